Background: an optimization exercise with open tools, aiming at small area. Do not read the settings as production practice.
Where RTL was checked, it was by simulation tests only, not by an equivalence proof against the original.
Runs are listed by start time; runs that overlapped did not see each other's results, and the first one shown may already differ from the original design.
Not every run is shown, and edits may drop behaviour that the tests do not exercise.
No functional check of the RTL was part of run 5.

==> design/flow/design.v <==
`timescale 1ns / 1ps
module adc_fsm ( clk, rst, start_fsm, stop_sampling, samplingInProcess, configInProcess, CSnot, SCLK, SSTRB, 
							DIN, DOUT, ADC_ValueCH1, ADC_ValueCH2, ADC_ValueCH3 , sample_updated  );
input 										clk ;								 
input 										rst ;								 
input 										start_fsm ;						 
input 										stop_sampling ;				 
input 										DOUT ;							 
output 		reg 						 	SSTRB;							 
output 		reg 						 	DIN;								 
output 			 						 	SCLK;								 
output 			 						 	CSnot;							 
output		reg							samplingInProcess;	 
output		reg							configInProcess;		 
output		reg	[15:0]				ADC_ValueCH1;		 
output		reg	[15:0]				ADC_ValueCH2;		 
output		reg	[15:0]				ADC_ValueCH3;  		 
output 										sample_updated;				 
				reg	[15:0]				ADC_ValueCH1_temp;	 
				reg	[15:0]				ADC_ValueCH2_temp;	 
				reg	[15:0]				ADC_ValueCH3_temp;  
				reg [7:0]	ChannelConfig;
				reg [7:0]	ChannelConfig_config;
				reg [7:0]	ChannelConfigSample;
parameter ADC_channel0 = 4'b0001;
parameter ADC_channel1 = 4'b1001;
parameter ADC_channel2 = 4'b0101;
parameter ADC_config0 = 4'b1100;													 
parameter ADC_config1 = 4'b1100;
parameter ADC_config2 = 4'b1100;
parameter config_config_ADC0 = { ADC_config0 , ADC_channel0 };			 
parameter config_config_ADC1 = { ADC_config1 , ADC_channel1 };			 
parameter config_config_ADC2 = { ADC_config2 , ADC_channel2 };			 
parameter config_sample_ADC0 = { 	4'd0 , ADC_channel0 };	 			 
parameter config_sample_ADC1 = {  	4'd0 , ADC_channel1 };	 			 
parameter config_sample_ADC2 = {  	4'd0 , ADC_channel2 };	 			 
				reg 			start_transmit_config;											
				reg 			start_transmit_sampling;
	parameter	HIGH 			= 1'b1;
	parameter 	LOW 			= 1'b0;
			reg done_config;
			reg done_spi;
   parameter 	state0 		= 2'b00;											 
   parameter 	state1 		= 2'b01;											 
   parameter 	state2 		= 2'b10;											 
   reg [1:0] state;
   always@(posedge clk)
      if (rst || stop_sampling) begin										 
         state <= state0;
         samplingInProcess <= LOW;
			configInProcess <= LOW;
      end
      else
         case (state)
            state0 : begin
               if (start_fsm)
                  state <= state1;
               else
               state <= state0;
               samplingInProcess <= LOW;
					configInProcess <= LOW;
            end
            state1 : begin														
               if (done_config)
                  state <= state2;
               else
                  state <= state1;
               samplingInProcess <= LOW;
					configInProcess <= HIGH;
            end
            state2 : begin														 
               if (stop_sampling)
                  state <= state0;
               else
                  state <= state2;
               samplingInProcess <= HIGH;
					configInProcess <= LOW;
            end
         endcase
   parameter config_state0 = 3'b000;												 
   parameter config_ch1 	= 3'b001;
   parameter config_ch2 	= 3'b010;
   parameter config_ch3 	= 3'b011;
   parameter config_idle 	= 3'b100;												 
  reg [2:0] config_state;
   always@(posedge clk)
      if (rst || stop_sampling) begin
         config_state <= config_state0;
			done_config <= LOW;
			if (rst) begin
				start_transmit_config <= LOW;
				ChannelConfig_config <= 8'd0;
			end
      end
      else
 case (config_state)
            config_state0 : begin
               if (state==state1)													 
						begin
                  config_state <= config_ch1;
						start_transmit_config <= HIGH;
						ChannelConfig_config <= config_config_ADC0;
						end
               else
                  begin
						config_state <= config_state0;
						start_transmit_config <= LOW;
						end
            end
            config_ch1 : begin
               if (done_spi)
                  begin
						config_state <= config_ch2;
						start_transmit_config <= HIGH;
						ChannelConfig_config <= config_config_ADC1;
						end
               else
						begin
                  config_state <= config_ch1;
						done_config <= LOW;
						start_transmit_config <= LOW;
						end
            end
            config_ch2 : begin
               if (done_spi)
						begin
                  config_state <= config_ch3;
						start_transmit_config <= HIGH;		
						ChannelConfig_config <= config_config_ADC2;						
						end
               else
						begin
                  config_state <= config_ch2;
						done_config <= LOW;
						start_transmit_config <= LOW;						
						end
            end
            config_ch3 : begin
               if (done_spi)
						begin
						config_state <= config_idle;
						done_config <= LOW;
						start_transmit_config <= LOW;
						end
               else
						begin
						config_state <= config_ch3;
						done_config <= LOW;
						start_transmit_config <= LOW;						
						end
            end
				 config_idle : 																		 
					begin
               	config_state <= config_idle;
						done_config <= HIGH;
					end
         endcase
   parameter sampling_state0 			= 3'b000;
   parameter sampling_ch1 				= 3'b001;
   parameter sampling_ch2 				= 3'b010;
   parameter sampling_ch3 				= 3'b011;
   parameter sampling_wait 			= 3'b100;										 
 reg [2:0] sampling_state;
	reg [9:0] counter;
	always@(posedge clk)
      if (rst || stop_sampling) begin
         sampling_state <= sampling_state0;
			start_transmit_sampling <= LOW;
			counter <= 7'd0;
			if (rst)
				ChannelConfigSample <= 8'd0;
      end
      else
         case (sampling_state)
            sampling_state0 : begin
               if (state==state2) 
						begin
                  sampling_state <= sampling_ch1;
						start_transmit_sampling <= HIGH;
						ChannelConfigSample <= config_sample_ADC0;
						end
               else
						begin
                  sampling_state <= sampling_state0;
						start_transmit_sampling <= LOW;
						end
            end
            sampling_ch1 : begin
               if (done_spi)
                  begin
						sampling_state <= sampling_ch2;
						start_transmit_sampling <= HIGH;
						ChannelConfigSample <= config_sample_ADC1;
						end
               else 
						begin
                  sampling_state <= sampling_ch1;
						start_transmit_sampling <= LOW;
						end
            end
            sampling_ch2 : begin
               if (done_spi)
                  begin
						sampling_state <= sampling_ch3;
						start_transmit_sampling <= HIGH;
						ChannelConfigSample <= config_sample_ADC2;
						end
               else
                  begin
						sampling_state <= sampling_ch2;
						start_transmit_sampling <= LOW;
						end
            end
				sampling_ch3 : begin
               if (done_spi)
						begin
                  sampling_state <= sampling_wait;
						start_transmit_sampling <= LOW;
						end
               else
                  begin
						sampling_state <= sampling_ch3;
						start_transmit_sampling <= LOW;
						end
            end
				sampling_wait : begin
               if (counter == 10'd90)		 
						begin
                  sampling_state <= sampling_state0;
						counter <= 10'd0;
						start_transmit_sampling <= LOW;						
						end
               else
						begin
                  counter <= counter + 10'd1;
						sampling_state <= sampling_wait;
						start_transmit_sampling <= LOW;
						end
            end
         endcase
assign sample_updated = (counter == 10'd1)? HIGH : LOW;
 always @ (posedge clk)
 if (rst)
 ChannelConfig <= 8'd0;
 else if( start_transmit_config)
 ChannelConfig <= ChannelConfig_config;					 
 else
  ChannelConfig <= ChannelConfigSample;					 
	parameter state1_adc 		= 2'b00;
   parameter state2_adc 		= 2'b01;
   parameter state3_adc 		= 2'b10;
	parameter incr 		= 6'd1;
	reg 			[5:0] counter_adc;
	reg DIN_start;
	reg reg_sclk;
	reg reg_CSnot;
  reg [1:0] state_adc;
   always@(posedge clk)
      if (rst) begin
         state_adc <= state1_adc;
			reg_sclk 	<= LOW;
			SSTRB <= LOW;
			done_spi <= LOW;
			counter_adc <= 6'd0;
			DIN_start <= LOW;
      end
      else
  case (state_adc)
            state1_adc : begin
               if (start_transmit_sampling || start_transmit_config)						 
                  begin
						state_adc 		<= state2_adc;
						reg_sclk 	<= LOW;
						SSTRB 		<= LOW;
						DIN_start	<= LOW;
						done_spi <= LOW;
						end
               else
					begin
                  state_adc 		<= state1_adc;
						reg_sclk 	<= LOW;
						SSTRB 		<= LOW;
						DIN_start	<= LOW;
						done_spi <= LOW;
					end
            end
            state2_adc : begin
               if (counter_adc <  6'd32)
						begin
							if (counter_adc >= 6'd7)	
								begin
								DIN_start	<= LOW;
								end
							else 
								begin 
								DIN_start	<= HIGH;
								end
                  state_adc <= state2_adc;
						counter_adc <= counter_adc + incr;
						reg_sclk 	<= HIGH;
						SSTRB <= LOW;
						done_spi <= LOW;
						end
               else if (counter_adc == 6'd32)
                  begin
						state_adc <= state3_adc;
						reg_sclk 	<= LOW;
						SSTRB <= LOW;
						done_spi <= LOW;
						end
            end
            state3_adc : begin
						counter_adc <= 6'd0;
                  state_adc <= state1_adc;
						reg_sclk 	<= LOW;
						SSTRB <= LOW;
						done_spi <= HIGH;
            end
         endcase
	assign CSnot = (state_adc == state1_adc || ( counter_adc == 6'd32 && reg_CSnot))? HIGH :LOW;
	assign SCLK = reg_sclk;	 
	parameter piso_shift = 8;
   reg [piso_shift-2:0] reg_DIN;
   always @(negedge clk)
      if (rst) begin
         reg_DIN <= 7'd0;
         DIN    <= LOW;
      end
      else if (state_adc == state2_adc && ~DIN_start && counter_adc == 6'd0) begin
         reg_DIN <= ChannelConfig[piso_shift-1:1];
         DIN    <= ChannelConfig[0];
      end
      else if (DIN_start) begin
         reg_DIN <= {1'b0, reg_DIN[piso_shift-2:1]};
         DIN   <= reg_DIN[0];
			end
		else if (state_adc == state2_adc)
			  begin
         DIN   <= LOW;
			end
		else
			DIN <= LOW;    
    parameter shift = 16;
   reg [shift-1:0] reg_adc_value;
   always @(negedge clk)
	if (rst) begin
	reg_CSnot <= LOW;
	reg_adc_value <= 16'd0;
	end
	else if (counter_adc >= 6'd16 && counter_adc <= 6'd32 && (state_adc!=state3_adc) )
      begin
			if (counter_adc == 6'd32)
				begin
				reg_CSnot <= HIGH;
				end
			else
				begin
				reg_CSnot <= LOW;
				end
			reg_adc_value  <= { reg_adc_value[shift-2:0], DOUT};
		end
	else 
		begin
		reg_adc_value <= reg_adc_value;
		end
always @ (posedge clk)
	if (rst) 
		begin 
		ADC_ValueCH1 	<= 16'd0;
		ADC_ValueCH2	<= 16'd0;
		ADC_ValueCH3	<= 16'd0;
		ADC_ValueCH1_temp	<= 16'd0;
		ADC_ValueCH2_temp	<= 16'd0;
		ADC_ValueCH3_temp	<= 16'd0;
		end
	else if (sampling_state == sampling_ch1)
				ADC_ValueCH1_temp <= reg_adc_value;
	else if (sampling_state == sampling_ch2)	
				ADC_ValueCH2_temp <= reg_adc_value;	
	else if (sampling_state == sampling_ch3)				
				ADC_ValueCH3_temp <= reg_adc_value;
	else if(sampling_state == sampling_wait)
				begin 
				ADC_ValueCH1 <= ADC_ValueCH1_temp;
				ADC_ValueCH2 <= ADC_ValueCH2_temp;
				ADC_ValueCH3 <= ADC_ValueCH3_temp;
				end
endmodule
==> design/flow/run.sh <==
#!/bin/bash
# synth_recipe.tcl (not shown) runs the flow's synth.tcl, then flattens the netlist and writes it again
# the make line also repeats each setting of config.mk as NAME=value (left out here)
make -C /OpenROAD-flow-scripts/flow DESIGN_CONFIG=/design/flow/config.mk WORK_HOME=/design/flow/orfs CLKGATE_MAP_FILE= SYNTH_SCRIPT=/design/flow/synth_recipe.tcl finish
==> design/flow/config.mk <==
export PLATFORM = sky130hd
export DESIGN_NAME = adc_fsm
export DESIGN_NICKNAME = adc_fsm
export VERILOG_FILES = /design/flow/design.v
export SDC_FILE = /design/flow/constraint.sdc
export NUM_CORES = 4
export LEC_CHECK = 0
export CAP_MARGIN = 20
export CORE_MARGIN = 2
export CORE_UTILIZATION = 40
export SLEW_MARGIN = 20
==> design/flow/constraint.sdc <==
create_clock -name core_clock -period 8.0 [get_ports {clk}]
set_input_delay 1.6000 -clock core_clock [delete_from_list [all_inputs] [get_ports {clk}]]
set_output_delay 1.6000 -clock core_clock [all_outputs]
set_load 0.01 [all_outputs]
==> impl_metrics.env, run 1 <==
export IMPL_status="finished clean"
export IMPL_slew_violations=0
export IMPL_synth_area_leaders="dfxtp_1, nand2_1, a21oi_1"
export IMPL_hold_class="register to register"
export IMPL_synthFlopType="dfxtp_1"
export IMPL_synthCells=778
export IMPL_clk_pin_slew_worst_paths_ns=0.06
export IMPL_cp_arrival_ns=5.47
export IMPL_cts_resized_gates=0
export IMPL_final_common_cell="nand2_1"
export IMPL_syn_to_final_growth_pct=20.3
export IMPL_drv_cap=0
export IMPL_ant_nets=0
export IMPL_fp_coreArea_sq_um=15900
export IMPL_drt_first_iter_violations=255
export IMPL_finalHoldViolations=0
export IMPL_wl_met2_mm=6.85
export IMPL_totalWireLength_mm=14.0
export IMPL_grt_pass1_vias=5011
export IMPL_cp_end_kind="output port"
export IMPL_hold_buffers=0
export IMPL_cts_root_buf="clkbuf_16"
export IMPL_layout_common_cells="nand2_1, dfxtp_1, a21oi_1"
export IMPL_rsz0062_at_grt="false"
export IMPL_cts_num_sinks=165
export IMPL_hpwl_mm=9.27
export IMPL_grt_max_degree=84
export IMPL_gp_congestion=0.774
export IMPL_synth_cell_area_sq_um=6560
export IMPL_dr_total_vias=5178
export IMPL_rows=46
export IMPL_worst_pin_slew_ns=1.00
export IMPL_die_h_um=132
export IMPL_fin_nets=844
export IMPL_routed_top_layer="met4"
export IMPL_grt_pass1_wl_mm=23.4
export IMPL_viasPerCell=4.91
export IMPL_clockBufferDepth=2
export IMPL_synthArstFlopShare_pct=0
export IMPL_io_pins=60
export IMPL_die_area_sq_um=17400
export IMPL_critPathKind="register to output port"
export IMPL_synth_avg_cell_area_sq_um=8.43
export IMPL_overflow=0
export IMPL_synth_seq_cells=165
export IMPL_first_pass_iters=4
export IMPL_ys_seq_area_share_pct=51.5
export IMPL_cts_made_buffers=17
export IMPL_nFillCells=1563
export IMPL_fin_worst_skew_ns=0.0397
export IMPL_multi_input_area_sq_um=2880
export IMPL_slew_headroom_pct=33.1
export IMPL_clk_insertion_delay_late_ns=0.45
export IMPL_wl_met3_um=443
export IMPL_synth_edf_count=7
export IMPL_initial_core_util_pct=41.1
export IMPL_critPathLaunchType="register"
export IMPL_synth_nets=796
export IMPL_synth_warnings=1
export IMPL_yosys_area_top_type="dfxtp_1"
export IMPL_netlist_area_leader_share_pct=48.3
export IMPL_final_util_pct=49.5
export IMPL_wl_met1_mm=6.45
export IMPL_drive_gt1_share_pct=5.96
export IMPL_cts_tree="built"
export IMPL_drc=0
export IMPL_ys_types=56
export IMPL_regArea_sq_um=3370
export IMPL_fin_tns_setup_ns=0
export IMPL_cts_htree_levels=4
export IMPL_post_cts_buffers=0
export IMPL_grt_usage_pct=16.4
export IMPL_finalSetupViolCount=0
export IMPL_die_w_um=132
export IMPL_routedWlPerCell_um=13.2
export IMPL_stdcell_count=1055
export IMPL_cp_max_fo=3
export IMPL_dp_cells=999
export IMPL_antenna_cells=0
export IMPL_portBuffers=58
export IMPL_required_ns=6.40
export IMPL_antenna_found_initial=0
## cells in the mapped netlist (all sizes together), types with 7 or more instances
library cell,instances
o21ai,12
nor2,39
nand2,213
nand2b,23
buf,14
nor3,10
clkbuf,41
a211oi,7
mux2i,26
ha,13
xnor2,8
dfxtp,158
a21oi,122
edfxtp,7
inv,16
## registers in the layout, summed over array words and instances, names as in the netlist, 2 cells and up
name / count
ChannelConfig_config: 3
config_state: 3
counter_adc: 6
state_adc: 2
counter: 10
sampling_state: 3
ADC_ValueCH3_temp: 16
ChannelConfig: 4
ADC_ValueCH1: 16
ADC_ValueCH2: 16
ADC_ValueCH1_temp: 16
reg_adc_value: 16
state: 2
ADC_ValueCH2_temp: 16
reg_DIN: 7
ADC_ValueCH3: 16
ChannelConfigSample: 3
## logic make-up after synthesis
kind of cell             after synthesis  share of synthesized area (%)
AO/OA/AOI/OAI                        158                           13.2
XOR/XNOR                              11                           1.47
adder cells (fa/ha/maj)               13                           2.48
buffers and inverters                 72                           4.58
flip-flops                           165                           51.5
multiplexers                          26                           3.97
other                                  1                         0.0572
AND/OR/NAND/NOR                      332                           22.8
## path summary, 6_finish.rpt
| check | from | to | slack, ns | cells past startpoint |
|---|---|---|---|---|
| max | reg_CSnot | CSnot | 0.93 | 2 |
| min | ADC_ValueCH3[10] | ADC_ValueCH3[10] | 0.45 | 2 |
| max reg2reg | counter_adc[0] | reg_adc_value[12] | 1.96 | 6 |
| min reg2reg | ADC_ValueCH3[10] | ADC_ValueCH3[10] | 0.45 | 2 |
## worst max-delay path, cell delays in order, from the launching register on
cell and delay (ns):
dfxtp_1 0.34, a31o_2 0.16, clkdlybuf4s50_1 0.53
## routing by layer
layer	GRT usage, %	vias to the layer above
met4	5.98	0
met2	28.5	68
met5	0	-
met3	4.08	17
met1	19.7	2414
li1	-	2679
## metrics by stage
| step | hold slack (ns) | instance area [sq um] | worst slack [ns] |
|---|---|---|---|
| global route | 0.468 | 7890 | 0.862 |
| global placement | 0.444 | 7180 | 1.35 |
| CTS | 0.455 | 7880 | 0.908 |
| finish | 0.451 | 7890 | 0.930 |
| detailed placement | 0.446 | 7180 | 1.30 |
| floorplan | 0.432 | 6560 | 1.72 |
## layout make-up
| class | count | area share [%] |
|---|---|---|
| Clock buffer | 21 | 5.97 |
| Inverter | 16 | 0.762 |
| Clock inverter | 36 | 2.97 |
| Multi-Input combinational cell | 541 | 36.6 |
| Sequential cell | 165 | 42.8 |
| Timing Repair Buffer | 60 | 7.52 |
| Tap cell | 216 | 3.43 |
Power of run 1 is not shown: the default activity estimate is doubtful for this run.
==> run 2: changes to the inputs <==
==> design/flow/design.v (replaced) <==
`timescale 1ns / 1ps
module adc_fsm ( clk, rst, start_fsm, stop_sampling, samplingInProcess, configInProcess, CSnot, SCLK, SSTRB,
                 DIN, DOUT, ADC_ValueCH1, ADC_ValueCH2, ADC_ValueCH3 , sample_updated );
input             clk;
input             rst;
input             start_fsm;
input             stop_sampling;
input             DOUT;
output            SSTRB;
output reg        DIN;
output            SCLK;
output            CSnot;
output            samplingInProcess;
output            configInProcess;
output reg [15:0] ADC_ValueCH1;
output reg [15:0] ADC_ValueCH2;
output reg [15:0] ADC_ValueCH3;
output            sample_updated;
localparam [6:0] J_A  = 7'd26,   
                 J_B  = 7'd27,   
                 J_C1 = 7'd28,
                 J_C2 = 7'd29,
                 J_C3 = 7'd30,
                 J_D0 = 7'd31,   
                 J_D1 = 7'd32,   
                 J_E1 = 7'd33,   
                 J_S1 = 7'd34,
                 J_S2 = 7'd35,
                 J_S3 = 7'd36,
                 J_W0 = 7'd37,   
                 J_W1 = 7'd38,
                 J_E2 = 7'd0;    
reg  [6:0] js;
reg  [1:0] stc;       
reg        sts;       
reg  [5:0] t;         
reg        done_spi;
reg  [2:0] cw;        
wire wait_st = js >= J_W0;
wire adv = ((js == J_A) & start_fsm) | (js == J_B) | (js == J_D0) | (js == J_D1) | (js == J_E1) |
           (((js == J_C1) | (js == J_C2) | (js == J_C3) | (js == J_S1) | (js == J_S2) | (js == J_S3)) & done_spi) |
           wait_st;
always @(posedge clk)
  if (rst || stop_sampling)
    js <= J_A;
  else if (js == J_E2)
    js <= J_S1;
  else if (adv)
    js <= js + 7'd1;
always @(posedge clk)
  if (rst)
    stc <= 2'd0;
  else if (!stop_sampling)
    stc <= (js == J_B) ? 2'd1 :
           ((js == J_C1) & done_spi) ? 2'd2 :
           ((js == J_C2) & done_spi) ? 2'd3 : 2'd0;
always @(posedge clk)
  if (rst || stop_sampling)
    sts <= 1'b0;
  else
    sts <= (js == J_E1) | (js == J_E2) | (((js == J_S1) | (js == J_S2)) & done_spi);
assign configInProcess   = (js >= J_C1) & (js <= J_E1);
assign samplingInProcess = (js >= J_S1) | (js == J_E2);
assign sample_updated    = (js == J_W1);
assign SSTRB             = 1'b0;
wire idle  = (t == 6'd0);
wire start = idle & ((stc != 2'd0) | sts);
always @(posedge clk)
  if (rst) begin
    t        <= 6'd0;
    done_spi <= 1'b0;
  end else begin
    done_spi <= (t == 6'd34);
    if (idle)
      t <= start ? 6'd1 : 6'd0;
    else if (t == 6'd34)
      t <= 6'd0;
    else
      t <= t + 6'd1;
  end
always @(posedge clk)
  if (idle)
    cw <= (stc != 2'd0) ? {1'b1, stc == 2'd2, stc == 2'd3} : {1'b0, js == J_S2, js == J_S3};
assign SCLK  = (t >= 6'd2) & (t <= 6'd33);
reg cs_hold;
assign CSnot = idle | (((t == 6'd33) | (t == 6'd34)) & cs_hold);
always @(negedge clk) begin
  cs_hold <= ~rst & ((t == 6'd33) | (t == 6'd34));
  DIN     <= ~rst & ((t == 6'd1) | ((t == 6'd3) & cw[0]) | ((t == 6'd4) & cw[1]) |
                     (((t == 6'd7) | (t == 6'd8)) & cw[2]));
end
reg [18:0] sr;
reg [15:0] ring1, ring2;
always @(negedge clk) begin
  sr    <= {sr[17:0], DOUT};
  ring1 <= {ring1[14:0], (js == J_S1) ? sr[1] : ring1[15]};
  ring2 <= {ring2[14:0], (js == J_S2) ? sr[1] : ring2[15]};
end
wire ld_g = (js == J_W0) & ~rst;    
wire ld_h = (js != J_W0) & ~rst;    
wire [47:0] ch_new = {ring1[8:0], ring1[15:9], ring2[4:0], ring2[15:5], sr[18:3]};
wire [47:0] ch_q   = {ADC_ValueCH1, ADC_ValueCH2, ADC_ValueCH3};
wire [47:0] ch_d   = ({48{ld_g}} & ch_new) | ({48{ld_h}} & ch_q);
always @(posedge clk)
  {ADC_ValueCH1, ADC_ValueCH2, ADC_ValueCH3} <= ch_d;
endmodule
==> run 2 against run 1 <==
  * Still clean
  * Hold slack got worse by 0.13 ns
  * Clock skew fell by 0.013 ns
  * Synthesized area decreased by 38%
  * Routed wire length decreased by 39%
  * Utilization rose by 6.0 points
  * Critical path type unchanged
  * Largest cell class unchanged
==> impl_metrics.env, run 2 <==
export IMPL_status="finished clean"
export IMPL_die_area_sq_um=11000
export IMPL_max_stage_delay_ns=0.55
export IMPL_overflow=0
export IMPL_clk_pin_slew_worst_paths_ns=0.03
export IMPL_totalWireLength_mm=8.50
export IMPL_synth_cell_area_sq_um=4080
export IMPL_viasPerCell=4.78
export IMPL_netlist_area_leader_share_pct=57.8
export IMPL_die_h_um=105
export IMPL_cp_arrival_ns=5.57
export IMPL_die_w_um=105
export IMPL_required_ns=6.40
export IMPL_synth_seq_cells=121
export IMPL_rows=36
export IMPL_final_common_cell="dfxtp_1"
export IMPL_cp_end_kind="output port"
export IMPL_initial_core_util_pct=41.4
export IMPL_portBuffers=58
export IMPL_clk_insertion_delay_late_ns=0.51
export IMPL_slew_headroom_pct=39.2
export IMPL_drv_cap=0
export IMPL_ys_seq_area_share_pct=60.0
export IMPL_cts_htree_levels=4
export IMPL_synth_area_leaders="dfxtp_1, nand2_1, a21oi_1"
export IMPL_critPathLaunchType="register"
export IMPL_path_cells="o211ai_1 -> a21oi_1 -> clkdlybuf4s50_1"
export IMPL_syn_to_final_growth_pct=34.1
export IMPL_crit_slowest_cell="clkdlybuf4s50_1"
export IMPL_nFillCells=900
export IMPL_ys_types=50
export IMPL_synth_warnings=1
export IMPL_hold_buffers=0
export IMPL_synthFlopType="dfxtp_1"
export IMPL_finalSetupViolCount=0
export IMPL_critPathKind="register to output port"
export IMPL_first_pass_iters=4
export IMPL_post_cts_buffers=0
export IMPL_worst_pin_slew_ns=0.909
export IMPL_gp_congestion=0.889
export IMPL_largest_reg_flops=19
export IMPL_grt_pass1_wl_mm=14.2
export IMPL_synthCells=436
export IMPL_rsz0062_at_grt="false"
export IMPL_grt_pass1_vias=3047
export IMPL_hpwl_mm=5.17
export IMPL_cp_max_fo=1
export IMPL_synth_avg_cell_area_sq_um=9.37
export IMPL_cts_made_buffers=17
export IMPL_fin_worst_skew_ns=0.0272
export IMPL_synthArstFlopShare_pct=0
export IMPL_ant_nets=0
export IMPL_fp_coreArea_sq_um=9860
export IMPL_synth_edf_count=3
export IMPL_cts_root_buf="clkbuf_8"
export IMPL_io_pins=60
export IMPL_slew_violations=0
export IMPL_path_buf_inv=1
export IMPL_routedWlPerCell_um=12.4
export IMPL_synth_nets=449
export IMPL_hold_class="register to register"
export IMPL_fin_nets=553
export IMPL_drive_gt1_share_pct=8.14
export IMPL_grt_usage_pct=16.1
export IMPL_layout_common_cells="dfxtp_1, nand2_1, inv_1"
export IMPL_regMostFlops="sr"
export IMPL_drc=0
export IMPL_dr_total_vias=3276
export IMPL_synth_common_cells="dfxtp_1, nand2_1, a21oi_1"
export IMPL_fin_tns_setup_ns=0
export IMPL_drt_first_iter_violations=134
export IMPL_yosys_area_top_type="dfxtp_1"
export IMPL_finalHoldViolations=0
export IMPL_cts_resized_gates=0
export IMPL_clockBufferDepth=2
export IMPL_crit_family="buffers and inverters"
export IMPL_cts_num_sinks=121
export IMPL_antenna_cells=0
export IMPL_antenna_found_initial=0
export IMPL_grt_max_degree=53
export IMPL_cts_tree="built"
export IMPL_yosysMostFrequentCell="dfxtp_1"
run 2: logic make-up after synthesis:
group | Yosys count | synth area share [%]
AO/OA/AOI/OAI | 90 | 12.4
XOR/XNOR | 5 | 1.07
buffers and inverters | 37 | 4.32
flip-flops | 121 | 60.0
multiplexers | 3 | 0.827
other | 1 | 0.0918
adder cells (fa/ha/maj) | 8 | 2.45
AND/OR/NAND/NOR | 171 | 18.8
run 2: path summary, 6_finish.rpt:
path                            startpoint  depth (start not counted)  slack, ns        to
worst min register to register       sr[2]                          0       0.32     sr[3]
worst max-delay path               cs_hold                          3       0.83     CSnot
worst min-delay path                 sr[2]                          0       0.32     sr[3]
worst max register to register       js[5]                          4       2.18  ring1[0]
run 2: layer usage:
metal  vias to the layer above  GRT usage [%]  share of wire (%)
met1                      1520           20.5                 47
met5                         -              0                  0
met2                        79           25.4                 48
met4                         0           7.81                1.1
li1                       1668              -                  -
met3                         9           4.30                4.2
run 2: layout make-up:
class	instances	area [sq um]	share of cell area, %
sequential	121	2450	44.8
clock inverter	65	310	5.67
tap	133	166	3.04
clock buffer	20	468	8.55
timing repair buffer	59	583	10.6
inverter	10	37.5	0.686
multi-input combinational	278	1460	26.6
run 2: stage by stage:
step | hold slack [ns] | instances | setup WS [ns] | util [%] | area [sq um]
finish | 0.321 | 686 | 0.833 | 55.5 | 5480
detailed placement | 0.315 | 602 | 1.32 | 47.7 | 4700
global placement | 0.315 | 602 | 1.34 | 47.7 | 4700
floorplan | 0.310 | 436 | 1.80 | - | 4080
CTS | 0.322 | 686 | 0.804 | 55.5 | 5480
global route | 0.338 | 686 | 0.752 | 55.5 | 5480
Power of run 2 is not shown: the default activity estimate is doubtful for this run.
==> run 3: changes to the inputs <==
--- a/design/flow/design.v
+++ b/design/flow/design.v
@@ -34,9 +34,9 @@
 reg  [1:0] stc;       
 reg        sts;       
 reg  [5:0] t;         
-reg        done_spi;
 reg  [2:0] cw;        
-wire wait_st = js >= J_W0;
+wire done_spi = (t == 6'd35);
+wire wait_st  = js >= J_W0;
 wire adv = ((js == J_A) & start_fsm) | (js == J_B) | (js == J_D0) | (js == J_D1) | (js == J_E1) |
            (((js == J_C1) | (js == J_C2) | (js == J_C3) | (js == J_S1) | (js == J_S2) | (js == J_S3)) & done_spi) |
            wait_st;
@@ -63,42 +63,40 @@
 assign samplingInProcess = (js >= J_S1) | (js == J_E2);
 assign sample_updated    = (js == J_W1);
 assign SSTRB             = 1'b0;
-wire idle  = (t == 6'd0);
+wire idle  = (t == 6'd0) | done_spi;
 wire start = idle & ((stc != 2'd0) | sts);
 always @(posedge clk)
-  if (rst) begin
-    t        <= 6'd0;
-    done_spi <= 1'b0;
-  end else begin
-    done_spi <= (t == 6'd34);
-    if (idle)
-      t <= start ? 6'd1 : 6'd0;
-    else if (t == 6'd34)
-      t <= 6'd0;
-    else
-      t <= t + 6'd1;
-  end
+  if (rst)
+    t <= 6'd0;
+  else if (idle)
+    t <= start ? 6'd1 : 6'd0;
+  else
+    t <= t + 6'd1;
 always @(posedge clk)
   if (idle)
     cw <= (stc != 2'd0) ? {1'b1, stc == 2'd2, stc == 2'd3} : {1'b0, js == J_S2, js == J_S3};
+wire t_end = (t == 6'd33) | (t == 6'd34);    
 assign SCLK  = (t >= 6'd2) & (t <= 6'd33);
 reg cs_hold;
-assign CSnot = idle | (((t == 6'd33) | (t == 6'd34)) & cs_hold);
+assign CSnot = idle | (t_end & cs_hold);
 always @(negedge clk) begin
-  cs_hold <= ~rst & ((t == 6'd33) | (t == 6'd34));
+  cs_hold <= ~rst & t_end;
   DIN     <= ~rst & ((t == 6'd1) | ((t == 6'd3) & cw[0]) | ((t == 6'd4) & cw[1]) |
                      (((t == 6'd7) | (t == 6'd8)) & cw[2]));
 end
-reg [18:0] sr;
-reg [15:0] ring1, ring2;
-always @(negedge clk) begin
-  sr    <= {sr[17:0], DOUT};
-  ring1 <= {ring1[14:0], (js == J_S1) ? sr[1] : ring1[15]};
-  ring2 <= {ring2[14:0], (js == J_S2) ? sr[1] : ring2[15]};
+wire shift_in = (t <= 6'd33);
+reg        dout_n;    
+reg [15:0] ring1, ring2, ring3;
+always @(negedge clk)
+  dout_n <= DOUT;
+always @(posedge clk) begin
+  ring1 <= {ring1[14:0], ((js == J_S1) & shift_in) ? dout_n : ring1[15]};
+  ring2 <= {ring2[14:0], ((js == J_S2) & shift_in) ? dout_n : ring2[15]};
+  ring3 <= {ring3[14:0], ((js == J_S3) & shift_in) ? dout_n : ring3[15]};
 end
 wire ld_g = (js == J_W0) & ~rst;    
 wire ld_h = (js != J_W0) & ~rst;    
-wire [47:0] ch_new = {ring1[8:0], ring1[15:9], ring2[4:0], ring2[15:5], sr[18:3]};
+wire [47:0] ch_new = {ring1[9:0], ring1[15:10], ring2[5:0], ring2[15:6], ring3[1:0], ring3[15:2]};
 wire [47:0] ch_q   = {ADC_ValueCH1, ADC_ValueCH2, ADC_ValueCH3};
 wire [47:0] ch_d   = ({48{ld_g}} & ch_new) | ({48{ld_h}} & ch_q);
 always @(posedge clk)
==> run 3 against run 2 <==
  * Still clean
  * Non-clock buffer count stayed put
  * Routed wire length is 2.2% lower
  * Register-to-register slack better by 0.42 ns
  * Synthesized cell count is 1.6% lower
  * Count of clock-buffer cells in the layout is 1 lower
  * First-iteration DRC count is 3.0% higher
  * Final cell count is 8.5% lower
  * Critical path depth is 1 lower
  * Flip-flop and latch count is 3 lower
  * Final area is 4.0% lower
  * Worst setup slack better by 0.17 ns
  * Critical endpoint unchanged
  * Largest cell class unchanged
==> impl_metrics.env, run 3 <==
export IMPL_synth_warnings=1
export IMPL_ys_seq_area_share_pct=59.6
export IMPL_first_pass_iters=4
export IMPL_routedWlPerCell_um=13.2
export IMPL_dr_total_vias=2990
export IMPL_r2r_end="DIN"
export IMPL_cp_end_kind="output port"
export IMPL_drc=0
export IMPL_yosysMostFrequentCell="dfxtp_1"
export IMPL_synth_top_family_by_area="simple AND/OR/NAND/NOR gates"
export IMPL_antenna_cells=0
export IMPL_synth_area_leaders="dfxtp_1, nand2_1, a21oi_1"
export IMPL_finalHoldViolations=0
export IMPL_gp_congestion=0.833
export IMPL_use_met2_pct=24.0
export IMPL_fin_ws_ns=1.00
export IMPL_fin_nets=496
export IMPL_synth_edf_count=3
export IMPL_drive_gt1_share_pct=9.49
export IMPL_final_common_cell="dfxtp_1"
export IMPL_rsz0062_at_grt="false"
export IMPL_place_ws_ns=1.49
export IMPL_fin_area_sq_um=5260
export IMPL_post_cts_buffers=0
export IMPL_synth_xor_area_share_pct=1.09
export IMPL_grt_pass1_vias=2901
export IMPL_yosys_area_top_type="dfxtp_1"
export IMPL_drv_cap=0
export IMPL_fin_tns_setup_ns=0
export IMPL_hold_buffers=0
export IMPL_overflow=0
export IMPL_hold_class="register to register"
export IMPL_dpl_cell_area_sq_um=4650
export IMPL_synth_nets=443
export IMPL_synthArstFlopShare_pct=0
export IMPL_rows=36
export IMPL_cp_max_fo=1
export IMPL_hpwl_mm=5.29
export IMPL_required_ns=6.40
export IMPL_grt_usage_pct=16.2
export IMPL_critPathKind="register to output port"
export IMPL_die_h_um=104
export IMPL_synthAdderAreaFrac_pct=2.81
export IMPL_cts_root_buf="clkbuf_8"
export IMPL_yosys_area_share_simple_pct=18.2
export IMPL_synthCells=429
export IMPL_portBuffers=58
export IMPL_hold_depth=0
export IMPL_totalWireLength_mm=8.31
export IMPL_synth_cell_area_sq_um=4010
export IMPL_antenna_found_initial=0
export IMPL_layout_common_cells="dfxtp_1, nand2_1, a21oi_1, clkdlybuf4s50_1, nor2_1"
export IMPL_ff2ff_path_depth=6
export IMPL_clk_insertion_delay_late_ns=0.50
export IMPL_netlist_area_leader_share_pct=57.4
export IMPL_clockBufferDepth=2
export IMPL_critPathLaunchType="register"
export IMPL_grt_max_degree=52
export IMPL_synth_seq_cells=118
export IMPL_initial_core_util_pct=41.0
export IMPL_whs_endpoint="ring2[4]"
export IMPL_top_usage_layer="met2"
export IMPL_cts_num_sinks=118
export IMPL_worst_pin_slew_ns=0.891
export IMPL_r2r_start="t[0]"
export IMPL_synth_avg_cell_area_sq_um=9.35
export IMPL_grt_util_met3_pct=4.39
export IMPL_synth_common_cells="dfxtp_1, nand2_1, a21oi_1"
export IMPL_synthFlopType="dfxtp_1"
export IMPL_cts_tree="built"
export IMPL_r2r_setup_slack_ns=2.60
export IMPL_slew_violations=0
export IMPL_fin_worst_skew_ns=0.0265
export IMPL_slew_headroom_pct=40.6
export IMPL_die_area_sq_um=10800
export IMPL_viasPerCell=4.76
export IMPL_hold_start="ring2[3]"
export IMPL_synth_compound_area_share_pct=13.2
export IMPL_clk_pin_slew_worst_paths_ns=0.05
export IMPL_cts_htree_levels=4
export IMPL_cp_arrival_ns=5.40
export IMPL_die_w_um=104
export IMPL_syn_to_final_growth_pct=31.0
export IMPL_ant_nets=0
export IMPL_use_met1_pct=22.0
export IMPL_finalSetupViolCount=0
export IMPL_drt_first_iter_violations=138
export IMPL_cts_resized_gates=0
export IMPL_fp_coreArea_sq_um=9770
export IMPL_cts_made_buffers=17
export IMPL_synth_mux_area_share_pct=1.34
export IMPL_status="finished clean"
export IMPL_grt_pass1_wl_mm=14.1
export IMPL_io_pins=60
export IMPL_final_util_pct=53.8
export IMPL_ys_types=49
==> run 3: worst max-delay path by stage <==
stage	startpoint	endpoint	depth (start not counted)
final	cs_hold	CSnot	2
after global placement	cs_hold	CSnot	2
after global routing	cs_hold	CSnot	2
after detailed placement	cs_hold	CSnot	2
after floorplan	rst	DIN	2
after CTS	cs_hold	CSnot	2
==> run 3: critical path, cell delays in order, from the launching register on <==
cell and delay [ns]:
dfxtp_1 0.29, a21o_1 0.10, clkdlybuf4s50_1 0.52
==> run 3: routing by layer <==
metal | vias to the layer above | share of wire (%)
met4 | 0 | 1.1
met3 | 7 | 3.5
met1 | 1383 | 50
met2 | 58 | 45
li1 | 1542 | -
met5 | - | 0
==> run 3: cell type report <==
class | count | area, sq um
fill | 907 | 4520
sequential | 118 | 2390
multi-input combinational | 277 | 1480
timing repair buffer | 59 | 583
clock buffer | 19 | 432
clock inverter | 16 | 183
tap | 133 | 166
inverter | 6 | 22.5
==> run 3: cells by family (layout without fill, tap and decap cells) <==
family	Yosys count	in the layout
adder cells (fa/ha/maj)	9	9
XOR/XNOR	5	5
AO/OA/AOI/OAI	88	88
flip-flops	118	118
multiplexers	5	5
other	1	1
AND/OR/NAND/NOR	169	169
buffers and inverters	34	100
==> run 3: stage by stage <==
step                      hold slack, ns  cells
after floorplan                    0.331    429
after global placement             0.334    594
after global routing               0.354    628
after detailed placement           0.336    594
final                              0.349    628
after CTS                          0.349    628
Power of run 3 is not shown: the default activity estimate is doubtful for this run.
==> run 4: changes to the inputs <==
--- a/design/flow/config.mk
+++ b/design/flow/config.mk
@@ -8,4 +8,5 @@
 export CAP_MARGIN = 20
 export CORE_MARGIN = 2
 export CORE_UTILIZATION = 40
+export CTS_BUF_LIST = sky130_fd_sc_hd__clkbuf_8
 export SLEW_MARGIN = 20
==> run 4 against run 3 <==
  * Routed wire length fell by 1.7%
  * Via count rose by 0.10%
  * Sequential share of layout area rose by 1.6 points
  * Hold slack got worse by 0.0012 ns
  * Final area fell by 3.4%
  * Critical path depth did not move
  * Non-clock buffer count did not move
  * Final cell count did not move
  * Global-route usage fell by 0.13 points
  * Die area did not move
  * Worst setup slack improved by 0.059 ns
  * Synthesized cell count did not move
  * Largest cell class unchanged
==> impl_metrics.env, run 4 <==
export IMPL_status="finished clean"
export IMPL_rows=36
export IMPL_cts_made_buffers=17
export IMPL_drive_gt1_share_pct=9.49
export IMPL_cp_arrival_ns=5.34
export IMPL_post_cts_buffers=0
export IMPL_fin_worst_skew_ns=0.0153
export IMPL_cts_htree_levels=4
export IMPL_portBuffers=58
export IMPL_ff2ff_path_depth=6
export IMPL_whs_endpoint="ring3[3]"
export IMPL_viasPerCell=4.77
export IMPL_ys_seq_area_share_pct=59.6
export IMPL_finalSetupViolCount=0
export IMPL_hold_depth=0
export IMPL_rsz0062_at_grt="false"
export IMPL_totalWireLength_mm=8.17
export IMPL_hold_class="register to register"
export IMPL_ant_nets=0
export IMPL_slew_violations=0
export IMPL_die_w_um=104
export IMPL_hold_buffers=0
export IMPL_final_common_cell="dfxtp_1"
export IMPL_dr_total_vias=2993
export IMPL_drc=0
export IMPL_io_pins=60
export IMPL_synth_warnings=1
export IMPL_hpwl_mm=5.29
export IMPL_multi_input_area_sq_um=1480
export IMPL_clk_insertion_delay_late_ns=0.43
export IMPL_fin_tns_setup_ns=0
export IMPL_synthFlopType="dfxtp_1"
export IMPL_synth_avg_cell_area_sq_um=9.35
export IMPL_yosys_area_top_type="dfxtp_1"
export IMPL_nFillCells=942
export IMPL_die_area_sq_um=10800
export IMPL_clk_pin_slew_worst_paths_ns=0.08
export IMPL_first_pass_iters=4
export IMPL_fin_nets=496
export IMPL_synthArstFlopShare_pct=0
export IMPL_netlist_area_leader_share_pct=57.4
export IMPL_antenna_found_initial=0
export IMPL_hold_ws_ns=0.348
export IMPL_gp_congestion=0.833
export IMPL_die_h_um=104
export IMPL_overflow=0
export IMPL_initial_core_util_pct=41.0
export IMPL_synth_area_leaders="dfxtp_1, nand2_1, a21oi_1"
export IMPL_critPathKind="register to output port"
export IMPL_cts_resized_gates=0
export IMPL_worst_pin_slew_ns=0.885
export IMPL_clockBufferDepth=2
export IMPL_synth_cell_area_sq_um=4010
export IMPL_critPathLaunchType="register"
export IMPL_fp_coreArea_sq_um=9770
export IMPL_grt_pass1_wl_mm=14.0
export IMPL_grt_pass1_vias=2886
export IMPL_r2r_setup_slack_ns=2.63
export IMPL_synth_common_cells="dfxtp_1, nand2_1, a21oi_1"
export IMPL_ys_types=49
export IMPL_yosysMostFrequentCell="dfxtp_1"
export IMPL_cp_end_kind="output port"
export IMPL_antenna_cells=0
export IMPL_regArea_sq_um=2390
export IMPL_grt_max_degree=52
export IMPL_layout_common_cells="dfxtp_1, nand2_1, a21oi_1, clkdlybuf4s50_1, nor2_1"
export IMPL_synth_edf_count=3
export IMPL_grt_usage_pct=16.1
export IMPL_synth_nets=443
export IMPL_cts_root_buf="clkbuf_8"
export IMPL_cts_tree="built"
export IMPL_required_ns=6.40
export IMPL_synthCells=429
export IMPL_r2r_start="t[0]"
export IMPL_slew_headroom_pct=40.8
export IMPL_finalHoldViolations=0
export IMPL_synth_seq_cells=118
export IMPL_drv_cap=0
export IMPL_drt_first_iter_violations=76
export IMPL_r2r_end="DIN"
export IMPL_routedWlPerCell_um=13.0
export IMPL_hold_start="ring3[2]"
export IMPL_cts_num_sinks=118
export IMPL_syn_to_final_growth_pct=26.5
export IMPL_cp_max_fo=1
run 4: logic make-up (layout without fill, tap and decap cells):
family | count (synthesis) | count (layout) | share of synthesized area (%)
compound gates | 88 | 88 | 13.2
buf+inv | 34 | 100 | 3.62
fa+ha+maj | 9 | 9 | 2.81
other cells | 1 | 1 | 0.0935
flops | 118 | 118 | 59.6
mux | 5 | 5 | 1.34
xor+xnor | 5 | 5 | 1.09
simple gates | 169 | 169 | 18.2
run 4: routing by layer:
metal | track usage, % | vias to the layer above | share of wire (%)
met1 | 21.7 | 1383 | 50
met5 | 0 | - | 0
met2 | 24.1 | 61 | 45
met3 | 4.95 | 6 | 4.2
li1 | - | 1543 | -
met4 | 6.27 | 0 | 0.70
run 4: worst max-delay path by stage:
stage / startpoint / to / slack, ns / cells after the start
2_1_floorplan: rst / DIN / 1.90 / 2
3_3_place_gp: cs_hold / CSnot / 1.48 / 2
3_5_place_dp: cs_hold / CSnot / 1.49 / 2
4_1_cts: cs_hold / CSnot / 1.03 / 2
5_1_grt: cs_hold / CSnot / 0.99 / 2
6_report: cs_hold / CSnot / 1.06 / 2
run 4: final cells by class:
class | instances | share of cell area (%)
clock buffer | 18 | 4.88
tap | 133 | 3.28
clock inverter | 17 | 3.67
timing repair buffer | 59 | 11.5
inverter | 6 | 0.444
sequential | 118 | 47.1
multi-input combinational | 277 | 29.1
run 4: per-stage QoR:
step	area [sq um]	cells	utilization [%]	setup slack (ns)
6_report	5080	628	51.9	1.06
4_1_cts	5080	628	51.9	1.03
2_1_floorplan	4010	429	-	1.90
3_5_place_dp	4650	594	47.5	1.49
3_3_place_gp	4650	594	47.5	1.48
5_1_grt	5080	628	51.9	0.992
run 4: worst max-delay path: stages (launching register included):
cell and delay (ns):
dfxtp_1 0.29, a21o_1 0.10, clkdlybuf4s50_1 0.52
Power of run 4 is not shown: the default activity estimate is doubtful for this run.
==> run 5: changes to the inputs <==
==> design/flow/design.v (replaced) <==
`timescale 1ns / 1ps
module adc_fsm ( clk, rst, start_fsm, stop_sampling, samplingInProcess, configInProcess, CSnot, SCLK, SSTRB,
                 DIN, DOUT, ADC_ValueCH1, ADC_ValueCH2, ADC_ValueCH3 , sample_updated );
input             clk;
input             rst;
input             start_fsm;
input             stop_sampling;
input             DOUT;
output            SSTRB;
output reg        DIN;
output            SCLK;
output            CSnot;
output            samplingInProcess;
output            configInProcess;
output reg [15:0] ADC_ValueCH1;
output reg [15:0] ADC_ValueCH2;
output reg [15:0] ADC_ValueCH3;
output            sample_updated;
localparam [3:0] J_A  = 4'd0,    
                 J_B  = 4'd1,    
                 J_C1 = 4'd2,    
                 J_C2 = 4'd3,
                 J_C3 = 4'd4,
                 J_D0 = 4'd5,    
                 J_D1 = 4'd6,    
                 J_E1 = 4'd7,    
                 J_S1 = 4'd12,   
                 J_S2 = 4'd13,
                 J_S3 = 4'd14,   
                 J_E2 = 4'd15;   
localparam [6:0] T_DONE = 7'd35,
                 T_W0   = 7'd37,
                 T_W1   = 7'd38,
                 T_WEND = 7'd127;
reg  [3:0] js;
reg  [1:0] stc;       
reg        sts;       
reg  [6:0] t;
reg  [2:0] cw;        
wire done_spi = (t == T_DONE);
wire waiting  = (t >= T_W0);
wire adv = ((js == J_A) & start_fsm) | (js == J_B) | (js == J_D0) | (js == J_D1) |
           (((js == J_C1) | (js == J_C2) | (js == J_C3) | (js == J_S1) | (js == J_S2)) & done_spi) |
           ((js == J_S3) & (t == T_WEND));
always @(posedge clk)
  if (rst || stop_sampling)
    js <= J_A;
  else if (js == J_E1 || js == J_E2)
    js <= J_S1;
  else if (adv)
    js <= js + 4'd1;
always @(posedge clk)
  if (rst)
    stc <= 2'd0;
  else if (!stop_sampling)
    stc <= (js == J_B) ? 2'd1 :
           ((js == J_C1) & done_spi) ? 2'd2 :
           ((js == J_C2) & done_spi) ? 2'd3 : 2'd0;
always @(posedge clk)
  if (rst || stop_sampling)
    sts <= 1'b0;
  else
    sts <= (js == J_E1) | (js == J_E2) | (((js == J_S1) | (js == J_S2)) & done_spi);
assign configInProcess   = (js >= J_C1) & (js <= J_E1);
assign samplingInProcess = (js >= J_S1);
assign sample_updated    = (t == T_W1);
assign SSTRB             = 1'b0;
wire idle  = (t == 7'd0) | done_spi;
wire start = idle & ((stc != 2'd0) | sts);
always @(posedge clk)
  if (rst)
    t <= 7'd0;
  else if (idle)
    t <= start ? 7'd1 : (done_spi & (js == J_S3) & ~stop_sampling) ? T_W0 : 7'd0;
  else if (waiting & stop_sampling)
    t <= 7'd0;
  else
    t <= t + 7'd1;
always @(posedge clk)
  if (idle)
    cw <= (stc != 2'd0) ? {1'b1, stc == 2'd2, stc == 2'd3} : {1'b0, js == J_S2, js == J_S3};
wire t_end = (t == 7'd33) | (t == 7'd34);    
assign SCLK  = (t >= 7'd2) & (t <= 7'd33);
reg cs_hold;
assign CSnot = ~((t >= 7'd1) & (t <= 7'd34)) | (t_end & cs_hold);
always @(negedge clk) begin
  cs_hold <= ~rst & t_end;
  DIN     <= ~rst & ((t == 7'd1) | ((t == 7'd3) & cw[0]) | ((t == 7'd4) & cw[1]) |
                     (((t == 7'd7) | (t == 7'd8)) & cw[2]));
end
wire shift_in = (t <= 7'd33);
reg        dout_n;    
reg [15:0] ring1, ring2, ring3;
always @(negedge clk)
  dout_n <= DOUT;
always @(posedge clk) begin
  ring1 <= {ring1[14:0], ((js == J_S1) & shift_in) ? dout_n : ring1[15]};
  ring2 <= {ring2[14:0], ((js == J_S2) & shift_in) ? dout_n : ring2[15]};
  ring3 <= {ring3[14:0], ((js == J_S3) & shift_in) ? dout_n : ring3[15]};
end
wire ld_g = (t == T_W0) & ~rst;    
wire ld_h = (t != T_W0) & ~rst;    
wire [47:0] ch_new = {ring1[9:0], ring1[15:10], ring2[5:0], ring2[15:6], ring3[1:0], ring3[15:2]};
wire [47:0] ch_q   = {ADC_ValueCH1, ADC_ValueCH2, ADC_ValueCH3};
wire [47:0] ch_d   = ({48{ld_g}} & ch_new) | ({48{ld_h}} & ch_q);
always @(posedge clk)
  {ADC_ValueCH1, ADC_ValueCH2, ADC_ValueCH3} <= ch_d;
endmodule
==> design/flow/flow/run.sh (new file) <==
#!/bin/bash
# Standard layout (standard.sh: ORFS from synthesis to the final layout) with
# two changes to the ORFS defaults:
#  - ports are buffered with the smallest buffer (buf_1);
#  - clock tree synthesis uses clkbuf_8 and inserts no dummy loads.
# make's full output goes to flow_make.log in this folder; ORFS's own per-step logs
# are under orfs/logs/.
set -euo pipefail
export BUFFER_PORTS_ARGS="-buffer_cell sky130_fd_sc_hd__buf_1"
export CTS_ARGS="-sink_clustering_enable -repair_clock_nets -buf_list sky130_fd_sc_hd__clkbuf_8 -dont_use_dummy_load"
bash standard.sh > flow_make.log 2>&1
==> design/flow/standard.sh (new file) <==
#!/bin/bash
# synth_recipe.tcl (not shown) runs the flow's synth.tcl, then flattens the netlist and writes it again
# the make line also repeats each setting of config.mk as NAME=value (left out here)
make -C /OpenROAD-flow-scripts/flow DESIGN_CONFIG=/design/flow/config.mk WORK_HOME=/design/flow/orfs CLKGATE_MAP_FILE= SYNTH_SCRIPT=/design/flow/synth_recipe.tcl "${@:-finish}"
--- a/design/flow/config.mk
+++ b/design/flow/config.mk
@@ -8,5 +8,4 @@
 export CAP_MARGIN = 20
 export CORE_MARGIN = 2
 export CORE_UTILIZATION = 40
-export CTS_BUF_LIST = sky130_fd_sc_hd__clkbuf_8
 export SLEW_MARGIN = 20
removed: design/flow/run.sh
==> run 5 against run 4 <==
  * Utilization shrank 4.6 points
  * Critical path depth stayed put
  * Hold slack improved by 0.0021 ns
  * Routed wire length shrank 3.0%
==> impl_metrics.env, run 5 <==
export IMPL_nFillCells=937
export IMPL_initial_core_util_pct=41.7
export IMPL_antenna_found_initial=0
export IMPL_grt_usage_pct=15.9
export IMPL_place_ws_ns=1.50
export IMPL_layout_common_cells="dfxtp_1, nand2_1, a21oi_1"
export IMPL_hpwl_mm=5.10
export IMPL_required_ns=6.40
export IMPL_drv_cap=0
export IMPL_clk_insertion_delay_late_ns=0.42
export IMPL_synth_common_cells="dfxtp_1, nand2_1, a21oi_1"
export IMPL_synth_area_leaders="dfxtp_1, nand2_1, a21oi_1"
export IMPL_slew_headroom_pct=38.6
export IMPL_hold_class="register to register"
export IMPL_die_h_um=103
export IMPL_drive_gt1_share_pct=6.00
export IMPL_portBuffers=58
export IMPL_critPathKind="register to output port"
export IMPL_finalSetupViolCount=0
export IMPL_cts_tree="built"
export IMPL_final_util_pct=47.3
export IMPL_hold_buffers=0
export IMPL_cts_num_sinks=116
export IMPL_grt_pass1_wl_mm=12.6
export IMPL_drt_first_iter_violations=135
export IMPL_synthCells=414
export IMPL_ys_types=47
export IMPL_synth_seq_cells=116
export IMPL_routedWlPerCell_um=13.3
export IMPL_yosys_area_top_type="dfxtp_1"
export IMPL_synth_edf_count=3
export IMPL_status="finished clean"
export IMPL_finalHoldViolations=0
export IMPL_fp_coreArea_sq_um=9330
export IMPL_critPathLaunchType="register"
export IMPL_synth_cell_area_sq_um=3890
export IMPL_totalWireLength_mm=7.92
export IMPL_clk_pin_slew_worst_paths_ns=0.07
export IMPL_rsz0062_at_grt="false"
export IMPL_gp_congestion=0.822
export IMPL_synth_avg_cell_area_sq_um=9.40
export IMPL_antenna_cells=0
export IMPL_synthArstFlopShare_pct=0
export IMPL_cts_root_buf="clkbuf_8"
export IMPL_synth_nets=427
export IMPL_yosysMostFrequentCell="dfxtp_1"
export IMPL_cp_arrival_ns=5.12
export IMPL_synthFlopType="dfxtp_1"
export IMPL_slew_violations=0
export IMPL_viasPerCell=4.87
export IMPL_cts_made_buffers=17
export IMPL_die_w_um=103
export IMPL_grt_pass1_vias=2642
export IMPL_dr_total_vias=2905
export IMPL_grt_max_degree=56
export IMPL_cts_resized_gates=0
export IMPL_post_cts_buffers=0
export IMPL_cp_end_kind="output port"
export IMPL_fin_ws_ns=1.28
export IMPL_syn_to_final_growth_pct=13.4
export IMPL_clockBufferDepth=2
export IMPL_fin_nets=482
export IMPL_die_area_sq_um=10500
export IMPL_io_pins=60
export IMPL_ys_seq_area_share_pct=60.5
export IMPL_worst_pin_slew_ns=0.918
export IMPL_fin_tns_setup_ns=0
export IMPL_drc=0
export IMPL_rows=35
export IMPL_cp_max_fo=1
export IMPL_final_common_cell="dfxtp_1"
export IMPL_cts_htree_levels=4
export IMPL_ant_nets=0
export IMPL_synth_warnings=1
export IMPL_first_pass_iters=4
export IMPL_netlist_area_leader_share_pct=58.1
export IMPL_fin_worst_skew_ns=0.0190
export IMPL_overflow=0
==> run 5: changes by cell type after synthesis, moves of 3 or more <==
cell / before / now
o21ai_0: 6 / 2
and3_1: 4 / 1
a211oi_1: 3 / 0
nand3_1: 10 / 5
or4_1: 0 / 3
mux2_1: 0 / 3
nand2_1: 111 / 107
nor2_1: 19 / 22
==> run 5: metrics by stage <==
stage,hold slack [ns],instances,instance area [sq um]
after detailed placement,0.337,577,4170
after floorplan,0.331,414,3890
after global placement,0.336,577,4170
final,0.350,596,4410
after CTS,0.349,596,4410
after global routing,0.356,596,4410
==> run 5: layout make-up <==
cell class                      count  area, sq um  share of cell area, %
Clock buffer                       17          234                   5.30
Clock inverter                      3         11.3                  0.255
Inverter                            8         30.0                  0.680
Multi-Input combinational cell    264         1400                   31.7
Sequential cell                   116         2350                   53.3
Tap cell                          129          161                   3.66
Timing Repair Buffer               59          226                   5.13
==> run 5: final timing paths <==
| kind | start | end | slack [ns] | depth (start not counted) |
|---|---|---|---|---|
| setup / recovery | cs_hold | CSnot | 1.28 | 2 |
| hold reg to reg | ring2[8] | ring2[9] | 0.35 | 0 |
| hold / removal | ring2[8] | ring2[9] | 0.35 | 0 |
| setup reg to reg | t[1] | DIN | 2.46 | 7 |
==> run 5: cells by family (layout without fill, tap and decap cells) <==
group	Yosys count	after routing	synth area share, %
compound gates	79	79	11.8
xor+xnor	6	6	1.35
fa+ha+maj	8	8	2.57
buf+inv	34	87	3.70
flops	116	116	60.5
mux	5	5	1.41
other cells	1	1	0.0964
simple gates	165	165	18.6
==> run 5: metal layers <==
metal	wire length, um	vias to the layer above	global-route usage [%]
li1	-	1479	-
met1	3970	1346	20.9
met2	3490	70	23.7
met3	328	10	4.41
met4	133	0	8.72
met5	0	-	0
==> run 5: worst max-delay path, cell delays in order, from the launching register on <==
cell and delay, ns:
dfxtp_1 0.29, a221o_1 0.30, buf_1 0.13
Power of run 5 is not shown: the default activity estimate is doubtful for this run.
==> run 6: changes to the inputs <==
--- a/design/flow/design.v
+++ b/design/flow/design.v
@@ -98,11 +98,19 @@
   ring2 <= {ring2[14:0], ((js == J_S2) & shift_in) ? dout_n : ring2[15]};
   ring3 <= {ring3[14:0], ((js == J_S3) & shift_in) ? dout_n : ring3[15]};
 end
-wire ld_g = (t == T_W0) & ~rst;    
-wire ld_h = (t != T_W0) & ~rst;    
+wire ld_g, ld_h;
+adc_fsm_load u_load (.t(t), .rst(rst), .ld_g(ld_g), .ld_h(ld_h));
 wire [47:0] ch_new = {ring1[9:0], ring1[15:10], ring2[5:0], ring2[15:6], ring3[1:0], ring3[15:2]};
 wire [47:0] ch_q   = {ADC_ValueCH1, ADC_ValueCH2, ADC_ValueCH3};
 wire [47:0] ch_d   = ({48{ld_g}} & ch_new) | ({48{ld_h}} & ch_q);
 always @(posedge clk)
   {ADC_ValueCH1, ADC_ValueCH2, ADC_ValueCH3} <= ch_d;
 endmodule
+module adc_fsm_load ( t, rst, ld_g, ld_h );
+input  [6:0] t;
+input        rst;
+output       ld_g;
+output       ld_h;
+assign ld_g = (t == 7'd37) & ~rst;
+assign ld_h = (t != 7'd37) & ~rst;
+endmodule
==> design/flow/run.sh (new file) <==
#!/bin/bash
# synth_recipe.tcl (not shown) runs the flow's synth.tcl, then flattens the netlist and writes it again
# the make line also repeats each setting of config.mk as NAME=value (left out here)
make -C /OpenROAD-flow-scripts/flow DESIGN_CONFIG=/design/flow/config.mk WORK_HOME=/design/flow/orfs CLKGATE_MAP_FILE= SYNTH_SCRIPT=/design/flow/synth_recipe.tcl finish
--- a/design/flow/config.mk
+++ b/design/flow/config.mk
@@ -8,4 +8,7 @@
 export CAP_MARGIN = 20
 export CORE_MARGIN = 2
 export CORE_UTILIZATION = 40
+export CTS_BUF_LIST = sky130_fd_sc_hd__clkbuf_8
 export SLEW_MARGIN = 20
+export SYNTH_HIERARCHICAL = 1
+export SYNTH_MINIMUM_KEEP_SIZE = 0
removed: design/flow/flow/run.sh
removed: design/flow/standard.sh
==> run 6 against run 5 <==
  * Still clean
  * Count of clock-buffer cells in the layout is 1 higher
  * Flip-flop and latch count did not move
  * Synthesized cell count fell by 24%
  * Die area down 4.3%
  * Via count is 13% lower
  * Highest routed layer unchanged
==> impl_metrics.env, run 6 <==
export IMPL_rows=35
export IMPL_hold_buffers=0
export IMPL_drt_first_iter_violations=94
export IMPL_ys_seq_area_share_pct=63.3
export IMPL_viasPerCell=5.08
export IMPL_clk_pin_slew_worst_paths_ns=0.07
export IMPL_final_common_cell="dfxtp_1"
export IMPL_drv_cap=0
export IMPL_yosysMostFrequentCell="dfxtp_1"
export IMPL_finalHoldViolations=0
export IMPL_grt_usage_pct=15.3
export IMPL_syn_to_final_growth_pct=29.3
export IMPL_cp_max_fo=2
export IMPL_dr_total_vias=2532
export IMPL_post_cts_buffers=0
export IMPL_synth_nets=327
export IMPL_die_area_sq_um=10100
export IMPL_grt_pass1_vias=2415
export IMPL_synth_edf_count=3
export IMPL_cts_root_buf="clkbuf_8"
export IMPL_slew_headroom_pct=38.6
export IMPL_synth_seq_cells=116
export IMPL_synth_warnings=7
export IMPL_initial_core_util_pct=40.8
export IMPL_die_h_um=100
export IMPL_synth_mux_area_share_pct=1.18
export IMPL_first_pass_iters=4
export IMPL_slew_violations=0
export IMPL_finalSetupViolCount=0
export IMPL_hold_class="register to register"
export IMPL_synthAdderAreaFrac_pct=2.69
export IMPL_totalWireLength_mm=7.28
export IMPL_hpwl_mm=4.67
export IMPL_synth_common_cells="dfxtp_1, a22o_1, nor2_1"
export IMPL_antenna_cells=0
export IMPL_critPathLaunchType="register"
export IMPL_cp_arrival_ns=5.60
export IMPL_routedWlPerCell_um=14.6
export IMPL_gp_congestion=0.875
export IMPL_critPathKind="register to output port"
export IMPL_drive_gt1_share_pct=11.9
export IMPL_clk_insertion_delay_late_ns=0.43
export IMPL_fin_nets=388
export IMPL_synthArstFlopShare_pct=0
export IMPL_cts_htree_levels=4
export IMPL_fp_coreArea_sq_um=9110
export IMPL_synth_avg_cell_area_sq_um=11.8
export IMPL_clockBufferDepth=2
export IMPL_synth_cell_area_sq_um=3720
export IMPL_cts_made_buffers=17
export IMPL_required_ns=6.40
export IMPL_ant_nets=0
export IMPL_ys_types=51
export IMPL_drc=0
export IMPL_fin_worst_skew_ns=0.0210
export IMPL_fin_tns_setup_ns=0
export IMPL_grt_max_degree=49
export IMPL_cts_num_sinks=116
export IMPL_worst_pin_slew_ns=0.922
export IMPL_cts_tree="built"
export IMPL_die_w_um=100
export IMPL_antenna_found_initial=0
export IMPL_yosys_area_top_type="dfxtp_1"
export IMPL_portBuffers=58
export IMPL_cts_resized_gates=0
export IMPL_grt_pass1_wl_mm=11.9
export IMPL_synth_top_family_by_area="compound AO/OA/AOI/OAI gates"
export IMPL_synthCells=314
export IMPL_cp_end_kind="output port"
export IMPL_synth_compound_area_share_pct=17.6
export IMPL_synth_xor_area_share_pct=1.41
export IMPL_yosys_area_share_simple_pct=9.76
export IMPL_rsz0062_at_grt="false"
export IMPL_synth_area_leaders="dfxtp_1, a22o_1, ha_1"
export IMPL_netlist_area_leader_share_pct=60.9
export IMPL_layout_common_cells="dfxtp_1, clkdlybuf4s50_1, a22o_1"
export IMPL_io_pins=60
export IMPL_status="finished clean"
export IMPL_overflow=0
export IMPL_synthFlopType="dfxtp_1"
run 6: per-stage QoR:
stage	setup slack [ns]	cells	hold WS, ns	util, %	area (sq um)
6_report	0.796	498	0.349	52.8	4810
5_1_grt	0.674	498	0.348	52.8	4810
4_1_cts	0.783	498	0.349	52.8	4810
3_5_place_dp	1.23	465	0.338	47.8	4350
3_3_place_gp	1.25	465	0.336	47.8	4350
2_1_floorplan	1.73	314	0.331	-	3720
run 6: logic make-up (layout without fill, tap and decap cells):
group / count (synthesis) / in the layout
flip-flops: 116 / 116
AO/OA/AOI/OAI: 82 / 82
AND/OR/NAND/NOR: 67 / 67
buffers and inverters: 30 / 103
adder cells (fa/ha/maj): 8 / 8
XOR/XNOR: 6 / 6
multiplexers: 4 / 4
other: 1 / 1
run 6: final cells by class:
type                            instances  area (sq um)
Timing Repair Buffer                   59           588
Clock buffer                           18           248
Tap cell                              111           139
Multi-Input combinational cell        168          1230
Sequential cell                       116          2350
Fill cell                             822          4300
Inverter                               10          37.5
Clock inverter                         16           209
run 6: per-layer routing:
layer	up-vias	GRT usage [%]	part of all wire, %
met5	-	0	0
li1	1259	-	-
met1	1205	20.6	48
met3	6	6.82	6.0
met4	0	5.90	0.76
met2	62	21.6	45
run 6: path summary, 6_finish.rpt:
path	start	endpoint	slack, ns	cells past startpoint
hold / removal	ring1[10]	ring1[11]	0.35	0
setup / recovery	cs_hold	CSnot	0.80	3
setup reg to reg	t[1]	DIN	2.41	4
hold reg to reg	ring1[10]	ring1[11]	0.35	0
run 6: Yosys stat by module (local to each module, per instance):
module | area (sq um) | times used | cells inside
adc_fsm_load | 32.5 | 1 | 4
adc_fsm | 3680 | 1 | 310
run 6: critical path, cell delays in order, from the launching register on:
cell	delay (ns)
dfxtp_1	0.31
a41oi_1	0.12
o211ai_1	0.20
clkdlybuf4s50_1	0.56
Power of run 6 is not shown: the default activity estimate is doubtful for this run.
==> run 7: changes to the inputs <==
==> design/flow/flow/run.sh (new file) <==
#!/bin/bash
# Standard layout (standard.sh: ORFS from synthesis to the final layout) with
# two changes to the ORFS defaults:
#  - ports are buffered with the smallest buffer (buf_1);
#  - clock tree synthesis uses the buffers in CTS_BUFS and inserts no dummy loads.
# make's full output goes to flow_make.log in this folder; ORFS's own per-step logs
# are under orfs/logs/.
set -euo pipefail
CTS_BUFS="sky130_fd_sc_hd__clkbuf_4"
export BUFFER_PORTS_ARGS="-buffer_cell sky130_fd_sc_hd__buf_1"
export CTS_ARGS="-sink_clustering_enable -repair_clock_nets -buf_list $CTS_BUFS -dont_use_dummy_load"
bash standard.sh > flow_make.log 2>&1
==> design/flow/standard.sh (new file) <==
#!/bin/bash
# synth_recipe.tcl (not shown) runs the flow's synth.tcl, then flattens the netlist and writes it again
# the make line also repeats each setting of config.mk as NAME=value (left out here)
make -C /OpenROAD-flow-scripts/flow DESIGN_CONFIG=/design/flow/config.mk WORK_HOME=/design/flow/orfs CLKGATE_MAP_FILE= SYNTH_SCRIPT=/design/flow/synth_recipe.tcl "${@:-finish}"
--- a/design/flow/config.mk
+++ b/design/flow/config.mk
@@ -7,8 +7,7 @@
 export LEC_CHECK = 0
 export CAP_MARGIN = 20
 export CORE_MARGIN = 2
-export CORE_UTILIZATION = 40
-export CTS_BUF_LIST = sky130_fd_sc_hd__clkbuf_8
+export CORE_UTILIZATION = 65
 export SLEW_MARGIN = 20
 export SYNTH_HIERARCHICAL = 1
 export SYNTH_MINIMUM_KEEP_SIZE = 0
removed: design/flow/run.sh
==> run 7 against run 6 <==
  * Final cell count shrank 11%
  * Still clean on timing, DRC and antenna
  * Critical path depth unchanged
  * Count of clock-buffer cells in the layout is 1 lower
  * Synthesized cell count stayed put
  * First-iteration DRC count up 130%
  * Synthesized area stayed put
  * Clock skew grew 0.023 ns
==> impl_metrics.env, run 7 <==
export IMPL_status="finished clean"
export IMPL_rsz0062_at_grt="false"
export IMPL_cp_startpoint="cs_hold"
export IMPL_r2r_start="t[1]"
export IMPL_fin_nets=388
export IMPL_gp_congestion=0.908
export IMPL_first_pass_iters=4
export IMPL_r2r_end="DIN"
export IMPL_cts_made_buffers=17
export IMPL_die_area_sq_um=6340
export IMPL_synth_cell_area_sq_um=3720
export IMPL_dr_total_vias=2510
export IMPL_synth_avg_cell_area_sq_um=11.8
export IMPL_clockBufferDepth=2
export IMPL_slew_headroom_pct=38.0
export IMPL_cp_end_kind="output port"
export IMPL_dpl_cell_area_sq_um=3940
export IMPL_hold_class="register to register"
export IMPL_synth_area_leaders="dfxtp_1, a22o_1, ha_1"
export IMPL_hpwl_mm=4.57
export IMPL_synth_seq_cells=116
export IMPL_yosys_area_top_type="dfxtp_1"
export IMPL_slew_violations=0
export IMPL_whs_endpoint="ring1[9]"
export IMPL_drc=0
export IMPL_routedWlPerCell_um=15.0
export IMPL_totalWireLength_mm=6.68
export IMPL_clk_pin_slew_worst_paths_ns=0.11
export IMPL_grt_pass1_wl_mm=11.0
export IMPL_initial_core_util_pct=67.5
export IMPL_synth_common_cells="dfxtp_1, a22o_1, nor2_1"
export IMPL_r2r_setup_slack_ns=2.42
export IMPL_fp_coreArea_sq_um=5510
export IMPL_viasPerCell=5.64
export IMPL_hold_depth=0
export IMPL_synthFlopType="dfxtp_1"
export IMPL_grt_max_degree=49
export IMPL_hold_start="ring1[8]"
export IMPL_cts_num_sinks=116
export IMPL_die_h_um=79.6
export IMPL_portBuffers=58
export IMPL_ant_nets=0
export IMPL_layout_common_cells="dfxtp_1, buf_1, a22o_1"
export IMPL_ff2ff_path_depth=4
export IMPL_syn_to_final_growth_pct=9.69
export IMPL_fin_worst_skew_ns=0.0442
export IMPL_cp_max_fo=2
export IMPL_post_cts_buffers=0
export IMPL_place_ws_ns=1.61
export IMPL_clk_insertion_delay_late_ns=0.48
export IMPL_netlist_area_leader_share_pct=60.9
export IMPL_critPathKind="register to output port"
export IMPL_hold_buffers=0
export IMPL_fin_ws_ns=1.16
export IMPL_grt_pass1_vias=2336
export IMPL_drive_gt1_share_pct=8.58
export IMPL_cp_arrival_ns=5.24
export IMPL_yosysMostFrequentCell="dfxtp_1"
export IMPL_fin_tns_setup_ns=0
export IMPL_fin_area_sq_um=4080
export IMPL_drt_first_iter_violations=212
export IMPL_finalHoldViolations=0
export IMPL_antenna_cells=0
export IMPL_overflow=0
export IMPL_grt_usage_pct=22.6
export IMPL_cts_htree_levels=4
export IMPL_die_w_um=79.6
export IMPL_worst_pin_slew_ns=0.930
export IMPL_cts_root_buf="clkbuf_4"
export IMPL_synthCells=314
export IMPL_synth_warnings=7
export IMPL_finalSetupViolCount=0
export IMPL_required_ns=6.40
export IMPL_cts_tree="built"
export IMPL_ys_seq_area_share_pct=63.3
export IMPL_ys_types=51
export IMPL_antenna_found_initial=0
export IMPL_cts_resized_gates=0
export IMPL_final_common_cell="dfxtp_1"
export IMPL_drv_cap=0
export IMPL_rows=27
export IMPL_nFillCells=415
export IMPL_critPathLaunchType="register"
export IMPL_synth_edf_count=3
export IMPL_synth_nets=327
export IMPL_io_pins=60
export IMPL_synthArstFlopShare_pct=0
==> run 7: cell counts after synthesis <==
No cell type changed its count.
==> run 7: cell type report <==
| type | instances | area [sq um] | area share (%) |
|---|---|---|---|
| Clock buffer | 17 | 128 | 3.13 |
| Clock inverter | 3 | 11.3 | 0.276 |
| Inverter | 10 | 37.5 | 0.921 |
| Multi-Input combinational cell | 168 | 1230 | 30.3 |
| Sequential cell | 116 | 2350 | 57.7 |
| Tap cell | 72 | 90.1 | 2.21 |
| Timing Repair Buffer | 59 | 225 | 5.52 |
==> run 7: worst max-delay path, stage by stage (launching register included) <==
cell	delay, ns
dfxtp_1	0.32
a41oi_1	0.13
o211ai_1	0.18
buf_1	0.17
==> run 7: per-module statistics from Yosys (local to each module, per instance) <==
module,flip-flops and latches,copies in the design,cells
adc_fsm,116,1,310
adc_fsm_load,0,1,4
==> run 7: cells by family after synthesis <==
kind of cell / synth area share (%)
and+or+nand+nor: 9.76
other: 0.101
xor gates and xnor gates: 1.41
adders and majority gates: 2.69
muxes: 1.18
buffers and inverters: 3.97
AOI/OAI and AO/OA: 17.6
DFF: 63.3
==> run 7: per-stage QoR <==
step | utilization, % | cells | hold slack [ns]
global route | 74.1 | 445 | 0.326
CTS | 74.1 | 445 | 0.320
finish | 74.1 | 445 | 0.323
global placement | 71.6 | 426 | 0.335
floorplan | - | 314 | 0.331
detailed placement | 71.6 | 426 | 0.340
==> run 7: how the worst max path moves through the flow <==
stage,to,depth (start not counted)
3_3_place_gp,CSnot,3
3_5_place_dp,CSnot,3
6_report,CSnot,3
5_1_grt,CSnot,3
2_1_floorplan,CSnot,2
4_1_cts,CSnot,3
==> run 7: per-layer routing <==
metal	routed length [um]	track usage [%]
met3	494	6.67
met5	0	0
met4	69	10.3
met2	3030	33.3
met1	3090	30.8
Power of run 7 is not shown: the default activity estimate is doubtful for this run.
==> run 8: changes to the inputs <==
--- a/design/flow/flow/run.sh
+++ b/design/flow/flow/run.sh
@@ -6,7 +6,7 @@
 # make's full output goes to flow_make.log in this folder; ORFS's own per-step logs
 # are under orfs/logs/.
 set -euo pipefail
-CTS_BUFS="sky130_fd_sc_hd__clkbuf_4"
+CTS_BUFS="${CTS_BUFS:-sky130_fd_sc_hd__clkbuf_8}"
 export BUFFER_PORTS_ARGS="-buffer_cell sky130_fd_sc_hd__buf_1"
 export CTS_ARGS="-sink_clustering_enable -repair_clock_nets -buf_list $CTS_BUFS -dont_use_dummy_load"
 bash standard.sh > flow_make.log 2>&1
--- a/design/flow/config.mk
+++ b/design/flow/config.mk
@@ -7,7 +7,7 @@
 export LEC_CHECK = 0
 export CAP_MARGIN = 20
 export CORE_MARGIN = 2
-export CORE_UTILIZATION = 65
+export CORE_UTILIZATION = 40
 export SLEW_MARGIN = 20
 export SYNTH_HIERARCHICAL = 1
 export SYNTH_MINIMUM_KEEP_SIZE = 0
==> run 8 against run 7 <==
  * Critical path depth did not move
  * Global-route usage down 7.6 points
  * Worst setup slack better by 0.042 ns
  * Still clean
  * Count of clock-buffer cells in the layout did not move
  * Via count is 0.68% lower
==> impl_metrics.env, run 8 <==
export IMPL_clk_pin_slew_worst_paths_ns=0.07
export IMPL_hold_buffers=0
export IMPL_required_ns=6.40
export IMPL_multi_input_area_sq_um=1230
export IMPL_synth_warnings=7
export IMPL_critPathKind="register to output port"
export IMPL_final_common_cell="dfxtp_1"
export IMPL_path_cells="a41oi_1 -> o211ai_1 -> buf_1"
export IMPL_routedWlPerCell_um=14.4
export IMPL_regArea_sq_um=2350
export IMPL_final_util_pct=46.5
export IMPL_synth_edf_count=3
export IMPL_layout_common_cells="dfxtp_1, buf_1, a22o_1"
export IMPL_die_h_um=100
export IMPL_place_ws_ns=1.64
export IMPL_grt_usage_pct=15.0
export IMPL_drive_gt1_share_pct=8.58
export IMPL_synth_seq_cells=116
export IMPL_die_area_sq_um=10100
export IMPL_fp_coreArea_sq_um=9110
export IMPL_dpl_cell_area_sq_um=3990
export IMPL_cts_num_sinks=116
export IMPL_synth_cell_area_sq_um=3720
export IMPL_dr_total_vias=2493
export IMPL_synthCells=314
export IMPL_grt_pass1_vias=2394
export IMPL_clockBufferDepth=2
export IMPL_slew_headroom_pct=38.3
export IMPL_finalHoldViolations=0
export IMPL_synth_area_leaders="dfxtp_1, a22o_1, ha_1"
export IMPL_cp_max_fo=2
export IMPL_cp_arrival_ns=5.19
export IMPL_cts_tree="built"
export IMPL_fin_tns_setup_ns=0
export IMPL_totalWireLength_mm=6.97
export IMPL_path_buf_inv=1
export IMPL_rsz0062_at_grt="false"
export IMPL_yosys_area_top_type="dfxtp_1"
export IMPL_fin_nets=388
export IMPL_initial_core_util_pct=40.8
export IMPL_worst_pin_slew_ns=0.926
export IMPL_synthFlopType="dfxtp_1"
export IMPL_fin_worst_skew_ns=0.0281
export IMPL_first_pass_iters=4
export IMPL_synth_common_cells="dfxtp_1, a22o_1, nor2_1"
export IMPL_synth_avg_cell_area_sq_um=11.8
export IMPL_io_pins=60
export IMPL_ys_types=51
export IMPL_nFillCells=851
export IMPL_synth_nets=327
export IMPL_antenna_cells=0
export IMPL_grt_pass1_wl_mm=11.6
export IMPL_post_cts_buffers=0
export IMPL_status="finished clean"
export IMPL_slew_violations=0
export IMPL_finalSetupViolCount=0
export IMPL_cts_made_buffers=17
export IMPL_viasPerCell=5.15
export IMPL_netlist_area_leader_share_pct=60.9
export IMPL_max_stage_delay_ns=0.32
export IMPL_overflow=0
export IMPL_portBuffers=58
export IMPL_hpwl_mm=4.56
export IMPL_yosysMostFrequentCell="dfxtp_1"
export IMPL_drt_first_iter_violations=138
export IMPL_synthArstFlopShare_pct=0
export IMPL_crit_slowest_cell="dfxtp_1"
export IMPL_critPathLaunchType="register"
export IMPL_rows=35
export IMPL_fin_ws_ns=1.21
export IMPL_syn_to_final_growth_pct=13.9
export IMPL_grt_max_degree=49
export IMPL_clk_insertion_delay_late_ns=0.41
export IMPL_die_w_um=100
export IMPL_cts_resized_gates=0
export IMPL_fin_area_sq_um=4230
export IMPL_cts_root_buf="clkbuf_8"
export IMPL_ant_nets=0
export IMPL_drc=0
export IMPL_gp_congestion=0.867
export IMPL_drv_cap=0
export IMPL_hold_class="register to register"
export IMPL_crit_family="flip-flops"
export IMPL_cts_htree_levels=4
export IMPL_ys_seq_area_share_pct=63.3
export IMPL_antenna_found_initial=0
export IMPL_cp_end_kind="output port"
## run 8: cell counts after synthesis
No cell type changed its count.
## run 8: worst paths after layout
check                start  endpoint  slack [ns]  cells after the start
hold reg to reg   ring3[2]  ring3[3]        0.33                      0
setup reg to reg      t[1]       DIN        2.45                      4
hold / removal    ring3[2]  ring3[3]        0.33                      0
setup / recovery   cs_hold     CSnot        1.21                      3
## run 8: layout make-up
class | count | share of cell area (%)
repair buffers | 59 | 5.32
clock inverters | 3 | 0.266
inverters | 10 | 0.887
multi-input cells | 168 | 29.1
well taps | 111 | 3.28
flip-flops and latches | 116 | 55.6
clock buffers | 17 | 5.53
## run 8: Yosys stat by module (local to each module, per instance)
| module | cell area, sq um | flops+latches |
|---|---|---|
| adc_fsm | 3680 | 116 |
| adc_fsm_load | 32.5 | 0 |
## run 8: cell families after synthesis
group	Yosys count	share of synthesized area, %
AOI/OAI and AO/OA	82	17.6
xor gates and xnor gates	6	1.41
adders and majority gates	8	2.69
buffers and inverters	30	3.97
DFF	116	63.3
muxes	4	1.18
other	1	0.101
and+or+nand+nor	67	9.76
## run 8: per-layer routing
layer | vias up | track usage, % | part of all wire (%)
met4 | 0 | 6.95 | 1.0
met5 | - | 0 | 0
met1 | 1179 | 20.0 | 49
li1 | 1245 | - | -
met2 | 61 | 21.4 | 44
met3 | 8 | 5.85 | 5.0
## run 8: stage by stage
step                cells  hold WS [ns]
detailed placement    465         0.338
global placement      465         0.337
global route          484         0.340
CTS                   484         0.335
floorplan             314         0.331
finish                484         0.333
Power of run 8 is not shown: the default activity estimate is doubtful for this run.
==> run 9: changes to the inputs <==
==> design/flow/flow/run.sh (replaced) <==
#!/bin/bash
# Layout flow: standard.sh (ORFS from synthesis to the final layout) with
#  - synthesis: the standard synthesis script, but ABC maps the combinational
#    logic with an area-oriented script (flow/my_synth.tcl, flow/abc_area.script);
#  - ports buffered with the smallest buffer (buf_1);
#  - clock tree synthesis with CTS_BUFS and no dummy loads.
# make's full output goes to flow_make.log in this folder; ORFS's per-step logs are
# under orfs/logs/.
set -euo pipefail
HERE="$(cd "$(dirname "${BASH_SOURCE[0]}")" && pwd)"
CTS_BUFS="sky130_fd_sc_hd__clkbuf_8"
export BUFFER_PORTS_ARGS="-buffer_cell sky130_fd_sc_hd__buf_1"
export CTS_ARGS="-sink_clustering_enable -repair_clock_nets -buf_list $CTS_BUFS -dont_use_dummy_load"
bash standard.sh SYNTH_SCRIPT="$HERE/my_synth.tcl" finish > flow_make.log 2>&1
==> design/flow/flow/abc_area.script (new file) <==
&get -n
&st
&dch -f
&nf -a -R 1000
&put
==> design/flow/flow/my_synth.tcl (new file) <==
# The standard synthesis (synth_recipe.tcl, in the folder above) with one change:
# the technology mapping of the combinational logic uses the area-oriented ABC script
# abc_area.script beside this file instead of ORFS's speed script. The registers
# (dfflibmap, before ABC) are exactly the standard synthesis's.
set my_flow_dir [file dirname [file normalize [info script]]]
proc abc {args} {
  set i [lsearch -exact $args -script]
  if {$i >= 0} { lset args [expr {$i + 1}] [file join $::my_flow_dir abc_area.script] }
  yosys abc {*}$args
}
source [file join $my_flow_dir .. synth_recipe.tcl]
==> run 9 against run 8 <==
  * Die area is 4.7% lower
  * Flip-flop and latch count stayed put
  * Routed wire length is 1.6% lower
  * Sequential share of layout area is 0.61 points higher
  * Synthesized cell count is 6.7% lower
  * First-iteration DRC count is 72% lower
  * Via count is 1.0% lower
==> impl_metrics.env, run 9 <==
export IMPL_status="finished clean"
export IMPL_post_cts_buffers=0
export IMPL_synthFlopType="dfxtp_1"
export IMPL_rsz0062_at_grt="false"
export IMPL_hold_class="register to register"
export IMPL_synthCells=293
export IMPL_cts_tree="built"
export IMPL_finalHoldViolations=0
export IMPL_clk_insertion_delay_late_ns=0.41
export IMPL_fin_worst_skew_ns=0.0223
export IMPL_critPathKind="register to output port"
export IMPL_layout_common_cells="dfxtp_1, buf_1, a22o_1"
export IMPL_cts_num_sinks=116
export IMPL_synth_avg_cell_area_sq_um=12.1
export IMPL_drv_cap=0
export IMPL_hold_buffers=0
export IMPL_cts_resized_gates=0
export IMPL_synthAdderAreaFrac_pct=2.83
export IMPL_r2r_setup_slack_ns=2.37
export IMPL_overflow=0
export IMPL_synth_common_cells="dfxtp_1, a22o_1, nor2_1"
export IMPL_r2r_start="t[0]"
export IMPL_dr_total_vias=2468
export IMPL_ys_seq_area_share_pct=66.5
export IMPL_syn_to_final_growth_pct=18.4
export IMPL_io_pins=60
export IMPL_synth_compound_area_share_pct=17.5
export IMPL_drt_first_iter_violations=38
export IMPL_totalWireLength_mm=6.87
export IMPL_clk_pin_slew_worst_paths_ns=0.07
export IMPL_synth_nets=306
export IMPL_ant_nets=0
export IMPL_synthArstFlopShare_pct=0
export IMPL_initial_core_util_pct=41.0
export IMPL_final_common_cell="dfxtp_1"
export IMPL_grt_pass1_vias=2340
export IMPL_cp_arrival_ns=5.04
export IMPL_clockBufferDepth=2
export IMPL_hold_start="ring2[5]"
export IMPL_hpwl_mm=4.46
export IMPL_die_area_sq_um=9610
export IMPL_ys_types=36
export IMPL_gp_congestion=0.852
export IMPL_dp_cells=458
export IMPL_cts_made_buffers=17
export IMPL_finalSetupViolCount=0
export IMPL_drive_gt1_share_pct=5.66
export IMPL_yosysMostFrequentCell="dfxtp_1"
export IMPL_antenna_found_initial=0
export IMPL_yosys_area_share_simple_pct=10.0
export IMPL_routedWlPerCell_um=14.3
export IMPL_stdcell_count=479
export IMPL_slew_headroom_pct=48.2
export IMPL_synth_edf_count=3
export IMPL_cp_max_fo=1
export IMPL_synth_mux_area_share_pct=0.955
export IMPL_die_w_um=98.0
export IMPL_grt_max_degree=49
export IMPL_critPathLaunchType="register"
export IMPL_required_ns=6.40
export IMPL_cts_htree_levels=4
export IMPL_synth_xor_area_share_pct=0.990
export IMPL_fp_coreArea_sq_um=8640
export IMPL_cp_end_kind="output port"
export IMPL_portBuffers=58
export IMPL_yosys_area_top_type="dfxtp_1"
export IMPL_rows=34
export IMPL_grt_pass1_wl_mm=11.5
export IMPL_first_pass_iters=4
export IMPL_synth_warnings=7
export IMPL_netlist_area_leader_share_pct=64.0
export IMPL_cts_root_buf="clkbuf_8"
export IMPL_die_h_um=98.0
export IMPL_viasPerCell=5.15
export IMPL_synth_cell_area_sq_um=3540
export IMPL_synth_area_leaders="dfxtp_1, a22o_1, ha_1"
export IMPL_drc=0
export IMPL_synth_top_family_by_area="compound AO/OA/AOI/OAI gates"
export IMPL_worst_pin_slew_ns=0.778
export IMPL_grt_usage_pct=15.2
export IMPL_antenna_cells=0
export IMPL_slew_violations=0
export IMPL_synth_seq_cells=116
export IMPL_fin_nets=386
export IMPL_fin_tns_setup_ns=0
export IMPL_cp_startpoint="cs_hold"
## run 9: cell types whose count changed after synthesis, sizes merged, moves of 3 or more
cell,before,now
inv,11,0
buf,10,1
clkbuf,9,0
clkinv,0,8
nand2,12,15
## run 9: worst max-delay path, stage by stage, from the launching register on
cell     delay [ns]
dfxtp_1        0.29
a22oi_1        0.16
nand2_1        0.07
buf_1          0.13
## run 9: final cells by class
| cell class | count | area (sq um) |
|---|---|---|
| Fill cell | 814 | 4450 |
| Sequential cell | 116 | 2350 |
| Multi-Input combinational cell | 168 | 1160 |
| Timing Repair Buffer | 60 | 265 |
| Clock buffer | 17 | 234 |
| Tap cell | 108 | 135 |
| Inverter | 7 | 26.3 |
| Clock inverter | 3 | 11.3 |
## run 9: modules after synthesis, one instance, submodules excluded
module	copies in the design	area [sq um]	cells	flip-flops and latches
adc_fsm_load	1	26.3	4	0
adc_fsm	1	3510	289	116
## run 9: kinds of logic (layout without fill, tap and decap cells)
family | after synthesis | count (layout)
buffers and inverters | 9 | 87
other | 1 | 1
xor gates and xnor gates | 4 | 4
DFF | 116 | 116
adders and majority gates | 8 | 8
muxes | 3 | 3
AOI/OAI and AO/OA | 80 | 80
and+or+nand+nor | 72 | 72
## run 9: path summary, 6_finish.rpt
| check | cells after the start | end |
|---|---|---|
| worst max-delay path | 3 | CSnot |
| worst min-delay path | 0 | ring2[6] |
| worst max register to register | 7 | DIN |
| worst min register to register | 0 | ring2[6] |
## run 9: metal layers
metal  vias to the layer above  track usage [%]  routed length, um
li1                       1229                -                  -
met1                      1163             21.5               3480
met2                        67             19.7               2870
met3                         9             6.51                403
met4                         0             7.69                110
met5                         -                0                  0
## run 9: per-stage QoR
step                      hold slack [ns]  util [%]  area, sq um  worst slack [ns]
after global placement              0.334      45.1         3900              1.55
after global routing                0.336      48.5         4190              1.25
final                               0.330      48.5         4190              1.36
after floorplan                     0.331         -         3540              1.87
after CTS                           0.329      47.9         4140              1.34
after detailed placement            0.339      45.1         3900              1.56
Power of run 9 is not shown: the default activity estimate is doubtful for this run.
==> run 10: changes to the inputs <==
--- a/design/flow/design.v
+++ b/design/flow/design.v
@@ -16,18 +16,18 @@
 output reg [15:0] ADC_ValueCH2;
 output reg [15:0] ADC_ValueCH3;
 output            sample_updated;
-localparam [3:0] J_A  = 4'd0,    
-                 J_B  = 4'd1,    
-                 J_C1 = 4'd2,    
+localparam [3:0] J_A = 4'd0,
+                 J_B = 4'd1,
+                 J_C1 = 4'd2,
                  J_C2 = 4'd3,
                  J_C3 = 4'd4,
-                 J_D0 = 4'd5,    
-                 J_D1 = 4'd6,    
-                 J_E1 = 4'd7,    
-                 J_S1 = 4'd12,   
+                 J_D0 = 4'd5,
+                 J_D1 = 4'd6,
+                 J_E1 = 4'd7,
+                 J_S1 = 4'd12,
                  J_S2 = 4'd13,
-                 J_S3 = 4'd14,   
-                 J_E2 = 4'd15;   
+                 J_S3 = 4'd14,
+                 J_E2 = 4'd15;
 localparam [6:0] T_DONE = 7'd35,
                  T_W0   = 7'd37,
                  T_W1   = 7'd38,
@@ -39,16 +39,25 @@
 reg  [2:0] cw;        
 wire done_spi = (t == T_DONE);
 wire waiting  = (t >= T_W0);
-wire adv = ((js == J_A) & start_fsm) | (js == J_B) | (js == J_D0) | (js == J_D1) |
-           (((js == J_C1) | (js == J_C2) | (js == J_C3) | (js == J_S1) | (js == J_S2)) & done_spi) |
-           ((js == J_S3) & (t == T_WEND));
 always @(posedge clk)
   if (rst || stop_sampling)
     js <= J_A;
-  else if (js == J_E1 || js == J_E2)
-    js <= J_S1;
-  else if (adv)
-    js <= js + 4'd1;
+  else
+    case (js)
+      J_A:  if (start_fsm) js <= J_B;
+      J_B:  js <= J_C1;
+      J_C1: if (done_spi) js <= J_C2;
+      J_C2: if (done_spi) js <= J_C3;
+      J_C3: if (done_spi) js <= J_D0;
+      J_D0: js <= J_D1;
+      J_D1: js <= J_E1;
+      J_E1: js <= J_S1;
+      J_S1: if (done_spi) js <= J_S2;
+      J_S2: if (done_spi) js <= J_S3;
+      J_S3: if (t == T_WEND) js <= J_E2;
+      J_E2: js <= J_S1;
+      default: js <= J_A;
+    endcase
 always @(posedge clk)
   if (rst)
     stc <= 2'd0;
@@ -61,8 +70,8 @@
     sts <= 1'b0;
   else
     sts <= (js == J_E1) | (js == J_E2) | (((js == J_S1) | (js == J_S2)) & done_spi);
-assign configInProcess   = (js >= J_C1) & (js <= J_E1);
-assign samplingInProcess = (js >= J_S1);
+assign configInProcess   = (js == J_C1) | (js == J_C2) | (js == J_C3) | (js == J_D0) | (js == J_D1) | (js == J_E1);
+assign samplingInProcess = (js == J_S1) | (js == J_S2) | (js == J_S3) | (js == J_E2);
 assign sample_updated    = (t == T_W1);
 assign SSTRB             = 1'b0;
 wire idle  = (t == 7'd0) | done_spi;
@@ -98,19 +107,25 @@
   ring2 <= {ring2[14:0], ((js == J_S2) & shift_in) ? dout_n : ring2[15]};
   ring3 <= {ring3[14:0], ((js == J_S3) & shift_in) ? dout_n : ring3[15]};
 end
-wire ld_g, ld_h;
-adc_fsm_load u_load (.t(t), .rst(rst), .ld_g(ld_g), .ld_h(ld_h));
-wire [47:0] ch_new = {ring1[9:0], ring1[15:10], ring2[5:0], ring2[15:6], ring3[1:0], ring3[15:2]};
-wire [47:0] ch_q   = {ADC_ValueCH1, ADC_ValueCH2, ADC_ValueCH3};
-wire [47:0] ch_d   = ({48{ld_g}} & ch_new) | ({48{ld_h}} & ch_q);
-always @(posedge clk)
-  {ADC_ValueCH1, ADC_ValueCH2, ADC_ValueCH3} <= ch_d;
+wire [2:0] ld_g, ld_h;
+wire w0 = (t == T_W0);
+adc_fsm_load u_load1 (.ld(w0), .rst(rst), .ld_g(ld_g[0]), .ld_h(ld_h[0]));
+adc_fsm_load u_load2 (.ld(w0), .rst(rst), .ld_g(ld_g[1]), .ld_h(ld_h[1]));
+adc_fsm_load u_load3 (.ld(w0), .rst(rst), .ld_g(ld_g[2]), .ld_h(ld_h[2]));
+wire [15:0] ch1_new = {ring1[9:0], ring1[15:10]};
+wire [15:0] ch2_new = {ring2[5:0], ring2[15:6]};
+wire [15:0] ch3_new = {ring3[1:0], ring3[15:2]};
+always @(posedge clk) begin
+  ADC_ValueCH1 <= ({16{ld_g[0]}} & ch1_new) | ({16{ld_h[0]}} & ADC_ValueCH1);
+  ADC_ValueCH2 <= ({16{ld_g[1]}} & ch2_new) | ({16{ld_h[1]}} & ADC_ValueCH2);
+  ADC_ValueCH3 <= ({16{ld_g[2]}} & ch3_new) | ({16{ld_h[2]}} & ADC_ValueCH3);
+end
 endmodule
-module adc_fsm_load ( t, rst, ld_g, ld_h );
-input  [6:0] t;
+module adc_fsm_load ( ld, rst, ld_g, ld_h );
+input        ld;
 input        rst;
 output       ld_g;
 output       ld_h;
-assign ld_g = (t == 7'd37) & ~rst;
-assign ld_h = (t != 7'd37) & ~rst;
+assign ld_g = ld & ~rst;
+assign ld_h = ~ld & ~rst;
 endmodule
--- a/design/flow/flow/run.sh
+++ b/design/flow/flow/run.sh
@@ -8,7 +8,7 @@
 # under orfs/logs/.
 set -euo pipefail
 HERE="$(cd "$(dirname "${BASH_SOURCE[0]}")" && pwd)"
-CTS_BUFS="sky130_fd_sc_hd__clkbuf_8"
+CTS_BUFS="sky130_fd_sc_hd__clkbuf_4"
 export BUFFER_PORTS_ARGS="-buffer_cell sky130_fd_sc_hd__buf_1"
 export CTS_ARGS="-sink_clustering_enable -repair_clock_nets -buf_list $CTS_BUFS -dont_use_dummy_load"
 bash standard.sh SYNTH_SCRIPT="$HERE/my_synth.tcl" finish > flow_make.log 2>&1
--- a/design/flow/config.mk
+++ b/design/flow/config.mk
@@ -7,7 +7,7 @@
 export LEC_CHECK = 0
 export CAP_MARGIN = 20
 export CORE_MARGIN = 2
-export CORE_UTILIZATION = 40
+export CORE_UTILIZATION = 65
 export SLEW_MARGIN = 20
 export SYNTH_HIERARCHICAL = 1
 export SYNTH_MINIMUM_KEEP_SIZE = 0
==> run 10 against run 9 <==
  * Still clean
  * Final cell count down 8.1%
  * Routed wire length fell by 6.1%
  * Via count up 0.77%
  * Synthesized area is 1.1% lower
  * Worst setup slack worse by 0.031 ns
  * Synthesized cell count is 0.34% higher
  * Final area shrank 6.0%
==> impl_metrics.env, run 10 <==
export IMPL_status="finished clean"
export IMPL_cp_depth=3
export IMPL_clockBufferDepth=2
export IMPL_ant_nets=0
export IMPL_slew_headroom_pct=28.9
export IMPL_cts_root_buf="clkbuf_4"
export IMPL_cts_resized_gates=0
export IMPL_cts_htree_levels=4
export IMPL_grt_pass1_vias=2216
export IMPL_synthCells=294
export IMPL_die_w_um=77.4
export IMPL_synth_nets=303
export IMPL_synth_common_cells="dfxtp_1, a22o_1, nor2_1"
export IMPL_fin_nets=381
export IMPL_yosys_area_top_type="dfxtp_1"
export IMPL_nFillCells=361
export IMPL_drt_first_iter_violations=142
export IMPL_yosysMostFrequentCell="dfxtp_1"
export IMPL_die_area_sq_um=5990
export IMPL_hold_class="register to register"
export IMPL_cp_startpoint="cs_hold"
export IMPL_finalHoldViolations=0
export IMPL_netlist_area_leader_share_pct=64.6
export IMPL_grt_usage_pct=22.9
export IMPL_r2r_start="t[0]"
export IMPL_synth_cell_area_sq_um=3500
export IMPL_synth_avg_cell_area_sq_um=11.9
export IMPL_initial_core_util_pct=68.1
export IMPL_cp_max_fo=1
export IMPL_hold_buffers=0
export IMPL_cp_arrival_ns=5.07
export IMPL_hpwl_mm=4.24
export IMPL_crit_slowest_cell="dfxtp_1"
export IMPL_required_ns=6.40
export IMPL_grt_pass1_wl_mm=10.5
export IMPL_hold_ws_ns=0.332
export IMPL_rsz0062_at_grt="false"
export IMPL_totalWireLength_mm=6.45
export IMPL_path_cells="a21oi_1 -> o41ai_1 -> buf_1"
export IMPL_fin_worst_skew_ns=0.0292
export IMPL_cts_tree="built"
export IMPL_synthArstFlopShare_pct=0
export IMPL_cts_num_sinks=116
export IMPL_layout_common_cells="dfxtp_1, buf_1, a22o_1"
export IMPL_cts_made_buffers=17
export IMPL_path_buf_inv=1
export IMPL_final_common_cell="dfxtp_1"
export IMPL_rows=26
export IMPL_gp_congestion=0.853
export IMPL_io_pins=60
export IMPL_cp_endpoint="CSnot"
export IMPL_viasPerCell=5.65
export IMPL_finalSetupViolCount=0
export IMPL_clk_pin_slew_worst_paths_ns=0.10
export IMPL_synthFlopType="dfxtp_1"
export IMPL_crit_family="flip-flops"
export IMPL_r2r_end="DIN"
export IMPL_antenna_found_initial=0
export IMPL_clk_insertion_delay_late_ns=0.49
export IMPL_synth_seq_cells=116
export IMPL_r2r_setup_slack_ns=2.38
export IMPL_critPathKind="register to output port"
export IMPL_critPathLaunchType="register"
export IMPL_ys_seq_area_share_pct=67.2
export IMPL_max_stage_delay_ns=0.28
export IMPL_ff2ff_path_depth=7
export IMPL_drv_cap=0
export IMPL_portBuffers=58
export IMPL_synth_edf_count=3
export IMPL_drc=0
export IMPL_slew_violations=0
export IMPL_cp_end_kind="output port"
export IMPL_first_pass_iters=4
export IMPL_synth_area_leaders="dfxtp_1, a22o_1, nor2_1"
export IMPL_ys_types=34
export IMPL_antenna_cells=0
export IMPL_drive_gt1_share_pct=4.86
export IMPL_grt_max_degree=17
export IMPL_dr_total_vias=2487
export IMPL_fp_coreArea_sq_um=5140
export IMPL_fin_tns_setup_ns=0
export IMPL_syn_to_final_growth_pct=12.4
export IMPL_die_h_um=77.4
export IMPL_post_cts_buffers=0
export IMPL_overflow=0
export IMPL_worst_pin_slew_ns=1.06
export IMPL_synth_warnings=7
export IMPL_routedWlPerCell_um=14.7
run 10: changes by cell type after synthesis, moves of 3 or more:
cell     before  now
o22ai_1       3    0
a21oi_1       9   13
nor2_1       20   27
ha_1          8    4
or3_1         2    5
a31oi_1       0    4
run 10: kinds of logic after synthesis:
kind of cell / Yosys count / share of synthesized area (%)
xor+xnor: 4 / 1.00
flops: 116 / 67.2
other cells: 1 / 0.107
buf+inv: 8 / 0.966
compound gates: 78 / 17.1
mux: 4 / 1.25
fa+ha+maj: 4 / 1.43
simple gates: 79 / 10.9
run 10: worst register-to-register path, delay by kind of cell (launching register included):
family / cells / cell delay, ns
compound gates: 2 / 0.31
flops: 1 / 0.49
simple gates: 3 / 0.18
buf+inv: 1 / 0.20
fa+ha+maj: 1 / 0.28
run 10: Yosys stat by module (local to each module, per instance):
| module | flops+latches | cells | area (sq um) |
|---|---|---|---|
| adc_fsm | 116 | 288 | 3470 |
| adc_fsm_load | 0 | 2 | 10.0 |
run 10: layout make-up:
type | count | area (sq um) | area share [%]
Clock inverter | 3 | 11.3 | 0.286
Multi-Input combinational cell | 170 | 1120 | 28.4
Inverter | 6 | 22.5 | 0.572
Tap cell | 70 | 87.6 | 2.23
Sequential cell | 116 | 2350 | 59.8
Timing Repair Buffer | 58 | 218 | 5.53
Clock buffer | 17 | 128 | 3.24
run 10: worst min-delay path by stage:
stage                     startpoint   endpoint  slack, ns  cells after the start
after floorplan             ring1[8]   ring1[9]       0.33                      0
after global placement      ring3[6]   ring3[7]       0.33                      0
after detailed placement    ring2[9]  ring2[10]       0.34                      0
after CTS                   ring3[5]   ring3[6]       0.32                      0
after global routing        ring1[7]   ring1[8]       0.34                      0
final                       ring3[5]   ring3[6]       0.33                      0
run 10: routing by layer:
layer | up-vias | global-route usage (%) | share of wire, %
met5 | - | 0 | 0
met4 | 0 | 11.1 | 0.95
met1 | 1188 | 30.4 | 48
met3 | 8 | 9.07 | 4.9
met2 | 69 | 32.7 | 46
li1 | 1222 | - | -
run 10: per-stage QoR:
step | cells | instance area [sq um] | util [%] | setup WS (ns)
2_1_floorplan | 294 | 3500 | - | 1.90
3_3_place_gp | 421 | 3800 | 73.9 | 1.67
3_5_place_dp | 421 | 3800 | 73.9 | 1.64
4_1_cts | 440 | 3930 | 76.5 | 1.30
5_1_grt | 440 | 3940 | 76.6 | 1.23
6_report | 440 | 3940 | 76.6 | 1.33
Power of run 10 is not shown: the default activity estimate is doubtful for this run.
==> run 11: changes to the inputs <==
--- a/design/flow/config.mk
+++ b/design/flow/config.mk
@@ -5,9 +5,9 @@
 export SDC_FILE = /design/flow/constraint.sdc
 export NUM_CORES = 4
 export LEC_CHECK = 0
-export CAP_MARGIN = 20
+export CAP_MARGIN = 0
 export CORE_MARGIN = 2
 export CORE_UTILIZATION = 65
-export SLEW_MARGIN = 20
+export SLEW_MARGIN = 0
 export SYNTH_HIERARCHICAL = 1
 export SYNTH_MINIMUM_KEEP_SIZE = 0
==> run 11 against run 10 <==
  * Synthesized area is the same
  * Non-clock buffer count is the same
  * Sequential share of layout area is essentially flat
  * Register-to-register slack is essentially flat
  * Global-route usage is the same
  * Hold slack lost 0.0015 ns
  * Final area is essentially flat
  * Via count shrank 0.60%
  * Largest cell class unchanged
  * Highest routed layer unchanged
==> impl_metrics.env, run 11 <==
export IMPL_slew_headroom_pct=29.8
export IMPL_ff2ff_path_depth=7
export IMPL_cts_tree="built"
export IMPL_cp_end_kind="output port"
export IMPL_drv_cap=0
export IMPL_hold_class="register to register"
export IMPL_gp_congestion=0.853
export IMPL_clk_pin_slew_worst_paths_ns=0.10
export IMPL_synth_warnings=7
export IMPL_cp_arrival_ns=5.08
export IMPL_stdcell_count=440
export IMPL_synthCells=294
export IMPL_fin_worst_skew_ns=0.0313
export IMPL_hold_ws_ns=0.331
export IMPL_finalHoldViolations=0
export IMPL_totalWireLength_mm=6.42
export IMPL_wl_met3_um=288
export IMPL_final_util_pct=76.5
export IMPL_routed_top_layer="met4"
export IMPL_wl_met1_mm=3.09
export IMPL_overflow=0
export IMPL_antenna_cells=0
export IMPL_crit_slowest_cell="dfxtp_1"
export IMPL_cts_htree_levels=4
export IMPL_critPathKind="register to output port"
export IMPL_cts_resized_gates=0
export IMPL_synthArstFlopShare_pct=0
export IMPL_ant_nets=0
export IMPL_cts_root_buf="clkbuf_4"
export IMPL_routedWlPerCell_um=14.6
export IMPL_drt_first_iter_violations=133
export IMPL_layout_common_cells="dfxtp_1, buf_1, a22o_1"
export IMPL_die_area_sq_um=5990
export IMPL_grt_max_degree=17
export IMPL_drc=0
export IMPL_synth_common_cells="dfxtp_1, a22o_1, nor2_1"
export IMPL_worst_pin_slew_ns=1.05
export IMPL_nFillCells=363
export IMPL_cts_made_buffers=17
export IMPL_yosys_area_top_type="dfxtp_1"
export IMPL_die_w_um=77.4
export IMPL_antenna_found_initial=0
export IMPL_hpwl_mm=4.24
export IMPL_wl_met2_mm=2.93
export IMPL_initial_core_util_pct=68.1
export IMPL_hold_start="ring1[7]"
export IMPL_ys_seq_area_share_pct=67.2
export IMPL_fin_tns_setup_ns=0
export IMPL_hold_buffers=0
export IMPL_cp_startpoint="cs_hold"
export IMPL_viasPerCell=5.62
export IMPL_clockBufferDepth=2
export IMPL_critPathLaunchType="register"
export IMPL_r2r_end="DIN"
export IMPL_synth_area_leaders="dfxtp_1, a22o_1, nor2_1"
export IMPL_multi_input_area_sq_um=1110
export IMPL_r2r_setup_slack_ns=2.38
export IMPL_grt_usage_pct=22.9
export IMPL_drive_gt1_share_pct=4.59
export IMPL_fin_nets=381
export IMPL_grt_pass1_wl_mm=10.5
export IMPL_first_pass_iters=4
export IMPL_syn_to_final_growth_pct=12.4
export IMPL_synthFlopType="dfxtp_1"
export IMPL_required_ns=6.40
export IMPL_synth_nets=303
export IMPL_dr_total_vias=2472
export IMPL_synth_seq_cells=116
export IMPL_synth_edf_count=3
export IMPL_slew_violations=0
export IMPL_netlist_area_leader_share_pct=64.6
export IMPL_cts_num_sinks=116
export IMPL_status="finished clean"
export IMPL_cp_endpoint="CSnot"
export IMPL_grt_pass1_vias=2216
export IMPL_finalSetupViolCount=0
export IMPL_r2r_start="t[0]"
export IMPL_regArea_sq_um=2350
export IMPL_post_cts_buffers=0
export IMPL_rsz0062_at_grt="false"
export IMPL_fp_coreArea_sq_um=5140
export IMPL_synth_cell_area_sq_um=3500
export IMPL_die_h_um=77.4
export IMPL_final_common_cell="dfxtp_1"
export IMPL_rows=26
export IMPL_portBuffers=58
export IMPL_dp_cells=421
export IMPL_ys_types=34
export IMPL_clk_insertion_delay_late_ns=0.50
export IMPL_io_pins=60
export IMPL_yosysMostFrequentCell="dfxtp_1"
export IMPL_max_stage_delay_ns=0.28
export IMPL_path_cells="a21oi_1 -> o41ai_1 -> buf_1"
export IMPL_cp_max_fo=1
export IMPL_synth_avg_cell_area_sq_um=11.9
[run 11: cell counts after synthesis]
No cell type changed its count.
[run 11: cell type report]
| type | count | area share [%] |
|---|---|---|
| Inverter | 6 | 0.573 |
| Multi-Input combinational cell | 170 | 28.3 |
| Clock buffer | 17 | 3.25 |
| Sequential cell | 116 | 59.8 |
| Timing Repair Buffer | 58 | 5.54 |
| Clock inverter | 3 | 0.286 |
| Tap cell | 70 | 2.23 |
[run 11: per-layer routing]
metal | GRT usage (%) | vias to the layer above
met1 | 30.4 | 1167
li1 | - | 1220
met3 | 9.07 | 9
met4 | 11.1 | 0
met2 | 32.7 | 76
met5 | 0 | -
[run 11: kinds of logic after synthesis]
family / count (synthesis) / synth area share (%)
AOI/OAI and AO/OA: 78 / 17.1
other: 1 / 0.107
buffers and inverters: 8 / 0.966
muxes: 4 / 1.25
DFF: 116 / 67.2
xor gates and xnor gates: 4 / 1.00
adders and majority gates: 4 / 1.43
and+or+nand+nor: 79 / 10.9
[run 11: worst min-delay path by stage]
stage,end,slack [ns],cells after the start
after floorplan,ring1[9],0.33,0
final,ring1[8],0.33,0
after global placement,ring3[7],0.33,0
after detailed placement,ring2[10],0.34,0
after global routing,ring1[8],0.34,0
after CTS,ring3[6],0.32,0
[run 11: Yosys stat by module, one instance, submodules excluded]
| module | cells | times used | flops+latches | area, sq um |
|---|---|---|---|---|
| adc_fsm | 288 | 1 | 116 | 3470 |
| adc_fsm_load | 2 | 3 | 0 | 10.0 |
[run 11: metrics by stage]
| stage | setup WS [ns] | cell area [sq um] |
|---|---|---|
| 6_report | 1.32 | 3930 |
| 5_1_grt | 1.23 | 3930 |
| 4_1_cts | 1.30 | 3930 |
| 3_5_place_dp | 1.64 | 3800 |
| 3_3_place_gp | 1.67 | 3800 |
| 2_1_floorplan | 1.90 | 3500 |
[run 11: worst max-delay path, delay by kind of cell (launching register included)]
kind	cells	cell delay, ns
AOI/OAI and AO/OA	2	0.20
buffers and inverters	1	0.13
DFF	1	0.28
Power of run 11 is not shown: the default activity estimate is doubtful for this run.
==> run 12: changes to the inputs <==
--- a/design/flow/design.v
+++ b/design/flow/design.v
@@ -28,13 +28,13 @@
                  J_S2 = 4'd13,
                  J_S3 = 4'd14,
                  J_E2 = 4'd15;
-localparam [6:0] T_DONE = 7'd35,
+localparam [6:0] T_DONE = 7'd34,
+                 T_IDLE = 7'd35,
                  T_W0   = 7'd37,
                  T_W1   = 7'd38,
                  T_WEND = 7'd127;
 reg  [3:0] js;
 reg  [1:0] stc;       
-reg        sts;       
 reg  [6:0] t;
 reg  [2:0] cw;        
 wire done_spi = (t == T_DONE);
@@ -65,39 +65,35 @@
     stc <= (js == J_B) ? 2'd1 :
            ((js == J_C1) & done_spi) ? 2'd2 :
            ((js == J_C2) & done_spi) ? 2'd3 : 2'd0;
-always @(posedge clk)
-  if (rst || stop_sampling)
-    sts <= 1'b0;
-  else
-    sts <= (js == J_E1) | (js == J_E2) | (((js == J_S1) | (js == J_S2)) & done_spi);
 assign configInProcess   = (js == J_C1) | (js == J_C2) | (js == J_C3) | (js == J_D0) | (js == J_D1) | (js == J_E1);
 assign samplingInProcess = (js == J_S1) | (js == J_S2) | (js == J_S3) | (js == J_E2);
 assign sample_updated    = (t == T_W1);
 assign SSTRB             = 1'b0;
-wire idle  = (t == 7'd0) | done_spi;
+wire idle  = (t == T_IDLE) | done_spi;
+wire sts   = ((js == J_S1) | (js == J_S2) | (js == J_S3)) & (t == T_IDLE);
 wire start = idle & ((stc != 2'd0) | sts);
 always @(posedge clk)
   if (rst)
-    t <= 7'd0;
+    t <= T_IDLE;
   else if (idle)
-    t <= start ? 7'd1 : (done_spi & (js == J_S3) & ~stop_sampling) ? T_W0 : 7'd0;
-  else if (waiting & stop_sampling)
-    t <= 7'd0;
+    t <= start ? 7'd0 : (done_spi & (js == J_S3) & ~stop_sampling) ? T_W0 : T_IDLE;
+  else if ((waiting & stop_sampling) | (t == T_WEND))
+    t <= T_IDLE;
   else
     t <= t + 7'd1;
 always @(posedge clk)
   if (idle)
     cw <= (stc != 2'd0) ? {1'b1, stc == 2'd2, stc == 2'd3} : {1'b0, js == J_S2, js == J_S3};
-wire t_end = (t == 7'd33) | (t == 7'd34);    
-assign SCLK  = (t >= 7'd2) & (t <= 7'd33);
+wire t_end = (t == 7'd32) | (t == 7'd33);    
+assign SCLK  = (t >= 7'd1) & (t <= 7'd32);
 reg cs_hold;
-assign CSnot = ~((t >= 7'd1) & (t <= 7'd34)) | (t_end & cs_hold);
+assign CSnot = (t >= 7'd34) | (t_end & cs_hold);
 always @(negedge clk) begin
   cs_hold <= ~rst & t_end;
-  DIN     <= ~rst & ((t == 7'd1) | ((t == 7'd3) & cw[0]) | ((t == 7'd4) & cw[1]) |
-                     (((t == 7'd7) | (t == 7'd8)) & cw[2]));
+  DIN     <= ~rst & ((t == 7'd0) | ((t == 7'd2) & cw[0]) | ((t == 7'd3) & cw[1]) |
+                     (((t == 7'd6) | (t == 7'd7)) & cw[2]));
 end
-wire shift_in = (t <= 7'd33);
+wire shift_in = SCLK;
 reg        dout_n;    
 reg [15:0] ring1, ring2, ring3;
 always @(negedge clk)
==> run 12 against run 11 <==
  * Still clean on timing, DRC and antenna
  * Hold slack got worse by 0.0072 ns
  * Global-route usage decreased by 0.44 points
  * Clock skew rose by 0.0051 ns
  * Count of clock-buffer cells in the layout stayed put
  * Synthesized area down 1.0%
  * Largest cell class unchanged
  * Highest routed layer unchanged
==> impl_metrics.env, run 12 <==
export IMPL_status="finished clean"
export IMPL_synth_seq_cells=115
export IMPL_overflow=0
export IMPL_fin_tns_setup_ns=0
export IMPL_synth_nets=300
export IMPL_r2r_start="t[0]"
export IMPL_synth_avg_cell_area_sq_um=11.9
export IMPL_clk_pin_slew_worst_paths_ns=0.11
export IMPL_netlist_area_leader_share_pct=64.7
export IMPL_hold_class="register to register"
export IMPL_syn_to_final_growth_pct=12.5
export IMPL_finalHoldViolations=0
export IMPL_cp_end_kind="output port"
export IMPL_antenna_cells=0
export IMPL_synthAdderAreaFrac_pct=1.45
export IMPL_drive_gt1_share_pct=4.63
export IMPL_cts_resized_gates=0
export IMPL_post_cts_buffers=0
export IMPL_totalWireLength_mm=6.24
export IMPL_slew_violations=0
export IMPL_synth_top_family_by_area="compound AO/OA/AOI/OAI gates"
export IMPL_grt_pass1_vias=2185
export IMPL_grt_max_degree=19
export IMPL_worst_pin_slew_ns=1.17
export IMPL_initial_core_util_pct=67.4
export IMPL_clockBufferDepth=2
export IMPL_first_pass_iters=4
export IMPL_drc=0
export IMPL_cp_arrival_ns=5.14
export IMPL_drt_first_iter_violations=119
export IMPL_synth_mux_area_share_pct=0.975
export IMPL_cp_max_fo=1
export IMPL_cts_tree="built"
export IMPL_path_cells="clkinv_1 -> o211ai_1 -> buf_1"
export IMPL_r2r_setup_slack_ns=2.55
export IMPL_synth_common_cells="dfxtp_1, a22o_1, nor2_1"
export IMPL_die_h_um=77.0
export IMPL_rsz0062_at_grt="false"
export IMPL_required_ns=6.40
export IMPL_clk_insertion_delay_late_ns=0.48
export IMPL_portBuffers=58
export IMPL_cts_htree_levels=4
export IMPL_cp_startpoint="cs_hold"
export IMPL_synthArstFlopShare_pct=0
export IMPL_r2r_end="DIN"
export IMPL_cts_root_buf="clkbuf_4"
export IMPL_final_common_cell="dfxtp_1"
export IMPL_synthFlopType="dfxtp_1"
export IMPL_synth_warnings=7
export IMPL_finalSetupViolCount=0
export IMPL_hold_depth=0
export IMPL_critPathLaunchType="register"
export IMPL_layout_common_cells="dfxtp_1, buf_1, a22o_1"
export IMPL_fin_nets=378
export IMPL_max_stage_delay_ns=0.30
export IMPL_antenna_found_initial=0
export IMPL_yosys_area_share_simple_pct=10.3
export IMPL_cts_num_sinks=115
export IMPL_ff2ff_path_depth=5
export IMPL_grt_usage_pct=22.4
export IMPL_ys_seq_area_share_pct=67.3
export IMPL_ys_types=31
export IMPL_gp_congestion=0.853
export IMPL_synth_compound_area_share_pct=17.6
export IMPL_slew_headroom_pct=21.8
export IMPL_critPathKind="register to output port"
export IMPL_synth_cell_area_sq_um=3460
export IMPL_hold_buffers=0
export IMPL_viasPerCell=5.57
export IMPL_fp_coreArea_sq_um=5140
export IMPL_synthCells=291
export IMPL_whs_endpoint="ring3[10]"
export IMPL_synth_edf_count=3
export IMPL_die_w_um=77.0
export IMPL_io_pins=60
export IMPL_yosys_area_top_type="dfxtp_1"
export IMPL_cts_made_buffers=17
export IMPL_dr_total_vias=2435
export IMPL_grt_pass1_wl_mm=10.3
export IMPL_synth_xor_area_share_pct=1.01
export IMPL_synth_area_leaders="dfxtp_1, a22o_1, nor2_1"
export IMPL_ant_nets=0
export IMPL_hold_start="ring3[9]"
export IMPL_fin_worst_skew_ns=0.0364
export IMPL_rows=26
export IMPL_routedWlPerCell_um=14.3
export IMPL_hold_ws_ns=0.324
export IMPL_hpwl_mm=4.15
export IMPL_crit_slowest_cell="dfxtp_1"
export IMPL_drv_cap=0
export IMPL_die_area_sq_um=5930
export IMPL_yosysMostFrequentCell="dfxtp_1"
-- run 12: cell types whose count changed after synthesis, sizes merged, moves of 2 or more --
| cell | previous run | this run |
|---|---|---|
| a31oi | 4 | 2 |
| o211ai | 0 | 4 |
| or2 | 3 | 1 |
| nor2 | 27 | 25 |
| a21oi | 13 | 11 |
| o21ai | 6 | 8 |
| nand4b | 2 | 0 |
| o31ai | 0 | 2 |
| clkinv | 7 | 10 |
-- run 12: layer usage --
metal / up-vias / part of all wire, % / GRT usage, % / routed length, um
met5: - / 0 / 0 / 0
met4: 0 / 0.75 / 9.11 / 47
met2: 75 / 45 / 33.2 / 2820
li1: 1212 / - / - / -
met1: 1144 / 48 / 29.7 / 3000
met3: 4 / 5.9 / 8.71 / 368
-- run 12: layout make-up --
class	instances	area (sq um)
Tap cell	70	87.6
Multi-Input combinational cell	165	1090
Clock inverter	3	11.3
Fill cell	392	1240
Clock buffer	17	128
Sequential cell	115	2330
Timing Repair Buffer	58	218
Inverter	9	33.8
-- run 12: how the worst max path moves through the flow --
stage,end,slack (ns),cells after the start
after floorplan,CSnot,1.81,2
after global placement,DIN,1.49,3
after detailed placement,DIN,1.48,3
after CTS,CSnot,1.22,3
after global routing,CSnot,1.15,3
final,CSnot,1.26,3
-- run 12: worst max-delay path: cells and delay by family, from the launching register on --
| family | cells | cell delay [ns] |
|---|---|---|
| AO/OA/AOI/OAI | 1 | 0.16 |
| buffers and inverters | 2 | 0.22 |
| flip-flops | 1 | 0.30 |
-- run 12: logic make-up after synthesis --
| kind of cell | after synthesis |
|---|---|
| flops | 115 |
| compound gates | 79 |
| simple gates | 74 |
| buf+inv | 11 |
| fa+ha+maj | 4 |
| xor+xnor | 4 |
| mux | 3 |
| other cells | 1 |
-- run 12: stage by stage --
| stage | setup slack [ns] | std cells | instance area (sq um) | utilization (%) |
|---|---|---|---|---|
| 2_1_floorplan | 1.81 | 291 | 3460 | - |
| 3_3_place_gp | 1.49 | 418 | 3760 | 73.2 |
| 3_5_place_dp | 1.48 | 418 | 3760 | 73.2 |
| 4_1_cts | 1.22 | 437 | 3900 | 75.8 |
| 5_1_grt | 1.15 | 437 | 3900 | 75.8 |
| 6_report | 1.26 | 437 | 3900 | 75.8 |
-- run 12: modules after synthesis (local to each module, per instance) --
module	area [sq um]	cells	flops+latches	copies in the design
adc_fsm	3430	285	115	1
adc_fsm_load	10.0	2	0	3
Power of run 12 is not shown: the default activity estimate is doubtful for this run.
==> run 13: changes to the inputs <==
--- a/design/flow/design.v
+++ b/design/flow/design.v
@@ -7,7 +7,7 @@
 input             stop_sampling;
 input             DOUT;
 output            SSTRB;
-output reg        DIN;
+output            DIN;
 output            SCLK;
 output            CSnot;
 output            samplingInProcess;
@@ -86,13 +86,12 @@
     cw <= (stc != 2'd0) ? {1'b1, stc == 2'd2, stc == 2'd3} : {1'b0, js == J_S2, js == J_S3};
 wire t_end = (t == 7'd32) | (t == 7'd33);    
 assign SCLK  = (t >= 7'd1) & (t <= 7'd32);
-reg cs_hold;
-assign CSnot = (t >= 7'd34) | (t_end & cs_hold);
-always @(negedge clk) begin
-  cs_hold <= ~rst & t_end;
-  DIN     <= ~rst & ((t == 7'd0) | ((t == 7'd2) & cw[0]) | ((t == 7'd3) & cw[1]) |
-                     (((t == 7'd6) | (t == 7'd7)) & cw[2]));
-end
+reg nq;
+assign DIN   = nq & (t <= 7'd8);
+assign CSnot = (t >= 7'd34) | (t_end & nq);
+always @(negedge clk)
+  nq <= ~rst & ((t == 7'd0) | ((t == 7'd2) & cw[0]) | ((t == 7'd3) & cw[1]) |
+                ((t == 7'd6) | (t == 7'd7)) & cw[2] | t_end);
 wire shift_in = SCLK;
 reg        dout_n;    
 reg [15:0] ring1, ring2, ring3;
==> design/flow/flow/abc_area.script (replaced) <==
&get -n
&st
&deepsyn -T 60 -S 5
&dch -f
&nf -a -R 1000
&put
==> design/flow/flow/my_synth.tcl (replaced) <==
# The standard synthesis (synth_recipe.tcl, in the folder above) with two changes
# to the mapping of the combinational logic, neither of which touches the registers
# (dfflibmap, and everything before it, is exactly the standard synthesis's):
#  - adders are not pre-mapped to half/full adder cells (ADDER_MAP_FILE empty), so ABC
#    maps the counter's incrementer with the rest of the logic;
#  - ABC uses the area-oriented script abc_area.script beside this file instead of
#    ORFS's speed script.
set my_flow_dir [file dirname [file normalize [info script]]]
set ::env(ADDER_MAP_FILE) ""
proc abc {args} {
  set i [lsearch -exact $args -script]
  if {$i >= 0} { lset args [expr {$i + 1}] [file join $::my_flow_dir abc_area.script] }
  yosys abc {*}$args
}
source [file join $my_flow_dir .. synth_recipe.tcl]
==> run 13 against run 12 <==
  * Still clean on timing, DRC and antenna
  * Utilization increased by 1.2 points
  * Clock skew decreased by 0.0011 ns
  * Worst setup slack got worse by 0.015 ns
  * Critical path depth unchanged
  * First-iteration DRC count increased by 24%
  * Flip-flop and latch count decreased by 1
  * Count of clock-buffer cells in the layout unchanged
  * Register-to-register slack improved by 0.10 ns
  * Die area decreased by 5.5%
  * Synthesized cell count decreased by 11%
  * Synthesized area decreased by 5.8%
  * Routed wire length decreased by 8.5%
  * Largest cell class unchanged
==> impl_metrics.env, run 13 <==
export IMPL_status="finished clean"
export IMPL_regArea_sq_um=2310
export IMPL_grt_pass1_vias=1984
export IMPL_synth_seq_cells=114
export IMPL_synth_avg_cell_area_sq_um=12.6
export IMPL_finalHoldViolations=0
export IMPL_cp_max_fo=2
export IMPL_hold_buffers=0
export IMPL_hpwl_mm=3.87
export IMPL_cts_root_buf="clkbuf_4"
export IMPL_fin_ws_ns=1.25
export IMPL_portBuffers=58
export IMPL_drv_cap=0
export IMPL_rows=25
export IMPL_slew_violations=0
export IMPL_synth_mux_area_share_pct=1.04
export IMPL_max_stage_delay_ns=0.33
export IMPL_post_cts_buffers=0
export IMPL_cts_tree="built"
export IMPL_path_buf_inv=1
export IMPL_cp_end_kind="output port"
export IMPL_cts_num_sinks=114
export IMPL_synthArstFlopShare_pct=0
export IMPL_dr_total_vias=2216
export IMPL_worst_pin_slew_ns=1.12
export IMPL_drive_gt1_share_pct=5.09
export IMPL_fin_nets=341
export IMPL_synthAdderAreaFrac_pct=0
export IMPL_first_pass_iters=5
export IMPL_synth_cell_area_sq_um=3260
export IMPL_synthCells=259
export IMPL_routed_top_layer="met4"
export IMPL_synth_nets=264
export IMPL_place_ws_ns=1.61
export IMPL_die_w_um=74.8
export IMPL_synth_compound_area_share_pct=20.1
export IMPL_io_pins=60
export IMPL_critPathLaunchType="register"
export IMPL_antenna_cells=0
export IMPL_netlist_area_leader_share_pct=68.1
export IMPL_fp_coreArea_sq_um=4790
export IMPL_yosysMostFrequentCell="dfxtp_1"
export IMPL_clk_pin_slew_worst_paths_ns=0.10
export IMPL_synth_warnings=7
export IMPL_path_cells="nor2_1 -> a21oi_1 -> buf_1"
export IMPL_drc=0
export IMPL_wl_met3_um=361
export IMPL_cts_made_buffers=17
export IMPL_ys_types=29
export IMPL_cts_htree_levels=4
export IMPL_initial_core_util_pct=68.2
export IMPL_synth_xor_area_share_pct=0
export IMPL_clk_insertion_delay_late_ns=0.49
export IMPL_layout_common_cells="dfxtp_1, buf_1, a22o_1"
export IMPL_grt_max_degree=17
export IMPL_wl_met1_mm=2.79
export IMPL_fin_worst_skew_ns=0.0353
export IMPL_overflow=0
export IMPL_slew_headroom_pct=25.3
export IMPL_fin_tns_setup_ns=0
export IMPL_synth_top_family_by_area="compound AO/OA/AOI/OAI gates"
export IMPL_yosys_area_top_type="dfxtp_1"
export IMPL_routedWlPerCell_um=14.2
export IMPL_multi_input_area_sq_um=920
export IMPL_rsz0062_at_grt="false"
export IMPL_final_util_pct=77.0
export IMPL_ant_nets=0
export IMPL_nFillCells=332
export IMPL_final_common_cell="dfxtp_1"
export IMPL_clockBufferDepth=2
export IMPL_die_h_um=74.8
export IMPL_syn_to_final_growth_pct=13.0
export IMPL_wl_met2_mm=2.49
export IMPL_drt_first_iter_violations=148
export IMPL_synth_common_cells="dfxtp_1, a22o_1, nor2_1"
export IMPL_synth_area_leaders="dfxtp_1, a22o_1, edfxtp_1"
export IMPL_hold_class="register to register"
export IMPL_gp_congestion=0.801
export IMPL_totalWireLength_mm=5.71
export IMPL_grt_pass1_wl_mm=9.32
export IMPL_yosys_area_share_simple_pct=6.94
export IMPL_crit_slowest_cell="dfxtp_1"
export IMPL_ys_seq_area_share_pct=70.9
export IMPL_finalSetupViolCount=0
export IMPL_crit_family="flip-flops"
export IMPL_synthFlopType="dfxtp_1"
export IMPL_synth_edf_count=3
export IMPL_antenna_found_initial=0
export IMPL_cts_resized_gates=0
export IMPL_critPathKind="register to output port"
export IMPL_required_ns=6.40
export IMPL_cp_arrival_ns=5.15
export IMPL_die_area_sq_um=5600
export IMPL_grt_usage_pct=23.0
export IMPL_viasPerCell=5.53
[run 13: changes by cell type in the layout (fill, tap and decap cells not counted), moves of 4 or more]
cell	previous run	this run
ha_1	4	0
clkinv_1	12	7
o211ai_1	4	0
nor2_1	25	21
or3_1	5	0
[run 13: layer usage]
metal | track usage (%) | up-vias
li1 | - | 1112
met1 | 31.4 | 1018
met2 | 30.9 | 79
met3 | 10.8 | 7
met4 | 11.1 | 0
met5 | 0 | -
[run 13: worst paths after layout]
| kind | from | end | slack (ns) | cells after the start |
|---|---|---|---|---|
| worst min-delay path | ring3[2] | ring3[3] | 0.32 | 0 |
| worst max register to register | t[1] | nq | 2.65 | 3 |
| worst min register to register | ring3[2] | ring3[3] | 0.32 | 0 |
| worst max-delay path | nq | CSnot | 1.25 | 3 |
[run 13: area by class of cell]
| type | instances | area share, % |
|---|---|---|
| flip-flops and latches | 114 | 62.7 |
| multi-input cells | 138 | 24.9 |
| repair buffers | 58 | 5.90 |
| clock buffers | 17 | 3.46 |
| well taps | 67 | 2.27 |
| inverters | 5 | 0.509 |
| clock inverters | 2 | 0.204 |
[run 13: cells by family after synthesis]
group / after synthesis
DFF: 114
and+or+nand+nor: 50
muxes: 3
AOI/OAI and AO/OA: 84
buffers and inverters: 7
other: 1
[run 13: worst reg2reg max path, cell delays in order (launching register included)]
cell,delay [ns]
dfxtp_1,0.50
nor2_1,0.13
a2111oi_0,0.49
a211oi_1,0.09
[run 13: per-stage QoR]
| stage | instance area, sq um | cells | hold WS, ns |
|---|---|---|---|
| after detailed placement | 3560 | 383 | 0.340 |
| after global routing | 3690 | 401 | 0.324 |
| after global placement | 3560 | 383 | 0.336 |
| after floorplan | 3260 | 259 | 0.331 |
| after CTS | 3690 | 401 | 0.317 |
| final | 3690 | 401 | 0.321 |
[run 13: Yosys stat by module (local to each module, per instance)]
module	cells inside	flops+latches	times used
adc_fsm_load	2	0	3
adc_fsm	253	114	1
Power of run 13 is not shown: the default activity estimate is doubtful for this run.
==> run 14: changes to the inputs <==
--- a/design/flow/design.v
+++ b/design/flow/design.v
@@ -16,29 +16,27 @@
 output reg [15:0] ADC_ValueCH2;
 output reg [15:0] ADC_ValueCH3;
 output            sample_updated;
-localparam [3:0] J_A = 4'd0,
-                 J_B = 4'd1,
-                 J_C1 = 4'd2,
-                 J_C2 = 4'd3,
-                 J_C3 = 4'd4,
-                 J_D0 = 4'd5,
-                 J_D1 = 4'd6,
-                 J_E1 = 4'd7,
-                 J_S1 = 4'd12,
-                 J_S2 = 4'd13,
-                 J_S3 = 4'd14,
-                 J_E2 = 4'd15;
+localparam [2:0] J_A  = 3'd0,    
+                 J_B  = 3'd1,    
+                 J_C1 = 3'd2,    
+                 J_C2 = 3'd3,
+                 J_C3 = 3'd4,    
+                 J_S1 = 3'd5,    
+                 J_S2 = 3'd6,
+                 J_S3 = 3'd7;    
 localparam [6:0] T_DONE = 7'd34,
                  T_IDLE = 7'd35,
-                 T_W0   = 7'd37,
-                 T_W1   = 7'd38,
-                 T_WEND = 7'd127;
-reg  [3:0] js;
+                 T_W0   = 7'd36,
+                 T_W1   = 7'd37,
+                 T_CEND = 7'd125,
+                 T_LAST = 7'd127;
+reg  [2:0] js;
 reg  [1:0] stc;       
 reg  [6:0] t;
 reg  [2:0] cw;        
 wire done_spi = (t == T_DONE);
 wire waiting  = (t >= T_W0);
+wire last     = (t == T_LAST);
 always @(posedge clk)
   if (rst || stop_sampling)
     js <= J_A;
@@ -48,14 +46,10 @@
       J_B:  js <= J_C1;
       J_C1: if (done_spi) js <= J_C2;
       J_C2: if (done_spi) js <= J_C3;
-      J_C3: if (done_spi) js <= J_D0;
-      J_D0: js <= J_D1;
-      J_D1: js <= J_E1;
-      J_E1: js <= J_S1;
+      J_C3: if (last) js <= J_S1;
       J_S1: if (done_spi) js <= J_S2;
       J_S2: if (done_spi) js <= J_S3;
-      J_S3: if (t == T_WEND) js <= J_E2;
-      J_E2: js <= J_S1;
+      J_S3: if (last) js <= J_S1;
       default: js <= J_A;
     endcase
 always @(posedge clk)
@@ -65,8 +59,8 @@
     stc <= (js == J_B) ? 2'd1 :
            ((js == J_C1) & done_spi) ? 2'd2 :
            ((js == J_C2) & done_spi) ? 2'd3 : 2'd0;
-assign configInProcess   = (js == J_C1) | (js == J_C2) | (js == J_C3) | (js == J_D0) | (js == J_D1) | (js == J_E1);
-assign samplingInProcess = (js == J_S1) | (js == J_S2) | (js == J_S3) | (js == J_E2);
+assign configInProcess   = (js == J_C1) | (js == J_C2) | (js == J_C3);
+assign samplingInProcess = (js == J_S1) | (js == J_S2) | (js == J_S3);
 assign sample_updated    = (t == T_W1);
 assign SSTRB             = 1'b0;
 wire idle  = (t == T_IDLE) | done_spi;
@@ -76,8 +70,10 @@
   if (rst)
     t <= T_IDLE;
   else if (idle)
-    t <= start ? 7'd0 : (done_spi & (js == J_S3) & ~stop_sampling) ? T_W0 : T_IDLE;
-  else if ((waiting & stop_sampling) | (t == T_WEND))
+    t <= start ? 7'd0 :
+         (done_spi & ~stop_sampling & (js == J_S3)) ? T_W0 :
+         (done_spi & ~stop_sampling & (js == J_C3)) ? T_CEND : T_IDLE;
+  else if ((waiting & stop_sampling) | last)
     t <= T_IDLE;
   else
     t <= t + 7'd1;
==> run 14 against run 13 <==
  * Count of clock-buffer cells in the layout did not move
  * First-iteration DRC count fell by 49%
  * Die area fell by 0.29%
  * Synthesized cell count rose by 0.39%
  * Global-route usage fell by 0.37 points
  * Critical path depth did not move
  * Routed wire length rose by 0.39%
  * Critical path type unchanged
  * Critical endpoint unchanged
  * Highest routed layer unchanged
==> impl_metrics.env, run 14 <==
export IMPL_cts_tree="built"
export IMPL_cp_end_kind="output port"
export IMPL_hold_class="register to register"
export IMPL_r2r_setup_slack_ns=2.58
export IMPL_initial_core_util_pct=67.9
export IMPL_final_util_pct=76.8
export IMPL_die_h_um=74.7
export IMPL_cp_startpoint="nq"
export IMPL_routedWlPerCell_um=14.3
export IMPL_fin_ws_ns=1.24
export IMPL_io_pins=60
export IMPL_synth_area_leaders="dfxtp_1, a22o_1, edfxtp_1"
export IMPL_drt_first_iter_violations=76
export IMPL_totalWireLength_mm=5.73
export IMPL_netlist_area_leader_share_pct=67.7
export IMPL_ys_seq_area_share_pct=70.5
export IMPL_r2r_end="nq"
export IMPL_synthFlopType="dfxtp_1"
export IMPL_cts_num_sinks=113
export IMPL_cts_root_buf="clkbuf_4"
export IMPL_overflow=0
export IMPL_hpwl_mm=3.71
export IMPL_finalHoldViolations=0
export IMPL_portBuffers=58
export IMPL_critPathLaunchType="register"
export IMPL_antenna_found_initial=0
export IMPL_grt_max_degree=17
export IMPL_stdcell_count=402
export IMPL_cts_made_buffers=17
export IMPL_rsz0062_at_grt="false"
export IMPL_synth_seq_cells=113
export IMPL_slew_violations=0
export IMPL_fin_worst_skew_ns=0.0335
export IMPL_critPathKind="register to output port"
export IMPL_cts_htree_levels=4
export IMPL_drv_cap=0
export IMPL_r2r_start="t[0]"
export IMPL_die_area_sq_um=5580
export IMPL_syn_to_final_growth_pct=13.1
export IMPL_drive_gt1_share_pct=5.07
export IMPL_clk_pin_slew_worst_paths_ns=0.09
export IMPL_synth_nets=265
export IMPL_cp_arrival_ns=5.16
export IMPL_post_cts_buffers=0
export IMPL_dr_total_vias=2246
export IMPL_yosysMostFrequentCell="dfxtp_1"
export IMPL_ff2ff_path_depth=4
export IMPL_synthCells=260
export IMPL_viasPerCell=5.59
export IMPL_synth_common_cells="dfxtp_1, a22o_1, nor2_1"
export IMPL_finalSetupViolCount=0
export IMPL_cp_endpoint="CSnot"
export IMPL_synth_edf_count=3
export IMPL_synth_warnings=7
export IMPL_synth_avg_cell_area_sq_um=12.5
export IMPL_grt_usage_pct=22.7
export IMPL_clockBufferDepth=2
export IMPL_antenna_cells=0
export IMPL_clk_insertion_delay_late_ns=0.48
export IMPL_rows=25
export IMPL_synth_cell_area_sq_um=3250
export IMPL_fp_coreArea_sq_um=4790
export IMPL_status="finished clean"
export IMPL_grt_pass1_vias=1995
export IMPL_fin_nets=342
export IMPL_worst_pin_slew_ns=1.13
export IMPL_layout_common_cells="dfxtp_1, buf_1, a22o_1"
export IMPL_grt_pass1_wl_mm=9.27
export IMPL_ys_types=26
export IMPL_place_ws_ns=1.69
export IMPL_die_w_um=74.7
export IMPL_first_pass_iters=4
export IMPL_required_ns=6.40
export IMPL_cts_resized_gates=0
export IMPL_cp_max_fo=2
export IMPL_synthArstFlopShare_pct=0
export IMPL_fin_tns_setup_ns=0
export IMPL_gp_congestion=0.822
export IMPL_hold_buffers=0
export IMPL_drc=0
export IMPL_slew_headroom_pct=24.3
export IMPL_yosys_area_top_type="dfxtp_1"
export IMPL_dp_cells=384
export IMPL_ant_nets=0
export IMPL_final_common_cell="dfxtp_1"
run 14: changes by cell type after synthesis, moves of 2 or more:
| cell | change |
|---|---|
| a21oi_1 | -4 |
| nand2_1 | +4 |
| xor2_1 | +4 |
| a21o_1 | -3 |
| a31oi_1 | +3 |
| a2111oi_0 | -2 |
| a211oi_1 | -2 |
| a22o_1 | -2 |
| a32o_1 | +2 |
| and2_0 | -2 |
| nor4_1 | +2 |
| or2_0 | +2 |
run 14: how the worst min path moves through the flow:
stage | startpoint | to | slack (ns) | depth (start not counted)
4_1_cts | ring3[1] | ring3[2] | 0.33 | 0
3_5_place_dp | ring3[7] | ring3[8] | 0.34 | 0
5_1_grt | ring3[1] | ring3[2] | 0.34 | 0
6_report | ring3[1] | ring3[2] | 0.33 | 0
2_1_floorplan | ring1[8] | ring1[9] | 0.33 | 0
3_3_place_gp | ring3[6] | ring3[7] | 0.34 | 0
run 14: cell families (layout without fill, tap and decap cells):
| logic type | Yosys count | in the layout | share of synthesized area (%) |
|---|---|---|---|
| buffers and inverters | 6 | 81 | 0.808 |
| XOR/XNOR | 4 | 4 | 1.08 |
| multiplexers | 3 | 3 | 1.04 |
| other | 1 | 1 | 0.115 |
| flip-flops | 113 | 113 | 70.5 |
| AND/OR/NAND/NOR | 59 | 59 | 8.54 |
| AO/OA/AOI/OAI | 74 | 74 | 17.9 |
run 14: worst max-delay path, cell delays in order, from the launching register on:
cell      delay [ns]
dfxtp_1         0.32
clkinv_1        0.06
a31oi_1         0.16
buf_1           0.17
run 14: Yosys stat by module (local to each module, per instance):
module	flops+latches	cells
adc_fsm	113	254
adc_fsm_load	0	2
run 14: cell type report:
type / count / area, sq um
Tap cell: 67 / 83.8
Inverter: 4 / 15.0
Sequential cell: 113 / 2290
Clock inverter: 2 / 7.51
Fill cell: 344 / 1110
Timing Repair Buffer: 58 / 218
Clock buffer: 17 / 128
Multi-Input combinational cell: 141 / 933
run 14: stage by stage:
stage          cell area, sq um  hold WS (ns)
6_report                   3680         0.334
5_1_grt                    3680         0.339
4_1_cts                    3680         0.329
3_5_place_dp               3550         0.339
3_3_place_gp               3550         0.335
2_1_floorplan              3250         0.331
run 14: per-layer routing:
metal	GRT usage (%)	vias to the layer above	wire, um
met5	0	-	0
met4	9.33	0	46
met3	9.91	5	287
met2	33.5	57	2580
met1	29.4	1084	2820
li1	-	1100	-
Power of run 14 is not shown: the default activity estimate is doubtful for this run.
==> run 15: changes to the inputs <==
==> design/flow/design.v (replaced) <==
`timescale 1ns / 1ps
module adc_fsm ( clk, rst, start_fsm, stop_sampling, samplingInProcess, configInProcess, CSnot, SCLK, SSTRB,
                 DIN, DOUT, ADC_ValueCH1, ADC_ValueCH2, ADC_ValueCH3 , sample_updated );
input             clk;
input             rst;
input             start_fsm;
input             stop_sampling;
input             DOUT;
output            SSTRB;
output            DIN;
output            SCLK;
output            CSnot;
output            samplingInProcess;
output            configInProcess;
output reg [15:0] ADC_ValueCH1;
output reg [15:0] ADC_ValueCH2;
output reg [15:0] ADC_ValueCH3;
output            sample_updated;
localparam [3:0] J_A   = 4'b0000,
                 J_B   = 4'b0100,
                 J_C1F = 4'b1101,
                 J_S1  = 4'b0001;
localparam [6:0] T_DONE = 7'd34,
                 T_IDLE = 7'd35,
                 T_W0   = 7'd36,
                 T_W1   = 7'd37,
                 T_CEND = 7'd125,
                 T_LAST = 7'd127;
reg  [3:0] js;
reg  [6:0] t;
reg  [2:0] cw;        
wire       pend = js[3];
wire       cfg  = js[2];
wire [1:0] ch   = js[1:0];
wire       ch3  = (ch == 2'd3);
wire done_spi = (t == T_DONE);
wire waiting  = (t >= T_W0);
wire last     = (t == T_LAST);
wire smp      = ~pend & ~cfg & (ch != 2'd0);      
wire conf     = cfg & (ch != 2'd0);               
always @(posedge clk)
  if (rst)
    js <= J_A;
  else if (stop_sampling)
    js <= pend ? {2'b10, ch} : J_A;
  else if (pend & ~cfg)                           
    js <= start_fsm ? J_B : J_A;
  else if (js == J_A)
    js <= start_fsm ? J_B : J_A;
  else if (js == J_B)
    js <= J_C1F;
  else if (done_spi & ~ch3)                       
    js <= {cfg, cfg, ch + 2'd1};
  else if (done_spi)                              
    js <= {1'b0, cfg, 2'b11};
  else if (last)
    js <= J_S1;
  else
    js <= {1'b0, js[2:0]};
assign configInProcess   = conf;
assign samplingInProcess = smp;
assign sample_updated    = (t == T_W1);
assign SSTRB             = 1'b0;
wire idle  = (t == T_IDLE) | done_spi;
wire sts   = smp & (t == T_IDLE);
wire start = idle & (pend | sts);
always @(posedge clk)
  if (rst)
    t <= T_IDLE;
  else if (idle)
    t <= start ? 7'd0 :
         (done_spi & ~stop_sampling & ch3 & ~pend & ~cfg) ? T_W0 :
         (done_spi & ~stop_sampling & ch3 & cfg) ? T_CEND : T_IDLE;
  else if ((waiting & stop_sampling) | last)
    t <= T_IDLE;
  else
    t <= t + 7'd1;
always @(posedge clk)
  if (idle)
    cw <= {pend, ch};
wire t_end = (t == 7'd32) | (t == 7'd33);    
assign SCLK  = (t >= 7'd1) & (t <= 7'd32);
reg nq;
assign DIN   = nq & (t <= 7'd8);
assign CSnot = (t >= 7'd34) | (t_end & nq);
always @(negedge clk)
  nq <= ~rst & ((t == 7'd0) | ((t == 7'd2) & (cw[1:0] == 2'd3)) | ((t == 7'd3) & (cw[1:0] == 2'd2)) |
                ((t == 7'd6) | (t == 7'd7)) & cw[2] | t_end);
wire shift_in = SCLK;
reg        dout_n;    
reg [15:0] ring1, ring2, ring3;
always @(negedge clk)
  dout_n <= DOUT;
always @(posedge clk) begin
  ring1 <= {ring1[14:0], (smp & (ch == 2'd1) & shift_in) ? dout_n : ring1[15]};
  ring2 <= {ring2[14:0], (smp & (ch == 2'd2) & shift_in) ? dout_n : ring2[15]};
  ring3 <= {ring3[14:0], (smp & ch3 & shift_in) ? dout_n : ring3[15]};
end
wire [2:0] ld_g, ld_h;
wire w0 = (t == T_W0);
adc_fsm_load u_load1 (.ld(w0), .rst(rst), .ld_g(ld_g[0]), .ld_h(ld_h[0]));
adc_fsm_load u_load2 (.ld(w0), .rst(rst), .ld_g(ld_g[1]), .ld_h(ld_h[1]));
adc_fsm_load u_load3 (.ld(w0), .rst(rst), .ld_g(ld_g[2]), .ld_h(ld_h[2]));
wire [15:0] ch1_new = {ring1[9:0], ring1[15:10]};
wire [15:0] ch2_new = {ring2[5:0], ring2[15:6]};
wire [15:0] ch3_new = {ring3[1:0], ring3[15:2]};
always @(posedge clk) begin
  ADC_ValueCH1 <= ({16{ld_g[0]}} & ch1_new) | ({16{ld_h[0]}} & ADC_ValueCH1);
  ADC_ValueCH2 <= ({16{ld_g[1]}} & ch2_new) | ({16{ld_h[1]}} & ADC_ValueCH2);
  ADC_ValueCH3 <= ({16{ld_g[2]}} & ch3_new) | ({16{ld_h[2]}} & ADC_ValueCH3);
end
endmodule
module adc_fsm_load ( ld, rst, ld_g, ld_h );
input        ld;
input        rst;
output       ld_g;
output       ld_h;
assign ld_g = ld & ~rst;
assign ld_h = ~ld & ~rst;
endmodule
--- a/design/flow/flow/run.sh
+++ b/design/flow/flow/run.sh
@@ -8,7 +8,7 @@
 # under orfs/logs/.
 set -euo pipefail
 HERE="$(cd "$(dirname "${BASH_SOURCE[0]}")" && pwd)"
-CTS_BUFS="sky130_fd_sc_hd__clkbuf_4"
+CTS_BUFS="sky130_fd_sc_hd__clkbuf_8"
 export BUFFER_PORTS_ARGS="-buffer_cell sky130_fd_sc_hd__buf_1"
 export CTS_ARGS="-sink_clustering_enable -repair_clock_nets -buf_list $CTS_BUFS -dont_use_dummy_load"
 bash standard.sh SYNTH_SCRIPT="$HERE/my_synth.tcl" finish > flow_make.log 2>&1
==> run 15 against run 14 <==
  * Still clean on timing, DRC and antenna
  * First-iteration DRC count is 120% higher
  * Count of clock-buffer cells in the layout is 8 lower
  * Via count is 2.8% lower
  * Sequential share of layout area is 0.10 points lower
  * Final cell count is 2.7% lower
  * Non-clock buffer count stayed put
  * Hold slack worse by 0.0052 ns
  * Critical path depth stayed put
  * Clock skew is 0.0041 ns higher
  * Register-to-register slack hardly changed
  * Utilization hardly changed
  * Routed wire length is 0.94% higher
  * Critical path type unchanged
  * Highest routed layer unchanged
==> impl_metrics.env, run 15 <==
export IMPL_drt_first_iter_violations=168
export IMPL_antenna_found_initial=0
export IMPL_r2r_end="nq"
export IMPL_fin_tns_setup_ns=0
export IMPL_rsz0062_at_grt="false"
export IMPL_layout_common_cells="dfxtp_1, buf_1, a22o_1"
export IMPL_synth_common_cells="dfxtp_1, a22o_1, nor2_1"
export IMPL_clk_pin_slew_worst_paths_ns=0.09
export IMPL_slew_violations=0
export IMPL_netlist_area_leader_share_pct=67.6
export IMPL_dpl_cell_area_sq_um=3520
export IMPL_synth_warnings=7
export IMPL_totalWireLength_mm=5.78
export IMPL_ys_seq_area_share_pct=70.4
export IMPL_fin_worst_skew_ns=0.0376
export IMPL_synth_avg_cell_area_sq_um=12.6
export IMPL_ff2ff_path_depth=4
export IMPL_hold_class="register to register"
export IMPL_synthFlopType="dfxtp_1"
export IMPL_drive_gt1_share_pct=2.78
export IMPL_finalHoldViolations=0
export IMPL_cp_arrival_ns=5.38
export IMPL_cts_resized_gates=0
export IMPL_grt_pass1_wl_mm=9.23
export IMPL_die_h_um=74.5
export IMPL_clk_insertion_delay_late_ns=0.37
export IMPL_synth_area_leaders="dfxtp_1, a22o_1, edfxtp_1"
export IMPL_routedWlPerCell_um=14.8
export IMPL_post_cts_buffers=0
export IMPL_drc=0
export IMPL_syn_to_final_growth_pct=13.1
export IMPL_gp_congestion=0.816
export IMPL_initial_core_util_pct=67.9
export IMPL_grt_usage_pct=22.1
export IMPL_synth_cell_area_sq_um=3230
export IMPL_fin_area_sq_um=3650
export IMPL_dr_total_vias=2182
export IMPL_synthArstFlopShare_pct=0
export IMPL_slew_headroom_pct=23.4
export IMPL_fp_coreArea_sq_um=4750
export IMPL_cts_htree_levels=3
export IMPL_cp_max_fo=2
export IMPL_synth_edf_count=3
export IMPL_synth_nets=262
export IMPL_portBuffers=58
export IMPL_cts_made_buffers=9
export IMPL_clockBufferDepth=2
export IMPL_cp_endpoint="DIN"
export IMPL_drv_cap=0
export IMPL_required_ns=6.40
export IMPL_r2r_setup_slack_ns=2.57
export IMPL_synthCells=257
export IMPL_r2r_start="t[3]"
export IMPL_grt_pass1_vias=2062
export IMPL_viasPerCell=5.58
export IMPL_cp_end_kind="output port"
export IMPL_ys_types=32
export IMPL_cts_root_buf="clkbuf_8"
export IMPL_die_w_um=74.5
export IMPL_fin_ws_ns=1.02
export IMPL_worst_pin_slew_ns=1.15
export IMPL_die_area_sq_um=5550
export IMPL_antenna_cells=0
export IMPL_rows=25
export IMPL_overflow=0
export IMPL_hold_ws_ns=0.329
export IMPL_grt_max_degree=18
export IMPL_hold_buffers=0
export IMPL_critPathKind="register to output port"
export IMPL_synth_seq_cells=112
export IMPL_first_pass_iters=4
export IMPL_critPathLaunchType="register"
export IMPL_fin_nets=331
export IMPL_cts_tree="built"
export IMPL_cp_startpoint="nq"
export IMPL_final_common_cell="dfxtp_1"
export IMPL_status="finished clean"
export IMPL_place_ws_ns=1.39
export IMPL_yosys_area_top_type="dfxtp_1"
export IMPL_cts_num_sinks=112
export IMPL_io_pins=60
export IMPL_finalSetupViolCount=0
export IMPL_ant_nets=0
export IMPL_yosysMostFrequentCell="dfxtp_1"
export IMPL_hpwl_mm=3.79
## run 15: changes by cell type in the layout (fill, tap and decap cells not counted), sizes merged, moves of 3 or more
cell	previous run	this run
nor2	20	17
clkbuf	17	9
nand3	6	3
a31oi	3	0
xor2	4	1
nor3	3	7
a21boi	0	3
o31ai	4	0
o21ai	5	8
## run 15: critical path, cell delays in order (launching register included)
cell     delay [ns]
dfxtp_1        0.31
or4b_1         0.43
a21oi_1        0.12
buf_1          0.16
## run 15: worst min-delay path by stage
stage / slack [ns] / start / endpoint / cells after the start
after detailed placement: 0.34 / ring3[7] / ring3[8] / 0
after floorplan: 0.33 / ring1[8] / ring1[9] / 0
after global routing: 0.32 / ring3[1] / ring3[2] / 0
after global placement: 0.33 / ring1[10] / ring1[11] / 0
final: 0.33 / ring3[1] / ring3[2] / 0
after CTS: 0.33 / ring3[1] / ring3[2] / 0
## run 15: cell type report
cell class                 instances  area [sq um]
clock buffer                       9           124
clock inverter                     2          7.51
fill                             326          1100
inverter                           2          7.51
multi-input combinational        141           938
sequential                       112          2270
tap                               67          83.8
timing repair buffer              58           218
## run 15: cell families after synthesis
logic type	Yosys count	share of synthesized area, %
buffers and inverters	4	0.581
AND/OR/NAND/NOR	56	8.45
AO/OA/AOI/OAI	78	18.6
flip-flops	112	70.4
XOR/XNOR	3	0.814
other	1	0.116
multiplexers	3	1.05
## run 15: routing by layer
layer | wire [um] | part of all wire, % | up-vias | global-route usage [%]
met2 | 2680 | 46 | 58 | 33.8
li1 | - | - | 1070 | -
met1 | 2690 | 47 | 1042 | 28.5
met4 | 107 | 1.9 | 0 | 8.73
met3 | 303 | 5.2 | 12 | 8.40
met5 | 0 | 0 | - | 0
## run 15: modules after synthesis, one instance, submodules excluded
module	flip-flops and latches	cells
adc_fsm_load	0	2
adc_fsm	112	251
## run 15: through the flow
step,util [%],instances
floorplan,-,257
global placement,74.1,381
detailed placement,74.1,381
CTS,76.8,391
global route,76.8,391
finish,76.8,391
Power of run 15 is not shown: the default activity estimate is doubtful for this run.
==> run 16: changes to the inputs <==
==> design/flow/flow/abc_area.script (replaced) <==
&get -n
&st
&deepsyn -J 2000 -T 900 -S 5
&dch -f
&nf -a -R 1000
&put
==> run 16 against run 15 <==
  * Hold slack unchanged
  * Still clean on timing, DRC and antenna
  * Critical path type unchanged
  * Routed wire length stayed put
  * Synthesized area unchanged
==> impl_metrics.env, run 16 <==
export IMPL_ys_types=32
export IMPL_drive_gt1_share_pct=2.78
export IMPL_r2r_start="t[3]"
export IMPL_rsz0062_at_grt="false"
export IMPL_path_cells="or4b_1 -> a21oi_1 -> buf_1"
export IMPL_grt_max_degree=18
export IMPL_r2r_end="nq"
export IMPL_synthFlopType="dfxtp_1"
export IMPL_critPathLaunchType="register"
export IMPL_multi_input_area_sq_um=938
export IMPL_first_pass_iters=4
export IMPL_cts_num_sinks=112
export IMPL_status="finished clean"
export IMPL_rows=25
export IMPL_die_area_sq_um=5550
export IMPL_synth_common_cells="dfxtp_1, a22o_1, nor2_1"
export IMPL_final_common_cell="dfxtp_1"
export IMPL_syn_to_final_growth_pct=13.1
export IMPL_hold_start="ring3[1]"
export IMPL_drc=0
export IMPL_synth_nets=262
export IMPL_synth_avg_cell_area_sq_um=12.6
export IMPL_ys_seq_area_share_pct=70.4
export IMPL_grt_pass1_wl_mm=9.23
export IMPL_ff2ff_path_depth=4
export IMPL_synth_cell_area_sq_um=3230
export IMPL_crit_slowest_cell="or4b_1"
export IMPL_antenna_found_initial=0
export IMPL_slew_violations=0
export IMPL_fin_worst_skew_ns=0.0376
export IMPL_cp_arrival_ns=5.38
export IMPL_synth_edf_count=3
export IMPL_finalHoldViolations=0
export IMPL_path_buf_inv=1
export IMPL_drv_cap=0
export IMPL_die_w_um=74.5
export IMPL_post_cts_buffers=0
export IMPL_synth_warnings=7
export IMPL_required_ns=6.40
export IMPL_cts_htree_levels=3
export IMPL_regArea_sq_um=2270
export IMPL_gp_congestion=0.816
export IMPL_hold_class="register to register"
export IMPL_dp_cells=381
export IMPL_fin_nets=331
export IMPL_viasPerCell=5.58
export IMPL_grt_pass1_vias=2062
export IMPL_synth_area_leaders="dfxtp_1, a22o_1, edfxtp_1"
export IMPL_cts_resized_gates=0
export IMPL_dr_total_vias=2182
export IMPL_hold_depth=0
export IMPL_fp_coreArea_sq_um=4750
export IMPL_synthArstFlopShare_pct=0
export IMPL_io_pins=60
export IMPL_fin_ws_ns=1.02
export IMPL_cts_root_buf="clkbuf_8"
export IMPL_place_ws_ns=1.39
export IMPL_clockBufferDepth=2
export IMPL_clk_pin_slew_worst_paths_ns=0.09
export IMPL_netlist_area_leader_share_pct=67.6
export IMPL_stdcell_count=391
export IMPL_worst_pin_slew_ns=1.15
export IMPL_antenna_cells=0
export IMPL_cts_tree="built"
export IMPL_synthCells=257
export IMPL_drt_first_iter_violations=168
export IMPL_yosys_area_top_type="dfxtp_1"
export IMPL_hold_buffers=0
export IMPL_hold_ws_ns=0.329
export IMPL_slew_headroom_pct=23.4
export IMPL_clk_insertion_delay_late_ns=0.37
export IMPL_cp_max_fo=2
export IMPL_hpwl_mm=3.79
export IMPL_cts_made_buffers=9
export IMPL_yosysMostFrequentCell="dfxtp_1"
export IMPL_overflow=0
export IMPL_ant_nets=0
export IMPL_max_stage_delay_ns=0.43
export IMPL_routedWlPerCell_um=14.8
export IMPL_grt_usage_pct=22.1
export IMPL_finalSetupViolCount=0
export IMPL_r2r_setup_slack_ns=2.57
export IMPL_critPathKind="register to output port"
export IMPL_portBuffers=58
export IMPL_layout_common_cells="dfxtp_1, buf_1, a22o_1"
export IMPL_fin_tns_setup_ns=0
export IMPL_crit_family="simple AND/OR/NAND/NOR gates"
export IMPL_totalWireLength_mm=5.78
export IMPL_die_h_um=74.5
export IMPL_cp_end_kind="output port"
export IMPL_nFillCells=326
export IMPL_whs_endpoint="ring3[2]"
export IMPL_synth_seq_cells=112
export IMPL_initial_core_util_pct=67.9
==> run 16: cell counts in the layout (fill, tap and decap cells not counted) <==
Identical to the previous run, type by type.
==> run 16: logic make-up after synthesis <==
| group | after synthesis | share of synthesized area, % |
|---|---|---|
| other cells | 1 | 0.116 |
| compound gates | 78 | 18.6 |
| simple gates | 56 | 8.45 |
| flops | 112 | 70.4 |
| mux | 3 | 1.05 |
| buf+inv | 4 | 0.581 |
| xor+xnor | 3 | 0.814 |
==> run 16: per-stage QoR <==
stage / instance area (sq um) / utilization (%)
after floorplan: 3230 / -
after global placement: 3520 / 74.1
after detailed placement: 3520 / 74.1
after CTS: 3650 / 76.8
after global routing: 3650 / 76.8
final: 3650 / 76.8
==> run 16: worst max path at each step <==
stage                     start  end  slack, ns  depth (start not counted)
after global routing         nq  DIN       0.91                          3
final                        nq  DIN       1.02                          3
after detailed placement     nq  DIN       1.39                          3
after global placement       nq  DIN       1.42                          3
after floorplan              nq  DIN       1.47                          2
after CTS                    nq  DIN        1.0                          3
==> run 16: layer usage <==
layer / global-route usage (%) / part of all wire (%) / vias up
met4: 8.73 / 1.9 / 0
met1: 28.5 / 47 / 1042
met2: 33.8 / 46 / 58
li1: - / - / 1070
met3: 8.40 / 5.2 / 12
met5: 0 / 0 / -
==> run 16: modules after synthesis, one instance, submodules excluded <==
module        copies in the design  cells  cell area, sq um
adc_fsm                          1    251              3200
adc_fsm_load                     3      2              10.0
==> run 16: area by class of cell <==
type,count,share of cell area [%]
flip-flops and latches,112,62.2
inverters,2,0.206
clock inverters,2,0.206
repair buffers,58,5.96
multi-input cells,141,25.7
well taps,67,2.30
clock buffers,9,3.39
Power of run 16 is not shown: the default activity estimate is doubtful for this run.
==> run 17: changes to the inputs <==
--- a/design/flow/flow/run.sh
+++ b/design/flow/flow/run.sh
@@ -1,7 +1,7 @@
 #!/bin/bash
 # Layout flow: standard.sh (ORFS from synthesis to the final layout) with
 #  - synthesis: the standard synthesis script, but ABC maps the combinational
-#    logic with an area-oriented script (flow/my_synth.tcl, flow/abc_area.script);
+#    logic with an area-oriented script, best of several seeds (flow/my_synth.tcl);
 #  - ports buffered with the smallest buffer (buf_1);
 #  - clock tree synthesis with CTS_BUFS and no dummy loads.
 # make's full output goes to flow_make.log in this folder; ORFS's per-step logs are
==> design/flow/flow/my_synth.tcl (replaced) <==
# The standard synthesis (synth_recipe.tcl, in the folder above) with two changes
# to the mapping of the combinational logic, neither of which touches the registers
# (dfflibmap, and everything before it, is exactly the standard synthesis's):
#  - adders are not pre-mapped to half/full adder cells (ADDER_MAP_FILE empty), so ABC
#    maps the counter's incrementer with the rest of the logic;
#  - ABC uses an area-oriented script (deepsyn, then area mapping) instead of ORFS's
#    speed script. deepsyn is a randomised search: the mapping is run with each seed
#    in my_seeds, and the seed giving the smallest cell area is used.
set my_flow_dir [file dirname [file normalize [info script]]]
set my_seeds {1 2 3 5 7}
set ::env(ADDER_MAP_FILE) ""

proc my_abc_script {seed} {
  set f [file join $::env(OBJECTS_DIR) abc_area_$seed.script]
  set fh [open $f w]
  puts $fh "&get -n\n&st\n&deepsyn -J 2000 -T 900 -S $seed\n&dch -f\n&nf -a -R 1000\n&put"
  close $fh
  return $f
}

proc my_area {} {
  set f [file join $::env(OBJECTS_DIR) abc_area_stat.txt]
  yosys tee -q -o $f stat -liberty [lindex $::env(LIB_FILES) 0]
  set fh [open $f r]; set txt [read $fh]; close $fh
  set total 0.0
  foreach {m a} [regexp -all -inline {Chip area for module [^:]*: ([0-9.]+)} $txt] { set total [expr {$total + $a}] }
  return $total
}

proc abc {args} {
  set i [lsearch -exact $args -script]
  if {$i < 0} { yosys abc {*}$args; return }
  yosys design -save my_pre_abc
  set best_seed [lindex $::my_seeds 0]; set best_area 1e12
  foreach seed $::my_seeds {
    yosys design -load my_pre_abc
    set a $args; lset a [expr {$i + 1}] [my_abc_script $seed]
    yosys abc {*}$a
    set area [my_area]
    puts "my_synth: deepsyn seed $seed area $area"
    if {$area < $best_area} { set best_area $area; set best_seed $seed }
  }
  puts "my_synth: using seed $best_seed (area $best_area)"
  yosys design -load my_pre_abc
  lset args [expr {$i + 1}] [my_abc_script $best_seed]
  yosys abc {*}$args
}

source [file join $my_flow_dir .. synth_recipe.tcl]
removed: design/flow/flow/abc_area.script
==> run 17 against run 16 <==
  * Still clean
  * Final area down 0.89%
  * Register-to-register slack improved by 0.22 ns
  * Flip-flop and latch count is the same
  * Non-clock buffer count unchanged
  * Die area shrank 0.95%
  * Clock skew up 0.022 ns
  * Hold slack better by 0.0029 ns
  * Routed wire length shrank 1.8%
  * Critical path type unchanged
==> impl_metrics.env, run 17 <==
export IMPL_status="finished clean"
export IMPL_final_common_cell="dfxtp_1"
export IMPL_rows=25
export IMPL_finalHoldViolations=0
export IMPL_grt_pass1_wl_mm=9.09
export IMPL_synth_cell_area_sq_um=3200
export IMPL_antenna_found_initial=0
export IMPL_slew_headroom_pct=26.4
export IMPL_cts_made_buffers=9
export IMPL_fin_nets=328
export IMPL_regArea_sq_um=2270
export IMPL_cts_tree="built"
export IMPL_ant_nets=0
export IMPL_synthArstFlopShare_pct=0
export IMPL_netlist_area_leader_share_pct=68.3
export IMPL_synthFlopType="dfxtp_1"
export IMPL_io_pins=60
export IMPL_hold_buffers=0
export IMPL_fin_tns_setup_ns=0
export IMPL_layout_common_cells="dfxtp_1, buf_1, a22o_1"
export IMPL_worst_pin_slew_ns=1.10
export IMPL_cp_max_fo=2
export IMPL_synth_edf_count=3
export IMPL_synth_seq_cells=112
export IMPL_yosys_area_top_type="dfxtp_1"
export IMPL_synth_area_leaders="dfxtp_1, a22o_1, edfxtp_1"
export IMPL_cp_arrival_ns=5.03
export IMPL_viasPerCell=5.53
export IMPL_ys_seq_area_share_pct=71.1
export IMPL_finalSetupViolCount=0
export IMPL_gp_congestion=0.838
export IMPL_hold_class="register to register"
export IMPL_initial_core_util_pct=67.7
export IMPL_cp_end_kind="output port"
export IMPL_synth_warnings=7
export IMPL_critPathLaunchType="register"
export IMPL_drt_first_iter_violations=89
export IMPL_grt_pass1_vias=1953
export IMPL_clockBufferDepth=2
export IMPL_fp_coreArea_sq_um=4720
export IMPL_first_pass_iters=4
export IMPL_synth_common_cells="dfxtp_1, a22o_1, nand2_1"
export IMPL_post_cts_buffers=0
export IMPL_synth_avg_cell_area_sq_um=12.6
export IMPL_synthCells=254
export IMPL_cts_num_sinks=112
export IMPL_portBuffers=58
export IMPL_grt_usage_pct=21.9
export IMPL_die_area_sq_um=5500
export IMPL_slew_violations=0
export IMPL_drc=0
export IMPL_totalWireLength_mm=5.68
export IMPL_grt_max_degree=19
export IMPL_die_w_um=74.1
export IMPL_antenna_cells=0
export IMPL_cts_htree_levels=3
export IMPL_syn_to_final_growth_pct=13.2
export IMPL_rsz0062_at_grt="false"
export IMPL_cts_root_buf="clkbuf_8"
export IMPL_nFillCells=338
export IMPL_yosysMostFrequentCell="dfxtp_1"
export IMPL_drive_gt1_share_pct=2.80
export IMPL_ys_types=29
export IMPL_fin_worst_skew_ns=0.0594
export IMPL_clk_insertion_delay_late_ns=0.38
export IMPL_critPathKind="register to output port"
export IMPL_cts_resized_gates=0
export IMPL_routedWlPerCell_um=14.6
export IMPL_die_h_um=74.1
export IMPL_overflow=0
export IMPL_hpwl_mm=3.65
export IMPL_drv_cap=0
export IMPL_clk_pin_slew_worst_paths_ns=0.10
export IMPL_dr_total_vias=2144
export IMPL_required_ns=6.40
export IMPL_synth_nets=259
export IMPL_multi_input_area_sq_um=910
==> run 17: cell type report <==
cell class	instances	area share (%)
inverter	1	0.104
timing repair buffer	58	6.02
multi-input combinational	139	25.1
clock inverter	2	0.207
sequential	112	62.8
clock buffer	9	3.42
tap	67	2.32
==> run 17: modules after synthesis (local to each module, per instance) <==
| module | flip-flops and latches | cells |
|---|---|---|
| adc_fsm_load | 0 | 2 |
| adc_fsm | 112 | 248 |
==> run 17: stage by stage <==
step | utilization [%] | cell area, sq um | setup WS [ns] | hold WS (ns) | instances
2_1_floorplan | - | 3200 | 1.83 | 0.331 | 254
3_3_place_gp | 73.9 | 3490 | 1.77 | 0.335 | 378
3_5_place_dp | 73.9 | 3490 | 1.73 | 0.337 | 378
4_1_cts | 76.6 | 3620 | 1.35 | 0.332 | 388
5_1_grt | 76.6 | 3620 | 1.32 | 0.340 | 388
6_report | 76.6 | 3620 | 1.37 | 0.332 | 388
==> run 17: logic make-up after synthesis <==
| logic type | count (synthesis) | synth area share [%] |
|---|---|---|
| and+or+nand+nor | 60 | 9.00 |
| xor gates and xnor gates | 1 | 0.274 |
| other | 1 | 0.117 |
| AOI/OAI and AO/OA | 73 | 17.7 |
| DFF | 112 | 71.1 |
| buffers and inverters | 3 | 0.470 |
| muxes | 4 | 1.37 |
==> run 17: worst paths after layout <==
path / startpoint / endpoint / slack [ns] / depth (start not counted)
setup / recovery: nq / CSnot / 1.37 / 3
hold / removal: ring2[4] / ring2[5] / 0.33 / 0
setup reg to reg: t[0] / nq / 2.79 / 4
hold reg to reg: ring2[4] / ring2[5] / 0.33 / 0
==> run 17: worst max-delay path: stages, from the launching register on <==
cell and delay [ns]:
dfxtp_1 0.30, nor2_1 0.04, a21oi_1 0.16, buf_1 0.17
==> run 17: metal layers <==
| layer | GRT usage (%) | wire length (um) | vias to the layer above |
|---|---|---|---|
| li1 | - | - | 1059 |
| met1 | 29.3 | 2730 | 1031 |
| met2 | 32.3 | 2590 | 48 |
| met3 | 7.32 | 291 | 6 |
| met4 | 10.1 | 58 | 0 |
| met5 | 0 | 0 | - |
Power of run 17 is not shown: the default activity estimate is doubtful for this run.
